This is an optimization exercise on Yosys and OpenROAD, whose aim is small area, not a production implementation. At most, simulation tests tie the RTL to the original design; equivalence was not proved. The runs stand in the order in which they began. Some may have run side by side, so a run need not build on the results above it, and the first need not be the original design. The series may have gaps, and a smaller design here may also do less where the tests do not look. No functional check of the RTL was part of runs 3 to 5. No activity file was given, so power comes from the tool's default toggle rates.

==> flow/design.v <==
`timescale 1ns / 1ps
module parking(
    input clk,
    input sw,
    input rst,
    input come, place, stop_car,
    output reg full_switch,
    output reg [15:0] stop_place_num_light, 
    input leave,
    input [3:0] outplace_carnum,
    output reg count_down,empty_switch,
    output reg [6:0] money,stop_time,
    output reg [127:0] car_leave_light,
    input [3:0]keyboard_val,
    input pay,
    input empty,change,
    input [3:0] initial_money,   
    input [2:0] per_money,
    input [3:0] place_number,
    output reg [119:0] information_light,
    output reg [55:0] pay_light,
    input time_end,
    output reg allpay
);
    reg [6:0] carplaceA[7:0],carplaceB[7:0];
    wire [7:0] A,B;
    reg A0,A1,A2,A3,A4,A5,A6,A7,B0,B1,B2,B3,B4,B5,B6,B7;
    reg [2:0]empty_place;
    reg [15:0] stop_time_light,money_light;
    reg [3:0]initial_mon;
    reg [2:0]per;
    reg [3:0]place_num;
    reg [13:0] cnt_first,cnt_second;
    reg [7:0] initial_money_light,place_number_light,A_light,B_light;
    reg [7:0] per_money_light,A_rest_light,B_rest_light;
    integer i,j,restA,restB;
    reg [7:0]haspay;
    reg pay_off;
    reg [1:0]t1;
    assign A = {A0,A1,A2,A3,A4,A5,A6,A7};
    assign B = {B0,B1,B2,B3,B4,B5,B6,B7};
    localparam [13:0] FIRST_WRAP  = 14'd4;
    localparam [13:0] SECOND_WRAP = 14'd9;
    localparam [13:0] PARK_SLOT   = 14'd1;
    always@(posedge clk)
        if(rst) cnt_first <= 14'd0;
        else if(cnt_first ==FIRST_WRAP)
        cnt_first<= 14'd0;
        else cnt_first <= cnt_first+1'b1;
    always@(posedge clk)
        if(rst) cnt_second <= 14'd0;
        else if(cnt_second == SECOND_WRAP) cnt_second <= 14'd0;
        else if (cnt_first == FIRST_WRAP) cnt_second<=cnt_second+1'b1;
    reg [3:0] kv_q;
    reg [7:0] haspay_n;
    reg [1:0] t1_n;
    reg allpay_n;
    always@(posedge clk) begin
    kv_q <= keyboard_val;
    if(rst ==1) begin
        t1 <= 0;
        haspay <= 0;
        allpay <= 0;
    end
    else if(keyboard_val != kv_q) begin
        t1_n = t1;
        haspay_n = haspay;
        allpay_n = allpay;
        if(keyboard_val == 4'hA) begin
            allpay_n = 0;
            t1_n = 0;
        end
        if(keyboard_val == 4'hD) begin
                    allpay_n = 1;
                    t1_n = 0;
         end
        if(pay&&allpay_n == 0)begin
        if(t1_n == 0) begin
            haspay_n = keyboard_val*10+haspay_n;
            t1_n = t1_n+1;
        end
        if(t1_n ==1) begin
            haspay_n =keyboard_val+haspay_n;
            t1_n = t1_n+1;
        end
        end
        t1 <= t1_n;
        haspay <= haspay_n;
        allpay <= allpay_n;
    end
    end
always @(posedge clk) begin
if(rst) begin
        {A0,A1,A2,A3,A4,A5,A6,A7} = 8'b00000000;
        {B0,B1,B2,B3,B4,B5,B6,B7} = 8'b00000000;
        for(j=0;j<8;j=j+1) begin
            carplaceA[j] <= 7'd0;
            carplaceB[j] <= 7'd0;
        end
        full_switch = 0;
        initial_mon = 4'b1001;
        place_num = 4'b1000;
        per = 3'b101;
        empty_place = 3'b000;
        stop_place_num_light = 16'd0;
        count_down = 0;
        empty_switch = 0;
        money = 7'd0;
        stop_time = 7'd0;
        car_leave_light = 128'd0;
        information_light = 120'd0;
        pay_light = 56'd0;
        stop_time_light = 16'd0;
        money_light = 16'd0;
        initial_money_light = 8'd0;
        per_money_light = 8'd0;
        A_rest_light = 8'd0;
        B_rest_light = 8'd0;
        pay_off = 0;
end
else begin
        if(cnt_second == SECOND_WRAP) begin
            if(A0==1&&carplaceA[0]<99) carplaceA[0]<=carplaceA[0]+1;
            if(A1==1&&carplaceA[1]<99) carplaceA[1]<=carplaceA[1]+1;
            if(A2==1&&carplaceA[2]<99) carplaceA[2]<=carplaceA[2]+1;
            if(A3==1&&carplaceA[3]<99) carplaceA[3]<=carplaceA[3]+1;
            if(A4==1&&carplaceA[4]<99) carplaceA[4]<=carplaceA[4]+1;
            if(A5==1&&carplaceA[5]<99) carplaceA[5]<=carplaceA[5]+1;
            if(A6==1&&carplaceA[6]<99) carplaceA[6]<=carplaceA[6]+1;
            if(A7==1&&carplaceA[7]<99) carplaceA[7]<=carplaceA[7]+1;
            if(B0==1&&carplaceB[0]<99) carplaceB[0]<=carplaceA[0]+1;
            if(B1==1&&carplaceB[1]<99) carplaceB[1]<=carplaceB[1]+1;
            if(B2==1&&carplaceB[2]<99) carplaceB[2]<=carplaceB[2]+1;
            if(B3==1&&carplaceB[3]<99) carplaceB[3]<=carplaceB[3]+1;
            if(B4==1&&carplaceB[4]<99) carplaceB[4]<=carplaceB[4]+1;
            if(B5==1&&carplaceB[5]<99) carplaceB[5]<=carplaceB[5]+1;
            if(B6==1&&carplaceB[6]<99) carplaceB[6]<=carplaceB[6]+1;
            if(B7==1&&carplaceB[7]<99) carplaceB[7]<=carplaceB[7]+1;
        end
    if(empty&&sw&&come ==0&&leave ==0&&stop_car==0) begin
        {A0,A1,A2,A3,A4,A5,A6,A7} = 8'b00000000;
        {B0,B1,B2,B3,B4,B5,B6,B7} = 8'b00000000;    
    end
    if(~change&&sw&&come ==0&&leave ==0&&stop_car == 0) begin
        restA = 0;
        restB = 0;
        initial_mon = initial_money;
        place_num = place_number;
        per = per_money;
        i = 0;
        if(i<place_num) begin
            if(A0 == 0) begin
                restA = restA+1;
            end
            i = i+1;
        end
        if(i<place_num) begin
            if(A1 == 0) begin
                restA = restA+1;
            end
            i = i+1;
        end
        if(i<place_num) begin
            if(A2 == 0) begin
                restA = restA+1;
            end
            i = i+1;
        end
        if(i<place_num) begin
            if(A3 == 0) begin
                restA = restA+1;
            end
            i = i+1;
        end
        if(i<place_num) begin
            if(A4 == 0) begin
                restA = restA+1;
            end
            i = i+1;
        end
        if(i<place_num) begin
            if(A5 == 0) begin
                restA = restA+1;
            end
            i = i+1;
        end
        if(i<place_num) begin
            if(A6 == 0) begin
                restA = restA+1;
            end
            i = i+1;
        end
        if(i<place_num) begin
            if(A7 == 0) begin
                restA = restA+1;
            end
            i = i+1;
        end
        i = 0;
        if(i<place_num) begin
            if(B0 == 0) begin
                restB = restB+1;
            end
            i = i+1;
        end
        if(i<place_num) begin
            if(B1 == 0) begin
                restB = restB+1;
            end
            i = i+1;
        end
        if(i<place_num) begin
            if(B2 == 0) begin
                restB = restB+1;
            end
            i = i+1;
        end
        if(i<place_num) begin
            if(B3 == 0) begin
                restB = restB+1;
            end
            i = i+1;
        end
        if(i<place_num) begin
            if(B4 == 0) begin
                restB = restB+1;
            end
            i = i+1;
        end
        if(i<place_num) begin
            if(B5 == 0) begin
                restB = restB+1;
            end
            i = i+1;
        end
        if(i<place_num) begin
            if(B6 == 0) begin
                restB = restB+1;
            end
            i = i+1;
        end
        if(i<place_num) begin
            if(B7 == 0) begin
                restB = restB+1;
            end
            i = i+1;
        end
        case (restA)
            4'b0000:A_rest_light = 8'b11000000;
            4'b0001:A_rest_light = 8'b11111001;
            4'b0010:A_rest_light = 8'b10100100;
            4'b0011:A_rest_light = 8'b10110000;
            4'b0100:A_rest_light = 8'b10011001;
            4'b0101:A_rest_light = 8'b10010010;
            4'b0110:A_rest_light = 8'b10000010;
            4'b0111:A_rest_light = 8'b11111000;
            4'b1000:A_rest_light = 8'b10000000;
            default:A_rest_light = 8'b11111111;
        endcase
        case (restB)
            4'b0000:B_rest_light= 8'b11000000;
            4'b0001:B_rest_light = 8'b11111001;
            4'b0010:B_rest_light = 8'b10100100;
            4'b0011:B_rest_light = 8'b10110000;
            4'b0100:B_rest_light = 8'b10011001;
            4'b0101:B_rest_light = 8'b10010010;
            4'b0110:B_rest_light = 8'b10000010;
            4'b0111:B_rest_light = 8'b11111000;
            4'b1000:A_rest_light = 8'b10000000;
            default:B_rest_light = 8'b11111111;
        endcase
        case (initial_mon)
            4'b0000:initial_money_light = 8'b11000000;
            4'b0001:initial_money_light = 8'b11111001;
            4'b0010:initial_money_light = 8'b10100100;
            4'b0011:initial_money_light = 8'b10110000;
            4'b0100:initial_money_light = 8'b10011001;
            4'b0101:initial_money_light = 8'b10010010;
            4'b0110:initial_money_light = 8'b10000010;
            4'b0111:initial_money_light = 8'b11111000;
            4'b1000:initial_money_light = 8'b10000000;
            4'b1001:initial_money_light = 8'b10010000;
            default:initial_money_light = 8'b11111111;
        endcase
        case (per)
            4'b0000:per_money_light = 8'b11000000;
            4'b0001:per_money_light = 8'b11111001;
            4'b0010:per_money_light = 8'b10100100;
            4'b0011:per_money_light = 8'b10110000;
            4'b0100:per_money_light = 8'b10011001;
            4'b0101:per_money_light = 8'b10010010;
            4'b0110:per_money_light = 8'b10000010;
            4'b0111:per_money_light = 8'b11111000;
            default:per_money_light = 8'b11111111;
        endcase
         information_light = {8'b10001000,A_rest_light,8'b11111111,8'b10000011,B_rest_light,8'b11111111,16'b10110110_10000111,initial_money_light,8'b11111111,16'b10000110_10001000,per_money_light};
    end
if(sw == 1&&come ==1&&leave ==0&&stop_car == 0) begin
        full_switch = 0;
        if(place == 1) begin
            if(A0 == 0) begin
                empty_place = 3'b000;
            end
            else if(A1 ==0) begin
                empty_place = 3'b001;
            end
            else if(A2 ==0) begin
                empty_place = 3'b010;
            end
            else if(A3 ==0) begin
                empty_place = 3'b011;
            end
            else if(A4 ==0) begin
                empty_place = 3'b100;
            end
            else if(A5 ==0) begin
                empty_place = 3'b101;
            end
            else if(A6 ==0) begin
                empty_place = 3'b110;
            end
            else if(A7 ==0) begin
                empty_place = 3'b111;
            end
            else begin
            full_switch = 1;
            end
            if(empty_place>=place_num) full_switch = 1;
        end
        else begin
            if(B0 == 0) begin
                empty_place = 000;
            end
            else if(B1 == 0) begin
                empty_place = 001;
            end
            else if(B2 == 0) begin
                empty_place = 010;
            end
            else if(B3 == 0) begin
                empty_place = 011;
            end
            else if(B4 == 0) begin
                empty_place = 100;
            end
            else if(B5 == 0) begin
                empty_place = 101;
            end
            else if(B6 == 0) begin
                empty_place = 110;
            end
            else if(B7 == 0) begin
                empty_place = 111;
            end
            else begin
            full_switch = 1;
            end
            if(empty_place>=place_num) full_switch = 1;
        end
end
if(sw == 1&&come ==1&&full_switch == 0&&leave ==0&&stop_car == 1) begin
 if(cnt_second == PARK_SLOT)begin
        if(place)
            case(empty_place)
                3'b000:begin stop_place_num_light = 16'b10001000_11000000;A0 = 1;end
                3'b001:begin stop_place_num_light = 16'b10001000_11111001;A1 = 1;end
                3'b010:begin stop_place_num_light = 16'b10001000_10100100;A2 = 1;end
                3'b011:begin stop_place_num_light = 16'b10001000_10110000;A3 = 1;end
                3'b100:begin stop_place_num_light = 16'b10001000_10011001;A4 = 1;end
                3'b101:begin stop_place_num_light = 16'b10001000_10010010;A5 = 1;end
                3'b110:begin stop_place_num_light = 16'b10001000_10000010;A6 = 1;end
                3'b111:begin stop_place_num_light = 16'b10001000_11111000;A7 = 1;end
                default:stop_place_num_light = 16'b11111111_11111111;
            endcase
        else 
            case(empty_place)
                3'b000:begin stop_place_num_light = 16'b10000011_11000000;B0 = 1;end
                3'b001:begin stop_place_num_light = 16'b10000011_11111001;B1 = 1;end
                3'b010:begin stop_place_num_light = 16'b10000011_10100100;B2 = 1;end
                3'b011:begin stop_place_num_light = 16'b10000011_10110000;B3 = 1;end
                3'b100:begin stop_place_num_light = 16'b10000011_10011001;B4 = 1;end
                3'b101:begin stop_place_num_light = 16'b10000011_10010010;B5 = 1;end
                3'b110:begin stop_place_num_light = 16'b10000011_10000010;B6 = 1;end
                3'b111:begin stop_place_num_light = 16'b10000011_11111000;B7 = 1;end
                default:stop_place_num_light = 16'b11111111_11111111;
            endcase
end
end
if(sw == 1&&come ==0&&full_switch == 0&&leave ==1&&stop_car == 0&&allpay ==0) begin
        empty_switch = 0;
        if(place) begin
            case(outplace_carnum)
                3'b000:if(A0 == 1) begin
                            stop_time = carplaceA[0];
                            if(carplaceA[0]>10) money = initial_mon+per*10;
                            else money = initial_mon+stop_time*per;
                       end
                       else empty_switch = 1;
                3'b001:if(A1 == 1) begin
                            stop_time = carplaceA[1];
                            if(carplaceA[1]>10) money = initial_mon+per*10;
                            else money = initial_mon+stop_time*per;
                       end
                       else empty_switch = 1;
                 3'b010:if(A2 == 1) begin
                           stop_time = carplaceA[2];
                           if(carplaceA[2]>10) money = initial_mon+per*10;
                           else money = initial_mon+stop_time*per;
                       end
                       else empty_switch = 1;                      
                3'b011:if(A3 == 1) begin
                           stop_time = carplaceA[3];
                           if(carplaceA[3]>10) money = initial_mon+per*10;
                              else money = initial_mon+stop_time*per;
                       end
                       else empty_switch = 1;                       
                3'b100:if(A4 == 1) begin
                           stop_time = carplaceA[4];
                           if(carplaceA[4]>10) money = initial_mon+per*10;
                              else money = initial_mon+stop_time*per;
                       end
                       else empty_switch = 1;                       
                3'b101:if(A5 == 1) begin
                           stop_time = carplaceA[5];
                           if(carplaceA[5]>10) money = initial_mon+per*10;
                              else money = initial_mon+stop_time*per;
                       end
                       else empty_switch = 1;   
                3'b110:if(A6 == 1) begin
                           stop_time = carplaceA[6];
                           if(carplaceA[6]>10) money = initial_mon+per*10;
                              else money = initial_mon+stop_time*per;
                       end
                       else empty_switch = 1;
                3'b111:if(A7 == 1) begin
                           stop_time = carplaceA[7];
                           if(carplaceA[7]>10) money = initial_mon+per*10;
                              else money = initial_mon+stop_time*per;
                       end
                       else empty_switch = 1;                                                       
            endcase
        end
        else begin
            case(outplace_carnum)
                3'b000:if(B0 == 1) begin
                            stop_time = carplaceB[0];
                            if(carplaceB[0]>10) money = initial_mon+per*10;
                            else money = initial_mon+stop_time*per;
                       end
                       else empty_switch = 1;
                3'b001:if(B1 == 1) begin
                            stop_time = carplaceB[1];
                            if(carplaceB[1]>10) money = initial_mon+per*10;
                            else money = initial_mon+stop_time*per;
                       end
                       else empty_switch = 1;
                3'b010:if(B2 == 1) begin
                            stop_time = carplaceB[2];
                            if(carplaceB[2]>10) money = initial_mon+per*10;
                            else money = initial_mon+stop_time*per;
                       end
                       else empty_switch = 1;                      
                3'b011:if(B3 == 1) begin
                            stop_time = carplaceB[3];
                            if(carplaceB[3]>10) money = initial_mon+per*10;
                            else money = initial_mon+stop_time*per;
                       end
                       else empty_switch = 1;                       
                 3'b100:if(B4 == 1) begin
                             stop_time = carplaceB[4];
                             if(carplaceB[4]>10) money = initial_mon+per*10;
                             else money = initial_mon+stop_time*per;
                        end
                        else empty_switch = 1;                       
                 3'b101:if(B5 == 1) begin
                             stop_time = carplaceB[5];
                             if(carplaceB[5]>10) money = initial_mon+per*10;
                             else money = initial_mon+stop_time*per;
                        end
                        else empty_switch = 1;   
                 3'b110:if(B6 == 1) begin
                             stop_time = carplaceB[6];
                             if(carplaceB[6]>10) money = initial_mon+per*10;
                             else money = initial_mon+stop_time*per;
                        end
                        else empty_switch = 1;
                 3'b111:if(B7 == 1) begin
                             stop_time = carplaceB[7];
                             if(carplaceB[7]>10) money = initial_mon+per*10;
                             else money = initial_mon+stop_time*per;
                        end
                        else empty_switch = 1;                                                       
            endcase
        end 
        case (stop_time/10)
            4'b0000:stop_time_light[15:8] = 8'b11000000;
            4'b0001:stop_time_light[15:8] = 8'b11111001;
            4'b0010:stop_time_light[15:8] = 8'b10100100;
            4'b0011:stop_time_light[15:8] = 8'b10110000;
            4'b0100:stop_time_light[15:8] = 8'b10011001;
            4'b0101:stop_time_light[15:8] = 8'b10010010;
            4'b0110:stop_time_light[15:8] = 8'b10000010;
            4'b0111:stop_time_light[15:8] = 8'b11111000;
            4'b1000:stop_time_light[15:8] = 8'b10000000;
            4'b1001:stop_time_light[15:8] = 8'b10010000;
            default: stop_time_light[15:8] = 8'b11111111;
        endcase
        case (stop_time-10*(stop_time/10))
            4'b0000:stop_time_light[7:0] = 8'b11000000;
            4'b0001:stop_time_light[7:0] = 8'b11111001;
            4'b0010:stop_time_light[7:0] = 8'b10100100;
            4'b0011:stop_time_light[7:0] = 8'b10110000;
            4'b0100:stop_time_light[7:0] = 8'b10011001;
            4'b0101:stop_time_light[7:0] = 8'b10010010;
            4'b0110:stop_time_light[7:0] = 8'b10000010;
            4'b0111:stop_time_light[7:0] = 8'b11111000;
            4'b1000:stop_time_light[7:0] = 8'b10000000;
            4'b1001:stop_time_light[7:0] = 8'b10010000;
            default: stop_time_light[7:0] = 8'b11111111;
        endcase
        case (money/10)
            4'b0000:money_light[15:8] = 8'b11000000;
            4'b0001:money_light[15:8] = 8'b11111001;
            4'b0010:money_light[15:8] = 8'b10100100;
            4'b0011:money_light[15:8] = 8'b10110000;
            4'b0100:money_light[15:8] = 8'b10011001;
            4'b0101:money_light[15:8] = 8'b10010010;
            4'b0110:money_light[15:8] = 8'b10000010;
            4'b0111:money_light[15:8] = 8'b11111000;
            4'b1000:money_light[15:8] = 8'b10000000;
            4'b1001:money_light[15:8] = 8'b10010000;
            default: money_light[15:8] = 8'b11111111;            
        endcase
        case (money-(money/10)*10)
            4'b0000:money_light[7:0] = 8'b11000000;
            4'b0001:money_light[7:0] = 8'b11111001;
            4'b0010:money_light[7:0] = 8'b10100100;
            4'b0011:money_light[7:0] = 8'b10110000;
            4'b0100:money_light[7:0] = 8'b10011001;
            4'b0101:money_light[7:0] = 8'b10010010;
            4'b0110:money_light[7:0] = 8'b10000010;
            4'b0111:money_light[7:0] = 8'b11111000;
            4'b1000:money_light[7:0] = 8'b10000000;
            4'b1001:money_light[7:0] = 8'b10010000;
            default: money_light[7:0] = 8'b11111111;            
        endcase
        count_down = ~count_down;
        pay_off = 0;
        car_leave_light = {32'b10000111_11110000_11001000_10000110,8'b11111111,stop_time_light,8'b1111111,40'b11001000_10100011_10101011_10000110_10010001,8'b11111111,money_light};
end
if(sw == 1&&come ==0&&full_switch == 0&&leave ==1&&stop_car == 0&&allpay ==1&&time_end== 0) begin
pay_light =56'b10000111_11110000_11001000_10000110_10000110_10101011_10100001 ;
end
if(sw == 1&&come ==0&&full_switch == 0&&leave ==1&&stop_car == 0&&allpay ==1&&time_end== 0&&pay_off ==0) begin
    if (money<haspay)begin
        money = haspay-money;
         case (money/10)
                            4'b0000: pay_light[15:8] = 8'b11000000;
                            4'b0001: pay_light[15:8] = 8'b11111001;
                            4'b0010: pay_light[15:8] = 8'b10100100;
                            4'b0011: pay_light[15:8] = 8'b10110000;
                            4'b0100: pay_light[15:8] = 8'b10011001;
                            4'b0101: pay_light[15:8] = 8'b10010010;
                            4'b0110: pay_light[15:8] = 8'b10000010;
                            4'b0111: pay_light[15:8] = 8'b11111000;
                            4'b1000: pay_light[15:8] = 8'b10000000;
                            4'b1001: pay_light[15:8] = 8'b10010000;
                            default: pay_light[15:8] = 8'b11111111;
                         endcase
                         case (money-(money/10)*10)
                             4'b0000: pay_light[7:0] = 8'b11000000;
                             4'b0001: pay_light[7:0] = 8'b11111001;
                             4'b0010: pay_light[7:0] = 8'b10100100;
                             4'b0011: pay_light[7:0] = 8'b10110000;
                             4'b0100: pay_light[7:0] = 8'b10011001;
                             4'b0101: pay_light[7:0] = 8'b10010010;
                             4'b0110: pay_light[7:0] = 8'b10000010;
                             4'b0111: pay_light[7:0] = 8'b11111000;
                             4'b1000: pay_light[7:0] = 8'b10000000;
                             4'b1001: pay_light[7:0] = 8'b10010000;
                             default: pay_light[7:0] = 8'b11111111;
                         endcase
            pay_light[55:16] =40'b10101011_10000110_10000110_10100001_11111111;
            count_down = ~count_down;
    end
    else begin
        money = haspay-money;
        case (money/10)
            4'b0000: pay_light[15:8] = 8'b11000000;
            4'b0001: pay_light[15:8] = 8'b11111001;
            4'b0010: pay_light[15:8] = 8'b10100100;
            4'b0011: pay_light[15:8] = 8'b10110000;
            4'b0100: pay_light[15:8] = 8'b10011001;
            4'b0101: pay_light[15:8] = 8'b10010010;
            4'b0110: pay_light[15:8] = 8'b10000010;
            4'b0111: pay_light[15:8] = 8'b11111000;
            4'b1000: pay_light[15:8] = 8'b10000000;
            4'b1001: pay_light[15:8] = 8'b10010000;
            default: pay_light[15:8] = 8'b11111111;
        endcase
        case (money-(money/10)*10)
            4'b0000: pay_light[7:0] = 8'b11000000;
            4'b0001: pay_light[7:0] = 8'b11111001;
            4'b0010: pay_light[7:0] = 8'b10100100;
            4'b0011: pay_light[7:0] = 8'b10110000;
            4'b0100: pay_light[7:0] = 8'b10011001;
            4'b0101: pay_light[7:0] = 8'b10010010;
            4'b0110: pay_light[7:0] = 8'b10000010;
            4'b0111: pay_light[7:0] = 8'b11111000;
            4'b1000: pay_light[7:0] = 8'b10000000;
            4'b1001: pay_light[7:0] = 8'b10010000;
            default: pay_light[7:0] = 8'b11111111;
        endcase
        pay_light[55:16] =40'b10000011_10001000_11000110_10001010_11111111;
        if(place) begin
            case(outplace_carnum)
                3'b000:A0 = 1;
                3'b001:A1 = 1;
                3'b010:A2 = 1;
                3'b011:A3 = 1;
                3'b100:A4 = 1;
                3'b101:A5 = 1;
                3'b110:A6 = 1;
                3'b111:A7 = 1;
            endcase
        end
        else begin
            case(outplace_carnum)
                3'b000:B0 = 1;
                3'b001:B1 = 1;
                3'b010:B2 = 1;
                3'b011:B3 = 1;
                3'b100:B4 = 1;
                3'b101:B5 = 1;
                3'b110:B6 = 1;
                3'b111:B7 = 1;
            endcase
        end
        pay_off =1;
    end
end
end
end
endmodule
==> flow/run.sh <==
#!/bin/bash
# synth_recipe.tcl (not shown) runs the flow's synth.tcl, then flattens the netlist and writes it again
# the make line also repeats each setting of config.mk as NAME=value (left out here)
make -C /OpenROAD-flow-scripts/flow DESIGN_CONFIG=/design/flow/config.mk WORK_HOME=/design/flow/orfs CLKGATE_MAP_FILE= SYNTH_SCRIPT=/design/flow/synth_recipe.tcl finish
==> flow/config.mk <==
export PLATFORM = sky130hd
export DESIGN_NAME = parking
export DESIGN_NICKNAME = parking
export VERILOG_FILES = /design/flow/design.v
export SDC_FILE = /design/flow/constraint.sdc
export NUM_CORES = 4
export LEC_CHECK = 0
export CAP_MARGIN = 20
export CORE_MARGIN = 2
export CORE_UTILIZATION = 40
export SLEW_MARGIN = 20
==> flow/constraint.sdc <==
create_clock -name core_clock -period 20.0 [get_ports {clk}]
set_input_delay 4.0000 -clock core_clock [delete_from_list [all_inputs] [get_ports {clk}]]
set_output_delay 4.0000 -clock core_clock [all_outputs]
set_load 0.01 [all_outputs]
==> results of run 1 <==
## sequential cells by signal (all words and copies together), names as in the netlist, 8 cells and up
signal                cells
cnt_second               14
haspay                    8
stop_place_num_light     10
carplaceB                56
car_leave_light          29
cnt_first                14
pay_light                20
information_light        23
carplaceA                56
## Yosys cell counts (17+ instances only)
cell type	number
a2111oi_0	23
a211oi_1	78
a21boi_0	17
a21o_1	53
a21oi_1	285
a22oi_1	34
a31oi_1	39
and2_1	44
and3_1	37
and4_1	19
buf_2	37
buf_4	238
clkbuf_1	207
dfxtp_1	292
fa_1	123
ha_1	347
inv_1	316
mux2_2	30
mux2i_1	77
nand2_1	552
nand2b_1	44
nand3_1	95
nand4_1	67
nor2_1	480
nor2b_1	42
nor3_1	83
nor4_1	26
o211ai_1	29
o21a_1	21
o21ai_0	177
o21ai_1	28
or2_2	17
or3_1	28
xnor2_1	133
xor2_1	138
## cells by family (layout without fill, tap and decap cells)
logic type	Yosys count	in the layout	share of synthesized area (%)
buffers and inverters	826	751	11.6
flip-flops	292	292	16.7
AO/OA/AOI/OAI	1034	1034	19.7
XOR/XNOR	282	282	7.47
adder cells (fa/ha/maj)	475	475	19.5
AND/OR/NAND/NOR	1623	1623	21.8
other	1	101	0.0107
multiplexers	107	107	3.16
## worst max-delay path by stage
stage,startpoint,end,cells past startpoint
4_1_cts,stop_car,pay_light[5],51
2_1_floorplan,stop_car,pay_light[2],48
6_report,sw,pay_light[5],51
3_3_place_gp,sw,pay_light[2],48
3_5_place_dp,stop_car,pay_light[5],51
5_1_grt,sw,pay_light[5],49
## worst register-to-register path: cells and delay by family, from the launching register on
kind / cells / cell delay, ps
adders and majority gates: 12 / 4080
AOI/OAI and AO/OA: 14 / 3420
and+or+nand+nor: 12 / 3050
buffers and inverters: 8 / 1650
xor gates and xnor gates: 3 / 640
muxes: 1 / 470
DFF: 1 / 300
## cell type report
type	count	area [um^2]
multi-input cells	3620	25600
diodes	2	5.00
fillers	8936	48200
flip-flops and latches	292	5850
clock inverters	11	101
well taps	1155	1450
clock buffers	53	1040
repair buffers	364	3440
inverters	323	1210
## stage by stage
step	setup slack, ps	utilization [%]
after CTS	2200	44.5
after floorplan	3210	-
after global placement	1630	43.2
after global routing	1110	44.5
final	1930	44.5
after detailed placement	1590	43.2
## routing by layer
| layer | global-route usage, % | vias to the layer above | part of all wire (%) |
|---|---|---|---|
| li1 | - | 15800 | - |
| met1 | 38.5 | 16300 | 41 |
| met2 | 45.9 | 1647 | 42 |
| met3 | 8.59 | 468 | 10 |
| met4 | 15.3 | 0 | 6.2 |
| met5 | 0 | - | 0 |
## power by group through the flow
| stage | Clock, mW | Combinational, mW | Sequential [mW] |
|---|---|---|---|
| 2_1_floorplan | 0 | 1.29 | 0.617 |
| 3_3_place_gp | 0 | 1.59 | 0.617 |
| 3_5_place_dp | 0 | 1.61 | 0.617 |
| 4_1_cts | 0.676 | 1.62 | 0.604 |
| 5_1_grt | 0.695 | 1.87 | 0.605 |
| 6_report | 0.659 | 1.64 | 0.604 |
==> summary.txt, run 1 <==
Worst EP arrival=18530 ps; Pint=1.63 mW; CP endpoint kind=register; sequential area share after synthesis=16.7%; Worst Hold Class=register to register; Comb power frac=56.5%; DR WL/cell=24.0 um; kind of critical path=input pin to register; I/O pin count=368; post-DP HPWL=107000 um; worst vdd ir=0.162 mV; total wire length=140000 um; max-cap violation count=0; Reg power frac=20.8%; sw power=1.27 mW; DRT antenna net count=0; Worst R2R Start=per[2]; clock share of power=22.7%; vias in the first global route=32100; # H-tree levels=2; unique cell type count in the Yosys netlist=118; post-synthesis register bit count=292; post-route insts no fill=5820; Worst path slowest cell=nor4_1; Synth Flop Type=dfxtp_1; DIE HEIGHT=300 um; Placer Congestion=1.07; Netlist Area Pre-Place=35100 um^2; Avg Inst Size Synth=7.56 um^2; DP Cell Count=5754; TritonCTS clock tree=yes; Initial Util=40.4%; leakage dissipation=15.9 nW; largest net degree at the start of global routing=85; Final Setup Violations=0; final hold viol count=0; CTS buffer count=37; Fin Setup TNS=0 ps; FF-to-FF setup slack=6260 ps; Worst slew margin=17.3%; die area=90100 um^2; Max clock buf depth=3; hold worst-path end=pay_light[10]; Syn Inst Count=4640; period utilisation layout=90.4%; design area=38700 um^2; Area Overhead vs Synth=10.4%; placed inst area=37600 um^2; hold path cells=2; Hold Startpoint=pay_light[10]; Required @ worst endpoint=20460 ps; Sw Share=43.9%; Worst-Margin Slew=1230 ps; most common cell after layout, fill and taps aside=nand2_1; total power=2.90 mW; skew final=34.5 ps; shortest period the worst path allows=18070 ps; top post-synthesis cells by area=dfxtp_1 (17%), ha_1 (12%), fa_1 (7.0%); FFs w/ async S/R, synth=0%; worst skew pair latency=600 ps; Power per Cell Area=74.9 nW/um^2; critical path's largest stage delay=1050 ps; YS warnings=3; Port-buffer cells=269; Cell Rows=108; clock sinks=292; post-cts resize count=0; first-pass GRT wire length=207000 um; post-route DRC violation count=0; CP bufs+invs=8; clk root buf=clkbuf_16; Max FO, Critical Path=28; status=complete, no violations; Crit path max-delay family=simple AND/OR/NAND/NOR gates; most frequent cells in the layout=nand2_1 (550), nor2_1 (475), ha_1 (347); GR Overflow Total=0; Via Count=34200; fin. max-slew vios=0; R2R Path End=pay_light[5]; cell mode on critical path=ha_1; Post-CTS Hold Buffers=0; WHS=449 ps; Setup crit start kind=input pin; via/cell ratio=5.88; antenna violations before repair=1; Layout Nets=5138; clock transition at the registers of the reported paths=50 ps; fmax=55.3 MHz; leading area contributor after synthesis=dfxtp_1; layout cells sized above 1=6.11%; All-Layer GR Usage=30.0%; chip width=300 um; Core Area=86900 um^2; Yosys top cell area share=16.7%; Post-synth EDFFs=0; RSZ-0062 raised after global routing=false; DR pass1 iterations=7; DRC marker count from the first detailed-route iteration=3698; Post-CTS Setup Repair Bufs=0; R2R cell count=50
==> run 2: changes to the inputs <==
==> flow/design.v (replaced) <==
`timescale 1ns / 1ps
module parking(
    input clk,
    input sw,
    input rst,
    input come, place, stop_car,
    output reg full_switch,
    output [15:0] stop_place_num_light,
    input leave,
    input [3:0] outplace_carnum,
    output reg count_down, empty_switch,
    output [6:0] money,
    output reg [6:0] stop_time,
    output [127:0] car_leave_light,
    input [3:0] keyboard_val,
    input pay,
    input empty, change,
    input [3:0] initial_money,
    input [2:0] per_money,
    input [3:0] place_number,
    output [119:0] information_light,
    output [55:0] pay_light,
    input time_end,
    output reg allpay
);
    function [7:0] seg;
        input [3:0] d;
        begin
            seg[7] = 1'b1;
            seg[0] = 16'b1111110000010010 >> d;
            seg[1] = 16'b1111110001100000 >> d;
            seg[2] = 16'b1111110000000100 >> d;
            seg[3] = 16'b1111110010010010 >> d;
            seg[4] = 16'b1111111010111010 >> d;
            seg[5] = 16'b1111110010001110 >> d;
            seg[6] = 16'b1111110010000011 >> d;
        end
    endfunction
    function [15:0] seg2;
        input [6:0] v;
        reg [3:0] t;
        reg [6:0] u;
        begin
            t = v / 7'd10;
            u = v - t * 7'd10;
            seg2 = {seg(t), seg(u[3:0])};
        end
    endfunction
    reg [5:0] tb;
    wire tick = (tb == 6'd0);
    wire slot = (tb >= 6'd5) && (tb <= 6'd9);
    always @(posedge clk)
        if (rst || tb == 6'd44) tb <= 6'd0;
        else tb <= tb + 6'd1;
    reg [3:0] kv_q;
    reg t1;
    reg [7:0] haspay;
    wire key_a = keyboard_val == 4'hA;
    wire key_d = keyboard_val == 4'hD;
    wire allpay_n = key_d | (allpay & ~key_a);
    wire t1_n = t1 & ~key_a & ~key_d;
    wire add = pay & ~allpay_n & ~t1_n;
    always @(posedge clk) begin
        kv_q <= keyboard_val;
        if (rst) begin
            t1 <= 1'b0;
            haspay <= 8'd0;
            allpay <= 1'b0;
        end else if (keyboard_val != kv_q) begin
            allpay <= allpay_n;
            t1 <= t1_n | add;
            if (add) haspay <= haspay + {keyboard_val, 3'b000} + {keyboard_val, 1'b0} + keyboard_val;
        end
    end
    reg [7:0] occA, occB;           
    reg [6:0] cpA [0:7];
    reg [6:0] cpB [0:7];
    reg [2:0] empty_place;
    reg [3:0] initial_mon, place_num;
    reg [2:0] per;
    reg sp_v, sp_row;
    reg [2:0] sp_idx;
    reg cl_v;
    reg [6:0] m_leave, m_pay;
    reg m_sel;                       
    reg [3:0] restA_c;               
    reg [3:0] restB_c;               
    reg [1:0] pl_mode;               
    reg pay_off;
    assign money = m_sel ? m_pay : m_leave;
    wire ctl = sw & ~stop_car;
    wire idle = ctl & ~come & ~leave;
    wire do_empty = idle & empty;
    wire do_info = idle & ~change;
    wire do_come = ctl & come & ~leave;
    wire do_park = sw & come & ~full_switch & ~leave & stop_car & slot;
    wire lv = ctl & ~come & ~full_switch & leave;
    wire do_leave = lv & ~allpay;
    wire do_pay = lv & allpay & ~time_end;
    wire [7:0] occA_i = do_empty ? 8'd0 : occA;
    wire [7:0] occB_i = do_empty ? 8'd0 : occB;
    wire [7:0] cmask = (place_number >= 4'd8) ? 8'hFF : ~(8'hFF << place_number[2:0]);
    wire [7:0] freeA = ~occA_i & cmask;
    wire [7:0] freeB = ~occB_i & cmask;
    wire [3:0] restA = freeA[0] + freeA[1] + freeA[2] + freeA[3] + freeA[4] + freeA[5] + freeA[6] + freeA[7];
    wire [3:0] restB = freeB[0] + freeB[1] + freeB[2] + freeB[3] + freeB[4] + freeB[5] + freeB[6] + freeB[7];
    wire [7:0] occR = place ? occA : occB;
    reg [2:0] ff;
    always @* begin
        casez (occR)
            8'b???????0: ff = 3'd0;
            8'b??????01: ff = 3'd1;
            8'b?????011: ff = 3'd2;
            8'b????0111: ff = 3'd3;
            8'b???01111: ff = 3'd4;
            8'b??011111: ff = 3'd5;
            8'b?0111111: ff = 3'd6;
            default:     ff = 3'd7;
        endcase
    end
    wire rfull = &occR;
    wire [2:0] ep_n = rfull ? empty_place : ff;
    wire [2:0] ox = outplace_carnum[2:0];
    wire ovalid = ~outplace_carnum[3];
    wire [7:0] occL = place ? occA : occB;
    wire occ_l = occL[ox];
    wire [6:0] cp_l = place ? cpA[ox] : cpB[ox];
    wire [3:0] units = (cp_l > 7'd10) ? 4'd10 : cp_l[3:0];
    wire [6:0] fee = initial_mon + per * units;
    wire taken = ovalid & occ_l;
    wire [6:0] money_lv = taken ? fee : money;
    wire [7:0] diff = haspay - {1'b0, money};
    wire short = {1'b0, money} < haspay;
    wire do_settle = do_pay & ~pay_off;
    wire pay_set = do_settle & ~short & ovalid;
    integer k;
    always @(posedge clk) begin
        if (rst) begin
            occA <= 8'd0;
            occB <= 8'd0;
            for (k = 0; k < 8; k = k + 1) begin
                cpA[k] <= 7'd0;
                cpB[k] <= 7'd0;
            end
            full_switch <= 1'b0;
            initial_mon <= 4'd9;
            place_num <= 4'd8;
            per <= 3'd5;
            empty_place <= 3'd0;
            count_down <= 1'b0;
            empty_switch <= 1'b0;
            stop_time <= 7'd0;
            sp_v <= 1'b0;
            sp_row <= 1'b0;
            sp_idx <= 3'd0;
            cl_v <= 1'b0;
            m_leave <= 7'd0;
            m_pay <= 7'd0;
            m_sel <= 1'b0;
            restA_c <= 4'd15;
            restB_c <= 4'd8;
            pl_mode <= 2'd0;
            pay_off <= 1'b0;
        end else begin
            if (tick) begin
                for (k = 0; k < 8; k = k + 1) begin
                    if (occA[k] && cpA[k] != 7'd99) cpA[k] <= cpA[k] + 7'd1;
                    if (k != 0 && occB[k] && cpB[k] != 7'd99) cpB[k] <= cpB[k] + 7'd1;
                end
                if (occB[0] && cpB[0] < 7'd99) cpB[0] <= cpA[0] + 7'd1;
            end
            if (do_empty) begin
                occA <= 8'd0;
                occB <= 8'd0;
            end
            if (do_info) begin
                initial_mon <= initial_money;
                place_num <= place_number;
                per <= per_money;
                restA_c <= (restB == 4'd8) ? 4'd8 : restA;
                if (restB != 4'd8) restB_c <= restB;
            end
            if (do_come) begin
                empty_place <= ep_n;
                full_switch <= rfull | ({1'b0, ep_n} >= place_num);
            end
            if (do_park) begin
                if (place) occA[empty_place] <= 1'b1;
                else occB[empty_place] <= 1'b1;
                sp_v <= 1'b1;
                sp_row <= place;
                sp_idx <= empty_place;
            end
            if (do_leave) begin
                empty_switch <= ovalid & ~occ_l;
                if (taken) stop_time <= cp_l;
                m_leave <= money_lv;
                m_sel <= 1'b0;
                count_down <= ~count_down;
                pay_off <= 1'b0;
                cl_v <= 1'b1;
            end
            if (do_pay) begin
                if (pay_off) pl_mode <= 2'd1;
                else begin
                    m_pay <= diff[6:0];
                    m_sel <= 1'b1;
                    if (short) begin
                        pl_mode <= 2'd2;
                        count_down <= ~count_down;
                    end else begin
                        pl_mode <= 2'd3;
                        pay_off <= 1'b1;
                    end
                end
            end
            if (pay_set) begin
                if (place) occA[ox] <= 1'b1;
                else occB[ox] <= 1'b1;
            end
        end
    end
    assign stop_place_num_light = sp_v ? {sp_row ? 8'b10001000 : 8'b10000011, seg({1'b0, sp_idx})} : 16'd0;
    assign car_leave_light = cl_v ? {32'b10000111_11110000_11001000_10000110, 8'b11111111, seg2(stop_time),
                                     8'b01111111, 40'b11001000_10100011_10101011_10000110_10010001, 8'b11111111,
                                     seg2(m_leave)} : 128'd0;
    wire info_v = restA_c != 4'd15;
    assign information_light = info_v ? {8'b10001000, seg(restA_c), 8'b11111111, 8'b10000011,
                                         restB_c[3] ? 8'd0 : seg(restB_c), 8'b11111111,
                                         16'b10110110_10000111, seg(initial_mon), 8'b11111111,
                                         16'b10000110_10001000, seg({1'b0, per})} : 120'd0;
    assign pay_light = (pl_mode == 2'd0) ? 56'd0 :
                       (pl_mode == 2'd1) ? 56'b10000111_11110000_11001000_10000110_10000110_10101011_10100001 :
                       {pl_mode[0] ? 40'b10000011_10001000_11000110_10001010_11111111
                                   : 40'b10101011_10000110_10000110_10100001_11111111, seg2(m_pay)};
endmodule
==> run 2 against run 1 <==
Effect of this change:
- largest cell class unchanged
- sequential share of layout area up 5.7 points
- utilization up 2.0 points
- critical endpoint is now pay_light[4]
- sequential power is about 30% lower
- synthesized cell count is 54% lower
- critical path depth shrank 34
==> summary.txt, run 2 <==
status=complete, no violations; Final Setup Violations=0 (unchanged); Place WS=9970 ps (+8380 ps); skew final=26.5 ps (-8.08 ps); Fin Setup TNS=0 ps (unchanged); critical path's largest stage delay=590 ps (-460 ps); Layout Nets=2398 (-53%); vias in the first global route=13400 (-58%); YS warnings=3 (unchanged); Pint=780 uW (-52%); post-synthesis register bit count=204 (-30%); first-pass GRT wire length=71300 um (-65%); sequential area share after synthesis=23.8% (+7.1 points); Yosys top cell area share=23.8% (+7.1 points); post-cts resize count=0 (unchanged); worst setup margin=9780 ps (+7850 ps); via/cell ratio=5.31 (-9.8%); FFs w/ async S/R, synth=0% (unchanged); fmax=97.9 MHz (+77%); unique cell type count in the Yosys netlist=80 (-32%); top post-synthesis cells by area=dfxtp_1 (24%), ha_1 (11%), buf_4 (10%); sw power=317 uW (-75%); multi-input logic area=10900 um^2 (-58%); Core Area=42100 um^2 (-52%); final hold viol count=0 (unchanged); layout cells sized above 1=4.02% (-2.1 points); Post-synth EDFFs=0 (unchanged); CP endpoint kind=output pin; Comb power frac=20.6% (-36 points); Via Count=14600 (-57%); clock share of power=41.0% (+18 points); worst vdd ir=0.0564 mV (-65%); kind of critical path=register to output pin; post-DP HPWL=34900 um (-67%); TritonCTS clock tree=yes; total power=1.10 mW (-62%); Placer Congestion=0.924 (-14%); cell with the most instances after synthesis=buf_4; max-cap violation count=0 (unchanged); design area=19600 um^2 (-49%); Setup crit start kind=register; Cell Rows=75 (-31%); WHS=456 ps (+7.77 ps); Max FO, Critical Path=10 (-64%); Worst Hold Class=register to register; Worst slew margin=34.2% (+17 points); most frequent cells in the layout=clkdlybuf4s50_1 (267), nor2_1 (213), dfxtp_1 (203); Syn Inst Count=2136 (-54%); most common cell after layout, fill and taps aside=clkdlybuf4s50_1; largest net degree at the start of global routing=122 (+44%); Max clock buf depth=3 (unchanged); RSZ-0062 raised after global routing=false; chip width=211 um (-30%); CTS buffer count=24 (-35%); I/O pin count=368 (unchanged); Required @ worst endpoint=16000 ps (-4460 ps); Avg Inst Size Synth=8.03 um^2 (+6.3%); leakage dissipation=7.79 nW (-51%); All-Layer GR Usage=19.5% (-11 points); leading area contributor after synthesis=dfxtp_1; Port-buffer cells=269 (unchanged); Post-CTS Setup Repair Bufs=0 (unchanged); fin. max-slew vios=0 (unchanged); Crit path max-delay family=compound AO/OA/AOI/OAI gates; Synth Flop Type=dfxtp_1; Power per Cell Area=55.9 nW/um^2 (-25%); Sw Share=28.9% (-15 points); total wire length=45500 um (-67%); DRC marker count from the first detailed-route iteration=1017 (-72%); GR Overflow Total=0 (unchanged); antenna violations before repair=1 (unchanged); die area=44600 um^2 (-51%); clk root buf=clkbuf_16; Reg power frac=38.4% (+18 points); Netlist Area Pre-Place=17200 um^2 (-51%); DIE HEIGHT=211 um (-30%); worst skew pair latency=550 ps (-50 ps); placed inst area=18800 um^2 (-50%); Post-CTS Hold Buffers=0 (unchanged); post-route DRC violation count=0 (unchanged); Worst path slowest cell=a211oi_2; Worst EP arrival=6220 ps (-12310 ps); clock sinks=204 (-30%); Register Area=4090 um^2 (-30%); period utilisation layout=51.1% (-39 points); DRT antenna net count=0 (unchanged); FILL cells=4148 (-54%); shortest period the worst path allows=10220 ps (-7850 ps); Worst-Margin Slew=987 ps (-241 ps); Post-synth top cells=buf_4 (235), nor2_1 (213), dfxtp_1 (204); clock transition at the registers of the reported paths=60 ps (about the same); # H-tree levels=1 (-1); Initial Util=40.7% (+0.36 points); CP bufs+invs=3 (-5); Area Overhead vs Synth=14.2%; DR WL/cell=16.5 um (-31%); CP Cell Sequence=nor2b_1 > o21ai_0 > a21oi_1 > inv_1 > ha_1 > nor2b_1 > o22ai_1 > a211oi_2 > inv_1 > ha_1 > fa_1 > and4b_1 > a31o_2 > a211oi_1 > xnor2_1 > mux2i_1 > clkdlybuf4s50_1; DR pass1 iterations=6 (-1)
run 2: cell count changes in the layout (fill, tap and decap cells not counted), moves of 51 or more:
cell	previous run	this run
nor2_1	475	213
a211oi_1	78	16
xor2_1	138	87
ha_1	347	144
buf_4	92	10
inv_1	315	101
nand2_1	550	139
o21ai_0	176	78
xnor2_1	132	38
nand4_1	67	9
a21oi_1	284	115
dfxtp_1	292	203
fa_1	123	23
nor3_1	83	26
run 2: tightest hold or removal path: stages, from the launching register on:
cell and delay (ps):
dfxtp_1 310, nand2_1 50, a21oi_1 50
run 2: kinds of logic (layout without fill, tap and decap cells):
family / Yosys count / count (layout) / synth area share (%)
and+or+nand+nor: 711 / 711 / 20.7
buffers and inverters: 440 / 423 / 15.1
AOI/OAI and AO/OA: 409 / 409 / 15.9
DFF: 204 / 204 / 23.8
adders and majority gates: 170 / 170 / 13.4
xor gates and xnor gates: 126 / 126 / 6.47
muxes: 75 / 75 / 4.66
other: 1 / 99 / 0.0219
run 2: power by group through the flow:
stage | clock network, mW | logic (mW) | registers [mW]
after floorplan | 0 | 0.185 | 0.427
final | 0.450 | 0.226 | 0.421
after CTS | 0.463 | 0.226 | 0.420
after global routing | 0.480 | 0.252 | 0.421
after detailed placement | 0 | 0.225 | 0.429
after global placement | 0 | 0.219 | 0.429
run 2: stage by stage:
stage,util (%),std cells
6_report,46.5,2756
5_1_grt,46.5,2756
4_1_cts,46.5,2755
3_5_place_dp,44.5,2713
3_3_place_gp,44.5,2713
2_1_floorplan,-,2233
run 2: area by class of cell:
cell class,count,share of cell area [%]
antenna,1,0.0128
clock buffer,37,3.87
clock inverter,5,0.326
inverter,102,1.95
multi-input combinational,1589,55.5
sequential,204,20.8
tap,539,3.44
timing repair buffer,279,14.1
run 2: metal layers:
layer | track usage (%) | part of all wire [%] | routed length (um)
met1 | 24.8 | 43 | 19600
met4 | 6.10 | 2.7 | 1230
met2 | 34.2 | 49 | 22400
met5 | 0 | 0 | 0
met3 | 2.57 | 4.9 | 2240
run 2: worst paths after layout:
path / start / end / slack [ps] / cells past startpoint
setup / recovery: m_pay[6] / pay_light[4] / 9780 / 17
hold / removal: empty_switch / empty_switch / 460 / 2
hold reg to reg: empty_switch / empty_switch / 460 / 2
setup reg to reg: cpA[2][3] / m_leave[6] / 15440 / 16
==> run 3: changes to the inputs <==
--- a/flow/design.v
+++ b/flow/design.v
@@ -75,4 +75,2 @@
     reg [7:0] occA, occB;           
-    reg [6:0] cpA [0:7];
-    reg [6:0] cpB [0:7];
     reg [2:0] empty_place;
@@ -99,2 +97,36 @@
     wire do_pay = lv & allpay & ~time_end;
+    reg [6:0] cpA [0:7];
+    reg [6:0] cpB [0:7];
+    wire [6:0] a0 = cpA[0];
+    wire [6:0] a0p;
+    assign a0p[0] = ~a0[0];
+    genvar g, h;
+    generate
+        for (h = 1; h < 7; h = h + 1) begin : inc_a0
+            assign a0p[h] = a0[h] ^ (&a0[h-1:0]);
+        end
+        for (g = 0; g < 8; g = g + 1) begin : ctr
+            wire [6:0] qa = cpA[g];
+            wire [6:0] qb = cpB[g];
+            wire ena = tick & occA[g] & ~(qa[6] & qa[5] & qa[1] & qa[0]);
+            wire [7:0] ca;
+            assign ca[0] = ena;
+            for (h = 0; h < 7; h = h + 1) begin : ch
+                assign ca[h+1] = ca[h] & qa[h];
+            end
+            always @(posedge clk) cpA[g] <= rst ? 7'd0 : qa ^ ca[6:0];
+            if (g == 0) begin : b0
+                wire enb = tick & occB[0] & ~(qb[6] & qb[5] & (qb[2] | (qb[1] & qb[0])));
+                always @(posedge clk) cpB[g] <= rst ? 7'd0 : enb ? a0p : qb;
+            end else begin : bn
+                wire enb = tick & occB[g] & ~(qb[6] & qb[5] & qb[1] & qb[0]);
+                wire [7:0] cb;
+                assign cb[0] = enb;
+                for (h = 0; h < 7; h = h + 1) begin : ch
+                    assign cb[h+1] = cb[h] & qb[h];
+                end
+                always @(posedge clk) cpB[g] <= rst ? 7'd0 : qb ^ cb[6:0];
+            end
+        end
+    endgenerate
     wire [7:0] occA_i = do_empty ? 8'd0 : occA;
@@ -140,6 +172,2 @@
             occB <= 8'd0;
-            for (k = 0; k < 8; k = k + 1) begin
-                cpA[k] <= 7'd0;
-                cpB[k] <= 7'd0;
-            end
             full_switch <= 1'b0;
@@ -164,9 +192,2 @@
         end else begin
-            if (tick) begin
-                for (k = 0; k < 8; k = k + 1) begin
-                    if (occA[k] && cpA[k] != 7'd99) cpA[k] <= cpA[k] + 7'd1;
-                    if (k != 0 && occB[k] && cpB[k] != 7'd99) cpB[k] <= cpB[k] + 7'd1;
-                end
-                if (occB[0] && cpB[0] < 7'd99) cpB[0] <= cpA[0] + 7'd1;
-            end
             if (do_empty) begin
--- a/flow/config.mk
+++ b/flow/config.mk
@@ -7,2 +7,3 @@
 export LEC_CHECK = 0
+export ABC_AREA = 1
 export CAP_MARGIN = 20
@@ -10,2 +11,3 @@
 export CORE_UTILIZATION = 40
+export CTS_BUF_LIST = sky130_fd_sc_hd__clkbuf_4
 export SLEW_MARGIN = 20
==> run 3 against run 2 <==
Effect of this change:
- critical endpoint is now car_leave_light[77]
- register-to-register slack improved by 200 ps
- synthesized area shrank 5.4%
- largest cell class unchanged
- sequential cell count unchanged
- synthesized cell count up 3.9%
- still clean on timing, DRC and antenna
- combinational power shrank 8%
- clock power shrank 17%
- utilization increased by 0.43 points
- via count shrank 5.0%
- worst setup slack better by 1300 ps
- global-route usage rose by 0.54 points
==> summary.txt, run 3 <==
most common cell after layout, fill and taps aside=inv_1; Placer Congestion=0.874 (-5.4%); Hold Startpoint=haspay[7]; YS warnings=3 (unchanged); met1 GRT Util=24.3% (-0.53 points); Worst slew margin=34.1% (-0.11 points); placed inst area=18000 um^2 (-3.9%); post-route DRC violation count=0 (unchanged); Power per Cell Area=53.5 nW/um^2 (-4.4%); Max clock buf depth=3 (unchanged); leakage dissipation=8.85 nW (+14%); post-synthesis register bit count=204 (unchanged); Post-CTS Hold Buffers=0 (unchanged); Syn Inst Count=2220 (+3.9%); Fin Setup TNS=0 ps (unchanged); TritonCTS clock tree=yes; Cell Rows=73 (-2.7%); period utilisation layout=44.6% (-6.5 points); clock sinks=204 (unchanged); I/O pin count=368 (unchanged); DIE HEIGHT=205 um (-2.7%); leading area contributor after synthesis=dfxtp_1; Worst R2R Start=cpB[7][5]; fin. max-slew vios=0 (unchanged); kind of critical path=register to output pin; via/cell ratio=4.75 (-11%); All-Layer GR Usage=20.1% (+0.54 points); GR peak layer=met2; max-cap violation count=0 (unchanged); CP endpoint kind=output pin; design area=18700 um^2 (-4.4%); FFs w/ async S/R, synth=0% (unchanged); Layout Nets=2637 (+10%); Area Overhead vs Synth=15.4%; FILL cells=4028 (-2.9%); final hold viol count=0 (unchanged); Setup crit start=stop_time[5]; DRT antenna net count=0 (unchanged); Port-buffer cells=269 (unchanged); Avg Inst Size Synth=7.31 um^2 (-9.0%); Worst-Margin Slew=981 ps (-5.92 ps); skew final=28.0 ps (+1.58 ps); Initial Util=40.7% (-0.049 points); M3 GR Usage=2.76% (+0.18 points); chip width=205 um (-2.7%); # H-tree levels=2 (+1); Core Area=39900 um^2 (-5.3%); first-pass GRT wire length=67200 um (-5.8%); shortest period the worst path allows=8920 ps (-1300 ps); worst skew pair latency=700 ps (+150 ps); total wire length=43100 um (-5.1%); Yosys top cell area share=25.2% (+1.4 points); Post-synth top cells=inv_1 (325), nand2_1 (313), nor2_1 (251); cell with the most instances after synthesis=inv_1; unique cell type count in the Yosys netlist=52 (-35%); Final Setup Violations=0 (unchanged); antenna violations before repair=2 (+1); status=complete, no violations; Synth Flop Type=dfxtp_1; die area=42200 um^2 (-5.3%); top post-synthesis cells by area=dfxtp_1 (25%), ha_1 (17%), buf_4 (11%); layout cells sized above 1=6.75% (+2.7 points); vias in the first global route=12900 (-4.2%); clock transition at the registers of the reported paths=60 ps (about the same); fmax=112 MHz (+15%); Worst Hold Class=register to register; Post-CTS Setup Repair Bufs=0 (unchanged); sequential area share after synthesis=25.2% (+1.4 points); DRC marker count from the first detailed-route iteration=748 (-26%); Worst EP arrival=4920 ps (-1300 ps); Setup crit start kind=register; DR WL/cell=14.7 um (-11%); Required @ worst endpoint=16000 ps (about the same); Netlist Area Pre-Place=16200 um^2 (-5.4%); worst vdd ir=0.0428 mV (-24%); most frequent cells in the layout=inv_1 (325), nand2_1 (313), clkdlybuf4s50_1 (268); CTS buffer count=56 (+130%); RSZ-0062 raised after global routing=false; grt met2 use=35.4% (+1.2 points); Post-synth EDFFs=0 (unchanged); post-cts resize count=0 (unchanged); largest net degree at the start of global routing=84 (-31%); post-DP HPWL=34600 um (-1.0%); GR Overflow Total=0 (unchanged); Via Count=13900 (-5.0%); DR pass1 iterations=5 (-1); clk root buf=clkbuf_4; Max FO, Critical Path=9 (-1)
## run 3: per-layer routing
| layer | wire [um] | vias to the layer above |
|---|---|---|
| li1 | - | 7107 |
| met1 | 18400 | 6299 |
| met2 | 21100 | 389 |
| met3 | 1870 | 95 |
| met4 | 1700 | 0 |
| met5 | 0 | - |
## run 3: through the flow
| step | total power [mW] | hold slack (ps) | util (%) | setup slack [ps] | instances |
|---|---|---|---|---|---|
| after floorplan | 0.596 | 422 | - | 11580 | 2317 |
| after global placement | 0.633 | 440 | 45.2 | 10580 | 2828 |
| after detailed placement | 0.637 | 444 | 45.2 | 10500 | 2828 |
| after CTS | 1.02 | 457 | 46.9 | 11000 | 2924 |
| after global routing | 1.07 | 477 | 47.0 | 10630 | 2926 |
| final | 1.00 | 455 | 47.0 | 11080 | 2926 |
## run 3: final timing paths
path / to / slack [ps] / depth (start not counted)
worst max-delay path: car_leave_light[77] / 11080 / 23
worst min-delay path: haspay[7] / 450 / 1
worst max register to register: m_leave[6] / 15640 / 25
worst min register to register: haspay[7] / 450 / 1
## run 3: layout make-up
cell class | instances | area [um^2] | share of cell area (%)
diodes | 2 | 5.00 | 0.0267
clock buffers | 84 | 631 | 3.36
clock inverters | 12 | 75.1 | 0.401
inverters | 333 | 1250 | 6.67
multi-input cells | 1489 | 9290 | 49.6
flip-flops and latches | 204 | 4090 | 21.8
well taps | 525 | 657 | 3.50
repair buffers | 277 | 2750 | 14.7
## run 3: critical path, stage by stage (launching register included)
cell and delay, ps:
dfxtp_1 400, o21ai_2 350, nand2_1 200, nand2_4 160, inv_2 90, nand2_1 60, nand2_1 90, inv_1 80
nand2_2 70, nand2_4 140, inv_1 130, ha_1 290, nand2_1 60, nand3_2 100, nand2_2 110, ha_1 210
fa_1 360, inv_1 70, xor2_1 220, nand3_1 140, nand3_1 110, nand2_2 100, nor2_1 130, clkdlybuf4s50_1 550
## run 3: kinds of logic (layout without fill, tap and decap cells)
logic type	Yosys count	after routing	synth area share (%)
xor+xnor	42	42	2.27
fa+ha+maj	246	246	20.0
compound gates	359	359	12.7
simple gates	741	741	19.7
flops	204	204	25.2
buf+inv	624	706	20.0
other cells	1	100	0.0231
mux	3	3	0.185
## run 3: power breakdown
part,internal [mW],switching (mW)
registers,0.412,0.00671
logic,0.0862,0.122
clock network,0.202,0.173
total,0.701,0.301
==> run 4: changes to the inputs <==
==> flow/flow/run.sh (new file) <==
#!/bin/bash
# The standard layout, with the port buffers made from the smallest buffer cell.
set -euo pipefail
bash standard.sh BUFFER_PORTS_ARGS="-buffer_cell sky130_fd_sc_hd__buf_1" > standard.log 2>&1
==> flow/standard.sh (new file) <==
#!/bin/bash
# synth_recipe.tcl (not shown) runs the flow's synth.tcl, then flattens the netlist and writes it again
# the make line also repeats each setting of config.mk as NAME=value (left out here)
make -C /OpenROAD-flow-scripts/flow DESIGN_CONFIG=/design/flow/config.mk WORK_HOME=/design/flow/orfs CLKGATE_MAP_FILE= SYNTH_SCRIPT=/design/flow/synth_recipe.tcl "${@:-finish}"
removed: flow/run.sh
==> run 4 against run 3 <==
Effect of this change:
- non-clock buffer count grew 1
- still clean
- hold slack barely moved
- clock power grew 3%
- final cell count up 0.14%
- combinational power down about 10%
- wire length shrank 3.2%
==> summary.txt, run 4 <==
Cell Rows=73 (unchanged); Power per Cell Area=58.0 nW/um^2 (+8.5%); cell mode on critical path=nand2_1; RSZ-0062 raised after global routing=false; GR Overflow Total=0 (unchanged); Post-synth EDFFs=0 (unchanged); hold worst-path end=cl_v; sequential area share after synthesis=25.2% (unchanged); DRT antenna net count=0 (unchanged); unique cell type count in the Yosys netlist=52 (unchanged); clk root buf=clkbuf_4; chip width=205 um (unchanged); placed inst area=16400 um^2 (-9.3%); most common cell after layout, fill and taps aside=inv_1; post-cts resize count=0 (unchanged); DR pass1 iterations=7 (+2); most frequent cells in the layout=inv_1 (325), nand2_1 (313), buf_1 (267); Setup crit start kind=input pin; Post-synth top cells=inv_1 (325), nand2_1 (313), nor2_1 (251); fmax=117 MHz (+4.3%); Fin Setup TNS=0 ps (unchanged); YS warnings=3 (unchanged); Crit path max-delay family=simple AND/OR/NAND/NOR gates; period utilisation layout=42.8% (-1.8 points); I/O pin count=368 (unchanged); DRC marker count from the first detailed-route iteration=912 (+22%); total wire length=41800 um (-3.2%); TritonCTS clock tree=yes; Syn Inst Count=2220 (unchanged); FF-to-FF setup slack=15710 ps (+70 ps); CTS buffer count=56 (unchanged); Required @ worst endpoint=20570 ps (+4570 ps); kind of critical path=input pin to register; shortest period the worst path allows=8550 ps (-370 ps); Max FO, Critical Path=26 (+17); status=complete, no violations; hold path cells=1 (unchanged); critical path's largest stage delay=600 ps (+50 ps); via/cell ratio=4.77 (+0.46%); design area=17100 um^2 (-8.9%); Area Overhead vs Synth=5.21%; clock sinks=204 (unchanged); R2R Path End=m_leave[6]; Port-buffer cells=269 (unchanged); Placer Congestion=0.925 (+5.9%); leakage dissipation=8.25 nW (-6.9%); vias in the first global route=12700 (-1.0%); post-synthesis register bit count=204 (unchanged); post-route DRC violation count=0 (unchanged); Worst Hold Class=register to register; die area=42200 um^2 (unchanged); fin. max-slew vios=0 (unchanged); largest net degree at the start of global routing=68 (-19%); layout cells sized above 1=6.83% (+0.075 points); Layout Nets=2638 (+0.038%); Worst path slowest cell=inv_1; Hold Startpoint=cl_v; DIE HEIGHT=205 um (unchanged); leading area contributor after synthesis=dfxtp_1; Max clock buf depth=3 (unchanged); R2R cell count=25 (unchanged); Worst EP arrival=9120 ps (+4200 ps); Yosys top cell area share=25.2% (unchanged); FFs w/ async S/R, synth=0% (unchanged); top post-synthesis cells by area=dfxtp_1 (25%), ha_1 (17%), buf_4 (11%); worst vdd ir=0.0497 mV (+16%); Post-CTS Hold Buffers=0 (unchanged); CP endpoint kind=register; Initial Util=40.7% (unchanged); Worst R2R Start=cpA[1][6]; Final Setup Violations=0 (unchanged); Core Area=39900 um^2 (unchanged); post-DP HPWL=33300 um (-3.7%); All-Layer GR Usage=19.3% (-0.82 points); CP bufs+invs=5 (unchanged); Avg Inst Size Synth=7.31 um^2 (unchanged); DR WL/cell=14.3 um (-3.3%); Post-CTS Setup Repair Bufs=0 (unchanged); Worst slew margin=37.6% (+3.5 points); Via Count=14000 (+0.60%); Synth Flop Type=dfxtp_1; skew final=39.5 ps (+11.5 ps); max-cap violation count=0 (unchanged); first-pass GRT wire length=65000 um (-3.3%); final hold viol count=0 (unchanged); worst skew pair latency=710 ps (about the same); antenna violations before repair=1 (-1); # H-tree levels=2 (unchanged); Netlist Area Pre-Place=16200 um^2 (unchanged); clock transition at the registers of the reported paths=60 ps (about the same); cell with the most instances after synthesis=inv_1; Worst-Margin Slew=924 ps (-57.6 ps)
==> run 4: cell counts after synthesis <==
No cell type changed its count.
==> run 4: metrics by stage <==
stage | worst slack, ps | instances | util, % | hold WS [ps] | power, mW
2_1_floorplan | 11580 | 2317 | - | 422 | 0.596
3_3_place_gp | 10970 | 2829 | 41.0 | 438 | 0.609
3_5_place_dp | 10850 | 2829 | 41.0 | 445 | 0.614
4_1_cts | 11340 | 2927 | 42.8 | 460 | 1.01
5_1_grt | 10980 | 2929 | 42.8 | 484 | 1.06
6_report | 11450 | 2930 | 42.8 | 455 | 0.991
==> run 4: worst reg2reg max path, cell delays in order, from the launching register on <==
cell and delay [ps]:
dfxtp_1 340, inv_1 110, nor2_1 70, a221oi_1 200, nand4_1 120, nand3_1 110
nand2_1 90, inv_1 90, nand2_1 50, nor2_1 240, nand2_1 200, nor2_1 160
nand2_1 90, fa_1 510, inv_1 50, fa_1 450, ha_1 360, a21oi_1 160
nand2_1 100, a21oi_1 140, nor2_1 50, nor2_1 100, xor2_1 150, nand2_1 60
o211ai_1 80, a21oi_1 80
==> run 4: cells by family after synthesis <==
group                    share of synthesized area, %
buffers and inverters                            20.0
flip-flops                                       25.2
XOR/XNOR                                         2.27
multiplexers                                    0.185
adder cells (fa/ha/maj)                          20.0
AND/OR/NAND/NOR                                  19.7
other                                          0.0231
AO/OA/AOI/OAI                                    12.7
==> run 4: per-layer routing <==
metal  vias to the layer above  global-route usage (%)  share of wire [%]
met1                      6413                    24.6                 44
met3                        72                    3.44                5.3
met5                         -                       0                  0
met2                       386                    32.9                 48
li1                       7102                       -                  -
met4                         0                    5.86                2.3
==> run 4: final cells by class <==
type | instances | area [um^2]
diodes | 3 | 7.51
clock inverters | 12 | 72.6
clock buffers | 86 | 646
repair buffers | 278 | 1080
fillers | 4144 | 22800
well taps | 525 | 657
multi-input cells | 1489 | 9280
flip-flops and latches | 204 | 4090
inverters | 333 | 1250
==> run 4: worst max path at each step <==
stage	startpoint	to	slack [ps]	cells after the start
after detailed placement	outplace_carnum[2]	m_leave[6]	10850	27
after global routing	outplace_carnum[2]	m_leave[6]	10980	27
after CTS	stop_time[4]	car_leave_light[73]	11340	23
final	outplace_carnum[2]	m_leave[6]	11450	27
after global placement	outplace_carnum[0]	m_leave[6]	10970	27
after floorplan	outplace_carnum[0]	m_leave[6]	11580	28
==> run 4: power breakdown <==
| part | total, mW | switching (mW) | internal, mW |
|---|---|---|---|
| clock network | 0.385 | 0.179 | 0.206 |
| logic | 0.187 | 0.124 | 0.0636 |
| registers | 0.419 | 0.00643 | 0.412 |
==> run 5: changes to the inputs <==
--- a/flow/design.v
+++ b/flow/design.v
@@ -25,13 +25,87 @@
 );
-    function [7:0] seg;
-        input [3:0] d;
-        begin
-            seg[7] = 1'b1;
-            seg[0] = 16'b1111110000010010 >> d;
-            seg[1] = 16'b1111110001100000 >> d;
-            seg[2] = 16'b1111110000000100 >> d;
-            seg[3] = 16'b1111110010010010 >> d;
-            seg[4] = 16'b1111111010111010 >> d;
-            seg[5] = 16'b1111110010001110 >> d;
-            seg[6] = 16'b1111110010000011 >> d;
+    function [7:0] seg_u;
+        input [3:0] d;
+        begin
+            seg_u[0] = (d[2] & ~d[1] & ~d[0]) | (~d[3] & ~d[2] & ~d[1] & d[0]);
+            seg_u[1] = (d[2] & ~d[1] & d[0]) | (d[2] & d[1] & ~d[0]);
+            seg_u[2] = (~d[2] & d[1] & ~d[0]);
+            seg_u[3] = (d[2] & ~d[1] & ~d[0]) | (d[2] & d[1] & d[0]) | (~d[3] & ~d[2] & ~d[1] & d[0]);
+            seg_u[4] = (d[0]) | (d[2] & ~d[1]);
+            seg_u[5] = (d[1] & d[0]) | (~d[2] & d[1]) | (~d[3] & ~d[2] & d[0]);
+            seg_u[6] = (d[2] & d[1] & d[0]) | (~d[3] & ~d[2] & ~d[1]);
+            seg_u[7] = 1'b1;
+        end
+    endfunction
+    function [7:0] seg_t;
+        input [3:0] d;
+        begin
+            seg_t[0] = (d[3] & d[1]) | (d[2] & ~d[1] & ~d[0]) | (~d[3] & ~d[2] & ~d[1] & d[0]);
+            seg_t[1] = (d[3] & d[1]) | (d[3] & d[2]) | (d[2] & ~d[1] & d[0]) | (d[2] & d[1] & ~d[0]);
+            seg_t[2] = ~((~d[2] & ~d[1]) | (~d[3] & d[0]) | (~d[3] & d[2]));
+            seg_t[3] = (d[3] & d[1]) | (d[2] & ~d[1] & ~d[0]) | (d[2] & d[1] & d[0]) | (~d[3] & ~d[2] & ~d[1] & d[0]);
+            seg_t[4] = (d[0]) | (d[2] & ~d[1]) | (d[3] & d[1]);
+            seg_t[5] = (d[1] & d[0]) | (~d[2] & d[1]) | (d[3] & d[2]) | (~d[3] & ~d[2] & d[0]);
+            seg_t[6] = (d[3] & d[1]) | (d[3] & d[2]) | (d[2] & d[1] & d[0]) | (~d[3] & ~d[2] & ~d[1]);
+            seg_t[7] = 1'b1;
+        end
+    endfunction
+    function [7:0] seg_10;
+        input [3:0] d;
+        begin
+            seg_10[0] = (d[3] & d[1]) | (d[3] & d[2]) | (d[2] & ~d[1] & ~d[0]) | (~d[3] & ~d[2] & ~d[1] & d[0]);
+            seg_10[1] = (d[3] & d[1]) | (d[3] & d[2]) | (d[2] & ~d[1] & d[0]) | (d[2] & d[1] & ~d[0]);
+            seg_10[2] = ~((~d[2] & ~d[1]) | (~d[3] & d[0]) | (~d[3] & d[2]));
+            seg_10[3] = (d[3] & d[1]) | (d[3] & d[2]) | (d[2] & ~d[1] & ~d[0]) | (d[2] & d[1] & d[0]) | (~d[3] & ~d[2] & ~d[1] & d[0]);
+            seg_10[4] = (d[0]) | (d[2] & ~d[1]) | (d[3] & d[1]);
+            seg_10[5] = (d[1] & d[0]) | (~d[2] & d[1]) | (d[3] & d[2]) | (~d[3] & ~d[2] & d[0]);
+            seg_10[6] = (d[3] & d[1]) | (d[3] & d[2]) | (d[2] & d[1] & d[0]) | (~d[3] & ~d[2] & ~d[1]);
+            seg_10[7] = 1'b1;
+        end
+    endfunction
+    function [7:0] seg_8;
+        input [2:0] d;
+        begin
+            seg_8[0] = (~d[2] & ~d[1] & d[0]) | (d[2] & ~d[1] & ~d[0]);
+            seg_8[1] = (d[2] & ~d[1] & d[0]) | (d[2] & d[1] & ~d[0]);
+            seg_8[2] = (~d[2] & d[1] & ~d[0]);
+            seg_8[3] = (~d[2] & ~d[1] & d[0]) | (d[2] & ~d[1] & ~d[0]) | (d[2] & d[1] & d[0]);
+            seg_8[4] = (d[0]) | (d[2] & ~d[1]);
+            seg_8[5] = (d[1] & d[0]) | (~d[2] & d[0]) | (~d[2] & d[1]);
+            seg_8[6] = (~d[2] & ~d[1]) | (d[2] & d[1] & d[0]);
+            seg_8[7] = 1'b1;
+        end
+    endfunction
+    function [7:0] seg_ra;
+        input [3:0] d;
+        begin
+            seg_ra[0] = (~d[2] & ~d[1] & d[0]) | (d[2] & ~d[1] & ~d[0]);
+            seg_ra[1] = (d[2] & ~d[1] & d[0]) | (d[2] & d[1] & ~d[0]);
+            seg_ra[2] = (~d[2] & d[1] & ~d[0]);
+            seg_ra[3] = (~d[2] & ~d[1] & d[0]) | (d[2] & ~d[1] & ~d[0]) | (~d[3] & d[2] & d[1] & d[0]);
+            seg_ra[4] = (d[2] & ~d[1]) | (~d[3] & d[0]);
+            seg_ra[5] = (~d[2] & d[0]) | (~d[2] & d[1]) | (~d[3] & d[1] & d[0]);
+            seg_ra[6] = (~d[3] & ~d[2] & ~d[1]) | (~d[3] & d[2] & d[1] & d[0]);
+            seg_ra[7] = ~((d[3] & d[0]));
+        end
+    endfunction
+    function [7:0] seg_rb;
+        input [3:0] d;
+        begin
+            seg_rb[0] = (~d[2] & ~d[1] & d[0]) | (d[2] & ~d[1] & ~d[0]);
+            seg_rb[1] = (d[2] & ~d[1] & d[0]) | (d[2] & d[1] & ~d[0]);
+            seg_rb[2] = (~d[2] & d[1] & ~d[0]);
+            seg_rb[3] = (~d[2] & ~d[1] & d[0]) | (d[2] & ~d[1] & ~d[0]) | (d[2] & d[1] & d[0]);
+            seg_rb[4] = (d[0]) | (d[2] & ~d[1]);
+            seg_rb[5] = (d[1] & d[0]) | (~d[2] & d[0]) | (~d[2] & d[1]);
+            seg_rb[6] = (d[2] & d[1] & d[0]) | (~d[3] & ~d[2] & ~d[1]);
+            seg_rb[7] = (~d[3]);
+        end
+    endfunction
+    function [3:0] add3;
+        input [3:0] d;
+        begin
+            add3[0] = (d[3] & ~d[0]) | (d[2] & d[1] & ~d[0]) | (~d[3] & ~d[2] & d[0]);
+            add3[1] = (d[1] & d[0]) | (~d[2] & d[1]) | (d[3] & ~d[0]);
+            add3[2] = (d[3] & d[0]) | (d[2] & ~d[1] & ~d[0]);
+            add3[3] = ~((~d[3] & ~d[2]) | (d[2] & ~d[1] & ~d[0]));
         end
@@ -40,8 +114,9 @@
         input [6:0] v;
-        reg [3:0] t;
-        reg [6:0] u;
-        begin
-            t = v / 7'd10;
-            u = v - t * 7'd10;
-            seg2 = {seg(t), seg(u[3:0])};
+        reg [3:0] a, b, c, d;
+        begin
+            a = add3({1'b0, v[6:4]});
+            b = add3({a[2:0], v[3]});
+            c = add3({b[2:0], v[2]});
+            d = add3({c[2:0], v[1]});
+            seg2 = {seg_t({a[3], b[3], c[3], d[3]}), seg_u({d[2:0], v[0]})};
         end
@@ -114,5 +189,5 @@
             for (h = 0; h < 7; h = h + 1) begin : ch
-                assign ca[h+1] = ca[h] & qa[h];
-            end
-            always @(posedge clk) cpA[g] <= rst ? 7'd0 : qa ^ ca[6:0];
+                assign ca[h+1] = ena & (&qa[h:0]);
+            end
+            always @(posedge clk) cpA[g] <= ~({7{rst}} | (qa ~^ ca[6:0]));
             if (g == 0) begin : b0
@@ -125,5 +200,5 @@
                 for (h = 0; h < 7; h = h + 1) begin : ch
-                    assign cb[h+1] = cb[h] & qb[h];
+                    assign cb[h+1] = enb & (&qb[h:0]);
                 end
-                always @(posedge clk) cpB[g] <= rst ? 7'd0 : qb ^ cb[6:0];
+                always @(posedge clk) cpB[g] <= ~({7{rst}} | (qb ~^ cb[6:0]));
             end
@@ -243,3 +318,3 @@
     end
-    assign stop_place_num_light = sp_v ? {sp_row ? 8'b10001000 : 8'b10000011, seg({1'b0, sp_idx})} : 16'd0;
+    assign stop_place_num_light = sp_v ? {sp_row ? 8'b10001000 : 8'b10000011, seg_8(sp_idx)} : 16'd0;
     assign car_leave_light = cl_v ? {32'b10000111_11110000_11001000_10000110, 8'b11111111, seg2(stop_time),
@@ -248,6 +323,6 @@
     wire info_v = restA_c != 4'd15;
-    assign information_light = info_v ? {8'b10001000, seg(restA_c), 8'b11111111, 8'b10000011,
-                                         restB_c[3] ? 8'd0 : seg(restB_c), 8'b11111111,
-                                         16'b10110110_10000111, seg(initial_mon), 8'b11111111,
-                                         16'b10000110_10001000, seg({1'b0, per})} : 120'd0;
+    assign information_light = {info_v ? 8'b10001000 : 8'd0, seg_ra(restA_c), {8{info_v}},
+                                info_v ? 8'b10000011 : 8'd0, seg_rb(restB_c), {8{info_v}},
+                                info_v ? 16'b10110110_10000111 : 16'd0, info_v ? seg_10(initial_mon) : 8'd0,
+                                {8{info_v}}, info_v ? 16'b10000110_10001000 : 16'd0, info_v ? seg_8(per) : 8'd0};
     assign pay_light = (pl_mode == 2'd0) ? 56'd0 :
--- a/flow/config.mk
+++ b/flow/config.mk
@@ -11,3 +11,5 @@
 export CORE_UTILIZATION = 40
-export CTS_BUF_LIST = sky130_fd_sc_hd__clkbuf_4
+export CTS_BUF_LIST = sky130_fd_sc_hd__clkbuf_8
+export CTS_CLUSTER_DIAMETER = 80
+export CTS_CLUSTER_SIZE = 16
 export SLEW_MARGIN = 20
==> run 5 against run 4 <==
Effect of this change:
- via count increased by 0.88%
- die area decreased by 5.5%
- critical path depth unchanged
- combinational power increased by 3%
- hold slack improved by 32 ps
- utilization decreased by 1.3 points
- clock-buffer cell count decreased by 70
- fmax increased by 1.6%
- first-iteration DRC count decreased by 3.6%
- worst setup slack improved by 130 ps
- sequential power about the same
- critical path type unchanged
- critical endpoint unchanged
==> summary.txt, run 5 <==
status=complete, no violations; area share of fa/ha/maj cells after synthesis=9.14% (-11 points); Post-CTS Hold Buffers=0 (unchanged); XOR/XNOR share of the synthesized area=2.29% (+0.021 points); DR WL/cell=14.2 um (-0.11%); post-route DRC violation count=0 (unchanged); chip width=200 um (-2.8%); Core Area=37700 um^2 (-5.6%); GR Overflow Total=0 (unchanged); shortest period the worst path allows=8420 ps (-132 ps); Post-CTS Setup Repair Bufs=0 (unchanged); DIE HEIGHT=200 um (-2.8%); skew final=30.4 ps (-9.08 ps); total wire length=40900 um (-2.0%); most frequent cells in the layout=nand2_1 (399), inv_1 (307), buf_1 (268); WHS=487 ps (+32.3 ps); Worst slew margin=29.5% (-8.1 points); CTS buffer count=16 (-71%); max-cap violation count=0 (unchanged); TritonCTS clock tree=yes; Max FO, Critical Path=22 (-15%); Fin Setup TNS=0 ps (unchanged); via/cell ratio=4.90 (+2.8%); YS warnings=3 (unchanged); Syn Inst Count=2260 (+1.8%); I/O pin count=368 (unchanged); Synth Flop Type=dfxtp_1; antenna violations before repair=0 (-1); leading area contributor after synthesis=dfxtp_1; Power per Cell Area=53.5 nW/um^2 (-7.7%); FFs w/ async S/R, synth=0% (unchanged); Netlist Area Pre-Place=15300 um^2 (-5.6%); cell with the most instances after synthesis=nand2_1; clk root buf=clkbuf_8; clock transition at the registers of the reported paths=110 ps (+50 ps); Required @ worst endpoint=20420 ps (-150 ps); Via Count=14100 (+0.88%); worst vdd ir=0.0338 mV (-32%); All-Layer GR Usage=19.6% (+0.39 points); Simple-Gate Fraction of Synth Area=24.9% (+5.3 points); Placer Congestion=0.971 (+5.0%); Cell Rows=71 (-2.7%); die area=39900 um^2 (-5.5%); CP endpoint kind=register; Inserted Diodes=0 (-3); largest net degree at the start of global routing=99 (+46%); Worst-Margin Slew=1060 ps (+134 ps); # H-tree levels=1 (-1); unique cell type count in the Yosys netlist=55 (+5.8%); fin. max-slew vios=0 (unchanged); final hold viol count=0 (unchanged); clock sinks=204 (unchanged); Worst EP arrival=8840 ps (-280 ps); Final Setup Violations=0 (unchanged); Worst Hold Class=register to register; post-route insts no fill=2874 (-1.9%); post-synthesis register bit count=204 (unchanged); post-DP HPWL=32600 um (-2.1%); top post-synthesis cells by area=dfxtp_1 (27%), buf_4 (12%), nand2_1 (9.8%); period utilisation layout=42.1% (-0.66 points); layout cells sized above 1=5.33% (-1.5 points); DRC marker count from the first detailed-route iteration=879 (-3.6%); post-cts resize count=0 (unchanged); vias in the first global route=12500 (-1.5%); DRT antenna net count=0 (unchanged); Port-buffer cells=269 (unchanged); Avg Inst Size Synth=6.78 um^2 (-7.3%); Initial Util=40.7% (about the same); leakage dissipation=6.80 nW (-18%); DP Cell Count=2856 (+0.95%); Setup crit start kind=input pin; first-pass GRT wire length=63300 um (-2.6%); Area Overhead vs Synth=2.10%; most common cell after layout, fill and taps aside=nand2_1; post-synthesis compound-gate area fraction=15.6% (+2.8 points); main combinational cell family by area after synthesis=simple AND/OR/NAND/NOR gates; RSZ-0062 raised after global routing=false; DR pass1 iterations=6 (-1); worst skew pair latency=530 ps (-180 ps); Post-synth top cells=nand2_1 (399), inv_1 (308), buf_4 (237); Max clock buf depth=3 (unchanged); multiplexer share of the synthesized area=0% (-0.18 points); Yosys top cell area share=26.6% (+1.5 points); sequential area share after synthesis=26.6% (+1.5 points); kind of critical path=input pin to register; Layout Nets=2493 (-5.5%); FF-to-FF setup slack=15970 ps (+260 ps); fmax=119 MHz (+1.6%); Post-synth EDFFs=0 (unchanged)
## run 5: changes by cell type in the layout (fill, tap and decap cells not counted), sizes merged, moves of 9 or more
cell,before,now
clkinv,14,5
ha,223,80
nor3,14,27
nand4,17,54
o21ai,124,152
nand2,340,425
o21a,5,18
nor2,258,249
or2,13,3
a41oi,15,0
o22ai,3,24
a21oi,144,170
clkbuf,88,17
## run 5: worst max-delay path: stages
cell      delay [ps]
buf_1            150
clkinv_1         190
ha_1             180
ha_1             480
nor2_1           120
nand2_2          320
inv_1            210
a21oi_1          200
nand4_1          120
nand2_1          100
nand4_1          170
nor2_4           200
nand3_2          120
nand2_1           70
inv_1             50
fa_1             550
fa_1             420
ha_1             360
a21oi_1          160
nand2_1           90
nand2_1           60
nand2_1           50
a21oi_1          140
xor2_1           170
o21ai_1           70
nand2_1           60
inv_1             30
## run 5: power by group
| group | leakage, nW | internal, mW | total, mW | switching [mW] |
|---|---|---|---|---|
| logic | 5.02 | 0.0659 | 0.193 | 0.127 |
| registers | 1.65 | 0.412 | 0.419 | 0.00721 |
| clock network | 0.134 | 0.0870 | 0.225 | 0.138 |
## run 5: area by class of cell
class | count | area, um^2
fill | 3989 | 22000
multi-input combinational | 1527 | 8330
sequential | 204 | 4090
inverter | 339 | 1270
timing repair buffer | 275 | 1060
tap | 511 | 639
clock buffer | 16 | 220
clock inverter | 2 | 38.8
## run 5: worst paths after layout
kind                      startpoint         end  cells past startpoint
setup / recovery  outplace_carnum[0]  m_leave[6]                     27
hold / removal             cpB[2][4]   cpB[2][4]                      2
setup reg to reg             occB[0]  restB_c[0]                     17
hold reg to reg            cpB[2][4]   cpB[2][4]                      2
## run 5: cells by family (layout without fill, tap and decap cells)
family,Yosys count,in the layout
and+or+nand+nor,864,864
buffers and inverters,626,632
AOI/OAI and AO/OA,425,425
xor gates and xnor gates,40,40
DFF,204,204
adders and majority gates,100,100
other,1,98
## run 5: per-layer routing
layer  part of all wire (%)  global-route usage, %  vias up  wire length (um)
met4                    2.8                   5.60        0              1140
met1                     44                   25.0     6442             17800
met3                    5.9                   2.64       70              2420
met5                      0                      0        -                 0
met2                     48                   34.7      434             19600
li1                       -                      -     7150                 -
## run 5: metrics by stage
stage | area (um^2) | power (mW) | utilization, % | setup slack (ps)
5_1_grt | 15600 | 0.891 | 41.5 | 11160
3_3_place_gp | 15400 | 0.619 | 40.8 | 11200
2_1_floorplan | 15700 | 0.606 | - | 12050
4_1_cts | 15600 | 0.846 | 41.5 | 11640
6_report | 15600 | 0.838 | 41.5 | 11580
3_5_place_dp | 15400 | 0.622 | 40.8 | 11080
==> run 6: changes to the inputs <==
--- a/flow/design.v
+++ b/flow/design.v
@@ -137,2 +137,35 @@
     wire add = pay & ~allpay_n & ~t1_n;
+    wire hp_1 = haspay[0] ^ keyboard_val[0];
+    wire hp_2 = haspay[0] & keyboard_val[0];
+    wire hp_3 = haspay[1] ^ keyboard_val[0] ^ keyboard_val[1];
+    wire hp_4 = (haspay[1] & keyboard_val[0]) | (haspay[1] & keyboard_val[1]) | (keyboard_val[0] & keyboard_val[1]);
+    wire hp_5 = hp_2 ^ hp_3;
+    wire hp_6 = hp_2 & hp_3;
+    wire hp_7 = haspay[2] ^ keyboard_val[1] ^ keyboard_val[2];
+    wire hp_8 = (haspay[2] & keyboard_val[1]) | (haspay[2] & keyboard_val[2]) | (keyboard_val[1] & keyboard_val[2]);
+    wire hp_9 = hp_4 ^ hp_6 ^ hp_7;
+    wire hp_10 = (hp_4 & hp_6) | (hp_4 & hp_7) | (hp_6 & hp_7);
+    wire hp_11 = haspay[3] ^ keyboard_val[0] ^ keyboard_val[2];
+    wire hp_12 = (haspay[3] & keyboard_val[0]) | (haspay[3] & keyboard_val[2]) | (keyboard_val[0] & keyboard_val[2]);
+    wire hp_13 = keyboard_val[3] ^ hp_8 ^ hp_10;
+    wire hp_14 = (keyboard_val[3] & hp_8) | (keyboard_val[3] & hp_10) | (hp_8 & hp_10);
+    wire hp_15 = hp_11 ^ hp_13;
+    wire hp_16 = hp_11 & hp_13;
+    wire hp_17 = haspay[4] ^ keyboard_val[1] ^ keyboard_val[3];
+    wire hp_18 = (haspay[4] & keyboard_val[1]) | (haspay[4] & keyboard_val[3]) | (keyboard_val[1] & keyboard_val[3]);
+    wire hp_19 = hp_12 ^ hp_14 ^ hp_16;
+    wire hp_20 = (hp_12 & hp_14) | (hp_12 & hp_16) | (hp_14 & hp_16);
+    wire hp_21 = hp_17 ^ hp_19;
+    wire hp_22 = hp_17 & hp_19;
+    wire hp_23 = haspay[5] ^ keyboard_val[2] ^ hp_18;
+    wire hp_24 = (haspay[5] & keyboard_val[2]) | (haspay[5] & hp_18) | (keyboard_val[2] & hp_18);
+    wire hp_25 = hp_20 ^ hp_22 ^ hp_23;
+    wire hp_26 = (hp_20 & hp_22) | (hp_20 & hp_23) | (hp_22 & hp_23);
+    wire hp_27 = haspay[6] ^ keyboard_val[3] ^ hp_24;
+    wire hp_28 = (haspay[6] & keyboard_val[3]) | (haspay[6] & hp_24) | (keyboard_val[3] & hp_24);
+    wire hp_29 = hp_26 ^ hp_27;
+    wire hp_30 = hp_26 & hp_27;
+    wire hp_31 = haspay[7] ^ hp_28 ^ hp_30;
+    wire hp_32 = (haspay[7] & hp_28) | (haspay[7] & hp_30) | (hp_28 & hp_30);
+    wire [7:0] haspay_add = {hp_31, hp_29, hp_25, hp_21, hp_15, hp_9, hp_5, hp_1};
     always @(posedge clk) begin
@@ -146,3 +179,3 @@
             t1 <= t1_n | add;
-            if (add) haspay <= haspay + {keyboard_val, 3'b000} + {keyboard_val, 1'b0} + keyboard_val;
+            if (add) haspay <= haspay_add;
         end
@@ -211,4 +244,32 @@
     wire [7:0] freeB = ~occB_i & cmask;
-    wire [3:0] restA = freeA[0] + freeA[1] + freeA[2] + freeA[3] + freeA[4] + freeA[5] + freeA[6] + freeA[7];
-    wire [3:0] restB = freeB[0] + freeB[1] + freeB[2] + freeB[3] + freeB[4] + freeB[5] + freeB[6] + freeB[7];
+    wire pcA_1 = freeA[0] ^ freeA[1] ^ freeA[2];
+    wire pcA_2 = (freeA[0] & freeA[1]) | (freeA[0] & freeA[2]) | (freeA[1] & freeA[2]);
+    wire pcA_3 = freeA[3] ^ freeA[4] ^ freeA[5];
+    wire pcA_4 = (freeA[3] & freeA[4]) | (freeA[3] & freeA[5]) | (freeA[4] & freeA[5]);
+    wire pcA_5 = freeA[6] ^ freeA[7] ^ pcA_1;
+    wire pcA_6 = (freeA[6] & freeA[7]) | (freeA[6] & pcA_1) | (freeA[7] & pcA_1);
+    wire pcA_7 = pcA_3 ^ pcA_5;
+    wire pcA_8 = pcA_3 & pcA_5;
+    wire pcA_9 = pcA_2 ^ pcA_4 ^ pcA_6;
+    wire pcA_10 = (pcA_2 & pcA_4) | (pcA_2 & pcA_6) | (pcA_4 & pcA_6);
+    wire pcA_11 = pcA_8 ^ pcA_9;
+    wire pcA_12 = pcA_8 & pcA_9;
+    wire pcA_13 = pcA_10 ^ pcA_12;
+    wire pcA_14 = pcA_10 & pcA_12;
+    wire [3:0] restA = {pcA_14, pcA_13, pcA_11, pcA_7};
+    wire pcB_1 = freeB[0] ^ freeB[1] ^ freeB[2];
+    wire pcB_2 = (freeB[0] & freeB[1]) | (freeB[0] & freeB[2]) | (freeB[1] & freeB[2]);
+    wire pcB_3 = freeB[3] ^ freeB[4] ^ freeB[5];
+    wire pcB_4 = (freeB[3] & freeB[4]) | (freeB[3] & freeB[5]) | (freeB[4] & freeB[5]);
+    wire pcB_5 = freeB[6] ^ freeB[7] ^ pcB_1;
+    wire pcB_6 = (freeB[6] & freeB[7]) | (freeB[6] & pcB_1) | (freeB[7] & pcB_1);
+    wire pcB_7 = pcB_3 ^ pcB_5;
+    wire pcB_8 = pcB_3 & pcB_5;
+    wire pcB_9 = pcB_2 ^ pcB_4 ^ pcB_6;
+    wire pcB_10 = (pcB_2 & pcB_4) | (pcB_2 & pcB_6) | (pcB_4 & pcB_6);
+    wire pcB_11 = pcB_8 ^ pcB_9;
+    wire pcB_12 = pcB_8 & pcB_9;
+    wire pcB_13 = pcB_10 ^ pcB_12;
+    wire pcB_14 = pcB_10 & pcB_12;
+    wire [3:0] restB = {pcB_14, pcB_13, pcB_11, pcB_7};
     wire [7:0] occR = place ? occA : occB;
@@ -235,7 +296,50 @@
     wire [3:0] units = (cp_l > 7'd10) ? 4'd10 : cp_l[3:0];
-    wire [6:0] fee = initial_mon + per * units;
+    wire fe_1 = initial_mon[0] ^ (per[0] & units[0]);
+    wire fe_2 = initial_mon[0] & (per[0] & units[0]);
+    wire fe_3 = initial_mon[1] ^ (per[0] & units[1]) ^ (per[1] & units[0]);
+    wire fe_4 = (initial_mon[1] & (per[0] & units[1])) | (initial_mon[1] & (per[1] & units[0])) | ((per[0] & units[1]) & (per[1] & units[0]));
+    wire fe_5 = fe_2 ^ fe_3;
+    wire fe_6 = fe_2 & fe_3;
+    wire fe_7 = initial_mon[2] ^ (per[0] & units[2]) ^ (per[1] & units[1]);
+    wire fe_8 = (initial_mon[2] & (per[0] & units[2])) | (initial_mon[2] & (per[1] & units[1])) | ((per[0] & units[2]) & (per[1] & units[1]));
+    wire fe_9 = (per[2] & units[0]) ^ fe_4 ^ fe_6;
+    wire fe_10 = ((per[2] & units[0]) & fe_4) | ((per[2] & units[0]) & fe_6) | (fe_4 & fe_6);
+    wire fe_11 = fe_7 ^ fe_9;
+    wire fe_12 = fe_7 & fe_9;
+    wire fe_13 = initial_mon[3] ^ (per[0] & units[3]) ^ (per[1] & units[2]);
+    wire fe_14 = (initial_mon[3] & (per[0] & units[3])) | (initial_mon[3] & (per[1] & units[2])) | ((per[0] & units[3]) & (per[1] & units[2]));
+    wire fe_15 = (per[2] & units[1]) ^ fe_8 ^ fe_10;
+    wire fe_16 = ((per[2] & units[1]) & fe_8) | ((per[2] & units[1]) & fe_10) | (fe_8 & fe_10);
+    wire fe_17 = fe_12 ^ fe_13 ^ fe_15;
+    wire fe_18 = (fe_12 & fe_13) | (fe_12 & fe_15) | (fe_13 & fe_15);
+    wire fe_19 = (per[1] & units[3]) ^ (per[2] & units[2]) ^ fe_14;
+    wire fe_20 = ((per[1] & units[3]) & (per[2] & units[2])) | ((per[1] & units[3]) & fe_14) | ((per[2] & units[2]) & fe_14);
+    wire fe_21 = fe_16 ^ fe_18 ^ fe_19;
+    wire fe_22 = (fe_16 & fe_18) | (fe_16 & fe_19) | (fe_18 & fe_19);
+    wire fe_23 = (per[2] & units[3]) ^ fe_20 ^ fe_22;
+    wire fe_24 = ((per[2] & units[3]) & fe_20) | ((per[2] & units[3]) & fe_22) | (fe_20 & fe_22);
+    wire [6:0] fee = {fe_24, fe_23, fe_21, fe_17, fe_11, fe_5, fe_1};
     wire taken = ovalid & occ_l;
     wire [6:0] money_lv = taken ? fee : money;
-    wire [7:0] diff = haspay - {1'b0, money};
-    wire short = {1'b0, money} < haspay;
+    wire df_1 = haspay[0] ^ ~money[0] ^ 1'b1;
+    wire df_2 = (haspay[0] & ~money[0]) | (haspay[0] & 1'b1) | (~money[0] & 1'b1);
+    wire df_3 = haspay[1] ^ ~money[1] ^ df_2;
+    wire df_4 = (haspay[1] & ~money[1]) | (haspay[1] & df_2) | (~money[1] & df_2);
+    wire df_5 = haspay[2] ^ ~money[2] ^ df_4;
+    wire df_6 = (haspay[2] & ~money[2]) | (haspay[2] & df_4) | (~money[2] & df_4);
+    wire df_7 = haspay[3] ^ ~money[3] ^ df_6;
+    wire df_8 = (haspay[3] & ~money[3]) | (haspay[3] & df_6) | (~money[3] & df_6);
+    wire df_9 = haspay[4] ^ ~money[4] ^ df_8;
+    wire df_10 = (haspay[4] & ~money[4]) | (haspay[4] & df_8) | (~money[4] & df_8);
+    wire df_11 = haspay[5] ^ ~money[5] ^ df_10;
+    wire df_12 = (haspay[5] & ~money[5]) | (haspay[5] & df_10) | (~money[5] & df_10);
+    wire df_13 = haspay[6] ^ ~money[6] ^ df_12;
+    wire df_14 = (haspay[6] & ~money[6]) | (haspay[6] & df_12) | (~money[6] & df_12);
+    wire df_15 = haspay[7] ^ 1'b1 ^ df_14;
+    wire df_16 = (haspay[7] & 1'b1) | (haspay[7] & df_14) | (1'b1 & df_14);
+    wire df_17 = 1'b1 ^ df_16;
+    wire df_18 = 1'b1 & df_16;
+    wire [8:0] dd = {df_17, df_15, df_13, df_11, df_9, df_7, df_5, df_3, df_1};
+    wire [7:0] diff = dd[7:0];
+    wire short = ~dd[8] & (|dd[7:0]);
     wire do_settle = do_pay & ~pay_off;
==> run 6 against run 5 <==
Effect of this change:
- global-route usage grew 1.1 points
- total power shrank 3.2%
- sequential cell count is the same
- worst setup slack lost 560 ps
- wire length grew 2.4%
- first-iteration DRC count shrank 4.4%
- clock-buffer cell count grew 1
- clock skew grew 15 ps
- synthesized cell count shrank 2.1%
- hold slack lost 8.4 ps
- largest cell class unchanged
==> summary.txt, run 6 <==
shortest period the worst path allows=8980 ps (+563 ps); FFs w/ async S/R, synth=0% (unchanged); worst skew pair latency=540 ps (about the same); Worst Hold Class=register to register; fmax=111 MHz (-6.3%); Fin Setup TNS=0 ps (unchanged); leakage dissipation=6.66 nW (-2.1%); FILL cells=3971 (-0.45%); Post-CTS Setup Repair Bufs=0 (unchanged); via/cell ratio=4.86 (-0.97%); DR WL/cell=14.8 um (+4.2%); first-pass GRT wire length=64300 um (+1.6%); post-cts resize count=0 (unchanged); area share of fa/ha/maj cells after synthesis=8.61% (-0.54 points); multiplexer share of the synthesized area=0% (unchanged); Setup crit start kind=input pin; Avg Inst Size Synth=6.82 um^2 (+0.56%); I/O pin count=368 (unchanged); DIE HEIGHT=198 um (-0.76%); die area=39300 um^2 (-1.5%); Register Area=4090 um^2 (about the same); multi-input logic area=7960 um^2 (-4.3%); Yosys top cell area share=27.1% (+0.42 points); status=complete, no violations; post-synthesis register bit count=204 (unchanged); Netlist Area Pre-Place=15100 um^2 (-1.5%); Max clock buf depth=3 (unchanged); clk root buf=clkbuf_8; post-DP HPWL=33700 um (+3.4%); Final Setup Violations=0 (unchanged); Worst slew margin=31.3% (+1.8 points); Simple-Gate Fraction of Synth Area=25.0% (+0.057 points); post-route DRC violation count=0 (unchanged); DR pass1 iterations=6 (unchanged); Post-CTS Hold Buffers=0 (unchanged); CTS buffer count=17 (+1); period utilisation layout=44.9% (+2.8 points); Max FO, Critical Path=11 (-50%); Post-synth EDFFs=0 (unchanged); Placer Congestion=0.892 (-8.2%); most common cell after layout, fill and taps aside=nand2_1; placed inst area=15100 um^2 (-1.9%); Worst EP arrival=9410 ps (+570 ps); most frequent cells in the layout=nand2_1 (375), inv_1 (326), buf_1 (268); Initial Util=40.3% (-0.34 points); worst vdd ir=0.0303 mV (-10%); Syn Inst Count=2213 (-2.1%); total wire length=41900 um (+2.4%); post-synthesis compound-gate area fraction=15.2% (-0.39 points); kind of critical path=input pin to register; Synth Flop Type=dfxtp_1; GR Overflow Total=0 (unchanged); chip width=198 um (-0.76%); largest net degree at the start of global routing=70 (-29%); Layout Nets=2425 (-2.7%); fin. max-slew vios=0 (unchanged); cell with the most instances after synthesis=nand2_1; max-cap violation count=0 (unchanged); Post-synth top cells=nand2_1 (375), inv_1 (325), buf_4 (240); sequential area share after synthesis=27.1% (+0.42 points); Worst-Margin Slew=1020 ps (-36.9 ps); Power per Cell Area=52.7 nW/um^2 (-1.5%); antenna violations before repair=0 (unchanged); YS warnings=3 (unchanged); # H-tree levels=1 (unchanged); final hold viol count=0 (unchanged); clock transition at the registers of the reported paths=110 ps (about the same); DRC marker count from the first detailed-route iteration=840 (-4.4%); DRT antenna net count=0 (unchanged); layout cells sized above 1=6.66% (+1.3 points); top post-synthesis cells by area=dfxtp_1 (27%), buf_4 (12%), nand2_1 (9.3%); Via Count=13700 (-2.7%); clock sinks=204 (unchanged); design area=15400 um^2 (-1.7%); vias in the first global route=12000 (-4.3%); Area Overhead vs Synth=1.97%; Port-buffer cells=269 (unchanged); TritonCTS clock tree=yes; FF-to-FF setup slack=14930 ps (-1040 ps); XOR/XNOR share of the synthesized area=1.57% (-0.72 points); leading area contributor after synthesis=dfxtp_1; Required @ worst endpoint=20430 ps (about the same); Cell Rows=71 (unchanged); All-Layer GR Usage=20.7% (+1.1 points); CP endpoint kind=register; unique cell type count in the Yosys netlist=60 (+9.1%); RSZ-0062 raised after global routing=false; skew final=45.4 ps (+15.0 ps); main combinational cell family by area after synthesis=simple AND/OR/NAND/NOR gates; Core Area=37400 um^2 (-0.71%)
[run 6: cell types whose count changed after synthesis, sizes merged, moves of 4 or more]
cell,delta
a21oi,-6
fa,+13
ha,-29
inv,+24
nand2,-15
nand3,+26
nand4,-18
nor2,-11
nor3,-4
o21a,-5
o21ai,-13
xnor2,-5
xor2,-8
[run 6: layer usage]
layer / track usage [%] / part of all wire (%)
met2: 35.3 / 47
met3: 2.37 / 5.6
met5: 0 / 0
met1: 26.8 / 44
met4: 7.94 / 3.7
[run 6: path summary, 6_finish.rpt]
path / start / end / depth (start not counted)
worst max-delay path: outplace_carnum[0] / m_leave[5] / 27
worst max register to register: m_leave[0] / occB[0] / 20
worst min-delay path: place_num[1] / place_num[1] / 2
worst min register to register: place_num[1] / place_num[1] / 2
[run 6: stage by stage]
step	cells	worst slack [ps]	util (%)	power [mW]	hold WS [ps]
floorplan	2310	11330	-	0.572	433
global placement	2802	10520	40.3	0.584	453
detailed placement	2802	10480	40.3	0.586	464
CTS	2823	11040	41.1	0.822	479
global route	2824	10600	41.1	0.860	502
finish	2825	11020	41.1	0.811	478
[run 6: power by group]
part | switching (mW) | internal, mW
registers | 0.00564 | 0.412
logic | 0.109 | 0.0487
clock network | 0.143 | 0.0925
total | 0.258 | 0.553
[run 6: cell families after synthesis]
| family | Yosys count |
|---|---|
| AO/OA/AOI/OAI | 405 |
| XOR/XNOR | 27 |
| adder cells (fa/ha/maj) | 84 |
| buffers and inverters | 653 |
| flip-flops | 204 |
| other | 1 |
| AND/OR/NAND/NOR | 839 |
[run 6: worst max-delay path, cell delays in order]
cell and delay [ps]:
buf_1 290, ha_1 510, nand2_1 380, o22ai_1 280, nor2_1 80, nand3_1 100
o211ai_1 90, nand2_1 130, inv_1 70, nand2_1 60, nand2_1 80, nand3b_1 140
nand2_1 90, fa_1 510, inv_1 40, ha_1 180, fa_1 350, inv_1 70
fa_1 420, fa_1 400, fa_1 390, inv_1 70, fa_1 400, inv_1 60
nor2_1 40, o21ai_1 130, inv_1 40
[run 6: layout make-up]
type                       instances  area share, %
sequential                       204           26.6
antenna                            1         0.0163
multi-input combinational       1453           51.8
clock inverter                     4          0.358
inverter                         361           8.81
timing repair buffer             274           6.83
clock buffer                      17           1.52
tap                              511           4.16
==> run 7: changes to the inputs <==
--- a/flow/config.mk
+++ b/flow/config.mk
@@ -11,5 +11,5 @@
 export CORE_UTILIZATION = 40
-export CTS_BUF_LIST = sky130_fd_sc_hd__clkbuf_8
-export CTS_CLUSTER_DIAMETER = 80
-export CTS_CLUSTER_SIZE = 16
+export CTS_BUF_LIST = sky130_fd_sc_hd__clkbuf_16
+export CTS_CLUSTER_DIAMETER = 100
+export CTS_CLUSTER_SIZE = 40
 export SLEW_MARGIN = 20
==> run 7 against run 6 <==
Effect of this change:
- non-clock buffer count unchanged
- clock power rose by 31%
- global-route usage fell by 0.074 points
- design area up 1.0%
- critical path depth stayed put
- total power increased by 9.0%
- hold slack lost 0.60 ps
- sequential power barely moved
- clock skew shrank 10 ps
- fmax fell by 0.24%
==> summary.txt, run 7 <==
cell with the most instances after synthesis=nand2_1; total power=884 uW (+9.0%); fin. max-slew vios=0 (unchanged); Core Area=37400 um^2 (unchanged); skew final=35.2 ps (-10.2 ps); post-synthesis register bit count=204 (unchanged); # H-tree levels=1 (unchanged); final hold viol count=0 (unchanged); worst vdd ir=0.0420 mV (+39%); TritonCTS clock tree=yes; GR Overflow Total=0 (unchanged); Post-CTS Setup Repair Bufs=0 (unchanged); worst setup margin=11000 ps (-21.3 ps); design area=15500 um^2 (+1.0%); Fin Setup TNS=0 ps (unchanged); total wire length=41700 um (-0.52%); Yosys top cell area share=27.1% (unchanged); Setup crit start kind=input pin; post-cts resize count=0 (unchanged); post-DP HPWL=33700 um (unchanged); CTS buffer count=12 (-5); chip width=198 um (unchanged); fmax=111 MHz (-0.24%); Worst Hold Class=register to register; Initial Util=40.3% (unchanged); Place WS=10480 ps (unchanged); FILL cells=3945 (-0.65%); Worst path slowest cell=fa_1; CP bufs+invs=7 (unchanged); Max clock buf depth=3 (unchanged); YS warnings=3 (unchanged); Post-synth EDFFs=0 (unchanged); Layout Nets=2420 (-0.21%); I/O pin count=368 (unchanged); FFs w/ async S/R, synth=0% (unchanged); Required @ worst endpoint=20400 ps (-30 ps); unique cell type count in the Yosys netlist=60 (unchanged); Worst-Margin Slew=1040 ps (+22.7 ps); DRC marker count from the first detailed-route iteration=826 (-1.7%); most common cell after layout, fill and taps aside=nand2_1; Syn Inst Count=2213 (unchanged); post-route DRC violation count=0 (unchanged); via/cell ratio=4.86 (+0.16%); Port-buffer cells=269 (unchanged); top post-synthesis cells by area=dfxtp_1 (27%), buf_4 (12%), nand2_1 (9.3%); Cell Rows=71 (unchanged); largest net degree at the start of global routing=70 (unchanged); shortest period the worst path allows=9000 ps (+21.3 ps); layout cells sized above 1=6.66% (about the same); CP endpoint kind=register; Synth Flop Type=dfxtp_1; Post-synth top cells=nand2_1 (375), inv_1 (325), buf_4 (240); Power per Cell Area=56.8 nW/um^2 (+7.8%); Post-CTS Hold Buffers=0 (unchanged); antenna violations before repair=0 (unchanged); placed inst area=15100 um^2 (unchanged); worst skew pair latency=500 ps (-40 ps); Via Count=13700 (+0.12%); RSZ-0062 raised after global routing=false; vias in the first global route=11900 (-0.49%); period utilisation layout=45.0% (+0.11 points); FF-to-FF setup slack=14920 ps (about the same); critical path's largest stage delay=510 ps (about the same); leading area contributor after synthesis=dfxtp_1; clock transition at the registers of the reported paths=120 ps (about the same); max-cap violation count=0 (unchanged); DRT antenna net count=0 (unchanged); Area Overhead vs Synth=3.03%; die area=39300 um^2 (unchanged); leakage dissipation=6.72 nW (+1.0%); most frequent cells in the layout=nand2_1 (375), inv_1 (325), buf_1 (268); DR pass1 iterations=5 (-1); Final Setup Violations=0 (unchanged); Crit path max-delay family=adder cells; clock sinks=204 (unchanged); status=complete, no violations; DR WL/cell=14.8 um (-0.48%); first-pass GRT wire length=64100 um (-0.30%); All-Layer GR Usage=20.6% (-0.074 points); Avg Inst Size Synth=6.82 um^2 (unchanged); Worst EP arrival=9400 ps (about the same); kind of critical path=input pin to register; DIE HEIGHT=198 um (unchanged); Worst slew margin=29.8% (-1.5 points); Netlist Area Pre-Place=15100 um^2 (unchanged); clk root buf=clkbuf_16; Max FO, Critical Path=11 (unchanged); Placer Congestion=0.892 (unchanged); sequential area share after synthesis=27.1% (unchanged)
run 7: cell counts after synthesis:
Identical to the previous run, type by type.
run 7: through the flow:
| step | hold WS (ps) | util, % | std cells |
|---|---|---|---|
| after floorplan | 433 | - | 2310 |
| after global placement | 453 | 40.3 | 2802 |
| after detailed placement | 464 | 40.3 | 2802 |
| after CTS | 478 | 41.5 | 2822 |
| after global routing | 501 | 41.6 | 2823 |
| final | 478 | 41.6 | 2824 |
run 7: final timing paths:
kind,to,depth (start not counted),from
worst min register to register,place_num[1],2,place_num[1]
worst max register to register,occB[0],20,m_leave[0]
worst min-delay path,place_num[1],2,place_num[1]
worst max-delay path,m_leave[5],27,outplace_carnum[0]
run 7: area by class of cell:
class / count / area (um^2) / area share (%)
diodes: 1 / 2.50 / 0.0161
clock buffers: 13 / 325 / 2.09
clock inverters: 7 / 124 / 0.797
well taps: 511 / 639 / 4.11
repair buffers: 274 / 1050 / 6.76
flip-flops and latches: 204 / 4090 / 26.3
multi-input cells: 1453 / 7960 / 51.2
inverters: 361 / 1360 / 8.72
run 7: power by group:
part	internal [mW]	total, mW	switching [mW]
registers	0.412	0.418	0.00565
logic	0.0487	0.158	0.109
clock network	0.152	0.308	0.156
run 7: metal layers:
metal / share of wire (%) / GRT usage [%] / vias to the layer above
li1: - / - / 6902
met1: 44 / 26.8 / 6341
met2: 47 / 35.4 / 425
met3: 5.7 / 2.30 / 70
met4: 3.2 / 7.21 / 0
met5: 0 / 0 / -
run 7: cell families after synthesis:
family	synth area share (%)
flops	27.1
xor+xnor	1.57
simple gates	25.0
compound gates	15.2
buf+inv	22.6
other cells	0.0249
fa+ha+maj	8.61
run 7: worst min-delay path, delay by kind of cell, from the launching register on:
| kind | cells | cell delay (ps) |
|---|---|---|
| buffers and inverters | 1 | 70 |
| AOI/OAI and AO/OA | 1 | 60 |
| DFF | 1 | 310 |
==> run 8: changes to the inputs <==
--- a/flow/design.v
+++ b/flow/design.v
@@ -346,2 +346,9 @@
     wire pay_set = do_settle & ~short & ovalid;
+    wire occ_set = do_park | pay_set;
+    wire [2:0] set_idx = do_park ? empty_place : ox;
+    wire [15:0] set_oh = {8'd0, occ_set} << {place, set_idx};
+    always @(posedge clk) begin
+        if (rst || do_empty) {occA, occB} <= 16'd0;
+        else {occA, occB} <= {occA, occB} | set_oh;
+    end
     integer k;
@@ -349,4 +356,2 @@
         if (rst) begin
-            occA <= 8'd0;
-            occB <= 8'd0;
             full_switch <= 1'b0;
@@ -371,6 +376,2 @@
         end else begin
-            if (do_empty) begin
-                occA <= 8'd0;
-                occB <= 8'd0;
-            end
             if (do_info) begin
@@ -387,4 +388,2 @@
             if (do_park) begin
-                if (place) occA[empty_place] <= 1'b1;
-                else occB[empty_place] <= 1'b1;
                 sp_v <= 1'b1;
@@ -416,6 +415,2 @@
             end
-            if (pay_set) begin
-                if (place) occA[ox] <= 1'b1;
-                else occB[ox] <= 1'b1;
-            end
         end
--- a/flow/config.mk
+++ b/flow/config.mk
@@ -11,5 +11,5 @@
 export CORE_UTILIZATION = 40
-export CTS_BUF_LIST = sky130_fd_sc_hd__clkbuf_16
-export CTS_CLUSTER_DIAMETER = 100
-export CTS_CLUSTER_SIZE = 40
+export CTS_BUF_LIST = sky130_fd_sc_hd__clkbuf_8
+export CTS_CLUSTER_DIAMETER = 80
+export CTS_CLUSTER_SIZE = 16
 export SLEW_MARGIN = 20
==> run 8 against run 7 <==
Effect of this change:
- still clean on timing, DRC and antenna
- wire length down 3.3%
- synthesized cell count down 4.1%
- first-iteration DRC count up 15%
- via count down 3.2%
- clock skew down 18 ps
- synthesized area down 4.1%
- design area down 5.2%
- clock-buffer cell count up 4
- fmax down 5.2%
- sequential cell count unchanged
- clock power down 31%
- critical path type unchanged
- largest cell class unchanged
- largest power group unchanged
==> summary.txt, run 8 <==
Port-buffer cells=269 (unchanged); Via Count=13300 (-3.2%); post-synthesis register bit count=204 (unchanged); layout cells sized above 1=4.53% (-2.1 points); Worst slew margin=40.6% (+11 points); status=complete, no violations; DR WL/cell=15.0 um (+1.5%); Worst R2R Start=m_sel; fin. max-slew vios=0 (unchanged); period utilisation layout=47.5% (+2.5 points); Yosys top cell area share=28.2% (+1.2 points); critical path's largest stage delay=710 ps (+200 ps); hold path cells=2 (unchanged); via/cell ratio=4.94 (+1.5%); Max clock buf depth=3 (unchanged); Netlist Area Pre-Place=14500 um^2 (-4.1%); Syn Inst Count=2122 (-4.1%); Area Overhead vs Synth=1.83%; GR Overflow Total=0 (unchanged); RSZ-0062 raised after global routing=false; max-cap violation count=0 (unchanged); Layout Nets=2334 (-3.6%); Post-CTS Hold Buffers=0 (unchanged); Placer Congestion=0.926 (+3.8%); post-route DRC violation count=0 (unchanged); chip width=194 um (-2.0%); worst vdd ir=0.0279 mV (-34%); R2R cell count=19 (-5.0%); Initial Util=40.7% (+0.34 points); YS warnings=3 (unchanged); total power=780 uW (-12%); Worst Hold Class=register to register; CTS buffer count=16 (+4); skew final=17.5 ps (-17.6 ps); Required @ worst endpoint=20430 ps (+30 ps); Max FO, Critical Path=11 (unchanged); clk root buf=clkbuf_8; Inserted Diodes=0 (-1); shortest period the worst path allows=9500 ps (+493 ps); kind of critical path=input pin to register; top post-synthesis cells by area=dfxtp_1 (28%), buf_4 (12%), nand2_1 (9.8%); DR pass1 iterations=5 (unchanged); clock transition at the registers of the reported paths=110 ps (about the same); final hold viol count=0 (unchanged); DRT antenna net count=0 (unchanged); die area=37700 um^2 (-4.0%); Fin Setup TNS=0 ps (unchanged); unique cell type count in the Yosys netlist=58 (-3.3%); sequential area share after synthesis=28.2% (+1.2 points); Setup crit start=outplace_carnum[1]; Post-synth top cells=nand2_1 (379), inv_1 (305), buf_4 (237); Hold Startpoint=place_num[2]; Post-CTS Setup Repair Bufs=0 (unchanged); total wire length=40300 um (-3.3%); Avg Inst Size Synth=6.82 um^2 (about the same); # H-tree levels=1 (unchanged); Power per Cell Area=52.9 nW/um^2 (-6.9%); DRC marker count from the first detailed-route iteration=953 (+15%); worst skew pair latency=530 ps (+30 ps); Post-synth EDFFs=0 (unchanged); Final Setup Violations=0 (unchanged); FFs w/ async S/R, synth=0% (unchanged); CP endpoint kind=register; leakage dissipation=6.32 nW (-6.0%); post-cts resize count=0 (unchanged); Core Area=35600 um^2 (-4.9%); Worst EP arrival=9920 ps (+520 ps); FILL cells=3790 (-3.9%); antenna violations before repair=0 (unchanged); leading area contributor after synthesis=dfxtp_1; Worst path slowest cell=nor2_1; vias in the first global route=11700 (-1.5%); first-pass GRT wire length=63500 um (-0.96%); All-Layer GR Usage=20.7% (+0.032 points); cell with the most instances after synthesis=nand2_1; I/O pin count=368 (unchanged); largest net degree at the start of global routing=75 (+7.1%); Worst-Margin Slew=881 ps (-162 ps); most common cell after layout, fill and taps aside=nand2_1; clock sinks=204 (unchanged); Cell Rows=69 (-2.8%); TritonCTS clock tree=yes; fmax=105 MHz (-5.2%); most frequent cells in the layout=nand2_1 (379), inv_1 (305), buf_1 (268); DIE HEIGHT=194 um (-2.0%); post-DP HPWL=32200 um (-4.4%); Synth Flop Type=dfxtp_1; Setup crit start kind=input pin
[run 8: kinds of logic (layout without fill, tap and decap cells)]
family	after synthesis	count (layout)	synth area share (%)
and+or+nand+nor	786	786	24.1
buffers and inverters	611	623	22.3
AOI/OAI and AO/OA	436	436	16.6
DFF	204	204	28.2
adders and majority gates	74	74	8.11
xor gates and xnor gates	10	10	0.605
other	1	98	0.0259
[run 8: worst paths after layout]
kind	slack, ps	end
hold reg to reg	480	place_num[2]
setup / recovery	10500	m_leave[5]
setup reg to reg	14930	occB[1]
hold / removal	480	place_num[2]
[run 8: metal layers]
metal	wire length [um]	global-route usage [%]	up-vias
li1	-	-	6717
met1	18400	28.5	6144
met2	18800	34.7	398
met3	2420	2.56	38
met4	765	4.12	0
met5	0	0	-
[run 8: area by class of cell]
| type | count | area [um^2] | area share (%) |
|---|---|---|---|
| well taps | 461 | 577 | 3.91 |
| clock inverters | 2 | 8.76 | 0.0594 |
| flip-flops and latches | 204 | 4090 | 27.7 |
| clock buffers | 17 | 234 | 1.59 |
| multi-input cells | 1404 | 7530 | 51.1 |
| inverters | 328 | 1230 | 8.38 |
| repair buffers | 276 | 1060 | 7.22 |
[run 8: through the flow]
step                util (%)  setup slack, ps  std cells  cell area, um^2  hold slack, ps
global route            41.4            10150       2692            14700             499
global placement        40.7            10100       2673            14500             453
detailed placement      40.7            10010       2673            14500             456
CTS                     41.4            10620       2692            14700             473
finish                  41.4            10500       2692            14700             476
floorplan                  -            11590       2219            14800             434
[run 8: worst max-delay path, delay by kind of cell]
family	cells	cell delay, ps
adders and majority gates	7	2660
and+or+nand+nor	11	1700
AOI/OAI and AO/OA	3	420
buffers and inverters	7	1110
[run 8: report_power, final]
| part | leakage [nW] | internal (mW) | switching (mW) | total, mW |
|---|---|---|---|---|
| clock | 0.131 | 0.0773 | 0.136 | 0.213 |
| sequential | 1.65 | 0.412 | 0.00579 | 0.418 |
| combinational | 4.54 | 0.0454 | 0.103 | 0.149 |
| total | 6.32 | 0.535 | 0.245 | 0.780 |
==> run 9: changes to the inputs <==
==> flow/flow/run.sh (replaced) <==
#!/bin/bash
# The standard layout with two changes:
#  - synthesis maps the logic with flow/abc_area.script instead of ORFS's ABC script (same
#    synthesis otherwise, so the registers are the standard synthesis's);
#  - the port buffers are the smallest buffer cell.
set -euo pipefail
work=$PWD
# ORFS's synth.tcl, with abc given our script
sed 's|^source \$::env(SCRIPTS_DIR)/synth_preamble.tcl$|&\nset abc_args [lreplace $abc_args 1 1 '"$work"'/flow/abc_area.script]|' \
    "$FLOW_HOME/scripts/synth.tcl" > "$work/synth_abc.tcl"
grep -q "flow/abc_area.script" "$work/synth_abc.tcl"
# The standard flow's synthesis script, sourcing that copy
sed 's|\$::env(SCRIPTS_DIR)/synth.tcl|'"$work"'/synth_abc.tcl|' synth_recipe.tcl > "$work/synth_recipe_abc.tcl"
grep -q "synth_abc.tcl" "$work/synth_recipe_abc.tcl"
sed 's|synth_recipe.tcl|synth_recipe_abc.tcl|' standard.sh > standard_abc.sh
grep -q "synth_recipe_abc.tcl" standard_abc.sh
bash standard_abc.sh BUFFER_PORTS_ARGS="-buffer_cell sky130_fd_sc_hd__buf_1" > standard.log 2>&1
==> flow/flow/abc_area.script (new file) <==
strash; &get -n; &deepsyn -T 20; &put; strash; &get -n; &dch -f; &nf -R 1000; &put; topo; stime -c
==> run 9 against run 8 <==
Effect of this change:
- fmax shrank 0.75%
- critical path depth shrank 6
- via count shrank 16%
- die area down 11%
- critical endpoint unchanged
- clock-buffer cell count did not move
- non-clock buffer count grew 4
- utilization grew 0.77 points
- still clean
- first-iteration DRC count decreased by 12%
- final cell count down 21%
==> summary.txt, run 9 <==
period utilisation layout=47.8% (+0.36 points); total wire length=35300 um (-12%); Layout Nets=1822 (-22%); FFs w/ async S/R, synth=0% (unchanged); TritonCTS clock tree=yes; Hold Startpoint=restB_c[3]; DRT antenna net count=0 (unchanged); Simple-Gate Fraction of Synth Area=20.8% (-3.3 points); All-Layer GR Usage=20.2% (-0.48 points); Worst R2R Start=m_sel; Port-buffer cells=269 (unchanged); post-synthesis compound-gate area fraction=18.8% (+2.1 points); top post-synthesis cells by area=dfxtp_1 (32%), buf_4 (14%), fa_1 (5.1%); chip width=183 um (-5.6%); layout cells sized above 1=1.86% (-2.7 points); multiplexer share of the synthesized area=1.50% (+1.5 points); worst vdd ir=0.0338 mV (+21%); Inserted Diodes=0 (unchanged); DRC marker count from the first detailed-route iteration=836 (-12%); die area=33600 um^2 (-11%); Worst-Margin Slew=1170 ps (+288 ps); Worst EP arrival=9980 ps (+60 ps); Post-CTS Setup Repair Bufs=0 (unchanged); Required @ worst endpoint=20420 ps (about the same); Yosys top cell area share=31.7% (+3.5 points); XOR/XNOR share of the synthesized area=2.24% (+1.6 points); hold path cells=2 (unchanged); # H-tree levels=1 (unchanged); Max FO, Critical Path=14 (+3); GR Overflow Total=0 (unchanged); YS warnings=3 (unchanged); Post-synth top cells=buf_4 (233), dfxtp_1 (204), nand2_1 (159); CP endpoint kind=register; final hold viol count=0 (unchanged); fmax=105 MHz (-0.75%); Core Area=31600 um^2 (-11%); Worst Hold Class=register to register; first-pass GRT wire length=53800 um (-15%); DIE HEIGHT=183 um (-5.6%); post-route DRC violation count=0 (unchanged); unique cell type count in the Yosys netlist=56 (-3.4%); R2R cell count=19 (unchanged); clock transition at the registers of the reported paths=100 ps (about the same); design area=13300 um^2 (-9.4%); RSZ-0062 raised after global routing=false; post-route insts no fill=2120 (-21%); leading area contributor after synthesis=dfxtp_1; Setup crit start kind=input pin; clk root buf=clkbuf_8; antenna violations before repair=0 (unchanged); Syn Inst Count=1558 (-27%); Max clock buf depth=3 (unchanged); post-synthesis register bit count=204 (unchanged); area share of fa/ha/maj cells after synthesis=9.12% (+1.0 points); Power per Cell Area=57.4 nW/um^2 (+8.5%); Post-CTS Hold Buffers=0 (unchanged); leakage dissipation=5.28 nW (-16%); most frequent cells in the layout=buf_1 (268), dfxtp_1 (203), nand2_1 (159); Post-synth EDFFs=0 (unchanged); main combinational cell family by area after synthesis=simple AND/OR/NAND/NOR gates; Via Count=11100 (-16%); max-cap violation count=0 (unchanged); Synth Flop Type=dfxtp_1; DP Cell Count=2102 (-21%); placed inst area=13100 um^2 (-9.7%); most common cell after layout, fill and taps aside=buf_1; status=complete, no violations; post-cts resize count=0 (unchanged); Worst slew margin=21.8% (-19 points); Place WS=9930 ps (-84.3 ps); FF-to-FF setup slack=14780 ps (-150 ps); worst skew pair latency=520 ps (about the same); skew final=14.9 ps (-2.61 ps); Area Overhead vs Synth=3.68%; Cell Rows=65 (-5.8%); cell with the most instances after synthesis=buf_4; I/O pin count=368 (unchanged); hold worst-path end=restB_c[3]; fin. max-slew vios=0 (unchanged); Placer Congestion=0.895 (-3.3%); Fin Setup TNS=0 ps (unchanged); Initial Util=40.7% (about the same); post-DP HPWL=27500 um (-15%); Netlist Area Pre-Place=12900 um^2 (-11%); clock sinks=204 (unchanged); shortest period the worst path allows=9570 ps (+71.9 ps); DR WL/cell=16.7 um (+11%); via/cell ratio=5.26 (+6.4%); CTS buffer count=16 (unchanged); vias in the first global route=9690 (-18%); FILL cells=3259 (-14%); R2R Path End=occA[7]; Avg Inst Size Synth=8.26 um^2 (+21%); Final Setup Violations=0 (unchanged); sequential area share after synthesis=31.7% (+3.5 points); DR pass1 iterations=9 (+4); worst setup margin=10430 ps (-71.9 ps); largest net degree at the start of global routing=80 (+6.7%); kind of critical path=input pin to register
==> run 9: kinds of logic (layout without fill, tap and decap cells) <==
family                     after synthesis  count (layout)
and+or+nand+nor                        556             556
AOI/OAI and AO/OA                      362             362
buffers and inverters                  310             373
DFF                                    204             204
adders and majority gates               74              74
xor gates and xnor gates                33              33
muxes                                   18              18
other                                    1              98
==> run 9: report_power, final <==
part	internal [mW]	total [mW]	leakage [nW]	switching (mW)
Clock	0.0899	0.223	0.136	0.133
Sequential	0.412	0.418	1.65	0.00607
Combinational	0.0427	0.125	3.50	0.0823
Total	0.545	0.767	5.28	0.222
==> run 9: stage by stage <==
step	power, mW	utilization, %	hold slack, ps
3_5_place_dp	0.553	41.4	450
6_report	0.767	42.2	461
3_3_place_gp	0.550	41.4	442
2_1_floorplan	0.542	-	433
5_1_grt	0.809	42.2	487
4_1_cts	0.776	42.2	470
==> run 9: how the worst max path moves through the flow <==
stage / start / end / slack (ps) / cells past startpoint
after CTS: outplace_carnum[0] / m_leave[5] / 10500 / 22
final: outplace_carnum[0] / m_leave[5] / 10430 / 22
after global routing: outplace_carnum[0] / m_leave[5] / 10210 / 22
after detailed placement: outplace_carnum[0] / m_leave[5] / 9930 / 22
after floorplan: outplace_carnum[2] / m_leave[5] / 10910 / 21
after global placement: outplace_carnum[0] / m_leave[5] / 10010 / 22
==> run 9: area by class of cell <==
type                            count  area, um^2  share of cell area, %
Inverter                           75         282                   2.11
Sequential cell                   204        4090                   30.6
Clock buffer                       17         234                   1.75
Multi-Input combinational cell   1141        7120                   53.3
Timing Repair Buffer              280        1100                   8.21
Clock inverter                      1        30.0                  0.225
Tap cell                          402         503                   3.77
==> run 9: layer usage <==
layer  track usage [%]  wire length (um)  vias to the layer above
li1                  -                 -                     5499
met1              26.6             15500                     5197
met2              34.7             17000                      394
met3              2.10              1830                       54
met4              6.18               988                        0
met5                 0                 0                        -
==> run 9: worst max-delay path, cell delays in order <==
cell      delay, ps
buf_1           360
nand2_1         190
nor2_1          870
a222oi_1        170
nand4_1         150
o21ai_0         130
a31oi_1         270
nor2_1           80
o21ai_0         200
or2_0           210
nand2_1         100
fa_1            540
clkinv_1         70
ha_1            190
fa_1            360
clkinv_1         70
fa_1            430
fa_1            400
fa_1            400
clkinv_1         60
fa_1            400
a221o_1         310
==> run 10: changes to the inputs <==
--- a/flow/flow/run.sh
+++ b/flow/flow/run.sh
@@ -4,3 +4,4 @@
 #    synthesis otherwise, so the registers are the standard synthesis's);
-#  - the port buffers are the smallest buffer cell.
+#  - the port buffers are the smallest buffer cell;
+#  - the constant outputs share the tie cell synthesis gives them (no repair_tie_fanout).
 set -euo pipefail
@@ -16,2 +17,2 @@
 grep -q "synth_recipe_abc.tcl" standard_abc.sh
-bash standard_abc.sh BUFFER_PORTS_ARGS="-buffer_cell sky130_fd_sc_hd__buf_1" > standard.log 2>&1
+bash standard_abc.sh BUFFER_PORTS_ARGS="-buffer_cell sky130_fd_sc_hd__buf_1" SKIP_REPAIR_TIE_FANOUT=1 > standard.log 2>&1
==> run 10 against run 9 <==
Effect of this change:
- still clean
- non-clock buffer count shrank 1
- sequential power is essentially flat
- first-iteration DRC count grew 17%
- utilization shrank 1.2 points
- global-route usage shrank 0.084 points
- synthesized area is the same
- sequential share of layout area grew 0.88 points
- clock-buffer cell count grew 2
- largest cell class unchanged
- largest power group unchanged
==> summary.txt, run 10 <==
Initial Util=40.7% (unchanged); clk root buf=clkbuf_8; post-synthesis register bit count=204 (unchanged); most common cell after layout, fill and taps aside=buf_1; first-pass GRT wire length=54100 um (+0.65%); M3 GR Usage=2.10% (unchanged); top post-synthesis cells by area=dfxtp_1 (32%), buf_4 (14%), fa_1 (5.1%); Cell Rows=65 (unchanged); antenna violations before repair=0 (unchanged); via/cell ratio=5.42 (+3.1%); Area Overhead vs Synth=0.777%; Netlist Area Pre-Place=12900 um^2 (unchanged); Register Area=4090 um^2 (unchanged); total wire length=34800 um (-1.6%); Layout Nets=1724 (-5.4%); Fin Setup TNS=0 ps (unchanged); post-DP HPWL=27200 um (-1.2%); GR Overflow Total=0 (unchanged); Worst-Margin Slew=1060 ps (-112 ps); multi-input logic area=6760 um^2 (-5.1%); leading area contributor after synthesis=dfxtp_1; largest net degree at the start of global routing=99 (+24%); # H-tree levels=1 (unchanged); fin. max-slew vios=0 (unchanged); Yosys top cell area share=31.7% (unchanged); die area=33600 um^2 (unchanged); Post-synth EDFFs=0 (unchanged); Via Count=11000 (-1.6%); FFs w/ async S/R, synth=0% (unchanged); worst skew pair latency=520 ps (about the same); unique cell type count in the Yosys netlist=56 (unchanged); DIE HEIGHT=183 um (unchanged); period utilisation layout=47.5% (-0.37 points); Post-CTS Hold Buffers=0 (unchanged); FILL cells=3195 (-2.0%); critical path's largest stage delay=850 ps (-20 ps); hold worst-path end=restB_c[3]; leakage dissipation=4.97 nW (-6.0%); post-route insts no fill=2023 (-4.6%); R2R Path End=occA[5]; CTS buffer count=16 (unchanged); CP Cell Sequence=buf_1 > clkinv_1 > nor2_1 > a222oi_1 > nand4_1 > o21ai_0 > a31oi_1 > nor2_1 > o21ai_0 > or2_0 > nand2_1 > fa_1 > clkinv_1 > ha_1 > fa_1 > clkinv_1 > fa_1 > fa_1 > fa_1 > clkinv_1 > fa_1 > a221o_1; hold path cells=2 (unchanged); DRT antenna net count=0 (unchanged); worst vdd ir=0.0507 mV (+50%); Setup crit start kind=input pin; skew final=30.6 ps (+15.7 ps); Placer Congestion=0.923 (+3.1%); All-Layer GR Usage=20.1% (-0.084 points); cell with the most instances after synthesis=buf_4; sequential area share after synthesis=31.7% (unchanged); TritonCTS clock tree=yes; Worst Hold Class=register to register; Inserted Diodes=0 (unchanged); post-route DRC violation count=0 (unchanged); max-cap violation count=0 (unchanged); RSZ-0062 raised after global routing=false; Worst EP arrival=9890 ps (-90 ps); cell mode on critical path=fa_1; DR pass1 iterations=6 (-3); post-cts resize count=0 (unchanged); status=complete, no violations; Final Setup Violations=0 (unchanged); fmax=105 MHz (+0.77%); Max clock buf depth=3 (unchanged); Avg Inst Size Synth=8.26 um^2 (unchanged); clock transition at the registers of the reported paths=100 ps (about the same); YS warnings=3 (unchanged); post-route core utilization=41.0% (-1.2 points); Hold Startpoint=restB_c[3]; vias in the first global route=9874 (+1.9%); Power per Cell Area=58.6 nW/um^2 (+2.0%); Required @ worst endpoint=20400 ps (-20 ps); Syn Inst Count=1558 (unchanged); final hold viol count=0 (unchanged); chip width=183 um (unchanged); R2R cell count=19 (unchanged); GR peak layer=met2; Max FO, Critical Path=14 (unchanged); CP endpoint kind=register; DR WL/cell=17.2 um (+3.1%); Post-CTS Setup Repair Bufs=0 (unchanged); DRC marker count from the first detailed-route iteration=974 (+17%); Port-buffer cells=269 (unchanged); clock sinks=204 (unchanged); met1 GRT Util=27.0% (+0.32 points); Worst R2R Start=m_sel; most frequent cells in the layout=buf_1 (268), dfxtp_1 (203), nand2_1 (159); shortest period the worst path allows=9490 ps (-73.0 ps); kind of critical path=input pin to register; Post-synth top cells=buf_4 (233), dfxtp_1 (204), nand2_1 (159); Worst slew margin=29.3% (+7.5 points); Core Area=31600 um^2 (unchanged); grt met2 use=34.4% (-0.30 points); FF-to-FF setup slack=14850 ps (+70 ps); Worst path slowest cell=nor2_1; DP Cell Count=2004 (-4.7%); I/O pin count=368 (unchanged); layout cells sized above 1=2.04% (+0.17 points); Synth Flop Type=dfxtp_1
==> run 10: cell count changes in the layout (fill, tap and decap cells not counted), sizes merged <==
cell / previous run / this run
clkbuf: 18 / 20
inv: 0 / 1
buf: 279 / 278
conb: 98 / 1
bufinv: 1 / 0
clkinv: 75 / 74
==> run 10: power by group <==
| part | switching (mW) | internal (mW) |
|---|---|---|
| registers | 0.00621 | 0.412 |
| clock network | 0.132 | 0.0848 |
| logic | 0.0820 | 0.0430 |
| total | 0.220 | 0.540 |
==> run 10: routing by layer <==
| layer | vias to the layer above | share of wire (%) |
|---|---|---|
| li1 | 5394 | - |
| met1 | 5150 | 45 |
| met2 | 372 | 48 |
| met3 | 49 | 5.0 |
| met4 | 0 | 2.2 |
| met5 | - | 0 |
==> run 10: how the worst max path moves through the flow <==
| stage | depth (start not counted) | start | end |
|---|---|---|---|
| 6_report | 22 | outplace_carnum[2] | m_leave[5] |
| 5_1_grt | 22 | outplace_carnum[2] | m_leave[5] |
| 4_1_cts | 22 | outplace_carnum[0] | m_leave[5] |
| 3_5_place_dp | 22 | outplace_carnum[0] | m_leave[5] |
| 3_3_place_gp | 22 | outplace_carnum[0] | m_leave[5] |
| 2_1_floorplan | 21 | outplace_carnum[2] | m_leave[5] |
==> run 10: area by class of cell <==
cell class / count / area share (%)
multi-input cells: 1044 / 52.1
repair buffers: 279 / 8.39
well taps: 402 / 3.88
clock buffers: 19 / 2.02
inverters: 75 / 2.17
flip-flops and latches: 204 / 31.5
==> run 10: metrics by stage <==
| step | area (um^2) | hold WS (ps) | worst slack, ps | power (mW) |
|---|---|---|---|---|
| floorplan | 12900 | 433 | 10910 | 0.542 |
| global placement | 12700 | 444 | 10050 | 0.550 |
| detailed placement | 12700 | 445 | 9920 | 0.554 |
| CTS | 13000 | 470 | 10490 | 0.772 |
| global route | 13000 | 492 | 10160 | 0.804 |
| finish | 13000 | 465 | 10510 | 0.760 |
==> run 10: worst max-delay path: cells and delay by family <==
kind / cells / cell delay (ps)
adders and majority gates: 7 / 2680
and+or+nand+nor: 5 / 1410
AOI/OAI and AO/OA: 5 / 1110
buffers and inverters: 5 / 690
==> run 10: cell families after synthesis <==
logic type	synth area share [%]
xor+xnor	2.24
buf+inv	15.8
mux	1.50
compound gates	18.8
other cells	0.0291
fa+ha+maj	9.12
flops	31.7
simple gates	20.8
==> run 11: changes to the inputs <==
--- a/flow/config.mk
+++ b/flow/config.mk
@@ -12,4 +12,4 @@
 export CTS_BUF_LIST = sky130_fd_sc_hd__clkbuf_8
-export CTS_CLUSTER_DIAMETER = 80
-export CTS_CLUSTER_SIZE = 16
+export CTS_CLUSTER_DIAMETER = 60
+export CTS_CLUSTER_SIZE = 20
 export SLEW_MARGIN = 20
==> run 11 against run 10 <==
Effect of this change:
- utilization increased by 0.45 points
- still clean
- largest power group unchanged
- sequential power barely moved
- largest cell class unchanged
- combinational power barely moved
- synthesized area stayed put
- sequential share of layout area fell by 0.35 points
- critical endpoint unchanged
==> summary.txt, run 11 <==
status=complete, no violations; FILL cells=3182 (-0.41%); Final Setup Violations=0 (unchanged); DRC marker count from the first detailed-route iteration=966 (-0.82%); Avg Inst Size Synth=8.26 um^2 (unchanged); DIE HEIGHT=183 um (unchanged); Worst path slowest cell=nor2_1; All-Layer GR Usage=20.1% (+0.038 points); GR Overflow Total=0 (unchanged); antenna violations before repair=0 (unchanged); clk root buf=clkbuf_8; Area Overhead vs Synth=1.89%; Post-synth top cells=buf_4 (233), dfxtp_1 (204), nand2_1 (159); clock transition at the registers of the reported paths=110 ps (about the same); Initial Util=40.7% (unchanged); final hold viol count=0 (unchanged); Required @ worst endpoint=20430 ps (+30 ps); Post-synth EDFFs=0 (unchanged); R2R Path End=occA[5]; worst skew pair latency=550 ps (+30 ps); placed inst area=12700 um^2 (unchanged); Yosys top cell area share=31.7% (unchanged); Post-CTS Setup Repair Bufs=0 (unchanged); Layout Nets=1726 (+0.12%); CP endpoint kind=register; top post-synthesis cells by area=dfxtp_1 (32%), buf_4 (14%), fa_1 (5.1%); total power=817 uW (+7.5%); Setup crit start kind=input pin; Worst EP arrival=9920 ps (+30 ps); post-DP HPWL=27200 um (unchanged); Worst path depth=22 (unchanged); cell with the most instances after synthesis=buf_4; period utilisation layout=47.5% (about the same); Fin Setup TNS=0 ps (unchanged); Netlist Area Pre-Place=12900 um^2 (unchanged); Hold Startpoint=restB_c[3]; Power per Cell Area=62.3 nW/um^2 (+6.3%); sequential area share after synthesis=31.7% (unchanged); Max clock buf depth=3 (unchanged); hold path cells=2 (unchanged); # H-tree levels=1 (unchanged); total wire length=35000 um (+0.84%); chip width=183 um (unchanged); multi-input logic area=6760 um^2 (unchanged); clock sinks=204 (unchanged); Inserted Diodes=0 (unchanged); CTS buffer count=18 (+2); Synth Flop Type=dfxtp_1; Worst R2R Start=m_sel; leakage dissipation=5.04 nW (+1.4%); layout cells sized above 1=2.70% (+0.66 points); Cell Rows=65 (unchanged); DR pass1 iterations=6 (unchanged); via/cell ratio=5.44 (+0.34%); most frequent cells in the layout=buf_1 (268), dfxtp_1 (203), nand2_1 (159); post-cts resize count=0 (unchanged); unique cell type count in the Yosys netlist=56 (unchanged); vias in the first global route=9888 (+0.14%); post-synthesis register bit count=204 (unchanged); Placer Congestion=0.923 (unchanged); critical path's largest stage delay=880 ps (+30 ps); largest net degree at the start of global routing=99 (unchanged); Worst Hold Class=register to register; first-pass GRT wire length=54200 um (+0.15%); Syn Inst Count=1558 (unchanged); Post-CTS Hold Buffers=0 (unchanged); YS warnings=3 (unchanged); R2R cell count=19 (unchanged); CP bufs+invs=5 (unchanged); fin. max-slew vios=0 (unchanged); design area=13100 um^2 (+1.1%); Port-buffer cells=269 (unchanged); FF-to-FF setup slack=14800 ps (-50 ps); post-route DRC violation count=0 (unchanged); DRT antenna net count=0 (unchanged); skew final=28.2 ps (-2.39 ps); fmax=105 MHz (about the same); Max FO, Critical Path=14 (unchanged); FFs w/ async S/R, synth=0% (unchanged); Worst-Margin Slew=1110 ps (+50.9 ps); hold worst-path end=restB_c[3]; DR WL/cell=17.2 um (+0.29%); cell mode on critical path=fa_1; WHS=466 ps (+0.904 ps); max-cap violation count=0 (unchanged); Via Count=11100 (+0.88%); CP Cell Sequence=buf_1 > clkinv_1 > nor2_1 > a222oi_1 > nand4_1 > o21ai_0 > a31oi_1 > nor2_1 > o21ai_0 > or2_0 > nand2_1 > fa_1 > clkinv_1 > ha_1 > fa_1 > clkinv_1 > fa_1 > fa_1 > fa_1 > clkinv_1 > fa_1 > a221o_1; Register Area=4090 um^2 (unchanged); leading area contributor after synthesis=dfxtp_1; TritonCTS clock tree=yes; most common cell after layout, fill and taps aside=buf_1; kind of critical path=input pin to register; I/O pin count=368 (unchanged); shortest period the worst path allows=9490 ps (-1.00 ps); Worst slew margin=25.9% (-3.4 points); Crit path max-delay family=adder cells; Core Area=31600 um^2 (unchanged); RSZ-0062 raised after global routing=false; die area=33600 um^2 (unchanged); worst vdd ir=0.0567 mV (+12%)
-- run 11: cell types whose count changed in the layout (fill, tap and decap cells not counted), sizes merged --
cell,before,now
bufinv,0,1
clkinv,74,80
inv,1,5
-- run 11: kinds of logic after synthesis --
kind of cell	after synthesis	share of synthesized area, %
adder cells (fa/ha/maj)	74	9.12
buffers and inverters	310	15.8
flip-flops	204	31.7
AO/OA/AOI/OAI	362	18.8
XOR/XNOR	33	2.24
AND/OR/NAND/NOR	556	20.8
other	1	0.0291
multiplexers	18	1.50
-- run 11: routing by layer --
metal,track usage [%],routed length [um],vias to the layer above
li1,-,-,5412
met1,27.1,15500,5202
met2,34.5,16900,401
met3,2.22,1950,47
met4,4.86,716,0
met5,0,0,-
-- run 11: power breakdown --
group          total [mW]  internal [mW]  switching (mW)
logic               0.125         0.0430          0.0824
clock network       0.273          0.111           0.161
registers           0.419          0.412         0.00619
-- run 11: how the worst max path moves through the flow --
stage	start	end
finish	outplace_carnum[2]	m_leave[5]
global route	outplace_carnum[2]	m_leave[5]
CTS	outplace_carnum[0]	m_leave[5]
detailed placement	outplace_carnum[0]	m_leave[5]
global placement	outplace_carnum[0]	m_leave[5]
floorplan	outplace_carnum[2]	m_leave[5]
-- run 11: through the flow --
| stage | setup slack (ps) | util [%] | instances |
|---|---|---|---|
| floorplan | 10910 | - | 1558 |
| global placement | 10050 | 40.2 | 2004 |
| detailed placement | 9920 | 40.2 | 2004 |
| CTS | 10510 | 41.5 | 2034 |
| global route | 10170 | 41.5 | 2034 |
| finish | 10510 | 41.5 | 2034 |
-- run 11: area by class of cell --
type	instances	area share [%]
sequential	204	31.1
inverter	75	2.15
multi-input combinational	1044	51.5
tap	402	3.83
clock buffer	19	1.99
timing repair buffer	279	8.30
clock inverter	11	1.10
-- run 11: worst register-to-register path, stage by stage (launching register included) --
cell	delay, ps
dfxtp_1	550
mux2_1	450
ha_1	240
fa_1	380
fa_1	370
clkinv_1	70
fa_1	190
fa_1	180
clkinv_1	70
fa_1	390
fa_1	400
ha_1	290
and4_1	200
a41o_1	240
and2_0	190
nand2b_1	200
o22ai_1	170
a21oi_1	210
nand2_1	160
o21ai_0	190
==> run 12: changes to the inputs <==
--- a/flow/config.mk
+++ b/flow/config.mk
@@ -12,4 +12,5 @@
 export CTS_BUF_LIST = sky130_fd_sc_hd__clkbuf_8
-export CTS_CLUSTER_DIAMETER = 60
-export CTS_CLUSTER_SIZE = 20
+export CTS_CLUSTER_DIAMETER = 80
+export CTS_CLUSTER_SIZE = 16
+export GPL_TIMING_DRIVEN = 0
 export SLEW_MARGIN = 20
==> run 12 against run 11 <==
Effect of this change:
- critical path type unchanged
- hold slack improved by 1.1 ps
- sequential cell count did not move
- clock skew rose by 1.9 ps
- wire length rose by 4.0%
- still clean
- utilization rose by 5.4 points
==> summary.txt, run 12 <==
GR Overflow Total=0 (unchanged); Post-synth top cells=buf_4 (233), dfxtp_1 (204), nand2_1 (159); post-synthesis register bit count=204 (unchanged); Post-synth EDFFs=0 (unchanged); worst vdd ir=0.0565 mV (-0.25%); vias in the first global route=10700 (+8.1%); Post-CTS Hold Buffers=0 (unchanged); Worst Hold Class=register to register; final hold viol count=0 (unchanged); largest net degree at the start of global routing=99 (unchanged); clk root buf=clkbuf_8; Via Count=11700 (+6.0%); post-cts resize count=0 (unchanged); Worst-Margin Slew=1020 ps (-88.6 ps); skew final=30.1 ps (+1.90 ps); antenna violations before repair=0 (unchanged); Worst EP arrival=10250 ps (+330 ps); DRT antenna net count=0 (unchanged); RSZ-0062 raised after global routing=false; chip width=183 um (unchanged); CTS buffer count=16 (-2); Area Overhead vs Synth=15.2%; cell mode on critical path=fa_1; worst skew pair latency=540 ps (about the same); # H-tree levels=1 (unchanged); Worst slew margin=31.8% (+5.9 points); cell with the most instances after synthesis=buf_4; Required @ worst endpoint=20420 ps (about the same); period utilisation layout=49.1% (+1.6 points); most frequent cells in the layout=buf_1 (269), buf_4 (235), dfxtp_1 (203); Crit path max-delay family=adder cells; WHS=467 ps (+1.15 ps); Placer Congestion=0.847 (-8.3%); Syn Inst Count=1558 (unchanged); leakage dissipation=6.25 nW (+24%); CP endpoint kind=register; Max clock buf depth=3 (unchanged); Cell Rows=65 (unchanged); Worst path slowest cell=nor2_1; fmax=102 MHz (-3.4%); All-Layer GR Usage=20.7% (+0.57 points); die area=33600 um^2 (unchanged); clock transition at the registers of the reported paths=110 ps (about the same); post-route DRC violation count=0 (unchanged); most common cell after layout, fill and taps aside=buf_1; DIE HEIGHT=183 um (unchanged); top post-synthesis cells by area=dfxtp_1 (32%), buf_4 (14%), fa_1 (5.1%); shortest period the worst path allows=9820 ps (+330 ps); leading area contributor after synthesis=dfxtp_1; fin. max-slew vios=0 (unchanged); layout cells sized above 1=14.5% (+12 points); CP Cell Sequence=buf_1 > clkinv_1 > nor2_1 > a222oi_1 > nand4_1 > o21ai_0 > a31oi_1 > nor2_1 > o21ai_0 > or2_0 > nand2_1 > fa_1 > clkinv_1 > ha_1 > fa_1 > clkinv_1 > fa_1 > fa_1 > fa_1 > clkinv_1 > fa_1 > a221o_1; Yosys top cell area share=31.7% (unchanged); total wire length=36500 um (+4.0%); Synth Flop Type=dfxtp_1; CP bufs+invs=5 (unchanged); Max FO, Critical Path=14 (unchanged); Port-buffer cells=269 (unchanged); status=complete, no violations; unique cell type count in the Yosys netlist=56 (unchanged); Final Setup Violations=0 (unchanged); clock sinks=204 (unchanged); I/O pin count=368 (unchanged); Inserted Diodes=0 (unchanged); max-cap violation count=0 (unchanged); YS warnings=3 (unchanged); critical path's largest stage delay=840 ps (-40 ps); Post-CTS Setup Repair Bufs=0 (unchanged); post-DP HPWL=28600 um (+5.3%); Initial Util=40.7% (unchanged); DRC marker count from the first detailed-route iteration=708 (-27%); FFs w/ async S/R, synth=0% (unchanged); via/cell ratio=5.20 (-4.4%); Layout Nets=1956 (+13%); Setup crit start kind=input pin; DR pass1 iterations=5 (-1); first-pass GRT wire length=56700 um (+4.7%); Fin Setup TNS=0 ps (unchanged); Netlist Area Pre-Place=12900 um^2 (unchanged); kind of critical path=input pin to register; Core Area=31600 um^2 (unchanged); sequential area share after synthesis=31.7% (unchanged); TritonCTS clock tree=yes; Power per Cell Area=54.2 nW/um^2 (-13%); Avg Inst Size Synth=8.26 um^2 (unchanged); DR WL/cell=16.2 um (-6.2%)
-- run 12: per-layer routing --
metal	vias to the layer above	GRT usage, %	share of wire, %
li1	5868	-	-
met1	5433	27.2	45
met2	377	36.0	48
met3	48	2.40	5.6
met4	0	5.41	1.9
met5	-	0	0
-- run 12: worst reg2reg max path, stage by stage (launching register included) --
cell      delay (ps)
dfxtp_1          360
nor3b_1          240
a221oi_1          80
nand4_1          160
o21ai_0          170
a31oi_1          360
nor2_1            90
o21ai_0          200
or2_0            210
nand2_1          100
fa_1             520
clkinv_1          60
ha_1             190
fa_1             370
clkinv_1          60
fa_1             430
fa_1             410
fa_1             400
clkinv_1          70
fa_1             400
a221o_1          330
-- run 12: per-stage QoR --
step           worst slack (ps)  utilization, %  instances  total power [mW]  area [um^2]
2_1_floorplan             10910               -       1558             0.542        12900
3_3_place_gp               7890            45.5       2229             0.586        14400
3_5_place_dp               9570            46.0       2236             0.590        14600
4_1_cts                   10100            46.9       2255             0.812        14800
5_1_grt                    9790            46.9       2255             0.849        14800
6_report                  10180            46.9       2255             0.803        14800
-- run 12: cell type report --
class	instances	area [um^2]
sequential	204	4090
multi-input combinational	1044	6790
clock buffer	16	220
fill	3163	16800
clock inverter	3	42.5
buffer	235	1760
inverter	75	282
tap	402	503
timing repair buffer	276	1150
-- run 12: worst paths after layout --
kind              slack [ps]               start          to  depth (start not counted)
setup / recovery       10180  outplace_carnum[2]  m_leave[5]                         22
hold / removal           470          restB_c[3]  restB_c[3]                          2
setup reg to reg       14660           cpB[4][2]  m_leave[5]                         20
hold reg to reg          470          restB_c[3]  restB_c[3]                          2
-- run 12: cell families after synthesis --
group	after synthesis	share of synthesized area (%)
AND/OR/NAND/NOR	556	20.8
flip-flops	204	31.7
XOR/XNOR	33	2.24
other	1	0.0291
AO/OA/AOI/OAI	362	18.8
adder cells (fa/ha/maj)	74	9.12
buffers and inverters	310	15.8
multiplexers	18	1.50
-- run 12: power breakdown --
group	switching (mW)	internal, mW
clock	0.135	0.0871
sequential	0.00803	0.412
combinational	0.0896	0.0713
total	0.233	0.570
==> run 13: changes to the inputs <==
--- a/flow/config.mk
+++ b/flow/config.mk
@@ -10,3 +10,3 @@
 export CORE_MARGIN = 2
-export CORE_UTILIZATION = 40
+export CORE_UTILIZATION = 75
 export CTS_BUF_LIST = sky130_fd_sc_hd__clkbuf_8
@@ -14,3 +14,2 @@
 export CTS_CLUSTER_SIZE = 16
-export GPL_TIMING_DRIVEN = 0
 export SLEW_MARGIN = 20
==> run 13 against run 12 <==
Effect of this change:
- still clean
- final cell count decreased by 18%
- worst setup slack improved by 140 ps
- utilization is 29 points higher
- total power is 6.6% lower
- non-clock buffer count fell by 232
- hold slack improved by 4.3 ps
- clock-buffer cell count is 1 higher
- first-iteration DRC count increased by 85%
- sequential cell count stayed put
- combinational power shrank 22%
- critical path type unchanged
- critical endpoint unchanged
- largest power group unchanged
==> summary.txt, run 13 <==
design area=12700 um^2 (-14%); via/cell ratio=6.21 (+19%); chip width=135 um (-26%); FFs w/ async S/R, synth=0% (unchanged); Synth Flop Type=dfxtp_1; Worst-Margin Slew=1170 ps (+151 ps); post-route insts no fill=1841 (-18%); post-cts resize count=0 (unchanged); worst setup margin=10320 ps (+143 ps); layout cells sized above 1=1.91% (-13 points); Syn Inst Count=1558 (unchanged); Avg Inst Size Synth=8.26 um^2 (unchanged); kind of critical path=input pin to register; Placer Congestion=0.965 (+14%); DR pass1 iterations=9 (+4); placed inst area=12500 um^2 (-14%); DR WL/cell=18.6 um (+15%); Post-synth top cells=buf_4 (233), dfxtp_1 (204), nand2_1 (159); Worst EP arrival=10090 ps (-160 ps); most common cell after layout, fill and taps aside=buf_1; Netlist Area Pre-Place=12900 um^2 (unchanged); RSZ-0062 raised after global routing=false; post-DP HPWL=26800 um (-6.4%); DIE HEIGHT=135 um (-26%); leakage dissipation=4.96 nW (-21%); FILL cells=1360 (-57%); Port-buffer cells=269 (unchanged); Inserted Diodes=0 (unchanged); first-pass GRT wire length=52600 um (-7.3%); Power per Cell Area=58.9 nW/um^2 (+8.8%); Layout Nets=1724 (-12%); fmax=103 MHz (+1.5%); DRC marker count from the first detailed-route iteration=1309 (+85%); Worst slew margin=21.0% (-11 points); Routed met3 length=3100 um (+52%); clock transition at the registers of the reported paths=100 ps (about the same); Highest Signal Layer=met4; vias in the first global route=10100 (-5.8%); Via Count=11400 (-2.6%); Worst Hold Class=register to register; Cell Rows=47 (-28%); CP endpoint kind=register; clock sinks=204 (unchanged); die area=18200 um^2 (-46%); CTS buffer count=16 (unchanged); antenna violations before repair=0 (unchanged); Post-synth EDFFs=0 (unchanged); max-cap violation count=0 (unchanged); Area Overhead vs Synth=-1.12%; leading area contributor after synthesis=dfxtp_1; total power=750 uW (-6.6%); All-Layer GR Usage=36.2% (+16 points); GR Overflow Total=0 (unchanged); sequential area share after synthesis=31.7% (unchanged); total wire length=34200 um (-6.2%); Place WS=9930 ps (+366 ps); largest net degree at the start of global routing=99 (unchanged); skew final=20.6 ps (-9.53 ps); Fin Setup TNS=0 ps (unchanged); I/O pin count=368 (unchanged); post-route DRC violation count=0 (unchanged); # H-tree levels=1 (unchanged); WHS=472 ps (+4.32 ps); DP Cell Count=1822 (-19%); final hold viol count=0 (unchanged); worst vdd ir=0.0691 mV (+22%); unique cell type count in the Yosys netlist=56 (unchanged); Max clock buf depth=3 (unchanged); most frequent cells in the layout=buf_1 (268), dfxtp_1 (203), nand2_1 (159); status=complete, no violations; shortest period the worst path allows=9680 ps (-143 ps); post-route core utilization=76.2% (+29 points); met2 WL=15700 um (-10%); TritonCTS clock tree=yes; Initial Util=77.1% (+36 points); Final Setup Violations=0 (unchanged); DRT antenna net count=0 (unchanged); Setup crit start kind=input pin; Yosys top cell area share=31.7% (unchanged); Post-CTS Hold Buffers=0 (unchanged); Max FO, Critical Path=15 (+1); Core Area=16700 um^2 (-47%); Required @ worst endpoint=20400 ps (-20 ps); YS warnings=3 (unchanged); period utilisation layout=48.4% (-0.71 points); top post-synthesis cells by area=dfxtp_1 (32%), buf_4 (14%), fa_1 (5.1%); met1 WL=14200 um (-12%); Post-CTS Setup Repair Bufs=0 (unchanged); worst skew pair latency=510 ps (-30 ps); fin. max-slew vios=0 (unchanged); cell with the most instances after synthesis=buf_4; post-synthesis register bit count=204 (unchanged); clk root buf=clkbuf_8
## run 13: changes by cell type in the layout (fill, tap and decap cells not counted), sizes merged
cell	delta
inv	-1
clkbuf	+2
buf	-233
clkinv	+1
bufinv	-1
## run 13: cell families after synthesis
logic type                 after synthesis  synth area share, %
muxes                                   18                 1.50
buffers and inverters                  310                 15.8
xor gates and xnor gates                33                 2.24
and+or+nand+nor                        556                 20.8
adders and majority gates               74                 9.12
DFF                                    204                 31.7
other                                    1               0.0291
AOI/OAI and AO/OA                      362                 18.8
## run 13: worst paths after layout
path | slack (ps) | startpoint | cells past startpoint | endpoint
worst max-delay path | 10320 | outplace_carnum[0] | 22 | m_leave[5]
worst min-delay path | 470 | empty_switch | 2 | empty_switch
worst max register to register | 14840 | m_sel | 19 | occB[1]
worst min register to register | 470 | empty_switch | 2 | empty_switch
## run 13: final cells by class
class	count	area (um^2)	area share, %
flip-flops and latches	204	4090	32.1
inverters	75	282	2.21
multi-input cells	1044	6760	53.1
repair buffers	279	1090	8.55
clock buffers	17	234	1.84
well taps	220	275	2.16
clock inverters	2	8.76	0.0688
## run 13: per-layer routing
| metal | global-route usage (%) | vias to the layer above |
|---|---|---|
| met5 | 0 | - |
| met4 | 11.7 | 0 |
| met3 | 6.46 | 99 |
| met2 | 58.0 | 578 |
| met1 | 50.0 | 5352 |
| li1 | - | 5397 |
## run 13: worst max-delay path, cell delays in order
cell and delay [ps]:
buf_1 360, nand2_1 150, nor2_1 870, a222oi_1 310, nand4_1 160, o21ai_0 140, a31oi_1 280, nor2_1 80
o21ai_0 190, or2_0 220, nand2_1 100, fa_1 530, clkinv_1 60, ha_1 190, fa_1 360, clkinv_1 60
fa_1 410, fa_1 400, fa_1 400, clkinv_1 70, fa_1 410, a221o_1 320
## run 13: power by group
| group | switching [mW] | internal [mW] |
|---|---|---|
| combinational | 0.0828 | 0.0424 |
| clock | 0.129 | 0.0773 |
| sequential | 0.00626 | 0.412 |
==> run 14: changes to the inputs <==
--- a/flow/config.mk
+++ b/flow/config.mk
@@ -10,3 +10,3 @@
 export CORE_MARGIN = 2
-export CORE_UTILIZATION = 75
+export CORE_UTILIZATION = 60
 export CTS_BUF_LIST = sky130_fd_sc_hd__clkbuf_8
==> run 14 against run 13 <==
Effect of this change:
- fmax up 2.9%
- global-route usage down 6.6 points
- die area up 24%
- wire length up 0.90%
- synthesized cell count unchanged
- still clean on timing, DRC and antenna
- design area up 0.81%
==> summary.txt, run 14 <==
Core Area=21000 um^2 (+26%); sequential area share after synthesis=31.7% (unchanged); DR pass1 iterations=9 (unchanged); Cell Rows=53 (+13%); skew final=16.4 ps (-4.20 ps); Post-synth EDFFs=0 (unchanged); CTS buffer count=16 (unchanged); CP endpoint kind=register; clk root buf=clkbuf_8; kind of critical path=input pin to register; Power per Cell Area=59.3 nW/um^2 (+0.60%); RSZ-0062 raised after global routing=false; most frequent cells in the layout=buf_1 (268), dfxtp_1 (203), nand2_1 (159); hold path cells=2 (unchanged); R2R cell count=19 (unchanged); DR WL/cell=18.2 um (-2.1%); post-DP HPWL=26900 um (+0.20%); worst vdd ir=0.0479 mV (-31%); post-cts resize count=0 (unchanged); total wire length=34500 um (+0.90%); top post-synthesis cells by area=dfxtp_1 (32%), buf_4 (14%), fa_1 (5.1%); Worst EP arrival=9810 ps (-280 ps); largest net degree at the start of global routing=99 (unchanged); DRC marker count from the first detailed-route iteration=1061 (-19%); Post-CTS Hold Buffers=0 (unchanged); leakage dissipation=4.98 nW (+0.31%); Yosys top cell area share=31.7% (unchanged); Port-buffer cells=269 (unchanged); Worst slew margin=29.6% (+8.6 points); chip width=150 um (+11%); # H-tree levels=1 (unchanged); Post-synth top cells=buf_4 (233), dfxtp_1 (204), nand2_1 (159); clock transition at the registers of the reported paths=100 ps (about the same); DIE HEIGHT=150 um (+11%); Post-CTS Setup Repair Bufs=0 (unchanged); antenna violations before repair=1 (+1); GR peak layer=met2; GR Overflow Total=0 (unchanged); DRT antenna net count=0 (unchanged); Fin Setup TNS=0 ps (unchanged); Via Count=11100 (-3.2%); YS warnings=3 (unchanged); I/O pin count=368 (unchanged); via/cell ratio=5.83 (-6.1%); leading area contributor after synthesis=dfxtp_1; Inserted Diodes=0 (unchanged); M3 GR Usage=6.39% (-0.063 points); Avg Inst Size Synth=8.26 um^2 (unchanged); post-route DRC violation count=0 (unchanged); All-Layer GR Usage=29.6% (-6.6 points); status=complete, no violations; unique cell type count in the Yosys netlist=56 (unchanged); Area Overhead vs Synth=-0.320%; die area=22600 um^2 (+24%); WHS=468 ps (-3.18 ps); max-cap violation count=0 (unchanged); vias in the first global route=9642 (-4.2%); Setup crit start kind=input pin; Netlist Area Pre-Place=12900 um^2 (unchanged); Max FO, Critical Path=14 (-1); Placer Congestion=0.887 (-8.1%); fmax=106 MHz (+2.9%); worst skew pair latency=520 ps (about the same); Required @ worst endpoint=20400 ps (about the same); final hold viol count=0 (unchanged); most common cell after layout, fill and taps aside=buf_1; shortest period the worst path allows=9410 ps (-271 ps); TritonCTS clock tree=yes; clock sinks=204 (unchanged); post-synthesis register bit count=204 (unchanged); layout cells sized above 1=2.09% (+0.18 points); period utilisation layout=47.0% (-1.4 points); Max clock buf depth=3 (unchanged); met1 GRT Util=40.7% (-9.2 points); fin. max-slew vios=0 (unchanged); cell with the most instances after synthesis=buf_4; Final Setup Violations=0 (unchanged); Syn Inst Count=1558 (unchanged); Worst Hold Class=register to register; Synth Flop Type=dfxtp_1; FFs w/ async S/R, synth=0% (unchanged); first-pass GRT wire length=52400 um (-0.33%); grt met2 use=47.0% (-11 points); Layout Nets=1726 (+0.12%); Initial Util=61.2% (-16 points); Worst-Margin Slew=1050 ps (-118 ps)
==> run 14: worst paths after layout <==
check | from | to | slack [ps]
setup / recovery | outplace_carnum[0] | m_leave[5] | 10590
hold / removal | empty_switch | empty_switch | 470
setup reg to reg | m_sel | occA[7] | 14910
hold reg to reg | empty_switch | empty_switch | 470
==> run 14: final cells by class <==
type / instances / area [um^2]
Fill cell: 1907 / 8190
Multi-Input combinational cell: 1044 / 6760
Sequential cell: 204 / 4090
Timing Repair Buffer: 281 / 1100
Tap cell: 275 / 344
Inverter: 75 / 282
Clock buffer: 19 / 262
==> run 14: logic make-up after synthesis <==
kind of cell,synth area share [%]
other cells,0.0291
mux,1.50
compound gates,18.8
xor+xnor,2.24
simple gates,20.8
buf+inv,15.8
fa+ha+maj,9.12
flops,31.7
==> run 14: worst max-delay path, stage by stage <==
cell	delay, ps
buf_1	360
nand2_1	160
nor2_1	820
a222oi_1	170
nand4_1	170
o21ai_0	130
a31oi_1	250
nor2_1	80
o21ai_0	180
or2_0	210
nand2_1	100
fa_1	520
clkinv_1	60
ha_1	190
fa_1	380
clkinv_1	70
fa_1	410
fa_1	400
fa_1	400
clkinv_1	60
fa_1	400
a221o_1	310
==> run 14: routing by layer <==
| layer | vias to the layer above | part of all wire (%) |
|---|---|---|
| met1 | 5190 | 44 |
| li1 | 5403 | - |
| met2 | 404 | 45 |
| met5 | - | 0 |
| met4 | 0 | 3.0 |
| met3 | 66 | 8.3 |
==> run 14: report_power, final <==
group          switching, mW  leakage, nW  internal, mW  total, mW
Sequential           0.00626         1.65         0.412      0.419
Clock                  0.133        0.137        0.0849      0.217
Combinational         0.0818         3.19        0.0428      0.125
Total                  0.221         4.98         0.540      0.761
==> run 14: through the flow <==
step | util (%) | std cells | instance area (um^2) | total power [mW] | worst slack (ps)
floorplan | - | 1558 | 12900 | 0.542 | 10910
global placement | 59.8 | 1879 | 12600 | 0.550 | 10160
detailed placement | 59.8 | 1879 | 12600 | 0.553 | 10160
CTS | 61.0 | 1898 | 12800 | 0.767 | 10700
global route | 61.0 | 1898 | 12800 | 0.799 | 10250
finish | 61.0 | 1898 | 12800 | 0.761 | 10590
==> run 15: changes to the inputs <==
--- a/flow/design.v
+++ b/flow/design.v
@@ -127,3 +127,3 @@
     always @(posedge clk)
-        if (rst || tb == 6'd44) tb <= 6'd0;
+        if (rst || (tb[5] & tb[3] & tb[2])) tb <= 6'd0;
         else tb <= tb + 6'd1;
@@ -135,3 +135,3 @@
     wire allpay_n = key_d | (allpay & ~key_a);
-    wire t1_n = t1 & ~key_a & ~key_d;
+    wire t1_n = t1 & ~key_a;
     wire add = pay & ~allpay_n & ~t1_n;
--- a/flow/config.mk
+++ b/flow/config.mk
@@ -10,3 +10,3 @@
 export CORE_MARGIN = 2
-export CORE_UTILIZATION = 60
+export CORE_UTILIZATION = 40
 export CTS_BUF_LIST = sky130_fd_sc_hd__clkbuf_8
==> run 15 against run 14 <==
Effect of this change:
- final cell count increased by 9.0%
- critical path depth increased by 2
- critical endpoint unchanged
- worst setup slack got worse by 560 ps
- clock skew increased by 16 ps
- hold slack got worse by 7.2 ps
- still clean
- fmax decreased by 5.6%
- clock power about the same
- register-to-register slack got worse by 510 ps
- sequential share of layout area decreased by 0.87 points
- synthesized cell count increased by 0.19%
==> summary.txt, run 15 <==
clock transition at the registers of the reported paths=110 ps (about the same); leading area contributor after synthesis=dfxtp_1; unique cell type count in the Yosys netlist=62 (+11%); CP bufs+invs=5 (+1); All-Layer GR Usage=21.5% (-8.1 points); skew final=32.0 ps (+15.6 ps); fin. max-slew vios=0 (unchanged); final hold viol count=0 (unchanged); cell with the most instances after synthesis=buf_4; most common cell after layout, fill and taps aside=buf_1; Post-CTS Setup Repair Bufs=0 (unchanged); Area Overhead vs Synth=1.29%; total wire length=37500 um (+8.7%); fmax=100 MHz (-5.6%); Power per Cell Area=59.0 nW/um^2 (-0.47%); Inserted Diodes=0 (unchanged); post-cts resize count=0 (unchanged); TritonCTS clock tree=yes; Post-CTS Hold Buffers=0 (unchanged); Sw Share=30.3% (+1.3 points); worst setup margin=10030 ps (-560 ps); largest net degree at the start of global routing=99 (unchanged); DR pass1 iterations=5 (-4); DRC marker count from the first detailed-route iteration=895 (-16%); layout cells sized above 1=2.09% (-0.0052 points); clock sinks=204 (unchanged); Placer Congestion=0.900 (+1.5%); Post-synth top cells=buf_4 (233), dfxtp_1 (204), nand2_1 (143); clock share of power=28.2% (-0.4 points); post-DP HPWL=29900 um (+11%); Required @ worst endpoint=20410 ps (about the same); period utilisation layout=49.8% (+2.8 points); post-route core utilization=40.9% (-20 points); Netlist Area Pre-Place=13000 um^2 (+1.2%); Final Setup Violations=0 (unchanged); Fin Setup TNS=0 ps (unchanged); Reg power frac=54.3% (-0.7 points); first-pass GRT wire length=56700 um (+8.2%); most frequent cells in the layout=buf_1 (268), dfxtp_1 (203), nand2_1 (143); post-route DRC violation count=0 (unchanged); Worst Hold Class=register to register; post-synthesis register bit count=204 (unchanged); Max FO, Critical Path=12 (-2); worst vdd ir=0.0312 mV (-35%); Initial Util=40.3% (-21 points); design area=13200 um^2 (+2.8%); Setup crit start kind=input pin; Syn Inst Count=1561 (+0.19%); CP Cell Sequence=buf_1 > clkinv_1 > nor3_2 > a22o_1 > a21oi_1 > and3_1 > a31oi_1 > or3_1 > or2_0 > o31ai_1 > nand2b_1 > nand2_1 > fa_1 > clkinv_1 > ha_1 > fa_1 > clkinv_1 > fa_1 > fa_1 > fa_1 > clkinv_1 > fa_1 > and2_0 > a221o_1; Via Count=11000 (-0.19%); chip width=184 um (+23%); YS warnings=3 (unchanged); leakage dissipation=5.04 nW (+1.4%); Post-synth EDFFs=0 (unchanged); Core Area=32300 um^2 (+54%); Pint=542 uW (+0.41%); critical path's largest stage delay=870 ps (+50 ps); DIE HEIGHT=184 um (+23%); Worst path slowest cell=nor3_2; Worst EP arrival=10380 ps (+570 ps); clk root buf=clkbuf_8; vias in the first global route=9807 (+1.7%); Worst slew margin=30.6% (+1.1 points); GR Overflow Total=0 (unchanged); CP endpoint kind=register; Comb power frac=17.6% (+1.2 points); DR WL/cell=18.1 um (-0.33%); Avg Inst Size Synth=8.34 um^2 (+0.98%); max-cap violation count=0 (unchanged); sw power=236 uW (+7.0%); Port-buffer cells=269 (unchanged); Max clock buf depth=3 (unchanged); cell mode on critical path=fa_1; # H-tree levels=1 (unchanged); Layout Nets=1730 (+0.23%); Crit path max-delay family=adder cells; die area=34000 um^2 (+50%); via/cell ratio=5.34 (-8.4%); Place WS=9500 ps (-659 ps); placed inst area=12900 um^2 (+2.9%); sequential area share after synthesis=31.4% (-0.37 points); antenna violations before repair=0 (-1); total power=778 uW (+2.3%); CTS buffer count=16 (unchanged); status=complete, no violations; shortest period the worst path allows=9970 ps (+560 ps); DRT antenna net count=0 (unchanged); top post-synthesis cells by area=dfxtp_1 (31%), buf_4 (13%), fa_1 (5.1%); I/O pin count=368 (unchanged); kind of critical path=input pin to register; Yosys top cell area share=31.4% (-0.37 points); FFs w/ async S/R, synth=0% (unchanged); worst skew pair latency=540 ps (+20 ps); RSZ-0062 raised after global routing=false; Cell Rows=66 (+25%); Synth Flop Type=dfxtp_1; Worst-Margin Slew=1040 ps (-15.7 ps)
==> run 15: changes by cell type after synthesis, sizes merged, moves of 5 or more <==
cell	change
a211oi	+5
o21ai	-21
nand2b	-5
o21bai	+16
a22o	+19
a222oi	-7
nand3	-13
nand2	-16
nand4	-5
==> run 15: layout make-up <==
class,instances,area [um^2]
flip-flops and latches,204,4090
well taps,442,553
fillers,3361,19100
inverters,79,297
clock inverters,2,7.51
multi-input cells,1043,6900
repair buffers,281,1100
clock buffers,18,248
==> run 15: worst min-delay path: stages (launching register included) <==
cell and delay [ps]:
dfxtp_1 340, nand2_1 50, o41ai_1 50
==> run 15: kinds of logic after synthesis <==
logic type | Yosys count | synth area share (%)
simple gates | 528 | 19.5
compound gates | 386 | 20.4
buf+inv | 314 | 15.8
flops | 204 | 31.4
fa+ha+maj | 76 | 9.18
xor+xnor | 34 | 2.29
mux | 18 | 1.48
other cells | 1 | 0.0288
==> run 15: layer usage <==
metal,track usage (%),routed length (um),up-vias
met5,0,0,-
met2,35.7,17300,358
met4,6.94,1190,0
li1,-,-,5430
met1,28.5,16600,5204
met3,3.58,2470,50
==> run 15: metrics by stage <==
| step | hold slack [ps] | cells |
|---|---|---|
| floorplan | 431 | 1561 |
| global placement | 439 | 2048 |
| detailed placement | 445 | 2048 |
| CTS | 467 | 2068 |
| global route | 483 | 2069 |
| finish | 461 | 2069 |
==> run 15: final timing paths <==
kind,endpoint,start,slack (ps),cells past startpoint
min,empty_switch,empty_switch,460,2
min reg2reg,empty_switch,empty_switch,460,2
max reg2reg,m_leave[5],cpB[4][5],14400,20
max,m_leave[5],outplace_carnum[2],10030,24
==> run 15: power groups by stage <==
stage / registers [mW] / logic [mW] / clock network [mW]
3_3_place_gp: 0.431 / 0.137 / 0
2_1_floorplan: 0.430 / 0.124 / 0
4_1_cts: 0.422 / 0.139 / 0.226
3_5_place_dp: 0.432 / 0.138 / 0
5_1_grt: 0.424 / 0.158 / 0.241
6_report: 0.422 / 0.137 / 0.219
==> run 16: changes to the inputs <==
--- a/flow/design.v
+++ b/flow/design.v
@@ -127,3 +127,3 @@
     always @(posedge clk)
-        if (rst || (tb[5] & tb[3] & tb[2])) tb <= 6'd0;
+        if (rst || tb == 6'd44) tb <= 6'd0;
         else tb <= tb + 6'd1;
@@ -135,3 +135,3 @@
     wire allpay_n = key_d | (allpay & ~key_a);
-    wire t1_n = t1 & ~key_a;
+    wire t1_n = t1 & ~key_a & ~key_d;
     wire add = pay & ~allpay_n & ~t1_n;
==> flow/flow/abc_area.script (replaced) <==
strash; &get -n; &deepsyn -J 50; &put; strash; &get -n; &dch -f; &nf -R 1000; &put; topo; stime -c
==> run 16 against run 15 <==
Effect of this change:
- combinational power decreased by 9%
- hold slack gained 4.0 ps
- highest routed layer unchanged
- first-iteration DRC count is 8.8% higher
- sequential cell count unchanged
- largest cell class unchanged
- critical path type unchanged
==> summary.txt, run 16 <==
skew final=30.6 ps (-1.36 ps); kind of critical path=input pin to register; Worst-Margin Slew=1060 ps (+20.2 ps); most frequent cells in the layout=buf_1 (268), dfxtp_1 (203), nand2_1 (159); leakage dissipation=4.97 nW (-1.5%); most common cell after layout, fill and taps aside=buf_1; Avg Inst Size Synth=8.26 um^2 (-0.97%); DRC marker count from the first detailed-route iteration=974 (+8.8%); Required @ worst endpoint=20400 ps (about the same); Placer Congestion=0.923 (+2.6%); Fin Setup TNS=0 ps (unchanged); main combinational cell family by area after synthesis=simple AND/OR/NAND/NOR gates; total wire length=34800 um (-7.3%); area share of fa/ha/maj cells after synthesis=9.12% (-0.067 points); # H-tree levels=1 (unchanged); YS warnings=3 (unchanged); Worst EP arrival=9890 ps (-490 ps); post-synthesis register bit count=204 (unchanged); Via Count=11000 (-0.70%); total power=760 uW (-2.3%); All-Layer GR Usage=20.1% (-1.4 points); max-cap violation count=0 (unchanged); XOR/XNOR share of the synthesized area=2.24% (-0.041 points); Register Area=4090 um^2 (unchanged); post-cts resize count=0 (unchanged); Post-CTS Hold Buffers=0 (unchanged); Area Overhead vs Synth=0.777%; Netlist Area Pre-Place=12900 um^2 (-1.2%); I/O pin count=368 (unchanged); RSZ-0062 raised after global routing=false; largest net degree at the start of global routing=99 (unchanged); antenna violations before repair=0 (unchanged); DR WL/cell=17.2 um (-5.2%); via/cell ratio=5.42 (+1.6%); post-route DRC violation count=0 (unchanged); Setup crit start kind=input pin; Core Area=31600 um^2 (-2.0%); CP endpoint kind=register; final hold viol count=0 (unchanged); Yosys top cell area share=31.7% (+0.37 points); clk root buf=clkbuf_8; post-synthesis compound-gate area fraction=18.8% (-1.6 points); Initial Util=40.7% (+0.35 points); Final Setup Violations=0 (unchanged); DRT antenna net count=0 (unchanged); Synth Flop Type=dfxtp_1; worst skew pair latency=520 ps (-20 ps); first-pass GRT wire length=54100 um (-4.6%); FFs w/ async S/R, synth=0% (unchanged); DR pass1 iterations=6 (+1); CTS buffer count=16 (unchanged); chip width=183 um (-0.57%); clock transition at the registers of the reported paths=100 ps (about the same); Post-CTS Setup Repair Bufs=0 (unchanged); status=complete, no violations; period utilisation layout=47.5% (-2.4 points); Port-buffer cells=269 (unchanged); fin. max-slew vios=0 (unchanged); sequential area share after synthesis=31.7% (+0.37 points); Power per Cell Area=58.6 nW/um^2 (-0.70%); unique cell type count in the Yosys netlist=56 (-9.7%); multiplexer share of the synthesized area=1.50% (+0.017 points); Layout Nets=1724 (-0.35%); worst vdd ir=0.0507 mV (+63%); Worst slew margin=29.3% (-1.3 points); Post-synth EDFFs=0 (unchanged); Max clock buf depth=3 (unchanged); layout cells sized above 1=2.04% (-0.054 points); FILL cells=3195 (-4.9%); Post-synth top cells=buf_4 (233), dfxtp_1 (204), nand2_1 (159); Inserted Diodes=0 (unchanged); Syn Inst Count=1558 (-0.19%); multi-input logic area=6760 um^2 (-2.1%); Simple-Gate Fraction of Synth Area=20.8% (+1.2 points); cell with the most instances after synthesis=buf_4; Cell Rows=65 (-1.5%); vias in the first global route=9874 (+0.68%); die area=33600 um^2 (-1.1%); TritonCTS clock tree=yes; clock sinks=204 (unchanged); fmax=105 MHz (+5.0%); GR Overflow Total=0 (unchanged); leading area contributor after synthesis=dfxtp_1; top post-synthesis cells by area=dfxtp_1 (32%), buf_4 (14%), fa_1 (5.1%); DIE HEIGHT=183 um (-0.57%); post-DP HPWL=27200 um (-9.0%); Max FO, Critical Path=14 (+2); Worst Hold Class=register to register; shortest period the worst path allows=9490 ps (-474 ps)
-- run 16: cell count changes after synthesis, moves of 5 or more --
| cell | change |
|---|---|
| a211oi_1 | -5 |
| nand2b_1 | +5 |
| a22o_1 | -19 |
| o21bai_1 | -16 |
| o21ai_0 | +21 |
| a222oi_1 | +7 |
| nand4_1 | +5 |
| nand2_1 | +16 |
| nand3_1 | +13 |
-- run 16: metal layers --
metal	vias up	share of wire, %	global-route usage, %
li1	5394	-	-
met1	5150	45	27.0
met2	372	48	34.4
met3	49	5.0	2.10
met4	0	2.2	5.38
met5	-	0	0
-- run 16: final timing paths --
kind / from / end / slack, ps / cells after the start
min: restB_c[3] / restB_c[3] / 470 / 2
min reg2reg: restB_c[3] / restB_c[3] / 470 / 2
max reg2reg: m_sel / occA[5] / 14850 / 19
max: outplace_carnum[2] / m_leave[5] / 10510 / 22
-- run 16: where the power goes --
| part | internal (mW) | switching (mW) | total (mW) |
|---|---|---|---|
| Combinational | 0.0430 | 0.0820 | 0.125 |
| Clock | 0.0848 | 0.132 | 0.217 |
| Sequential | 0.412 | 0.00621 | 0.418 |
-- run 16: area by class of cell --
cell class / instances / area share [%]
Inverter: 75 / 2.17
Multi-Input combinational cell: 1044 / 52.1
Timing Repair Buffer: 279 / 8.39
Tap cell: 402 / 3.88
Sequential cell: 204 / 31.5
Clock buffer: 19 / 2.02
-- run 16: worst max-delay path, cell delays in order --
cell      delay [ps]
buf_1            280
clkinv_1         230
nor2_1           850
a222oi_1         210
nand4_1          160
o21ai_0          110
a31oi_1          270
nor2_1            80
o21ai_0          200
or2_0            220
nand2_1          100
fa_1             520
clkinv_1          60
ha_1             180
fa_1             360
clkinv_1          60
fa_1             420
fa_1             400
fa_1             400
clkinv_1          60
fa_1             400
a221o_1          320
-- run 16: cell families after synthesis --
kind of cell | Yosys count
xor+xnor | 33
simple gates | 556
buf+inv | 310
mux | 18
flops | 204
fa+ha+maj | 74
compound gates | 362
other cells | 1
-- run 16: through the flow --
stage	util, %	hold slack [ps]	area (um^2)	instances	setup WS, ps
6_report	41.0	465	13000	2023	10510
5_1_grt	41.0	492	13000	2023	10160
2_1_floorplan	-	433	12900	1558	10910
3_5_place_dp	40.2	445	12700	2004	9920
3_3_place_gp	40.2	444	12700	2004	10050
4_1_cts	41.0	470	13000	2023	10490
==> run 17: changes to the inputs <==
--- a/flow/design.v
+++ b/flow/design.v
@@ -127,3 +127,3 @@
     always @(posedge clk)
-        if (rst || tb == 6'd44) tb <= 6'd0;
+        if (rst || (tb[5] & tb[3] & tb[2])) tb <= 6'd0;
         else tb <= tb + 6'd1;
@@ -135,3 +135,3 @@
     wire allpay_n = key_d | (allpay & ~key_a);
-    wire t1_n = t1 & ~key_a & ~key_d;
+    wire t1_n = t1 & ~key_a;
     wire add = pay & ~allpay_n & ~t1_n;
==> run 17 against run 16 <==
Effect of this change:
- still clean on timing, DRC and antenna
- clock-buffer cell count shrank 1
- die area grew 1.2%
- synthesized cell count grew 0.19%
- utilization shrank 0.15 points
- critical path depth grew 2
- wire length grew 7.9%
- via count grew 0.70%
- sequential cell count is the same
- design area grew 1.7%
- clock power is essentially flat
- non-clock buffer count grew 2
- worst setup slack lost 470 ps
- largest cell class unchanged
- largest power group unchanged
- highest routed layer unchanged
==> summary.txt, run 17 <==
status=complete, no violations; Via Count=11000 (+0.70%); Worst EP arrival=10380 ps (+490 ps); post-route DRC violation count=0 (unchanged); layout cells sized above 1=2.09% (+0.054 points); All-Layer GR Usage=21.5% (+1.4 points); DIE HEIGHT=184 um (+0.58%); most common cell after layout, fill and taps aside=buf_1; first-pass GRT wire length=56700 um (+4.8%); total wire length=37500 um (+7.9%); multi-input logic area=6900 um^2 (+2.1%); Avg Inst Size Synth=8.34 um^2 (+0.98%); clock share of power=28.2% (-0.3 points); die area=34000 um^2 (+1.2%); CTS buffer count=16 (unchanged); FFs w/ async S/R, synth=0% (unchanged); Cell Rows=66 (+1.5%); Worst slew margin=30.6% (+1.3 points); Post-CTS Hold Buffers=0 (unchanged); chip width=184 um (+0.58%); top post-synthesis cells by area=dfxtp_1 (31%), buf_4 (13%), fa_1 (5.1%); DRC marker count from the first detailed-route iteration=895 (-8.1%); Initial Util=40.3% (-0.35 points); Sw Share=30.3% (+1.4 points); DR pass1 iterations=5 (-1); antenna violations before repair=0 (unchanged); Comb power frac=17.6% (+1.2 points); FILL cells=3361 (+5.2%); sequential area share after synthesis=31.4% (-0.37 points); max-cap violation count=0 (unchanged); unique cell type count in the Yosys netlist=62 (+11%); Register Area=4090 um^2 (unchanged); most frequent cells in the layout=buf_1 (268), dfxtp_1 (203), nand2_1 (143); final hold viol count=0 (unchanged); Area Overhead vs Synth=1.29%; area share of fa/ha/maj cells after synthesis=9.18% (+0.067 points); worst vdd ir=0.0312 mV (-39%); Inserted Diodes=0 (unchanged); Synth Flop Type=dfxtp_1; YS warnings=3 (unchanged); Yosys top cell area share=31.4% (-0.37 points); Post-CTS Setup Repair Bufs=0 (unchanged); post-synthesis compound-gate area fraction=20.4% (+1.6 points); TritonCTS clock tree=yes; Worst Hold Class=register to register; shortest period the worst path allows=9970 ps (+474 ps); Worst-Margin Slew=1040 ps (-20.2 ps); Max FO, Critical Path=12 (-2); GR Overflow Total=0 (unchanged); post-DP HPWL=29900 um (+9.9%); post-synthesis register bit count=204 (unchanged); Fin Setup TNS=0 ps (unchanged); Post-synth EDFFs=0 (unchanged); Core Area=32300 um^2 (+2.1%); vias in the first global route=9807 (-0.68%); clk root buf=clkbuf_8; Port-buffer cells=269 (unchanged); Required @ worst endpoint=20410 ps (about the same); # H-tree levels=1 (unchanged); Power per Cell Area=59.0 nW/um^2 (+0.71%); Layout Nets=1730 (+0.35%); Simple-Gate Fraction of Synth Area=19.5% (-1.2 points); sw power=236 uW (+7.3%); Place WS=9500 ps (-420 ps); Syn Inst Count=1561 (+0.19%); worst skew pair latency=540 ps (+20 ps); via/cell ratio=5.34 (-1.5%); post-cts resize count=0 (unchanged); DR WL/cell=18.1 um (+5.5%); Pint=542 uW (+0.40%); period utilisation layout=49.8% (+2.4 points); DRT antenna net count=0 (unchanged); leakage dissipation=5.04 nW (+1.6%); cell with the most instances after synthesis=buf_4; clock sinks=204 (unchanged); XOR/XNOR share of the synthesized area=2.29% (+0.041 points); main combinational cell family by area after synthesis=compound AO/OA/AOI/OAI gates; fmax=100 MHz (-4.8%); I/O pin count=368 (unchanged); Setup crit start kind=input pin; fin. max-slew vios=0 (unchanged); Post-synth top cells=buf_4 (233), dfxtp_1 (204), nand2_1 (143); RSZ-0062 raised after global routing=false; largest net degree at the start of global routing=99 (unchanged); multiplexer share of the synthesized area=1.48% (-0.017 points); Final Setup Violations=0 (unchanged); Reg power frac=54.3% (-0.8 points); Netlist Area Pre-Place=13000 um^2 (+1.2%); Placer Congestion=0.900 (-2.6%); skew final=32.0 ps (+1.36 ps); worst setup margin=10030 ps (-474 ps); CP endpoint kind=register; leading area contributor after synthesis=dfxtp_1; kind of critical path=input pin to register; Max clock buf depth=3 (unchanged); post-route core utilization=40.9% (-0.15 points); clock transition at the registers of the reported paths=110 ps (about the same)
[run 17: worst max-delay path: stages]
cell and delay, ps:
buf_1 350, clkinv_1 310, nor3_2 870, a22o_1 270, a21oi_1 50, and3_1 200, a31oi_1 230, or3_1 170
or2_0 240, o31ai_1 170, nand2b_1 160, nand2_1 90, fa_1 540, clkinv_1 60, ha_1 180, fa_1 360
clkinv_1 70, fa_1 410, fa_1 400, fa_1 400, clkinv_1 60, fa_1 390, and2_0 130, a221o_1 250
[run 17: cell type report]
type	instances	area share [%]
clock buffers	18	1.88
clock inverters	2	0.0569
inverters	79	2.25
multi-input cells	1043	52.3
flip-flops and latches	204	31.0
well taps	442	4.19
repair buffers	281	8.36
[run 17: power by group through the flow]
stage,clock [mW],sequential (mW),combinational [mW]
floorplan,0,0.430,0.124
global placement,0,0.431,0.137
detailed placement,0,0.432,0.138
CTS,0.226,0.422,0.139
global route,0.241,0.424,0.158
finish,0.219,0.422,0.137
[run 17: logic make-up (layout without fill, tap and decap cells)]
group / Yosys count / after routing
simple gates: 528 / 528
xor+xnor: 34 / 34
compound gates: 386 / 386
mux: 18 / 18
flops: 204 / 204
fa+ha+maj: 76 / 76
buf+inv: 314 / 380
other cells: 1 / 1
[run 17: routing by layer]
layer  part of all wire [%]  up-vias  routed length (um)  GRT usage [%]
met5                      0        -                   0              0
met4                    3.2        0                1190           6.94
met3                    6.6       50                2470           3.58
met2                     46      358               17300           35.7
met1                     44     5204               16600           28.5
li1                       -     5430                   -              -
[run 17: stage by stage]
stage               hold slack [ps]  cell area [um^2]  std cells  power, mW
floorplan                       431             13000       1561      0.554
global placement                439             12900       2048      0.568
detailed placement              445             12900       2048      0.570
CTS                             467             13200       2068      0.787
global route                    483             13200       2069      0.823
finish                          461             13200       2069      0.778
[run 17: final timing paths]
| path | from | end | slack, ps | cells after the start |
|---|---|---|---|---|
| setup reg to reg | cpB[4][5] | m_leave[5] | 14400 | 20 |
| hold / removal | empty_switch | empty_switch | 460 | 2 |
| hold reg to reg | empty_switch | empty_switch | 460 | 2 |
| setup / recovery | outplace_carnum[2] | m_leave[5] | 10030 | 24 |
==> run 18: changes to the inputs <==
--- a/flow/design.v
+++ b/flow/design.v
@@ -127,3 +127,3 @@
     always @(posedge clk)
-        if (rst || (tb[5] & tb[3] & tb[2])) tb <= 6'd0;
+        if (rst || tb == 6'd44) tb <= 6'd0;
         else tb <= tb + 6'd1;
@@ -135,3 +135,3 @@
     wire allpay_n = key_d | (allpay & ~key_a);
-    wire t1_n = t1 & ~key_a;
+    wire t1_n = t1 & ~key_a;    
     wire add = pay & ~allpay_n & ~t1_n;
==> run 18 against run 17 <==
Effect of this change:
- critical path depth is 2 lower
- clock power is 9.1% higher
- fmax is 5.6% higher
- sequential share of layout area is 0.53 points higher
- final cell count is 2.8% lower
- synthesized cell count is 1.2% lower
- hold slack better by 9.8 ps
- sequential cell count stayed put
- wire length is 7.5% lower
- die area is 1.6% lower
==> summary.txt, run 18 <==
final hold viol count=0 (unchanged); Crit path max-delay family=adder cells; Inserted Diodes=0 (unchanged); Final Setup Violations=0 (unchanged); post-DP HPWL=27000 um (-9.7%); critical path's largest stage delay=510 ps (-360 ps); YS warnings=3 (unchanged); DIE HEIGHT=183 um (-0.80%); RSZ-0062 raised after global routing=false; met1 GRT Util=27.4% (-1.1 points); post-route insts no fill=2011 (-2.8%); I/O pin count=368 (unchanged); first-pass GRT wire length=54100 um (-4.6%); M3 GR Usage=2.62% (-0.96 points); post-synthesis register bit count=204 (unchanged); Power per Cell Area=60.0 nW/um^2 (+1.7%); Post-synth top cells=buf_4 (233), dfxtp_1 (204), nand2_1 (158); sw power=228 uW (-3.5%); FILL cells=3247 (-3.4%); post-route DRC violation count=0 (unchanged); Worst EP arrival=9870 ps (-510 ps); CP bufs+invs=5 (unchanged); Via Count=11000 (-0.81%); DRC marker count from the first detailed-route iteration=952 (+6.4%); clock sinks=204 (unchanged); Synth Flop Type=dfxtp_1; Worst-Margin Slew=967 ps (-69.6 ps); Cell Rows=65 (-1.5%); top post-synthesis cells by area=dfxtp_1 (32%), buf_4 (14%), fa_1 (5.2%); All-Layer GR Usage=20.1% (-1.5 points); Required @ worst endpoint=20430 ps (+20 ps); fmax=106 MHz (+5.6%); leakage dissipation=4.95 nW (-1.8%); total power=779 uW (about the same); Netlist Area Pre-Place=12800 um^2 (-1.6%); Post-CTS Setup Repair Bufs=0 (unchanged); sequential area share after synthesis=31.9% (+0.52 points); Worst Hold Class=register to register; Core Area=31600 um^2 (-2.3%); DP Cell Count=1988 (-2.9%); Syn Inst Count=1542 (-1.2%); unique cell type count in the Yosys netlist=59 (-4.8%); Port-buffer cells=269 (unchanged); status=complete, no violations; Fin Setup TNS=0 ps (unchanged); grt met2 use=33.7% (-2.1 points); Max FO, Critical Path=15 (+3); Max clock buf depth=3 (unchanged); Post-synth EDFFs=0 (unchanged); layout cells sized above 1=2.30% (+0.21 points); Comb power frac=15.7% (-1.9 points); shortest period the worst path allows=9440 ps (-526 ps); Sw Share=29.3% (-1.1 points); CP endpoint kind=register; vias in the first global route=9846 (+0.40%); TritonCTS clock tree=yes; CP Cell Sequence=buf_1 > clkinv_1 > and3_1 > a22o_1 > a221oi_1 > and3_1 > a31oi_1 > or3_1 > o31ai_1 > nand3_1 > fa_1 > clkinv_1 > ha_1 > fa_1 > clkinv_1 > fa_1 > fa_1 > fa_1 > clkinv_1 > fa_1 > a32o_1 > a21o_1; clock share of power=30.7% (+2.5 points); GR Overflow Total=0 (unchanged); DR WL/cell=17.2 um (-4.8%); Pint=551 uW (+1.6%); post-cts resize count=0 (unchanged); WHS=471 ps (+9.82 ps); Area Overhead vs Synth=1.24% (about the same); via/cell ratio=5.45 (+2.1%); Register Area=4090 um^2 (unchanged); multi-input logic area=6670 um^2 (-3.4%); antenna violations before repair=0 (unchanged); chip width=183 um (-0.80%); Reg power frac=53.6% (-0.7 points); clock transition at the registers of the reported paths=100 ps (about the same); clk root buf=clkbuf_8; worst skew pair latency=530 ps (about the same); kind of critical path=input pin to register; # H-tree levels=1 (unchanged); fin. max-slew vios=0 (unchanged); max-cap violation count=0 (unchanged); most frequent cells in the layout=buf_1 (268), dfxtp_1 (203), nand2_1 (158); GR peak layer=met2; most common cell after layout, fill and taps aside=buf_1; Post-CTS Hold Buffers=0 (unchanged); CTS buffer count=17 (+1); die area=33500 um^2 (-1.6%); skew final=22.9 ps (-9.05 ps); cell with the most instances after synthesis=buf_4; total wire length=34700 um (-7.5%); leading area contributor after synthesis=dfxtp_1; period utilisation layout=47.2% (-2.6 points); largest net degree at the start of global routing=99 (unchanged); Yosys top cell area share=31.9% (+0.52 points); Setup crit start kind=input pin; worst vdd ir=0.0548 mV (+76%); Placer Congestion=0.928 (+3.2%); Worst path slowest cell=fa_1; DR pass1 iterations=5 (unchanged); Avg Inst Size Synth=8.31 um^2 (-0.41%); FFs w/ async S/R, synth=0% (unchanged); DRT antenna net count=0 (unchanged); Worst slew margin=35.5% (+4.9 points); cell mode on critical path=fa_1; Initial Util=40.6% (+0.27 points); Layout Nets=1710 (-1.2%)
-- run 18: cell count changes in the layout (fill, tap and decap cells not counted), sizes merged, moves of 13 or more --
cell    delta
nand2     +15
nor2      -13
o21ai     +30
nor3      -22
nor2b     -13
o21bai    -17
o21a      -15
-- run 18: path summary, 6_finish.rpt --
| path | from | to | slack (ps) | cells after the start |
|---|---|---|---|---|
| setup / recovery | outplace_carnum[1] | m_leave[5] | 10560 | 22 |
| setup reg to reg | cpB[6][6] | m_leave[5] | 14610 | 19 |
| hold reg to reg | t1 | t1 | 470 | 2 |
| hold / removal | t1 | t1 | 470 | 2 |
-- run 18: logic make-up (layout without fill, tap and decap cells) --
family | Yosys count | in the layout | synth area share (%)
AOI/OAI and AO/OA | 398 | 398 | 20.8
xor gates and xnor gates | 31 | 31 | 2.12
adders and majority gates | 74 | 74 | 9.16
buffers and inverters | 320 | 387 | 16.2
DFF | 204 | 204 | 31.9
muxes | 16 | 16 | 1.33
other | 1 | 1 | 0.0293
and+or+nand+nor | 498 | 498 | 18.5
-- run 18: worst reg2reg max path, cell delays in order, from the launching register on --
cell and delay (ps):
dfxtp_1 360, a22o_1 220, a221oi_1 210, and3_1 200, a31oi_1 70, or3_1 410
o31ai_1 450, nand3_1 160, fa_1 510, clkinv_1 60, ha_1 190, fa_1 360
clkinv_1 60, fa_1 420, fa_1 400, fa_1 400, clkinv_1 70, fa_1 400
a32o_1 220, a21o_1 150
-- run 18: metrics by stage --
step	instance area, um^2	utilization [%]	setup slack [ps]
2_1_floorplan	12800	-	10420
3_3_place_gp	12700	40.1	9720
3_5_place_dp	12700	40.1	9870
4_1_cts	13000	41.1	10430
5_1_grt	13000	41.1	10190
6_report	13000	41.1	10560
-- run 18: final cells by class --
class | instances | share of cell area, %
Multi-Input combinational cell | 1018 | 51.4
Tap cell | 402 | 3.88
Timing Repair Buffer | 280 | 8.43
Clock inverter | 4 | 0.453
Sequential cell | 204 | 31.5
Inverter | 85 | 2.46
Clock buffer | 18 | 1.91
-- run 18: power by group through the flow --
stage	Sequential [mW]	Combinational [mW]	Clock, mW
finish	0.418	0.122	0.239
global route	0.419	0.141	0.259
CTS	0.418	0.123	0.245
detailed placement	0.427	0.122	0
global placement	0.427	0.120	0
floorplan	0.427	0.114	0
-- run 18: layer usage --
layer,vias to the layer above,part of all wire [%]
met3,48,6.3
li1,5366,-
met2,331,47
met5,-,0
met1,5208,44
met4,0,2.3

[re-timing with driven ports]
In the flow no input, the clock included, has a driving cell. The finished layouts below were timed again as built, in two steps. Step 1 (the two cells are an assumption about what drives the block):
set clk [get_ports {clk}]
set_driving_cell -lib_cell sky130_fd_sc_hd__clkbuf_16 $clk
set_driving_cell -lib_cell sky130_fd_sc_hd__buf_2 [delete_from_list [all_inputs] $clk]
Step 2 adds t to the input delays and takes it off the output delays; t is the mean of the earliest and latest rising clock arrival at the registers after step 1. Input paths then give back, and output paths get back, about the clock's delay inside the block. Slacks: no drivers / after step 1 / after step 2; pairs: no drivers / after step 1.
run	t, ns	setup WS [ns]	clock arrival spread, ns	worst register clock-pin slew, ns	worst data-port slew with drivers (ns)
run 1	0.651	1.927 / 1.966 / 1.314	0.034 / 0.035	0.07 / 0.07	0.07
run 2	0.583	9.782 / 9.731 / 10.190	0.027 / 0.027	0.06 / 0.06	0.10
run 3	0.732	11.080 / 11.032 / 10.365	0.028 / 0.028	0.07 / 0.07	0.08
run 4	0.734	11.450 / 11.434 / 10.705	0.042 / 0.041	0.08 / 0.08	0.08
run 5	0.567	11.582 / 11.597 / 11.031	0.031 / 0.031	0.11 / 0.11	0.06
run 6	0.559	11.019 / 11.023 / 10.463	0.047 / 0.047	0.11 / 0.11	0.07
run 7	0.534	10.997 / 11.003 / 10.469	0.035 / 0.036	0.12 / 0.12	0.07
run 8	0.566	10.504 / 10.527 / 9.961	0.018 / 0.018	0.11 / 0.11	0.06
run 9	0.554	10.432 / 10.438 / 9.884	0.016 / 0.015	0.11 / 0.11	0.06
run 10	0.549	10.505 / 10.493 / 9.943	0.031 / 0.031	0.11 / 0.11	0.08
run 11	0.579	10.506 / 10.497 / 9.918	0.029 / 0.029	0.12 / 0.12	0.07
run 12	0.572	10.177 / 10.172 / 9.600	0.032 / 0.032	0.11 / 0.11	0.08
run 13	0.542	10.319 / 10.310 / 9.768	0.021 / 0.022	0.11 / 0.11	0.07
run 14	0.554	10.591 / 10.577 / 10.023	0.017 / 0.017	0.11 / 0.11	0.07
run 15	0.568	10.031 / 10.006 / 9.439	0.033 / 0.033	0.11 / 0.11	0.07
run 16	0.549	10.505 / 10.493 / 9.943	0.031 / 0.031	0.11 / 0.11	0.08
run 17	0.568	10.031 / 10.006 / 9.439	0.033 / 0.033	0.11 / 0.11	0.07
run 18	0.567	10.557 / 10.536 / 9.969	0.025 / 0.024	0.11 / 0.11	0.06
After both steps every run listed still meets setup and hold. The setup slack of run 4, which loses most, moves by -0.016 ns with the drivers and by -0.745 ns with both steps.
